Source: an optimization exercise on an open RTL-to-GDS flow (aim: small area). Production flows keep margins and buffers that such runs may drop.
At most, simulation tests tie the RTL to the original design; equivalence was not proved.
The runs stand in the order in which they began. Some may have run side by side, so a run need not build on the results above it, and the first need not be the original design.
Some runs may be left out. An edit can pass the tests and still lose a function that they never use.
For runs 5 and 13 to 15, only the layout was checked, not whether the RTL still works.
No activity file was given, so power comes from the tool's default toggle rates.

$ cat flow/config.mk
export PLATFORM = sky130hd
export DESIGN_NAME = mini_audio
export DESIGN_NICKNAME = mini_audio
export VERILOG_FILES = /design/flow/design.v
export SDC_FILE = /design/flow/constraint.sdc
export NUM_CORES = 4
export LEC_CHECK = 0
export CAP_MARGIN = 20
export CORE_MARGIN = 2
export CORE_UTILIZATION = 40
export SLEW_MARGIN = 20
$ cat flow/constraint.sdc
create_clock -name core_clock -period 10.0 [get_ports {clk}]
set_input_delay 2.0000 -clock core_clock [delete_from_list [all_inputs] [get_ports {clk}]]
set_output_delay 2.0000 -clock core_clock [all_outputs]
set_load 0.01 [all_outputs]
$ cat flow/run.sh
#!/bin/bash
# synth_recipe.tcl (not shown) runs the flow's synth.tcl, then flattens the netlist and writes it again
# the make line also repeats each setting of config.mk as NAME=value (left out here)
make -C /OpenROAD-flow-scripts/flow DESIGN_CONFIG=/design/flow/config.mk WORK_HOME=/design/flow/orfs CLKGATE_MAP_FILE= SYNTH_SCRIPT=/design/flow/synth_recipe.tcl finish
$ cat flow/design.v
module fifo
  #(
    parameter WIDTH = 32,
    parameter DEPTH_IN_BITS = 3,
    parameter MAX_ITEMS = 5  
    )
  (
   input              clk,
   input              reset,
   input              req_r,
   input              we,
   input [WIDTH-1:0]  data_w,
   output [WIDTH-1:0] data_r,
   output             valid_r, 
   output             full,
   output             empty
   );
  localparam DEPTH = (1 << DEPTH_IN_BITS);
  localparam TRUE = 1'b1;
  localparam FALSE = 1'b0;
  localparam ONE = 1'd1;
  localparam ZERO = 1'd0;
  reg [WIDTH-1:0]     buffer [0:DEPTH-1];
  reg [DEPTH_IN_BITS-1:0] addr_r;
  reg [DEPTH_IN_BITS-1:0] addr_w;
  reg [DEPTH_IN_BITS-1:0] addr_r_next;
  reg [DEPTH_IN_BITS-1:0] addr_w_next;
  wire [DEPTH_IN_BITS-1:0] item_count;
  assign empty = (addr_r == addr_w) ? TRUE : FALSE;
  assign data_r = buffer[addr_r];
  assign item_count = addr_w - addr_r;
  assign full = (item_count > MAX_ITEMS) ? TRUE : FALSE;
  assign valid_r = ((req_r == TRUE) && (empty == FALSE)) ? TRUE : FALSE;
  always @(posedge clk)
    begin
      if (reset == TRUE)
        begin
          addr_r <= ZERO;
          addr_r_next <= ONE;
        end
      else
        begin
          if ((req_r == TRUE) && (empty == FALSE))
            begin
              addr_r <= addr_r_next;
              addr_r_next <= addr_r_next + ONE;
            end
        end
    end
  always @(posedge clk)
    begin
      if (reset == TRUE)
        begin
          addr_w <= ZERO;
          addr_w_next <= ONE;
        end
      else
        begin
          if (we)
            begin
              addr_w <= addr_w_next;
              addr_w_next <= addr_w_next + ONE;
              buffer[addr_w] <= data_w;
            end
        end
    end
endmodule
module frac_clk
  #(
    parameter COUNTER_BITS = 4
    )
  (
   input                           clk,
   input                           reset,
   input signed [COUNTER_BITS-1:0] factor_mul,
   input signed [COUNTER_BITS-1:0] factor_div,
   output reg                      en
   );
  localparam TRUE = 1'b1;
  localparam FALSE = 1'b0;
  localparam ONE = 1'd1;
  localparam ZERO = 1'd0;
  localparam SZERO = 1'sd0;
  reg signed [COUNTER_BITS-1:0] counter_mul;
  reg signed [COUNTER_BITS-1:0] counter_div;
  always @(posedge clk)
    begin
      if (reset == TRUE)
        begin
          counter_mul <= ZERO;
        end
      else
        begin
          counter_mul <= counter_mul + factor_mul;
        end
    end
  always @(posedge clk)
    begin
      if (reset == TRUE)
        begin
          counter_div <= ZERO;
          en <= FALSE;
        end
      else
        begin
          if (counter_mul - counter_div > SZERO)
            begin
              counter_div <= counter_div + factor_div;
              en <= TRUE;
            end
          else
            begin
              en <= FALSE;
            end
        end
    end
endmodule
module mini_audio
  #(
    parameter COUNTER_BITS = 32
    )
  (
   input                           clk,
   input                           reset,
   input [31:0]                    data,
   input                           valid_toggle,
   input signed [COUNTER_BITS-1:0] ext_factor_mul,
   input signed [COUNTER_BITS-1:0] ext_factor_div,
   output                          full,
   output                          ext_audio_r,
   output                          ext_audio_l
   );
  localparam TRUE = 1'b1;
  localparam FALSE = 1'b0;
  localparam ONE = 1'd1;
  localparam ZERO = 1'd0;
  localparam FIFO_DEPTH_IN_BITS = 4;
  wire          we;
  reg           toggle;
  reg           toggle_prev;
  reg [31:0]    data_in;
  assign we = ((toggle_prev != toggle) && (full == FALSE)) ? TRUE : FALSE;
  always @(posedge clk)
    begin
      if (reset == TRUE)
        begin
          toggle <= FALSE;
          data_in <= ZERO;
          toggle_prev <= FALSE;
        end
      else
        begin
          toggle <= valid_toggle;
          data_in <= data;
          toggle_prev <= toggle;
        end
    end
  wire          req;
  wire          empty;
  wire          valid;
  reg [15+1:0]  sample_sum_r;
  reg [15+1:0]  sample_sum_l;
  wire [31:0]   data_out;
  reg [31:0]    data_out_reg;
  assign ext_audio_r = sample_sum_r[15+1];
  assign ext_audio_l = sample_sum_l[15+1];
  always @(posedge clk)
    begin
      if (reset == TRUE)
        begin
          data_out_reg <=  ZERO;
        end
      else
        begin
          if (valid)
            begin
              data_out_reg <= data_out;
            end
        end
    end
  always @(posedge clk)
    begin
      if (reset == TRUE)
        begin
          sample_sum_r <= ZERO;
          sample_sum_l <= ZERO;
        end
      else
        begin
          sample_sum_r <= sample_sum_r[15:0] + data_out_reg[31:16];
          sample_sum_l <= sample_sum_l[15:0] + data_out_reg[15:0];
        end
    end
  frac_clk
    #(
      .COUNTER_BITS (COUNTER_BITS)
      )
  frac_clk_0
    (
     .clk (clk),
     .reset (reset),
     .factor_mul (ext_factor_mul),
     .factor_div (ext_factor_div),
     .en (req)
   );
  fifo
    #(
      .WIDTH (32),
      .DEPTH_IN_BITS (FIFO_DEPTH_IN_BITS),
      .MAX_ITEMS ((1 << FIFO_DEPTH_IN_BITS) - 3)
      )
  fifo_0
    (
     .clk (clk),
     .reset (reset),
     .req_r (req),
     .we (we),
     .data_w (data_in),
     .data_r (data_out),
     .valid_r (valid), 
     .full (full),
     .empty (empty)
     );
endmodule
==> qor.yml, run 1 <==
status: "timing/DRC/antenna clean"
vias_per_cell: 5.41
drcViolationCount: 0
route.antenna.remaining_nets: 0
fmax_mhz: 185
root_buffer: "clkbuf_16"
async_flop_share_pct: 0
reg2regPathDepth: 12
min-delay-start: "data_out_reg[15]"
grtUsageTotal_pct: 18.8
worst_pin_slew_ps: 977
portBuffers: 101
setup_viol: 0
cts_resized: 0
pwr_density_cell_nw_per_um2: 248
grt_max_degree: 115
clk_latency_ps: 630
relSlewSlack_pct: 34.8
cp-startpoint: "ext_factor_div[7]"
ys_warn_count: 3
synthTopCellsByArea: "edfxtp_1, dfxtp_1, mux4_2"
cp_max_fo: 5
boundaryPins: 102
vdd_ir_drop_max_uv: 163
maxCapViolCount: 0
rsz0062_at_grt: "no"
synth_flop_cell: "edfxtp_1"
worstHoldEndpoint: "data_out_reg[15]"
fin_setup_tns_ps: 0
largest_register_ffs: 512
p_leak_nw: 12.5
die_w_um: 281
syn_avg_cell_area_um2: 14.4
start_util_pct: 40.4
timing.final.hold_violations: 0
holdCritPathClass: "reg -> reg"
antenna_found_initial: 0
synth_seq_cells: 693
place_inst: 3226
clkTransAtPathRegs_ps: 60
postCtsSetupRepairBufs: 0
drive_above_1_share_pct: 15.2
top_register: "fifo_0.buffer"
cts_tree: "built"
r2r-end: "fifo_0.buffer[6][25]"
cts-buffers-inserted: 76
rrSetupSlack_ps: 5320
overflow: 0
crit_path_end_kind: "register"
drt_pass1_iterations: 5
slowest_delay_ps: 520
cts_htree_levels: 3
die_height_um: 281
worstSetupStartpointType: "primary input"
drt_iter0_markers: 1329
place_hpwl_um: 43300
area_delta_synth_final_pct: 16.4
fin_nets: 2509
syn_area_um2: 30800
cts.sinks: 693
crit_chain: "clkdlybuf4s50_1 -> ha_1 -> a21oi_1 -> nor2_1 -> a211oi_1 -> a21boi_0 -> a2111o_1 -> a311oi_1 -> o211ai_1 -> a21bo_2 -> o21ba_2 -> mux2i_1 -> o21ai_0 -> mux2_2"
skew_ps: 41.0
worstSetupPathType: "in -> reg"
yosysUniqueCellTypes: 77
crit_arrival_ps: 5910
clk_path_buf_depth: 3
grt_pass1_vias: 18500
hold_path_depth: 2
grt_pass1_wl_um: 111000
num_rows: 101
gp_congestion: 0.897
ys_seq_area_share_pct: 61.8
cp_data_required_time_ps: 10510
synthesis.instances: 2139
synth_edf_count: 512
synth_nets: 2374
cts_hold_buf: 0
vias: 18200
timing.rr.start: "fifo_0.addr_r[2]"
antenna_cells: 0
die_area_um2: 79100
post-synth-top-area-fraction_pct: 50.0
wire_per_inst_um: 22.0
min_period_over_period_pct: 53.9
finalNonFillerCells: 3368
totalWireLength_um: 74000
yosysTopAreaCell: "edfxtp_1"
nFillCells: 6658
post-route-min-period_ps: 5390
core-area_um2: 76100
cpMaxStageDelayCell: "a311oi_1"
drv_slew: 0
[layout by cell type (no fill, tap or decap), types with 10 or more instances in the layout]
cell and count:
a21boi_0 13, a21o_1 37, a21oi_1 125, buf_4 28, clkbuf_1 16, clkbuf_16 77
clkdlybuf4s50_1 100, clkinv_2 16, clkinvlp_4 10, dfxtp_1 178, edfxtp_1 512, ha_1 130
inv_1 86, mux2i_1 34, mux4_2 160, nand2_1 163, nand2b_1 20, nand3_1 22
nor2_1 141, nor2_4 13, nor2b_1 51, nor3_1 32, o211ai_1 11, o21a_1 16
o21ai_0 73, o21bai_1 12, xnor2_1 51, xor2_1 37
[cell usage after synthesis, drive strengths merged (10+ instances only)]
library cell	instances
edfxtp	512
dfxtp	181
nand2	163
mux4	160
nor2	154
ha	130
a21oi	125
inv	87
o21ai	75
nor2b	51
xnor2	51
clkbuf	46
a21o	37
xor2	37
nor3	36
mux2i	34
buf	27
nand3	22
nand2b	20
o21a	16
a21boi	13
o21bai	12
o211ai	11
a211oi	10
[metal layers]
layer | part of all wire, % | vias to the layer above | global-route usage [%] | wire [um]
li1 | - | 8430 | - | -
met1 | 42 | 9185 | 24.5 | 31400
met2 | 50 | 497 | 32.6 | 36700
met3 | 5.3 | 116 | 2.69 | 3900
met4 | 2.6 | 0 | 5.61 | 1950
met5 | 0 | - | 0 | 0
[cell families after synthesis]
| family | after synthesis | synth area share, % |
|---|---|---|
| flip-flops | 693 | 61.8 |
| AND/OR/NAND/NOR | 505 | 7.59 |
| AO/OA/AOI/OAI | 360 | 7.50 |
| multiplexers | 197 | 12.9 |
| buffers and inverters | 160 | 2.03 |
| adder cells (fa/ha/maj) | 136 | 5.68 |
| XOR/XNOR | 88 | 2.51 |
[worst max-delay path by stage]
stage               slack (ps)                    endpoint
finish                    4610  frac_clk_0.counter_div[31]
global route              4410  frac_clk_0.counter_div[31]
CTS                       4570                        full
detailed placement        4000  frac_clk_0.counter_div[31]
global placement          4110  frac_clk_0.counter_div[31]
floorplan                 4600         fifo_0.buffer[1][0]
[power by group]
group	total [W]	switching (W)	internal, W
Sequential	0.00339	0.000150	0.00324
Clock	0.00291	0.00119	0.00172
Combinational	0.00258	0.00143	0.00115
Total	0.00888	0.00277	0.00611
[area by class of cell]
type,count,area (um^2),share of cell area [%]
sequential,693,19000,53.1
multi-input combinational,1286,11300,31.4
clock buffer,98,2060,5.74
tap,1030,1290,3.60
timing repair buffer,130,1240,3.47
clock inverter,44,618,1.73
inverter,87,328,0.916
[critical path: cells and delay by family]
| kind | cells | cell delay, ps |
|---|---|---|
| fa+ha+maj | 1 | 360 |
| buf+inv | 1 | 420 |
| mux | 2 | 460 |
| simple gates | 1 | 60 |
| compound gates | 9 | 2600 |
[metrics by stage]
step / total power [W] / util (%) / instance area, um^2 / hold WS, ps / setup WS, ps
after floorplan: 0.00546 / - / 30800 / 440 / 4600
after global placement: 0.00597 / 43.5 / 33100 / 448 / 4110
after detailed placement: 0.00602 / 43.5 / 33100 / 453 / 4000
after CTS: 0.00896 / 47.1 / 35800 / 462 / 4570
after global routing: 0.00938 / 47.1 / 35800 / 476 / 4410
final: 0.00888 / 47.1 / 35800 / 460 / 4610
==> inputs of run 2 (changes only) <==
==> flow/design.v (replaced) <==
module fifo
  (
   input         clk,
   input         reset,
   input         req_r,
   input         toggle_diff,
   input [31:0]  data_w,
   output [31:0] data_held,
   output        full
   );
  reg [31:0] buffer [0:14];
  reg [3:0]  h;    
  reg [3:0]  w;    
  function [3:0] nxt;
    input [3:0] x;
    nxt = (x >= 4'd14) ? 4'd0 : x + 4'd1;
  endfunction
  wire [3:0] r = nxt(h);
  wire       empty = (w == r);
  assign full = (nxt(w) == r);
  wire       we = toggle_diff & ~full;
  wire       pop = req_r & ~empty;
  wire [3:0] w_next = we ? nxt(w) : w;
  wire [3:0] h_next = pop ? r : h;
  wire       wr_ok = (w_next != h_next);
  assign data_held = (h == 4'd15) ? 32'd0 : buffer[h];
  always @(posedge clk)
    begin
      if (reset)
        begin
          h <= 4'd15;
          w <= 4'd0;
        end
      else
        begin
          h <= h_next;
          w <= w_next;
        end
    end
  integer k;
  always @(posedge clk)
    for (k = 0; k < 15; k = k + 1)
      if (wr_ok && w_next == k)
        buffer[k] <= data_w;
endmodule
module frac_clk
  (
   input             clk,
   input             reset,
   input [29:0]      factor_mul,
   input [29:0]      factor_div,
   output reg        en
   );
  reg [30:0] e;
  wire       pos = ~e[30];
  always @(posedge clk)
    begin
      if (reset)
        begin
          e <= {31{1'b1}};
          en <= 1'b0;
        end
      else
        begin
          e <= e + {1'b0, factor_mul} - (pos ? {1'b0, factor_div} : 31'd0);
          en <= pos;
        end
    end
endmodule
module mini_audio
  (
   input         clk,
   input         reset,
   input [31:0]  data,
   input         valid_toggle,
   input [31:0]  ext_factor_mul,
   input [31:0]  ext_factor_div,
   output        full,
   output        ext_audio_r,
   output        ext_audio_l
   );
  reg toggle;
  reg toggle_prev;
  always @(posedge clk)
    begin
      if (reset)
        begin
          toggle <= 1'b0;
          toggle_prev <= 1'b0;
        end
      else
        begin
          toggle <= valid_toggle;
          toggle_prev <= toggle;
        end
    end
  wire        req;
  wire [31:0] sample;
  reg [16:0]  sample_sum_r;
  reg [16:0]  sample_sum_l;
  assign ext_audio_r = sample_sum_r[16];
  assign ext_audio_l = sample_sum_l[16];
  always @(posedge clk)
    begin
      if (reset)
        begin
          sample_sum_r <= 17'd0;
          sample_sum_l <= 17'd0;
        end
      else
        begin
          sample_sum_r <= sample_sum_r[15:0] + sample[31:16];
          sample_sum_l <= sample_sum_l[15:0] + sample[15:0];
        end
    end
  frac_clk frac_clk_0
    (
     .clk (clk),
     .reset (reset),
     .factor_mul (ext_factor_mul[29:0]),
     .factor_div (ext_factor_div[29:0]),
     .en (req)
     );
  fifo fifo_0
    (
     .clk (clk),
     .reset (reset),
     .req_r (req),
     .toggle_diff (toggle ^ toggle_prev),
     .data_w (data),
     .data_held (sample),
     .full (full)
     );
endmodule
==> run 2 against run 1 <==
Hold slack improved by 29 ps. Clock power fell by about 30%. Clock-buffer cell count fell by 25. Maximum frequency rose by 3.7%. Combinational power fell by 16%. Routed wire length fell by 17%. Clock skew fell by 20 ps. Critical path depth fell by 7. Flip-flop and latch count fell by 137. Sequential share of layout area rose by 4.5 points. Largest cell class unchanged. Highest routed layer is now met5.
==> qor.yml, run 2 <==
cp.depth: 7  # was 14
start_util_pct: 40.4  # about the same
power.switching_w: 0.00227  # was 0.00277 W
timing.final.hold_violations: 0  # unchanged
hold_path_depth: 1  # was 2
place_hpwl_um: 31900  # was 43,300 um
grt_max_degree: 51  # was 115
cp_top_family: "buffers and inverters"  # was compound AO/OA/AOI/OAI gates
pwr-share-seq_pct: 39.9  # was 38.1%
clk_path_buf_depth: 3  # unchanged
vias_per_cell: 5.62  # was 5.41
reg2regPathDepth: 12  # unchanged
cp_data_required_time_ps: 8000  # was 10,510 ps
boundaryPins: 102  # unchanged
final_cell_mix: "edfxtp_1, inv_1, nand2_1, clkdlybuf4s50_1, a221oi_1"  # was edfxtp_1, dfxtp_1, nand2_1, mux4_2, nor2_1
synth_flop_cell: "edfxtp_1"  # unchanged
die_height_um: 248  # was 281 um
syn_avg_cell_area_um2: 13.9  # was 14.4 um^2
top_register: "fifo_0.buffer"  # unchanged
num_rows: 89  # was 101
drcViolationCount: 0  # unchanged
clk_latency_ps: 630  # about the same
relSlewSlack_pct: 37.1  # was 34.8%
gp_congestion: 0.908  # was 0.897
crit_path_end_kind: "primary output"  # was register
post-route-util_pct: 46.9  # was 47.1%
worstSetupPathType: "reg -> out"  # was in -> reg
synthesis.instances: 1715  # was 2,139
worstSetupStartpointType: "register"  # was primary input
synth_edf_count: 480  # was 512
holdCritPathClass: "reg -> reg"  # unchanged
cts_hold_buf: 0  # unchanged
power_frac_comb_pct: 31.0  # was 29.1%
clkTransAtPathRegs_ps: 60  # about the same
pwr-share-clk_pct: 29.1  # was 32.8%
die_area_um2: 61600  # was 79,100 um^2
yosysUniqueCellTypes: 71  # was 77
cts_htree_levels: 2  # was 3
ys_warn_count: 4  # was 3
drt_pass1_iterations: 7  # was 5
vias: 14900  # was 18.2k
core-area_um2: 59000  # was 76,100 um^2
yosysTopAreaCell: "edfxtp_1"  # unchanged
wire_per_inst_um: 23.3  # was 22.0 um
cp_max_fo: 12  # was 5
syn_area_um2: 23900  # was 30,800 um^2
crit_buf_inv: 2  # was 1
drv_slew: 0  # unchanged
drive_above_1_share_pct: 8.44  # was 15.2%
synth_seq_cells: 556  # was 693
antenna_found_initial: 5  # was 0
totalWireLength_um: 61700  # was 74,000 um
cpMaxStageDelayCell: "dfxtp_1"  # was a311oi_1
p_sw_share_pct: 32.3  # was 31.2%
portBuffers: 97  # was 101
synth_nets: 1915  # was 2,374
root_buffer: "clkbuf_16"  # unchanged
worst_pin_slew_ps: 939  # was 977 ps
vdd_ir_drop_max_uv: 147  # was 163 uV
postCtsSetupRepairBufs: 0  # unchanged
crit_chain: "inv_1 -> ha_1 -> nor4b_1 -> a31oi_1 -> o32ai_2 -> and3_1 -> clkdlybuf4s50_1"  # was clkdlybuf4s50_1 -> ha_1 -> a21oi_1 -> nor2_1 -> a211oi_1 -> a21boi_0 -> a2111o_1 -> a311oi_1 -> o211ai_1 -> a21bo_2 -> o21ba_2 -> mux2i_1 -> o21ai_0 -> mux2_2
post-synth-top-area-fraction_pct: 60.4  # was 50.0%
cts_tree: "built"  # unchanged
intPower_w: 0.00476  # was 0.00611 W
post-route-min-period_ps: 5200  # was 5390 ps
route.antenna.remaining_nets: 0  # unchanged
status: "timing/DRC/antenna clean"  # unchanged
ys_seq_area_share_pct: 66.8  # was 61.8%
grt_pass1_wl_um: 91100  # was 111,000 um
rsz0062_at_grt: "no"  # unchanged
yosys-top-cells-count: "edfxtp_1, inv_1, nand2_1"  # was edfxtp_1, dfxtp_1, nand2_1
cts-buffers-inserted: 57  # was 76
die_w_um: 248  # was 281 um
area_delta_synth_final_pct: 15.9  # was 16.4%
fin_nets: 2027  # was 2,509
drt_iter0_markers: 1336  # was 1,329
min_period_over_period_pct: 52.0  # was 53.9%
async_flop_share_pct: 0  # unchanged
pwr_density_cell_nw_per_um2: 254  # was 248 nW/um^2
nFillCells: 5178  # was 6,658
cts_resized: 0  # unchanged
fmax_mhz: 192  # was 185 MHz
crit_arrival_ps: 3200  # was 5910 ps
slowest_delay_ps: 560  # was 520 ps
top_regs: "fifo_0.buffer (480), frac_clk_0.e (31)"
cts.sinks: 556  # was 693
largest_register_ffs: 480  # was 512
grtUsageTotal_pct: 20.0  # was 18.8%
maxCapViolCount: 0  # unchanged
skew_ps: 21.2  # was 41.0 ps
overflow: 0  # unchanged
grt_pass1_vias: 14600  # was 18.5k
fin_setup_tns_ps: 0  # unchanged
p_leak_nw: 9.94  # was 12.5 nW
setup_viol: 0  # unchanged
synthTopCellsByArea: "edfxtp_1, dfxtp_1, ha_1"  # was edfxtp_1, dfxtp_1, mux4_2
layout_commonest_cell: "edfxtp_1"  # unchanged
yosysMostFrequentCell: "edfxtp_1"  # unchanged
## run 2: stage by stage
step | cell area (um^2) | hold WS (ps) | power (W) | instances | setup slack, ps
2_1_floorplan | 23900 | 459 | 0.00444 | 1715 | 4580
3_3_place_gp | 25900 | 471 | 0.00496 | 2540 | 4270
3_5_place_dp | 25900 | 488 | 0.00501 | 2540 | 4260
4_1_cts | 27600 | 492 | 0.00705 | 2643 | 4800
5_1_grt | 27700 | 519 | 0.00742 | 2646 | 4520
6_report | 27700 | 489 | 0.00702 | 2647 | 4800
## run 2: final timing paths
check / start / end / slack (ps)
max reg2reg: fifo_0.w[0] / fifo_0.buffer[12][26] / 5010
min reg2reg: toggle / toggle_prev / 490
max: fifo_0.w[0] / full / 4800
min: toggle / toggle_prev / 490
## run 2: worst register-to-register path, delay by kind of cell (launching register included)
family	cells	cell delay [ps]
AOI/OAI and AO/OA	4	1070
xor gates and xnor gates	1	310
adders and majority gates	1	260
buffers and inverters	3	1000
DFF	1	560
muxes	1	530
and+or+nand+nor	2	880
## run 2: power by group through the flow
stage	Sequential, W	Clock [W]	Combinational (W)
after floorplan	0.00283	0	0.00162
after global placement	0.00284	0	0.00212
after detailed placement	0.00285	0	0.00216
after CTS	0.00280	0.00207	0.00217
after global routing	0.00282	0.00215	0.00245
final	0.00280	0.00204	0.00218
## run 2: kinds of logic (layout without fill, tap and decap cells)
group                    Yosys count  in the layout  share of synthesized area (%)
AO/OA/AOI/OAI                    423            423                           14.0
XOR/XNOR                          51             51                           1.87
adder cells (fa/ha/maj)          101            101                           6.30
buffers and inverters            235            391                           3.74
flip-flops                       556            556                           66.8
multiplexers                      10             10                          0.425
other                              0              3                              0
AND/OR/NAND/NOR                  339            339                           6.90
## run 2: routing by layer
layer | track usage, % | routed length, um | vias up
met5 | 0 | 43 | -
met4 | 5.78 | 1250 | 6
met3 | 3.10 | 4480 | 90
met2 | 34.1 | 30200 | 518
met1 | 26.3 | 25800 | 7492
li1 | - | - | 6757
## run 2: final cells by class
type | instances | area (um^2) | share of cell area, %
multi-input combinational | 924 | 7140 | 25.8
clock buffer | 73 | 1510 | 5.45
sequential | 556 | 15900 | 57.6
tap | 773 | 967 | 3.50
clock inverter | 30 | 278 | 1.00
inverter | 154 | 578 | 2.09
antenna | 3 | 7.51 | 0.0271
timing repair buffer | 134 | 1250 | 4.51
==> inputs of run 3 (changes only) <==
--- a/flow/config.mk
+++ b/flow/config.mk
@@ -6,6 +6,7 @@
 export NUM_CORES = 4
 export LEC_CHECK = 0
-export CAP_MARGIN = 20
+export CAP_MARGIN = 0
 export CORE_MARGIN = 2
 export CORE_UTILIZATION = 40
-export SLEW_MARGIN = 20
+export CTS_BUF_LIST = sky130_fd_sc_hd__clkbuf_4
+export SLEW_MARGIN = 0
==> run 3 against run 2 <==
Register-to-register slack improved by 20 ps. Synthesized cell count unchanged. First-iteration DRC count decreased by 16%. Maximum frequency decreased by 5.3%. Total power decreased by 1.1%. Combinational power about the same. Die area unchanged. Clock-buffer cell count increased by 143. Cell count increased by 5.7%. Global-route usage increased by 0.53 points. Largest cell class unchanged. Largest power group unchanged.
==> qor.yml, run 3 <==
yosysMostFrequentCell: "edfxtp_1"  # unchanged
final_cell_mix: "edfxtp_1, clkbuf_4, inv_1, nand2_1, clkdlybuf4s50_1"  # was edfxtp_1, inv_1, nand2_1, clkdlybuf4s50_1, a221oi_1
num_rows: 89  # unchanged
clkTransAtPathRegs_ps: 60  # about the same
drt_pass1_iterations: 8  # was 7
cts_hold_buf: 0  # unchanged
drv_slew: 0  # unchanged
place_inst: 2540  # unchanged
overflow: 0  # unchanged
cp_max_fo: 12  # unchanged
ys_warn_count: 4  # unchanged
post-synth-top-area-fraction_pct: 60.4  # unchanged
pwr_density_cell_nw_per_um2: 250  # was 254 nW/um^2
cpMaxStageDelayCell: "dfxtp_1"  # unchanged
maxCapViolCount: 0  # unchanged
die_w_um: 248  # unchanged
finalNonFillerCells: 2799  # was 2,647
cp_data_required_time_ps: 8000  # about the same
grt_max_degree: 51  # unchanged
skew_ps: 61.4  # was 21.2 ps
vias: 15400  # was 14.9k
crit_arrival_ps: 3490  # was 3200 ps
drive_above_1_share_pct: 15.3  # was 8.44%
rrSetupSlack_ps: 5030  # was 5010 ps
largest_register_ffs: 480  # unchanged
area_delta_synth_final_pct: 16.2  # was 15.9%
relSlewSlack_pct: 25.7  # was 37.1%
grtUsageTotal_pct: 20.5  # was 20.0%
vdd_ir_drop_max_uv: 122  # was 147 uV
totalWireLength_um: 62500  # was 61,700 um
synthesis.instances: 1715  # unchanged
layout_commonest_cell: "edfxtp_1"  # unchanged
yosysTopAreaCell: "edfxtp_1"  # unchanged
ys_seq_area_share_pct: 66.8  # unchanged
crit_path_end_kind: "primary output"  # unchanged
slowest_delay_ps: 560  # about the same
crit_chain: "inv_1 -> ha_1 -> nor4b_1 -> a31oi_1 -> o32ai_2 -> and3_1 -> clkdlybuf4s50_1"  # unchanged
holdCritPathClass: "reg -> reg"  # unchanged
grt_pass1_wl_um: 92500  # was 91,100 um
die_area_um2: 61600  # unchanged
yosysUniqueCellTypes: 71  # unchanged
grt_pass1_vias: 15400  # was 14.6k
root_buffer: "clkbuf_4"  # was clkbuf_16
post-route-min-period_ps: 5490  # was 5200 ps
p_leak_nw: 10.2  # was 9.94 nW
fmax_mhz: 182  # was 192 MHz
synth_edf_count: 480  # unchanged
postCtsSetupRepairBufs: 0  # unchanged
cts_tree: "built"  # unchanged
die_height_um: 248  # unchanged
place_hpwl_um: 31900  # unchanged
cts-buffers-inserted: 148  # was 57
drcViolationCount: 0  # unchanged
min_period_over_period_pct: 54.9  # was 52.0%
cts_htree_levels: 4  # was 2
cts.sinks: 556  # unchanged
clk_path_buf_depth: 3  # unchanged
fin_nets: 2117  # was 2,027
top_regs: "fifo_0.buffer (480), frac_clk_0.e (31)"  # unchanged
async_flop_share_pct: 0  # unchanged
core-area_um2: 59000  # unchanged
gp_congestion: 0.908  # unchanged
status: "timing/DRC/antenna clean"  # unchanged
worstSetupPathType: "reg -> out"  # unchanged
antenna_found_initial: 6  # was 5
route.antenna.remaining_nets: 0  # unchanged
rsz0062_at_grt: "no"  # unchanged
synth_nets: 1915  # unchanged
setup_viol: 0  # unchanged
timing.final.hold_violations: 0  # unchanged
fin_setup_tns_ps: 0  # unchanged
drt_iter0_markers: 1127  # was 1,336
boundaryPins: 102  # unchanged
top_register: "fifo_0.buffer"  # unchanged
start_util_pct: 40.4  # unchanged
worst_pin_slew_ps: 1110  # was 939 ps
syn_area_um2: 23900  # unchanged
syn_avg_cell_area_um2: 13.9  # unchanged
hold_slack_ps: 520  # was 489 ps
clk_latency_ps: 960  # was 630 ps
portBuffers: 97  # unchanged
yosys-top-cells-count: "edfxtp_1, inv_1, nand2_1"  # unchanged
nFillCells: 5266  # was 5,178
wire_per_inst_um: 22.3  # was 23.3 um
crit_buf_inv: 2  # unchanged
synthTopCellsByArea: "edfxtp_1, dfxtp_1, ha_1"  # unchanged
vias_per_cell: 5.50  # was 5.62
synth_flop_cell: "edfxtp_1"  # unchanged
cp_top_family: "buffers and inverters"  # unchanged
place_ws_ps: 4260  # unchanged
synth_seq_cells: 556  # unchanged
worstSetupStartpointType: "register"  # unchanged
timing.final.ws_setup_ps: 4510  # was 4800 ps
cts_resized: 0  # unchanged
[run 3: metrics by stage]
| step | power [W] | area [um^2] | utilization, % |
|---|---|---|---|
| global placement | 0.00496 | 25900 | 43.8 |
| floorplan | 0.00444 | 23900 | - |
| detailed placement | 0.00501 | 25900 | 43.8 |
| finish | 0.00695 | 27700 | 47.0 |
| global route | 0.00739 | 27700 | 47.0 |
| CTS | 0.00700 | 27700 | 47.0 |
[run 3: worst reg2reg max path, delay by kind of cell, from the launching register on]
family / cells / cell delay, ps
AO/OA/AOI/OAI: 4 / 1080
AND/OR/NAND/NOR: 2 / 1020
buffers and inverters: 2 / 840
flip-flops: 1 / 560
multiplexers: 1 / 530
XOR/XNOR: 1 / 310
adder cells (fa/ha/maj): 1 / 260
[run 3: routing by layer]
metal	part of all wire (%)	up-vias	wire length, um	track usage [%]
li1	-	7047	-	-
met5	0.064	-	40	0
met1	41	7653	25700	26.0
met4	2.0	6	1250	7.14
met3	7.8	95	4870	5.09
met2	49	592	30700	34.2
[run 3: logic make-up (layout without fill, tap and decap cells)]
family          Yosys count  count (layout)  synth area share (%)
xor+xnor                 51              51                  1.87
compound gates          423             423                  14.0
simple gates            339             339                  6.90
fa+ha+maj               101             101                  6.30
other cells               0               3                     0
flops                   556             556                  66.8
buf+inv                 235             543                  3.74
mux                      10              10                 0.425
[run 3: final timing paths]
kind	depth (start not counted)	from	end
setup reg to reg	11	fifo_0.w[0]	fifo_0.buffer[12][26]
hold / removal	1	toggle	toggle_prev
setup / recovery	7	fifo_0.w[0]	full
hold reg to reg	1	toggle	toggle_prev
[run 3: area by class of cell]
type                    count  area, um^2  area share (%)
inverters                 154         578            2.08
multi-input cells         924        7140            25.7
diodes                      3        7.51          0.0271
clock buffers             216        1620            5.85
flip-flops and latches    556       15900            57.5
clock inverters            40         254           0.916
well taps                 773         967            3.49
repair buffers            133        1240            4.46
[run 3: power breakdown]
group | leakage, nW | internal (W) | switching (W) | total, W
clock network | 1.11 | 0.00105 | 0.000927 | 0.00197
logic | 4.07 | 0.000879 | 0.00129 | 0.00217
registers | 4.99 | 0.00273 | 0.0000709 | 0.00280
total | 10.2 | 0.00466 | 0.00229 | 0.00695
==> inputs of run 4 (changes only) <==
==> flow/config.mk (replaced) <==
export PLATFORM = sky130hd
export DESIGN_NAME = mini_audio
export DESIGN_NICKNAME = mini_audio
export VERILOG_FILES = /design/flow/design.v
export SDC_FILE = /design/flow/constraint.sdc
export NUM_CORES = 4
export LEC_CHECK = 0
export CAP_MARGIN = 20
export CORE_MARGIN = 2
export CORE_UTILIZATION = 60
export CTS_BUF_LIST = sky130_fd_sc_hd__clkbuf_2 sky130_fd_sc_hd__clkbuf_4 sky130_fd_sc_hd__clkbuf_8
export CTS_CLUSTER_SIZE = 30
export SLEW_MARGIN = 20
==> run 4 against run 3 <==
Still clean. First-iteration DRC count grew 27%. Clock power is 6% lower. Routed wire length fell by 5.2%. Final area decreased by 1.8%. Combinational power hardly changed. Total power decreased by 2.1%. Cell count down 12%. Largest cell class unchanged.
==> qor.yml, run 4 <==
synthesis.instances: 1715  # unchanged
intPower_w: 0.00460  # was 0.00466 W
relSlewSlack_pct: 40.8  # was 25.7%
cts_htree_levels: 3  # was 4
synth_nets: 1915  # unchanged
fmax_mhz: 189  # was 182 MHz
setup_viol: 0  # unchanged
area_delta_synth_final_pct: 14.2  # was 16.2%
power.switching_w: 0.00221  # was 0.00229 W
rsz0062_at_grt: "no"  # unchanged
synthTopCellsByArea: "edfxtp_1, dfxtp_1, ha_1"  # unchanged
boundaryPins: 102  # unchanged
cp_data_required_time_ps: 10570  # was 8000 ps
cp_max_fo: 4  # was 12
final-seq-area_um2: 15900  # unchanged
yosysTopAreaCell: "edfxtp_1"  # unchanged
grt_max_degree: 51  # unchanged
async_flop_share_pct: 0  # unchanged
multiInputGateArea_um2: 7140  # unchanged
skew_ps: 27.0  # was 61.4 ps
totalWireLength_um: 59300  # was 62,500 um
crit_arrival_ps: 5860  # was 3490 ps
die_area_um2: 41400  # was 61,600 um^2
top_regs: "fifo_0.buffer (480), frac_clk_0.e (31)"  # unchanged
worst_pin_slew_ps: 877  # was 1110 ps
syn_avg_cell_area_um2: 13.9  # unchanged
holdCritPathClass: "reg -> reg"  # unchanged
wire_per_inst_um: 24.2  # was 22.3 um
top_register: "fifo_0.buffer"  # unchanged
num_rows: 73  # was 89
vias: 14900  # was 15.4k
drive_above_1_share_pct: 11.4  # was 15.3%
gp_congestion: 0.877  # was 0.908
start_util_pct: 60.5  # was 40.4%
grt_pass1_wl_um: 88800  # was 92,500 um
cts.sinks: 556  # unchanged
layout_commonest_cell: "edfxtp_1"  # unchanged
pwr-share-seq_pct: 41.1  # was 40.3%
post-synth-top-area-fraction_pct: 60.4  # unchanged
stdcell_area_um2: 27200  # was 27,700 um^2
cts-buffers-inserted: 88  # was 148
syn_area_um2: 23900  # unchanged
die_w_um: 203  # was 248 um
synth_edf_count: 480  # unchanged
p_leak_nw: 9.97  # was 10.2 nW
ys_warn_count: 4  # unchanged
clk_path_buf_depth: 3  # unchanged
fin_setup_tns_ps: 0  # unchanged
postCtsSetupRepairBufs: 0  # unchanged
yosys-top-cells-count: "edfxtp_1, inv_1, nand2_1"  # unchanged
maxCapViolCount: 0  # unchanged
pwr_density_cell_nw_per_um2: 250  # about the same
die_height_um: 203  # was 248 um
synth_seq_cells: 556  # unchanged
finalNonFillerCells: 2451  # was 2,799
drt_iter0_markers: 1428  # was 1,127
largest_register_ffs: 480  # unchanged
p_sw_share_pct: 32.4  # was 33.0%
root_buffer: "clkbuf_8"  # was clkbuf_4
yosysMostFrequentCell: "edfxtp_1"  # unchanged
cts_hold_buf: 0  # unchanged
antenna_found_initial: 0  # was 6
ys_seq_area_share_pct: 66.8  # unchanged
crit_path_end_kind: "register"  # was primary output
final_cell_mix: "edfxtp_1, inv_1, nand2_1, clkdlybuf4s50_1, a221oi_1"  # was edfxtp_1, clkbuf_4, inv_1, nand2_1, clkdlybuf4s50_1
power_frac_comb_pct: 31.8  # was 31.3%
status: "timing/DRC/antenna clean"  # unchanged
vdd_ir_drop_max_uv: 172  # was 122 uV
drcViolationCount: 0  # unchanged
fin_nets: 2060  # was 2,117
power_w: 0.00680  # was 0.00695 W
worstSetupStartpointType: "primary input"  # was register
worstSetupPathType: "in -> reg"  # was reg -> out
cts_resized: 0  # unchanged
cts_tree: "built"  # unchanged
place_hpwl_um: 31000  # was 31,900 um
yosysUniqueCellTypes: 71  # unchanged
grtUsageTotal_pct: 29.3  # was 20.5%
clkTransAtPathRegs_ps: 60  # about the same
nFillCells: 2832  # was 5,266
min_period_over_period_pct: 52.9  # was 54.9%
grt_pass1_vias: 15000  # was 15.4k
clk_latency_ps: 640  # was 960 ps
portBuffers: 97  # unchanged
dpl_cell_area_um2: 25600  # was 25,900 um^2
synth_flop_cell: "edfxtp_1"  # unchanged
post-route-min-period_ps: 5290  # was 5490 ps
place_inst: 2294  # was 2,540
overflow: 0  # unchanged
pwr-share-clk_pct: 27.1  # was 28.4%
drv_slew: 0  # unchanged
core-area_um2: 39500  # was 59,000 um^2
route.antenna.remaining_nets: 0  # unchanged
drt_pass1_iterations: 7  # was 8
timing.final.hold_violations: 0  # unchanged
vias_per_cell: 6.09  # was 5.50
==> run 4: cell counts after synthesis <==
No cell type changed its count.
==> run 4: cell families after synthesis <==
group / count (synthesis) / synth area share (%)
flip-flops: 556 / 66.8
adder cells (fa/ha/maj): 101 / 6.30
AND/OR/NAND/NOR: 339 / 6.90
multiplexers: 10 / 0.425
XOR/XNOR: 51 / 1.87
buffers and inverters: 235 / 3.74
AO/OA/AOI/OAI: 423 / 14.0
==> run 4: layout make-up <==
cell class,count,area share (%)
Tap cell,525,2.41
Sequential cell,556,58.5
Clock inverter,33,0.707
Clock buffer,122,5.45
Timing Repair Buffer,136,4.63
Inverter,154,2.12
Antenna cell,1,0.00918
Multi-Input combinational cell,924,26.2
==> run 4: power by group through the flow <==
stage,Sequential (W),Combinational [W],Clock (W)
after floorplan,0.00283,0.00162,0
after global placement,0.00284,0.00209,0
after detailed placement,0.00284,0.00213,0
after CTS,0.00280,0.00215,0.00188
after global routing,0.00281,0.00243,0.00198
final,0.00280,0.00216,0.00185
==> run 4: worst paths after layout <==
check | startpoint | to | slack, ps | cells after the start
worst max-delay path | ext_factor_mul[2] | frac_clk_0.e[25] | 4710 | 13
worst min-delay path | toggle | toggle_prev | 490 | 1
worst max register to register | fifo_0.h[2] | sample_sum_l[16] | 5010 | 15
worst min register to register | toggle | toggle_prev | 490 | 1
==> run 4: layer usage <==
layer  routed length (um)  track usage [%]  share of wire (%)  up-vias
li1                     -                -                  -     6827
met5                    0                0                  0        -
met1                23500             39.9                 40     7277
met2                28600             48.4                 48      710
met3                 5800             5.26                9.8      102
met4                 1340             9.31                2.3        0
==> run 4: metrics by stage <==
stage	util, %	setup slack, ps	hold slack, ps
floorplan	-	4580	459
global placement	64.8	4200	478
detailed placement	64.8	4130	471
CTS	69.0	4750	492
global route	69.1	4550	506
finish	69.1	4710	490
==> run 4: worst max-delay path, cell delays in order <==
cell and delay (ps):
clkdlybuf4s50_1 450, inv_1 60, fa_1 530, inv_1 40, ha_1 330, o21ai_0 160, o21ai_0 250, a31oi_1 220
o41ai_1 820, a21oi_1 250, o211a_1 310, or3_1 340, nand3_1 110
==> inputs of run 5 (changes only) <==
--- a/flow/design.v
+++ b/flow/design.v
@@ -54,4 +54,20 @@
   reg [30:0] e;
   wire       pos = ~e[30];
+  wire [30:0] a = e;
+  wire [30:0] b = {1'b0, factor_mul};
+  wire [30:0] c = {pos, ~factor_div & {30{pos}}};
+  wire [30:0] s = a ^ b ^ c;
+  wire [30:0] k = (a & b) | (a & c) | (b & c);
+  wire [30:0] y = {k[29:0], pos};
+  wire [31:0] cy;
+  assign cy[0] = 1'b0;
+  genvar i;
+  generate
+    for (i = 0; i < 31; i = i + 1)
+      begin : rc
+        assign cy[i+1] = (s[i] & y[i]) | (s[i] & cy[i]) | (y[i] & cy[i]);
+      end
+  endgenerate
+  wire [30:0] e_next = s ^ y ^ cy[30:0];
   always @(posedge clk)
     begin
@@ -63,5 +79,5 @@
       else
         begin
-          e <= e + {1'b0, factor_mul} - (pos ? {1'b0, factor_div} : 31'd0);
+          e <= e_next;
           en <= pos;
         end
@@ -101,4 +117,15 @@
   assign ext_audio_r = sample_sum_r[16];
   assign ext_audio_l = sample_sum_l[16];
+  wire [16:0] cr, cl;
+  assign cr[0] = 1'b0;
+  assign cl[0] = 1'b0;
+  genvar i;
+  generate
+    for (i = 0; i < 16; i = i + 1)
+      begin : rc
+        assign cr[i+1] = (sample_sum_r[i] & sample[16+i]) | (sample_sum_r[i] & cr[i]) | (sample[16+i] & cr[i]);
+        assign cl[i+1] = (sample_sum_l[i] & sample[i]) | (sample_sum_l[i] & cl[i]) | (sample[i] & cl[i]);
+      end
+  endgenerate
   always @(posedge clk)
     begin
@@ -110,6 +137,6 @@
       else
         begin
-          sample_sum_r <= sample_sum_r[15:0] + sample[31:16];
-          sample_sum_l <= sample_sum_l[15:0] + sample[15:0];
+          sample_sum_r <= {cr[16], sample_sum_r[15:0] ^ sample[31:16] ^ cr[15:0]};
+          sample_sum_l <= {cl[16], sample_sum_l[15:0] ^ sample[15:0] ^ cl[15:0]};
         end
     end
--- a/flow/config.mk
+++ b/flow/config.mk
@@ -8,6 +8,4 @@
 export CAP_MARGIN = 20
 export CORE_MARGIN = 2
-export CORE_UTILIZATION = 60
-export CTS_BUF_LIST = sky130_fd_sc_hd__clkbuf_2 sky130_fd_sc_hd__clkbuf_4 sky130_fd_sc_hd__clkbuf_8
-export CTS_CLUSTER_SIZE = 30
+export CORE_UTILIZATION = 40
 export SLEW_MARGIN = 20
==> run 5 against run 4 <==
The layout now fails its checks (negative setup slack). Maximum frequency shrank 58%. Flip-flop and latch count is the same. Critical path type unchanged. Critical endpoint is now frac_clk_0.e[29]. Final area shrank 5.0%. Highest routed layer is now met5. First-iteration DRC count shrank 21%. Cell count shrank 13%. Sequential share of layout area grew 3.1 points. Global-route usage shrank 9.0 points. Synthesized area shrank 7.9%.
==> qor.yml, run 5 <==
drt_iter0_markers: 1123  # was 1,428
vias: 12200  # was 14.9k
synthMuxAreaShare_pct: 0.256  # was 0.425%
grtUsageTotal_pct: 20.3  # was 29.3%
crit_arrival_ps: 13190  # was 5860 ps
syn_area_um2: 22000  # was 23,900 um^2
stdcell_area_um2: 25900  # was 27,200 um^2
cp-startpoint: "ext_factor_div[0]"  # was ext_factor_mul[2]
antenna_found_initial: 4  # was 0
rrSetupSlack_ps: -1670  # was 5010 ps
hold_path_depth: 1  # unchanged
post-route-util_pct: 47.9  # was 69.1%
power_frac_comb_pct: 19.8  # was 31.8%
grt_pass1_wl_um: 84000  # was 88,800 um
synth_simple_gate_area_share_pct: 5.44  # was 6.90%
slowest_delay_ps: 430  # was 820 ps
drt_pass1_iterations: 5  # was 7
dpl_cell_area_um2: 24000  # was 25,600 um^2
grt_pass1_vias: 12600  # was 15.0k
synthXorXnorAreaFrac_pct: 0.609  # was 1.87%
yosysUniqueCellTypes: 52  # was 71
async_flop_share_pct: 0  # unchanged
cts-buffers-inserted: 56  # was 88
synth_flop_cell: "edfxtp_1"  # unchanged
vdd_ir_drop_max_uv: 176  # was 172 uV
post-route-min-period_ps: 12700  # was 5290 ps
relSlewSlack_pct: 23.7  # was 40.8%
yosysTopAreaCell: "edfxtp_1"  # unchanged
die_w_um: 238  # was 203 um
die_area_um2: 56800  # was 41,400 um^2
vias_per_cell: 5.70  # was 6.09
totalWireLength_um: 56400  # was 59,300 um
power.switching_w: 0.00163  # was 0.00221 W
clk_latency_ps: 650  # was 640 ps
ys_seq_area_share_pct: 72.5  # was 66.8%
top_register: "fifo_0.buffer"  # unchanged
start_util_pct: 40.7  # was 60.5%
drv_slew: 0  # unchanged
syn_avg_cell_area_um2: 17.2  # was 13.9 um^2
worst_pin_slew_ps: 1140  # was 877 ps
synthTopCellsByArea: "edfxtp_1, fa_1, dfxtp_1"  # was edfxtp_1, dfxtp_1, ha_1
cts_hold_buf: 0  # unchanged
clkTransAtPathRegs_ps: 60  # about the same
synth_top_family_by_area: "compound AO/OA/AOI/OAI gates"  # unchanged
ys_warn_count: 4  # unchanged
min_period_over_period_pct: 127  # was 52.9%
crit_path_end_kind: "register"  # unchanged
grt_max_degree: 77  # was 51
status: "finished with violations"  # was timing/DRC/antenna clean
cpMaxStageDelayCell: "fa_1"  # was o41ai_1
cp_max_fo: 1  # was 4
rsz0062_at_grt: "yes"  # was no
cp_data_required_time_ps: 10490  # was 10,570 ps
fmax_mhz: 78.7  # was 189 MHz
worstSetupStartpointType: "primary input"  # unchanged
pwr-share-seq_pct: 46.1  # was 41.1%
timing.rr.start: "frac_clk_0.e[30]"  # was fifo_0.h[2]
yosysMostFrequentCell: "edfxtp_1"  # unchanged
largest_register_ffs: 480  # unchanged
fin_setup_tns_ps: -14790  # was 0 ps
layout_commonest_cell: "edfxtp_1"  # unchanged
overflow: 0  # unchanged
num_rows: 85  # was 73
wire_per_inst_um: 26.4  # was 24.2 um
r2r-end: "frac_clk_0.e[29]"  # was sample_sum_l[16]
synthAdderAreaFrac_pct: 8.62  # was 6.30%
core-area_um2: 54000  # was 39,500 um^2
timing.final.hold_violations: 0  # unchanged
worstSetupPathType: "in -> reg"  # unchanged
pwr-share-clk_pct: 34.1  # was 27.1%
clk_path_buf_depth: 3  # unchanged
p_sw_share_pct: 26.6  # was 32.4%
intPower_w: 0.00450  # was 0.00460 W
maxCapViolCount: 0  # unchanged
reg2regPathDepth: 33  # was 15
skew_ps: 52.6  # was 27.0 ps
place_ws_ps: -3790  # was 4130 ps
top_regs: "fifo_0.buffer (480), frac_clk_0.e (31)"  # unchanged
setup_viol: 9  # was 0
route.antenna.remaining_nets: 0  # unchanged
drive_above_1_share_pct: 16.9  # was 11.4%
boundaryPins: 102  # unchanged
area_delta_synth_final_pct: 17.8  # was 14.2%
violatedChecks: "negative setup slack"
fin_nets: 1596  # was 2,060
gp_congestion: 0.756  # was 0.877
cts_tree: "built"  # unchanged
synth_seq_cells: 556  # unchanged
synth_edf_count: 480  # unchanged
pwr_density_cell_nw_per_um2: 237  # was 250 nW/um^2
timing.final.ws_setup_ps: -2700  # was 4710 ps
cp_common_cell: "fa_2"
p_leak_nw: 8.70  # was 9.97 nW
hold_slack_ps: 485  # was 490 ps
portBuffers: 97  # unchanged
post-synth-top-area-fraction_pct: 65.6  # was 60.4%
root_buffer: "clkbuf_16"  # was clkbuf_8
cts.sinks: 556  # unchanged
cts_htree_levels: 2  # was 3
synth-compound-area-share_pct: 10.8  # was 14.0%
synthesis.instances: 1275  # was 1,715
drcViolationCount: 0  # unchanged
holdCritPathClass: "reg -> reg"  # unchanged
final_cell_mix: "edfxtp_1, a221oi_1, clkdlybuf4s50_1, dfxtp_1, nand2_1"  # was edfxtp_1, inv_1, nand2_1, clkdlybuf4s50_1, a221oi_1
place_hpwl_um: 30400  # was 31,000 um
die_height_um: 238  # was 203 um
endpoint: "frac_clk_0.e[29]"  # was frac_clk_0.e[25]
synth_nets: 1472  # was 1,915
yosys-top-cells-count: "edfxtp_1, a221oi_1, fa_1"  # was edfxtp_1, inv_1, nand2_1
nFillCells: 4575  # was 2,832
## run 5: timing repair
item	4_1_cts	5_1_grt
setup buffers	0	0
gates cloned	0	0
gates resized for setup	15	0
pin swaps	4	2
hold endpoints to repair	0	0
setup endpoints to repair	11	10
## run 5: cells by family (layout without fill, tap and decap cells)
logic type / after synthesis / in the layout
DFF: 556 / 556
AOI/OAI and AO/OA: 279 / 279
and+or+nand+nor: 231 / 231
adders and majority gates: 98 / 98
buffers and inverters: 96 / 262
xor gates and xnor gates: 11 / 11
muxes: 4 / 4
other: 0 / 1
## run 5: worst min-delay path by stage
stage	start	endpoint	slack (ps)
2_1_floorplan	frac_clk_0.e[30]	frac_clk_0.en	430
3_3_place_gp	toggle	toggle_prev	470
3_5_place_dp	toggle	toggle_prev	480
4_1_cts	toggle	toggle_prev	490
5_1_grt	toggle	toggle_prev	520
6_report	toggle	toggle_prev	480
## run 5: critical path, delay by kind of cell
kind                     cells  cell delay (ps)
adder cells (fa/ha/maj)     31            10790
buffers and inverters        1               90
AND/OR/NAND/NOR              2              290
## run 5: cell type report
cell class | count | area, um^2 | share of cell area, %
inverter | 17 | 63.8 | 0.246
multi-input combinational | 623 | 5850 | 22.6
antenna | 1 | 2.50 | 0.00967
timing repair buffer | 145 | 1320 | 5.11
sequential | 556 | 15900 | 61.6
clock inverter | 23 | 288 | 1.11
tap | 696 | 871 | 3.36
clock buffer | 77 | 1550 | 5.99
## run 5: per-layer routing
layer | track usage (%) | vias up | routed length (um)
li1 | - | 5257 | -
met5 | 0 | - | 23
met1 | 28.4 | 6334 | 24500
met2 | 32.8 | 519 | 26500
met4 | 5.55 | 4 | 1180
met3 | 3.52 | 83 | 4190
## run 5: power groups by stage
stage	Clock, W	Combinational (W)	Sequential (W)
after floorplan	0	0.000823	0.00285
after global placement	0	0.00119	0.00287
after detailed placement	0	0.00120	0.00287
after CTS	0.00212	0.00123	0.00282
after global routing	0.00221	0.00140	0.00284
final	0.00209	0.00121	0.00282
## run 5: through the flow
step / cells / power, W
3_3_place_gp: 2037 / 0.00406
4_1_cts: 2137 / 0.00618
5_1_grt: 2138 / 0.00646
3_5_place_dp: 2037 / 0.00407
6_report: 2138 / 0.00612
2_1_floorplan: 1275 / 0.00368
==> inputs of run 6 (changes only) <==
--- a/flow/design.v
+++ b/flow/design.v
@@ -52,7 +52,10 @@
    output reg        en
    );
-  reg [30:0] e;
-  wire       pos = ~e[30];
-  wire [30:0] a = e;
+  reg [14:0] eh;
+  reg [15:0] el;
+  reg        cp;
+  wire       neg = eh[14] ^ (cp & (&eh[13:0]));
+  wire       pos = ~neg;
+  wire [30:0] a = {eh, el};
   wire [30:0] b = {1'b0, factor_mul};
   wire [30:0] c = {pos, ~factor_div & {30{pos}}};
@@ -66,18 +69,24 @@
     for (i = 0; i < 31; i = i + 1)
       begin : rc
-        assign cy[i+1] = (s[i] & y[i]) | (s[i] & cy[i]) | (y[i] & cy[i]);
+        wire ci = (i == 16) ? cp : cy[i];
+        assign cy[i+1] = (s[i] & y[i]) | (s[i] & ci) | (y[i] & ci);
       end
   endgenerate
-  wire [30:0] e_next = s ^ y ^ cy[30:0];
+  wire [30:0] ci_all = {cy[30:17], cp, cy[15:0]};
+  wire [30:0] e_next = s ^ y ^ ci_all;
   always @(posedge clk)
     begin
       if (reset)
         begin
-          e <= {31{1'b1}};
+          eh <= {15{1'b1}};
+          el <= {16{1'b1}};
+          cp <= 1'b0;
           en <= 1'b0;
         end
       else
         begin
-          e <= e_next;
+          eh <= e_next[30:16];
+          el <= e_next[15:0];
+          cp <= cy[16];
           en <= pos;
         end
==> run 6 against run 5 <==
Now clean on timing, DRC and antenna. Die area grew 0.32%. Clock-buffer cell count grew 6. Cell count grew 2.5%. Flip-flop and latch count grew 1. Critical path depth shrank 14. Sequential power is essentially flat. Synthesized area grew 0.33%. Setup slack gained 3100 ps. Critical endpoint is now frac_clk_0.el[15].
==> qor.yml, run 6 <==
clk_latency_ps: 620  # was 650 ps
p_sw_share_pct: 27.2  # was 26.6%
timing.final.ws_setup_ps: 374  # was -2700 ps
fin_nets: 1636  # was 1,596
yosysUniqueCellTypes: 53  # was 52
worstSetupStartpointType: "primary input"  # unchanged
synth_nets: 1510  # was 1,472
pwr-share-clk_pct: 33.9  # was 34.1%
boundaryPins: 102  # unchanged
ys_warn_count: 4  # unchanged
worst_pin_slew_ps: 1090  # was 1140 ps
cts_htree_levels: 2  # unchanged
grt_pass1_vias: 12600  # about the same
finalNonFillerCells: 2191  # was 2,138
cp-startpoint: "ext_factor_div[0]"  # unchanged
min-delay-start: "toggle"  # unchanged
num_rows: 86  # was 85
clk_path_buf_depth: 3  # unchanged
skew_ps: 23.8  # was 52.6 ps
cts_tree: "built"  # unchanged
synth_flop_cell: "edfxtp_1"  # unchanged
place_hpwl_um: 32500  # was 30,400 um
worstSetupPathType: "in -> reg"  # unchanged
ys_seq_area_share_pct: 72.4  # was 72.5%
met3_usage_pct: 3.75  # was 3.52%
postCtsSetupRepairBufs: 0  # unchanged
cts-buffers-inserted: 56  # unchanged
drcViolationCount: 0  # unchanged
intPower_w: 0.00447  # was 0.00450 W
vias_per_cell: 5.65  # was 5.70
top_usage_layer: "met2"  # unchanged
wire_per_inst_um: 25.9  # was 26.4 um
post-route-min-period_ps: 9630  # was 12,700 ps
crit_chain: "clkdlybuf4s50_1 -> nor2_1 -> fa_1 -> ha_1 -> fa_1 -> fa_1 -> fa_2 -> fa_1 -> fa_1 -> fa_2 -> fa_2 -> fa_1 -> fa_2 -> fa_1 -> fa_1 -> fa_2 -> fa_1 -> fa_1 -> fa_1 -> or2_2"
slowest_delay_ps: 470  # was 430 ps
portBuffers: 97  # unchanged
timing.rr.start: "fifo_0.h[0]"  # was frac_clk_0.e[30]
grt_use_met2_pct: 33.2  # was 32.8%
vias: 12400  # was 12.2k
status: "timing/DRC/antenna clean"  # was finished with violations
crit_path_end_kind: "register"  # unchanged
cp_top_family: "adder cells"  # unchanged
die_area_um2: 57000  # was 56,800 um^2
place_ws_ps: -669  # was -3790 ps
die_w_um: 239  # was 238 um
fmax_mhz: 104  # was 78.7 MHz
min_period_over_period_pct: 96.3  # was 127%
drt_iter0_markers: 1110  # was 1,123
grt_pass1_wl_um: 83900  # was 84,000 um
synthesis.instances: 1313  # was 1,275
antenna_found_initial: 3  # was 4
drv_slew: 0  # unchanged
setup_viol: 0  # was 9
crit_buf_inv: 1  # unchanged
start_util_pct: 40.2  # was 40.7%
syn_avg_cell_area_um2: 16.8  # was 17.2 um^2
pwr-share-seq_pct: 46.4  # was 46.1%
fin_setup_tns_ps: 0  # was -14,790 ps
gp_congestion: 0.792  # was 0.756
grt.met1_usage_pct: 27.4  # was 28.4%
final_cell_mix: "edfxtp_1, a221oi_1, clkdlybuf4s50_1, nand2_1, fa_1"  # was edfxtp_1, a221oi_1, clkdlybuf4s50_1, dfxtp_1, nand2_1
cp_data_required_time_ps: 10500  # was 10,490 ps
relSlewSlack_pct: 27.3  # was 23.7%
totalWireLength_um: 56700  # was 56,400 um
yosys-top-cells-count: "edfxtp_1, a221oi_1, nand2_1"  # was edfxtp_1, a221oi_1, fa_1
layout_commonest_cell: "edfxtp_1"  # unchanged
yosysMostFrequentCell: "edfxtp_1"  # unchanged
post-route-util_pct: 47.4  # was 47.9%
syn_area_um2: 22000  # about the same
cp_common_cell: "fa_1"  # was fa_2
route.antenna.remaining_nets: 0  # unchanged
async_flop_share_pct: 0  # unchanged
place_inst: 2085  # was 2,037
cts.sinks: 557  # was 556
power_frac_comb_pct: 19.7  # was 19.8%
root_buffer: "clkbuf_16"  # unchanged
power.switching_w: 0.00167  # was 0.00163 W
synth_edf_count: 480  # unchanged
synthTopCellsByArea: "edfxtp_1, fa_1, dfxtp_1"  # unchanged
rsz0062_at_grt: "no"  # was yes
die_height_um: 239  # was 238 um
power_w: 0.00613  # was 0.00612 W
core-area_um2: 54800  # was 54,000 um^2
area_delta_synth_final_pct: 17.7  # was 17.8%
clkTransAtPathRegs_ps: 60  # about the same
grt_max_degree: 73  # was 77
overflow: 0  # unchanged
top_regs: "fifo_0.buffer (480), sample_sum_l (17), sample_sum_r (17)"  # was fifo_0.buffer (480), frac_clk_0.e (31)
yosysTopAreaCell: "edfxtp_1"  # unchanged
p_leak_nw: 8.74  # was 8.70 nW
pwr_density_cell_nw_per_um2: 236  # was 237 nW/um^2
drt_pass1_iterations: 5  # unchanged
timing.final.hold_violations: 0  # unchanged
grtUsageTotal_pct: 20.3  # about the same
holdCritPathClass: "reg -> reg"  # unchanged
cpMaxStageDelayCell: "fa_1"  # unchanged
largest_register_ffs: 480  # unchanged
synth_seq_cells: 557  # was 556
cp_max_fo: 1  # unchanged
top_register: "fifo_0.buffer"  # unchanged
maxCapViolCount: 0  # unchanged
post-synth-top-area-fraction_pct: 65.4  # was 65.6%
vdd_ir_drop_max_uv: 139  # was 176 uV
drive_above_1_share_pct: 13.7  # was 16.9%
crit_arrival_ps: 10130  # was 13,190 ps
==> run 6: cell types whose count changed after synthesis, sizes merged, moves of 4 or more <==
cell	before	now
buf	6	1
clkbuf	73	77
nand2	68	92
nor2	44	70
nor3	14	3
or2	34	29
==> run 6: logic make-up (layout without fill, tap and decap cells) <==
kind of cell             count (synthesis)  count (layout)  synth area share [%]
other                                    0               1                     0
AO/OA/AOI/OAI                          285             285                  10.9
flip-flops                             557             557                  72.4
buffers and inverters                   94             267                  1.62
AND/OR/NAND/NOR                        260             260                  5.74
XOR/XNOR                                15              15                 0.630
adder cells (fa/ha/maj)                 98              98                  8.59
multiplexers                             4               4                 0.182
==> run 6: through the flow <==
step           instance area, um^2  hold WS, ps
6_report                     26000          519
5_1_grt                      26000          561
4_1_cts                      25900          520
3_5_place_dp                 24100          501
3_3_place_gp                 24100          495
2_1_floorplan                22000          485
==> run 6: cell type report <==
type                       instances  area [um^2]
tap                              704          881
multi-input combinational        662         5900
fill                            4624        28800
sequential                       557        16000
inverter                          16         60.1
clock buffer                      83         1590
antenna                            1         2.50
clock inverter                    22          230
timing repair buffer             146         1330
==> run 6: what timing repair did <==
action | in CTS | in global routing
hold buffers | 0 | 0
resized for setup | 0 | 5
hold endpoints to repair | 0 | 0
endpoints found under the setup margin | 0 | 2
==> run 6: routing by layer <==
metal  vias to the layer above  routed length [um]
met5                         -                  26
met4                         4                1560
met3                        98                4250
met2                       508               27000
met1                      6382               23900
li1                       5395                   -
==> run 6: worst paths after layout <==
| kind | end | slack (ps) | cells past startpoint |
|---|---|---|---|
| hold / removal | toggle_prev | 520 | 1 |
| hold reg to reg | toggle_prev | 520 | 1 |
| setup / recovery | frac_clk_0.el[15] | 370 | 20 |
| setup reg to reg | sample_sum_l[15] | 600 | 26 |
==> run 6: power by group through the flow <==
| stage | registers, W | logic [W] | clock network [W] |
|---|---|---|---|
| finish | 0.00284 | 0.00121 | 0.00208 |
| detailed placement | 0.00289 | 0.00121 | 0 |
| global placement | 0.00289 | 0.00119 | 0 |
| CTS | 0.00285 | 0.00123 | 0.00211 |
| global route | 0.00287 | 0.00140 | 0.00220 |
| floorplan | 0.00287 | 0.000808 | 0 |
==> inputs of run 7 (changes only) <==
==> flow/flow/run.sh (new file) <==
#!/bin/bash
# Standard ORFS layout, with smaller port buffers and a clock tree without
# dummy loads. Each make step's output goes to flow.log here.
set -euo pipefail
export BUFFER_PORTS_ARGS="-buffer_cell sky130_fd_sc_hd__buf_1"
export CTS_ARGS="-sink_clustering_enable -repair_clock_nets -dont_use_dummy_load -buf_list sky130_fd_sc_hd__clkbuf_8 -sink_clustering_size 20 -sink_clustering_max_diameter 50"
bash standard.sh > flow.log 2>&1
==> flow/standard.sh (new file) <==
#!/bin/bash
# synth_recipe.tcl (not shown) runs the flow's synth.tcl, then flattens the netlist and writes it again
# the make line also repeats each setting of config.mk as NAME=value (left out here)
make -C /OpenROAD-flow-scripts/flow DESIGN_CONFIG=/design/flow/config.mk WORK_HOME=/design/flow/orfs CLKGATE_MAP_FILE= SYNTH_SCRIPT=/design/flow/synth_recipe.tcl "${@:-finish}"
removed: flow/run.sh
==> run 7 against run 6 <==
Sequential power hardly changed. Largest cell class unchanged. Still clean. Global-route usage is 0.39 points lower. Critical path type unchanged. Core utilization is 3.2 points lower.
==> qor.yml, run 7 <==
ys_warn_count: 4  # unchanged
fmax_mhz: 104  # about the same
syn_avg_cell_area_um2: 16.8  # unchanged
place_inst: 2085  # unchanged
portBuffers: 97  # unchanged
core-area_um2: 54800  # unchanged
syn_area_um2: 22000  # unchanged
setup_viol: 0  # unchanged
async_flop_share_pct: 0  # unchanged
num_rows: 86  # unchanged
finalNonFillerCells: 2134  # was 2,191
worstSetupStartpointType: "primary input"  # unchanged
dpl_cell_area_um2: 23500  # was 24,100 um^2
crit_path_end_kind: "register"  # unchanged
area_delta_synth_final_pct: 9.72  # was 17.7%
drive_above_1_share_pct: 11.9  # was 13.7%
synth_nets: 1510  # unchanged
cts_tree: "built"  # unchanged
largest_register_ffs: 480  # unchanged
drv_slew: 0  # unchanged
post-synth-top-area-fraction_pct: 65.4  # unchanged
top_register: "fifo_0.buffer"  # unchanged
timing.final.ws_setup_ps: 374  # about the same
yosysTopAreaCell: "edfxtp_1"  # unchanged
cp_max_fo: 1  # unchanged
worst_pin_slew_ps: 1090  # about the same
boundaryPins: 102  # unchanged
drt_iter0_markers: 1290  # was 1,110
yosysMostFrequentCell: "edfxtp_1"  # unchanged
holdCritPathClass: "reg -> reg"  # unchanged
synth_flop_cell: "edfxtp_1"  # unchanged
rsz0062_at_grt: "no"  # unchanged
route.antenna.remaining_nets: 0  # unchanged
cts_htree_levels: 2  # unchanged
start_util_pct: 40.2  # unchanged
gp_congestion: 0.746  # was 0.792
drcViolationCount: 0  # unchanged
grt_max_degree: 73  # unchanged
root_buffer: "clkbuf_8"  # was clkbuf_16
p_leak_nw: 7.96  # was 8.74 nW
top_regs: "fifo_0.buffer (480), sample_sum_l (17), sample_sum_r (17)"  # unchanged
place_hpwl_um: 30900  # was 32,500 um
layout_commonest_cell: "edfxtp_1"  # unchanged
pwr_density_cell_nw_per_um2: 213  # was 236 nW/um^2
overflow: 0  # unchanged
rrSetupSlack_ps: 610  # was 600 ps
die_area_um2: 57000  # unchanged
synth_seq_cells: 557  # unchanged
clk_latency_ps: 710  # was 620 ps
grt_pass1_vias: 12500  # was 12.6k
stdcell_area_um2: 24200  # was 26,000 um^2
cts-buffers-inserted: 49  # was 56
yosys-top-cells-count: "edfxtp_1, a221oi_1, nand2_1"  # unchanged
clkTransAtPathRegs_ps: 60  # about the same
maxCapViolCount: 0  # unchanged
worstSetupPathType: "in -> reg"  # unchanged
relSlewSlack_pct: 27.2  # was 27.3%
final_cell_mix: "edfxtp_1, a221oi_1, buf_1, nand2_1, fa_1"  # was edfxtp_1, a221oi_1, clkdlybuf4s50_1, nand2_1, fa_1
cts_hold_buf: 0  # unchanged
cp_data_required_time_ps: 10450  # was 10,500 ps
clk_path_buf_depth: 3  # unchanged
cts_resized: 0  # unchanged
die_w_um: 239  # unchanged
antenna_found_initial: 1  # was 3
synthesis.instances: 1313  # unchanged
post-route-min-period_ps: 9630  # about the same
status: "timing/DRC/antenna clean"  # unchanged
nFillCells: 4745  # was 4,624
cts.sinks: 557  # unchanged
vdd_ir_drop_max_uv: 130  # was 139 uV
vias_per_cell: 5.77  # was 5.65
skew_ps: 149  # was 23.8 ps
postCtsSetupRepairBufs: 0  # unchanged
ys_seq_area_share_pct: 72.4  # unchanged
place_ws_ps: -317  # was -669 ps
die_height_um: 239  # unchanged
yosysUniqueCellTypes: 53  # unchanged
timing.final.hold_violations: 0  # unchanged
grt_pass1_wl_um: 82500  # was 83,900 um
wire_per_inst_um: 26.2  # was 25.9 um
power_w: 0.00514  # was 0.00613 W
min_period_over_period_pct: 96.3  # about the same
final-seq-area_um2: 16000  # unchanged
synthTopCellsByArea: "edfxtp_1, fa_1, dfxtp_1"  # unchanged
drt_pass1_iterations: 5  # unchanged
crit_arrival_ps: 10080  # was 10,130 ps
grtUsageTotal_pct: 19.9  # was 20.3%
vias: 12300  # was 12.4k
multiInputGateArea_um2: 5880  # was 5900 um^2
synth_edf_count: 480  # unchanged
fin_nets: 1629  # was 1,636
antenna_cells: 0  # was 1
totalWireLength_um: 56000  # was 56,700 um
[run 7: changes by cell type in the layout (fill, tap and decap cells not counted), sizes merged, moves of 3 or more]
cell / before / now
buf: 50 / 145
bufinv: 3 / 0
clkbuf: 83 / 50
clkdlybuf4s50: 96 / 0
clkinv: 12 / 0
clkinvlp: 3 / 0
inv: 20 / 16
[run 7: path summary, 6_finish.rpt]
| check | start | cells after the start | endpoint |
|---|---|---|---|
| setup reg to reg | fifo_0.h[0] | 25 | sample_sum_l[15] |
| hold reg to reg | toggle | 1 | toggle_prev |
| hold / removal | toggle | 1 | toggle_prev |
| setup / recovery | ext_factor_div[0] | 20 | frac_clk_0.el[15] |
[run 7: report_power, final]
part / internal [W] / switching (W)
logic: 0.000502 / 0.000665
registers: 0.00274 / 0.0000985
clock network: 0.000436 / 0.000703
[run 7: final cells by class]
class	count	area share [%]
well taps	704	3.64
clock buffers	49	2.79
flip-flops and latches	557	66.0
multi-input cells	662	24.3
repair buffers	146	3.03
inverters	16	0.248
[run 7: logic make-up (layout without fill, tap and decap cells)]
family                     after synthesis  after routing  share of synthesized area (%)
adders and majority gates               98             98                           8.59
buffers and inverters                   94            211                           1.62
muxes                                    4              4                          0.182
xor gates and xnor gates                15             15                          0.630
AOI/OAI and AO/OA                      285            285                           10.9
and+or+nand+nor                        260            260                           5.74
DFF                                    557            557                           72.4
[run 7: metrics by stage]
step           hold WS [ps]  TNS, ps  util [%]
2_1_floorplan           485        0         -
3_3_place_gp            494     -240      42.9
3_5_place_dp            509     -465      42.9
4_1_cts                 516        0      44.2
5_1_grt                 531        0      44.2
6_report                513        0      44.2
[run 7: critical path: stages]
cell and delay, ps:
buf_1 70, nor2_1 120, fa_1 430, ha_1 240, fa_1 460, fa_1 460
fa_1 470, fa_1 480, fa_1 470, fa_1 460, fa_1 460, fa_1 460
fa_1 460, fa_1 460, fa_1 460, fa_1 460, fa_1 460, fa_1 460
fa_1 470, or2_2 280
[run 7: per-layer routing]
layer,wire length [um],global-route usage [%]
met1,24100,28.0
met5,13,0
met3,4360,3.38
met2,26500,32.3
met4,1000,4.87
==> inputs of run 8 (changes only) <==
==> flow/flow/run.sh (replaced) <==
#!/bin/bash
# Standard ORFS layout, with smaller port buffers and a clock tree without
# dummy loads. Each make step's output goes to flow.log here.
set -euo pipefail
export BUFFER_PORTS_ARGS="-buffer_cell sky130_fd_sc_hd__buf_1"
export CTS_ARGS="-sink_clustering_enable -repair_clock_nets -dont_use_dummy_load -buf_list sky130_fd_sc_hd__clkbuf_4 -sink_clustering_size 12 -sink_clustering_max_diameter 40"
bash standard.sh > flow.log 2>&1
--- a/flow/config.mk
+++ b/flow/config.mk
@@ -6,6 +6,6 @@
 export NUM_CORES = 4
 export LEC_CHECK = 0
-export CAP_MARGIN = 20
+export CAP_MARGIN = 0
 export CORE_MARGIN = 2
 export CORE_UTILIZATION = 40
-export SLEW_MARGIN = 20
+export SLEW_MARGIN = 0
==> run 8 against run 7 <==
Hold slack gained 0.53 ps. Critical path depth is the same. Routed wire length grew 0.24%. Largest cell class unchanged. Largest power group unchanged.
==> qor.yml, run 8 <==
cp_common_cell: "fa_1"  # unchanged
die_area_um2: 57000  # unchanged
post-synth-top-area-fraction_pct: 65.4  # unchanged
cp_max_fo: 1  # unchanged
grt_pass1_wl_um: 83400  # was 82,500 um
synth_seq_cells: 557  # unchanged
skew_ps: 148  # was 149 ps
gp_congestion: 0.746  # unchanged
post-route-min-period_ps: 9460  # was 9630 ps
postCtsSetupRepairBufs: 0  # unchanged
wire_per_inst_um: 25.9  # was 26.2 um
layout_commonest_cell: "edfxtp_1"  # unchanged
cts-buffers-inserted: 80  # was 49
maxCapViolCount: 0  # unchanged
area_delta_synth_final_pct: 9.40  # was 9.72%
totalWireLength_um: 56100  # was 56,000 um
grt_pass1_vias: 12700  # was 12.5k
core-area_um2: 54800  # unchanged
route.antenna.remaining_nets: 0  # unchanged
crit_path_end_kind: "register"  # unchanged
synth_nets: 1510  # unchanged
timing.final.hold_violations: 0  # unchanged
start_util_pct: 40.2  # unchanged
drt_iter0_markers: 1260  # was 1,290
p_leak_nw: 7.97  # was 7.96 nW
rsz0062_at_grt: "no"  # unchanged
cts_resized: 0  # unchanged
die_w_um: 239  # unchanged
stdcell_area_um2: 24100  # was 24,200 um^2
cts_hold_buf: 0  # unchanged
setup_viol: 0  # unchanged
die_height_um: 239  # unchanged
top_register: "fifo_0.buffer"  # unchanged
cp_data_required_time_ps: 10620  # was 10,450 ps
post-route-util_pct: 44.0  # was 44.2%
vdd_ir_drop_max_uv: 97.8  # was 130 uV
cts_tree: "built"  # unchanged
worstSetupStartpointType: "primary input"  # unchanged
clkTransAtPathRegs_ps: 70  # was 60 ps
drive_above_1_share_pct: 13.8  # was 11.9%
drt_pass1_iterations: 6  # was 5
ys_warn_count: 4  # unchanged
top_regs: "fifo_0.buffer (480), sample_sum_l (17), sample_sum_r (17)"  # unchanged
clk_path_buf_depth: 3  # unchanged
crit_arrival_ps: 10080  # about the same
slowest_delay_ps: 480  # about the same
syn_avg_cell_area_um2: 16.8  # unchanged
yosysTopAreaCell: "edfxtp_1"  # unchanged
min_period_over_period_pct: 94.6  # was 96.3%
yosys-top-cells-count: "edfxtp_1, a221oi_1, nand2_1"  # unchanged
ys_seq_area_share_pct: 72.4  # unchanged
clk_latency_ps: 850  # was 710 ps
synth_edf_count: 480  # unchanged
yosysMostFrequentCell: "edfxtp_1"  # unchanged
overflow: 0  # unchanged
fmax_mhz: 106  # was 104 MHz
yosysUniqueCellTypes: 53  # unchanged
synth_flop_cell: "edfxtp_1"  # unchanged
vias: 12500  # was 12.3k
grt_max_degree: 73  # unchanged
cp_top_family: "adder cells"  # unchanged
cpMaxStageDelayCell: "fa_1"  # unchanged
multiInputGateArea_um2: 5880  # unchanged
portBuffers: 97  # unchanged
dpl_cell_area_um2: 23500  # unchanged
syn_area_um2: 22000  # unchanged
boundaryPins: 102  # unchanged
cts_htree_levels: 3  # was 2
synthTopCellsByArea: "edfxtp_1, fa_1, dfxtp_1"  # unchanged
cts.sinks: 557  # unchanged
status: "timing/DRC/antenna clean"  # unchanged
largest_register_ffs: 480  # unchanged
synthesis.instances: 1313  # unchanged
async_flop_share_pct: 0  # unchanged
drv_slew: 0  # unchanged
antenna_found_initial: 2  # was 1
nFillCells: 4785  # was 4,745
root_buffer: "clkbuf_4"  # was clkbuf_8
drcViolationCount: 0  # unchanged
crit_buf_inv: 1  # unchanged
num_rows: 86  # unchanged
holdCritPathClass: "reg -> reg"  # unchanged
pwr_density_cell_nw_per_um2: 211  # was 213 nW/um^2
place_hpwl_um: 30900  # unchanged
grtUsageTotal_pct: 20.1  # was 19.9%
fin_nets: 1660  # was 1,629
worstSetupPathType: "in -> reg"  # unchanged
crit_chain: "buf_1 -> nor2_1 -> fa_1 -> ha_1 -> fa_1 -> fa_1 -> fa_1 -> fa_1 -> fa_1 -> fa_1 -> fa_1 -> fa_1 -> fa_1 -> fa_1 -> fa_1 -> fa_1 -> fa_1 -> fa_1 -> fa_1 -> or2_2"  # unchanged
final-seq-area_um2: 16000  # unchanged
vias_per_cell: 5.75  # was 5.77
worst_pin_slew_ps: 1090  # about the same
final_cell_mix: "edfxtp_1, a221oi_1, buf_1, nand2_1, fa_1"  # unchanged
relSlewSlack_pct: 27.0  # was 27.2%
## run 8: cell types whose count changed in the layout (fill, tap and decap cells not counted), sizes merged
cell	change
diode	+2
clkbuf	+31
## run 8: area by class of cell
| class | instances | share of cell area, % |
|---|---|---|
| sequential | 557 | 66.2 |
| multi-input combinational | 662 | 24.4 |
| tap | 704 | 3.65 |
| timing repair buffer | 146 | 3.04 |
| clock buffer | 80 | 2.49 |
| inverter | 16 | 0.249 |
| antenna | 2 | 0.0208 |
## run 8: worst register-to-register path: stages (launching register included)
cell,delay [ps]
dfxtp_1,510
inv_1,150
ha_1,360
and2_2,400
a22oi_1,250
nand2_1,80
a221oi_1,270
a41oi_1,180
ha_1,240
fa_1,440
fa_1,490
fa_1,440
fa_1,430
fa_1,430
fa_1,480
fa_1,470
fa_1,440
fa_1,490
fa_1,450
fa_1,440
fa_1,450
fa_1,430
fa_1,400
inv_1,90
fa_1,420
nor2_1,100
## run 8: kinds of logic after synthesis
family          count (synthesis)  share of synthesized area (%)
flops                         557                           72.4
xor+xnor                       15                          0.630
simple gates                  260                           5.74
fa+ha+maj                      98                           8.59
buf+inv                        94                           1.62
mux                             4                          0.182
compound gates                285                           10.9
## run 8: where the power goes
group	total, W	switching (W)	internal (W)
Combinational	0.00117	0.000666	0.000503
Sequential	0.00284	0.0000984	0.00274
Clock	0.00108	0.000712	0.000366
Total	0.00508	0.00148	0.00361
## run 8: metrics by stage
step | worst slack (ps) | TNS (ps) | std cells | power, W | hold slack, ps
3_3_place_gp | -201 | -240 | 2085 | 0.00404 | 494
3_5_place_dp | -317 | -465 | 2085 | 0.00407 | 509
6_report | 538 | 0 | 2167 | 0.00508 | 513
5_1_grt | 275 | 0 | 2167 | 0.00542 | 530
4_1_cts | 524 | 0 | 2165 | 0.00515 | 514
2_1_floorplan | 68.0 | 0 | 1313 | 0.00368 | 485
## run 8: worst paths after layout
path	from	to	slack, ps	depth (start not counted)
min	toggle	toggle_prev	510	1
max	ext_factor_div[0]	frac_clk_0.el[15]	540	20
min reg2reg	toggle	toggle_prev	510	1
max reg2reg	fifo_0.h[0]	sample_sum_l[15]	640	25
## run 8: layer usage
| metal | track usage, % | part of all wire, % | vias up |
|---|---|---|---|
| li1 | - | - | 5396 |
| met1 | 28.0 | 43 | 6386 |
| met2 | 32.3 | 47 | 571 |
| met3 | 4.18 | 8.4 | 96 |
| met4 | 5.30 | 2.1 | 2 |
| met5 | 0 | 0.023 | - |
==> inputs of run 9 (changes only) <==
==> flow/flow/run.sh (replaced) <==
#!/bin/bash
# Standard ORFS layout, with smaller port buffers and a clock tree without
# dummy loads. Each make step's output goes to flow.log here.
set -euo pipefail
export BUFFER_PORTS_ARGS="-buffer_cell sky130_fd_sc_hd__buf_1"
export CTS_ARGS="-sink_clustering_enable -repair_clock_nets -dont_use_dummy_load -buf_list sky130_fd_sc_hd__clkbuf_8 -sink_clustering_size 20 -sink_clustering_max_diameter 50"
bash standard.sh > flow.log 2>&1
--- a/flow/config.mk
+++ b/flow/config.mk
@@ -6,6 +6,6 @@
 export NUM_CORES = 4
 export LEC_CHECK = 0
-export CAP_MARGIN = 0
+export CAP_MARGIN = 20
 export CORE_MARGIN = 2
-export CORE_UTILIZATION = 40
-export SLEW_MARGIN = 0
+export CORE_UTILIZATION = 60
+export SLEW_MARGIN = 20
==> run 9 against run 8 <==
Via count fell by 1.7%. Final area fell by 0.88%. Sequential power barely moved. Clock power barely moved. Critical path type unchanged. Critical endpoint unchanged.
==> qor.yml, run 9 <==
status: "timing/DRC/antenna clean"  # unchanged
overflow: 0  # unchanged
largest_register_ffs: 480  # unchanged
clk_path_buf_depth: 3  # unchanged
finalNonFillerCells: 1903  # was 2,167
portBuffers: 97  # unchanged
fin_setup_tns_ps: 0  # unchanged
worstSetupStartpointType: "primary input"  # unchanged
nFillCells: 2566  # was 4,785
gp_congestion: 0.788  # was 0.746
async_flop_share_pct: 0  # unchanged
grt_pass1_vias: 12200  # was 12.7k
cts_hold_buf: 0  # unchanged
crit_path_end_kind: "register"  # unchanged
worstSetupPathType: "in -> reg"  # unchanged
drv_slew: 0  # unchanged
place_ws_ps: -281  # was -317 ps
post-route-min-period_ps: 9610  # was 9460 ps
syn_avg_cell_area_um2: 16.8  # unchanged
synth_edf_count: 480  # unchanged
yosysUniqueCellTypes: 53  # unchanged
totalWireLength_um: 53700  # was 56,100 um
pwr_density_cell_nw_per_um2: 213  # was 211 nW/um^2
cts.sinks: 557  # unchanged
relSlewSlack_pct: 24.6  # was 27.0%
timing.final.hold_violations: 0  # unchanged
start_util_pct: 60.5  # was 40.2%
syn_area_um2: 22000  # unchanged
top_regs: "fifo_0.buffer (480), sample_sum_l (17), sample_sum_r (17)"  # unchanged
grt_max_degree: 73  # unchanged
drcViolationCount: 0  # unchanged
timing.final.ws_setup_ps: 394  # was 538 ps
ys_seq_area_share_pct: 72.4  # unchanged
layout_commonest_cell: "edfxtp_1"  # unchanged
vdd_ir_drop_max_uv: 198  # was 97.8 uV
multiInputGateArea_um2: 5880  # unchanged
grtUsageTotal_pct: 29.0  # was 20.1%
yosysTopAreaCell: "edfxtp_1"  # unchanged
die_height_um: 196  # was 239 um
ys_warn_count: 4  # unchanged
vias: 12200  # was 12.5k
final-seq-area_um2: 16000  # unchanged
synth_flop_cell: "edfxtp_1"  # unchanged
cts_resized: 0  # unchanged
cp_max_fo: 1  # unchanged
wire_per_inst_um: 28.2  # was 25.9 um
drt_iter0_markers: 1312  # was 1,260
synthTopCellsByArea: "edfxtp_1, fa_1, dfxtp_1"  # unchanged
worst_pin_slew_ps: 1130  # was 1090 ps
num_rows: 70  # was 86
synthesis.instances: 1313  # unchanged
min_period_over_period_pct: 96.1  # was 94.6%
boundaryPins: 102  # unchanged
fmax_mhz: 104  # was 106 MHz
final_cell_mix: "edfxtp_1, a221oi_1, buf_1, nand2_1, fa_1"  # unchanged
cts_htree_levels: 2  # was 3
antenna_found_initial: 1  # was 2
skew_ps: 80.4  # was 148 ps
holdCritPathClass: "reg -> reg"  # unchanged
post-route-util_pct: 65.6  # was 44.0%
top_register: "fifo_0.buffer"  # unchanged
vias_per_cell: 6.43  # was 5.75
drive_above_1_share_pct: 12.1  # was 13.8%
die_area_um2: 38300  # was 57,000 um^2
cts_tree: "built"  # unchanged
maxCapViolCount: 0  # unchanged
yosys-top-cells-count: "edfxtp_1, a221oi_1, nand2_1"  # unchanged
place_inst: 1856  # was 2,085
area_delta_synth_final_pct: 8.44  # was 9.40%
setup_viol: 0  # unchanged
drt_pass1_iterations: 5  # was 6
core-area_um2: 36400  # was 54,800 um^2
synth_nets: 1510  # unchanged
crit_arrival_ps: 10090  # was 10,080 ps
clkTransAtPathRegs_ps: 50  # was 70 ps
place_hpwl_um: 29500  # was 30,900 um
grt_pass1_wl_um: 78900  # was 83,400 um
synth_seq_cells: 557  # unchanged
fin_nets: 1633  # was 1,660
route.antenna.remaining_nets: 0  # unchanged
root_buffer: "clkbuf_8"  # was clkbuf_4
rsz0062_at_grt: "no"  # unchanged
postCtsSetupRepairBufs: 0  # unchanged
p_leak_nw: 7.97  # about the same
yosysMostFrequentCell: "edfxtp_1"  # unchanged
cts-buffers-inserted: 46  # was 80
die_w_um: 196  # was 239 um
clk_latency_ps: 670  # was 850 ps
cp_data_required_time_ps: 10480  # was 10,620 ps
post-synth-top-area-fraction_pct: 65.4  # unchanged
## run 9: changes by cell type in the layout (fill, tap and decap cells not counted)
cell	change
clkbuf_4	-80
clkbuf_8	+46
buf_4	+7
buf_2	+1
clkbuf_2	-1
diode_2	-1
## run 9: per-stage QoR
stage	area (um^2)	hold WS (ps)	power, W
4_1_cts	23900	506	0.00515
2_1_floorplan	22000	485	0.00368
3_5_place_dp	23300	495	0.00406
3_3_place_gp	23300	496	0.00404
6_report	23900	501	0.00510
5_1_grt	23900	518	0.00539
## run 9: layout make-up
type                       count  share of cell area (%)
multi-input combinational    662                    24.6
tap                          468                    2.45
inverter                      16                   0.251
sequential                   557                    66.7
antenna                        1                  0.0105
clock buffer                  46                    2.65
timing repair buffer         153                    3.29
## run 9: final timing paths
path                     startpoint                 to  slack [ps]  cells past startpoint
setup / recovery  ext_factor_div[0]  frac_clk_0.el[15]         390                     20
hold / removal               toggle        toggle_prev         500                      1
hold reg to reg              toggle        toggle_prev         500                      1
setup reg to reg   frac_clk_0.eh[0]  frac_clk_0.el[15]         690                     24
## run 9: report_power, final
group	switching (W)	internal [W]	leakage [nW]	total (W)
logic	0.000662	0.000506	2.65	0.00117
registers	0.0000998	0.00274	5.00	0.00284
clock network	0.000678	0.000411	0.331	0.00109
## run 9: critical path: stages
cell	delay [ps]
buf_1	70
nor2_1	130
fa_1	440
ha_1	230
fa_1	450
fa_1	480
fa_1	470
fa_1	460
fa_1	460
fa_1	470
fa_1	460
fa_1	460
fa_1	460
fa_1	470
fa_1	460
fa_1	470
fa_1	460
fa_1	460
fa_1	460
or2_2	280
## run 9: layer usage
layer	vias to the layer above	track usage (%)	routed length, um
met5	-	0	11
met2	545	47.3	25900
met1	6298	41.1	22000
met3	86	4.44	4480
met4	2	9.12	1300
li1	5307	-	-
## run 9: kinds of logic after synthesis
kind of cell	Yosys count	share of synthesized area, %
buf+inv	94	1.62
xor+xnor	15	0.630
flops	557	72.4
compound gates	285	10.9
simple gates	260	5.74
mux	4	0.182
fa+ha+maj	98	8.59
==> inputs of run 10 (changes only) <==
==> flow/flow/run.sh (replaced) <==
#!/bin/bash
# Standard ORFS layout, with smaller port buffers and a clock tree without
# dummy loads. Each make step's output goes to flow.log here.
set -euo pipefail
export BUFFER_PORTS_ARGS="-buffer_cell sky130_fd_sc_hd__buf_1"
export CTS_ARGS="-sink_clustering_enable -repair_clock_nets -dont_use_dummy_load -buf_list sky130_fd_sc_hd__clkbuf_4 -sink_clustering_size 10 -sink_clustering_max_diameter 40"
bash standard.sh > flow.log 2>&1
--- a/flow/config.mk
+++ b/flow/config.mk
@@ -8,4 +8,5 @@
 export CAP_MARGIN = 20
 export CORE_MARGIN = 2
-export CORE_UTILIZATION = 60
+export CORE_UTILIZATION = 65
+export GPL_TIMING_DRIVEN = 0
 export SLEW_MARGIN = 20
==> run 10 against run 9 <==
Total power up 0.63%. Core utilization grew 7.3 points. Critical path type is now reg -> reg. Flip-flop and latch count stayed put. Highest routed layer is now met4. Setup slack got worse by 170 ps. Still clean.
==> qor.yml, run 10 <==
drv_slew: 0  # unchanged
syn_avg_cell_area_um2: 16.8  # unchanged
yosysMostFrequentCell: "edfxtp_1"  # unchanged
cts_htree_levels: 3  # was 2
synth_edf_count: 480  # unchanged
clk_latency_ps: 780  # was 670 ps
hold_slack_ps: 547  # was 501 ps
synthesis.instances: 1313  # unchanged
post-synth-top-area-fraction_pct: 65.4  # unchanged
layout_commonest_cell: "edfxtp_1"  # unchanged
grt_pass1_vias: 13300  # was 12.2k
start_util_pct: 65.9  # was 60.5%
cts_tree: "built"  # unchanged
yosys-top-cells-count: "edfxtp_1, a221oi_1, nand2_1"  # unchanged
drive_above_1_share_pct: 12.0  # was 12.1%
status: "timing/DRC/antenna clean"  # unchanged
totalWireLength_um: 60500  # was 53,700 um
p_leak_nw: 8.14  # was 7.97 nW
fmax_mhz: 102  # was 104 MHz
vias: 13200  # was 12.2k
drt_pass1_iterations: 5  # unchanged
num_rows: 67  # was 70
die_height_um: 188  # was 196 um
slowest_delay_ps: 530  # was 480 ps
cts-buffers-inserted: 74  # was 46
wire_per_inst_um: 30.8  # was 28.2 um
grt_max_degree: 20  # was 73
cp_data_required_time_ps: 10720  # was 10,480 ps
die_area_um2: 35400  # was 38,300 um^2
boundaryPins: 102  # unchanged
synth_seq_cells: 557  # unchanged
area_delta_synth_final_pct: 10.6  # was 8.44%
timing.final.ws_setup_ps: 225  # was 394 ps
final_cell_mix: "edfxtp_1, a221oi_1, buf_1, nand2_1, fa_1"  # unchanged
overflow: 0  # unchanged
yosysUniqueCellTypes: 53  # unchanged
synth_nets: 1510  # unchanged
crit_arrival_ps: 10490  # was 10,090 ps
syn_area_um2: 22000  # unchanged
relSlewSlack_pct: 15.3  # was 24.6%
min_period_over_period_pct: 97.7  # was 96.1%
fin_nets: 1712  # was 1,633
pwr_density_cell_nw_per_um2: 210  # was 213 nW/um^2
portBuffers: 96  # was 97
crit_path_end_kind: "register"  # unchanged
cp_common_cell: "fa_1"  # unchanged
holdCritPathClass: "reg -> reg"  # unchanged
grt_pass1_wl_um: 87600  # was 78,900 um
synthTopCellsByArea: "edfxtp_1, fa_1, dfxtp_1"  # unchanged
clkTransAtPathRegs_ps: 100  # was 50 ps
vdd_ir_drop_max_uv: 130  # was 198 uV
timing.final.hold_violations: 0  # unchanged
route.antenna.remaining_nets: 0  # unchanged
yosysTopAreaCell: "edfxtp_1"  # unchanged
cpMaxStageDelayCell: "fa_1"  # unchanged
fin_setup_tns_ps: 0  # unchanged
root_buffer: "clkbuf_4"  # was clkbuf_8
crit_buf_inv: 4  # was 1
ys_seq_area_share_pct: 72.4  # unchanged
worst_pin_slew_ps: 1270  # was 1130 ps
gp_congestion: 0.828  # was 0.788
skew_ps: 67.8  # was 80.4 ps
worstSetupPathType: "reg -> reg"  # was in -> reg
clk_path_buf_depth: 3  # unchanged
cp_max_fo: 10  # was 1
cts_hold_buf: 0  # unchanged
top_register: "fifo_0.buffer"  # unchanged
synth_flop_cell: "edfxtp_1"  # unchanged
die_w_um: 188  # was 196 um
maxCapViolCount: 0  # unchanged
place_ws_ps: -334  # was -281 ps
async_flop_share_pct: 0  # unchanged
place_hpwl_um: 38500  # was 29,500 um
antenna_found_initial: 1  # unchanged
setup_viol: 0  # unchanged
drt_iter0_markers: 1569  # was 1,312
largest_register_ffs: 480  # unchanged
cts.sinks: 557  # unchanged
post-route-util_pct: 72.9  # was 65.6%
vias_per_cell: 6.73  # was 6.43
rsz0062_at_grt: "yes"  # was no
post-route-min-period_ps: 9770  # was 9610 ps
grtUsageTotal_pct: 35.4  # was 29.0%
cp_top_family: "adder cells"  # unchanged
nFillCells: 2097  # was 2,566
core-area_um2: 33400  # was 36,400 um^2
top_regs: "fifo_0.buffer (480), sample_sum_l (17), sample_sum_r (17)"  # unchanged
worstSetupStartpointType: "register"  # was primary input
drcViolationCount: 0  # unchanged
ys_warn_count: 4  # unchanged
## run 10: area by class of cell
cell class	count	area, um^2	area share, %
diodes	1	2.50	0.0103
flip-flops and latches	557	16000	65.4
well taps	448	561	2.30
repair buffers	127	1080	4.43
multi-input cells	662	5850	24.0
clock buffers	74	556	2.28
plain buffers	77	314	1.29
inverters	16	60.1	0.246
## run 10: path summary, 6_finish.rpt
path,from,to,slack (ps),cells after the start
max,fifo_0.h[1],sample_sum_l[15],230,26
min,toggle,toggle_prev,550,1
max reg2reg,fifo_0.h[1],sample_sum_l[15],230,26
min reg2reg,toggle,toggle_prev,550,1
## run 10: kinds of logic (layout without fill, tap and decap cells)
group                    after synthesis  after routing  share of synthesized area (%)
AO/OA/AOI/OAI                        285            285                           10.9
XOR/XNOR                              15             15                          0.630
adder cells (fa/ha/maj)               98             98                           8.59
buffers and inverters                 94            294                           1.62
flip-flops                           557            557                           72.4
multiplexers                           4              4                          0.182
other                                  0              1                              0
AND/OR/NAND/NOR                      260            260                           5.74
## run 10: report_power, final
part           total [W]  leakage (nW)  switching [W]  internal [W]
Sequential       0.00284          5.00      0.0000985       0.00274
Combinational    0.00125          2.80       0.000718      0.000532
Clock            0.00104         0.340       0.000701      0.000341
## run 10: worst register-to-register path: cells and delay by family, from the launching register on
kind | cells | cell delay (ps)
fa+ha+maj | 17 | 7190
buf+inv | 4 | 950
compound gates | 3 | 830
flops | 1 | 490
simple gates | 2 | 300
## run 10: through the flow
step | cells | instance area (um^2) | total power [W]
global placement | 1857 | 23000 | 0.00405
CTS | 1961 | 24400 | 0.00515
detailed placement | 1886 | 23800 | 0.00413
global route | 1962 | 24400 | 0.00541
finish | 1962 | 24400 | 0.00513
floorplan | 1313 | 22000 | 0.00368
## run 10: layer usage
metal  routed length [um]  GRT usage (%)  part of all wire [%]
met5                    0              0                     0
met3                 7370           8.70                    12
met1                21900           48.4                    36
met2                28100           54.2                    46
met4                 3090           17.6                   5.1
## run 10: timing repair
action,in CTS,in global routing
gates cloned,0,0
pin swaps,1,0
gates resized for setup,7,17
setup buffers,2,0
endpoints found under the setup margin,6,6
==> inputs of run 11 (changes only) <==
==> flow/design.v (replaced) <==
module ao222n
  (
   input  a0, b0, a1, b1, a2, b2,
   output y
   );
  assign y = ~((a0 & b0) | (a1 & b1) | (a2 & b2));
endmodule
module mini_audio
  (
   input         clk,
   input         reset,
   input [31:0]  data,
   input         valid_toggle,
   input [31:0]  ext_factor_mul,
   input [31:0]  ext_factor_div,
   output        full,
   output        ext_audio_r,
   output        ext_audio_l
   );
  genvar i, j;
  reg toggle;
  reg toggle_prev;
  always @(posedge clk)
    begin
      if (reset)
        begin
          toggle <= 1'b0;
          toggle_prev <= 1'b0;
        end
      else
        begin
          toggle <= valid_toggle;
          toggle_prev <= toggle;
        end
    end
  reg [14:0] eh;
  reg [15:0] el;
  reg        cp;
  reg        en;
  wire       neg = eh[14] ^ (cp & (&eh[13:0]));
  wire       pos = ~neg;
  wire [30:0] fa = {eh, el};
  wire [30:0] fb = {1'b0, ext_factor_mul[29:0]};
  wire [30:0] fc = {pos, ~ext_factor_div[29:0] & {30{pos}}};
  wire [30:0] fs = fa ^ fb ^ fc;
  wire [30:0] fk = (fa & fb) | (fa & fc) | (fb & fc);
  wire [30:0] fy = {fk[29:0], pos};
  wire [31:0] fcy;
  assign fcy[0] = 1'b0;
  generate
    for (i = 0; i < 31; i = i + 1)
      begin : frc
        wire ci = (i == 16) ? cp : fcy[i];
        assign fcy[i+1] = (fs[i] & fy[i]) | (fs[i] & ci) | (fy[i] & ci);
      end
  endgenerate
  wire [30:0] fci = {fcy[30:17], cp, fcy[15:0]};
  wire [30:0] e_next = fs ^ fy ^ fci;
  always @(posedge clk)
    begin
      if (reset)
        begin
          eh <= {15{1'b1}};
          el <= {16{1'b1}};
          cp <= 1'b0;
          en <= 1'b0;
        end
      else
        begin
          eh <= e_next[30:16];
          el <= e_next[15:0];
          cp <= fcy[16];
          en <= pos;
        end
    end
  reg [31:0] buffer [0:14];
  reg [3:0]  h;    
  reg [3:0]  w;    
  function [3:0] nxt;
    input [3:0] x;
    nxt = (x >= 4'd14) ? 4'd0 : x + 4'd1;
  endfunction
  wire [3:0] r = nxt(h);
  wire       empty = (w == r);
  assign full = (nxt(w) == r);
  wire       we = (toggle ^ toggle_prev) & ~full;
  wire       pop = en & ~empty;
  wire [3:0] w_next = we ? nxt(w) : w;
  wire [3:0] h_next = pop ? r : h;
  wire       wr_ok = (w_next != h_next);
  always @(posedge clk)
    begin
      if (reset)
        begin
          h <= 4'd15;
          w <= 4'd0;
        end
      else
        begin
          h <= h_next;
          w <= w_next;
        end
    end
  integer k;
  always @(posedge clk)
    for (k = 0; k < 15; k = k + 1)
      if (wr_ok && w_next == k)
        buffer[k] <= data;
  wire [14:0] sel;
  wire [31:0] sample;
  generate
    for (j = 0; j < 15; j = j + 1)
      begin : dec
        assign sel[j] = (h == j);
      end
    for (i = 0; i < 32; i = i + 1)
      begin : rd
        wire [4:0] g;
        for (j = 0; j < 5; j = j + 1)
          begin : grp
            ao222n u (.a0(sel[3*j]), .b0(buffer[3*j][i]),
                      .a1(sel[3*j+1]), .b1(buffer[3*j+1][i]),
                      .a2(sel[3*j+2]), .b2(buffer[3*j+2][i]),
                      .y(g[j]));
          end
        assign sample[i] = ~&g;
      end
  endgenerate
  reg [16:0]  sample_sum_r;
  reg [16:0]  sample_sum_l;
  assign ext_audio_r = sample_sum_r[16];
  assign ext_audio_l = sample_sum_l[16];
  wire [16:0] cr, cl;
  assign cr[0] = 1'b0;
  assign cl[0] = 1'b0;
  generate
    for (i = 0; i < 16; i = i + 1)
      begin : dsc
        assign cr[i+1] = (sample_sum_r[i] & sample[16+i]) | (sample_sum_r[i] & cr[i]) | (sample[16+i] & cr[i]);
        assign cl[i+1] = (sample_sum_l[i] & sample[i]) | (sample_sum_l[i] & cl[i]) | (sample[i] & cl[i]);
      end
  endgenerate
  always @(posedge clk)
    begin
      if (reset)
        begin
          sample_sum_r <= 17'd0;
          sample_sum_l <= 17'd0;
        end
      else
        begin
          sample_sum_r <= {cr[16], sample_sum_r[15:0] ^ sample[31:16] ^ cr[15:0]};
          sample_sum_l <= {cl[16], sample_sum_l[15:0] ^ sample[15:0] ^ cl[15:0]};
        end
    end
endmodule
==> flow/flow/run.sh (replaced) <==
#!/bin/bash
# Standard ORFS layout, with smaller port buffers and a clock tree without
# dummy loads. Each make step's output goes to flow.log here.
set -euo pipefail
export BUFFER_PORTS_ARGS="-buffer_cell sky130_fd_sc_hd__buf_1"
export CTS_ARGS="-sink_clustering_enable -repair_clock_nets -dont_use_dummy_load -buf_list sky130_fd_sc_hd__clkbuf_4 -sink_clustering_size 10 -sink_clustering_max_diameter 35"
bash standard.sh > flow.log 2>&1
--- a/flow/config.mk
+++ b/flow/config.mk
@@ -8,5 +8,6 @@
 export CAP_MARGIN = 20
 export CORE_MARGIN = 2
-export CORE_UTILIZATION = 65
-export GPL_TIMING_DRIVEN = 0
+export CORE_UTILIZATION = 40
 export SLEW_MARGIN = 20
+export SYNTH_HIERARCHICAL = 1
+export SYNTH_MINIMUM_KEEP_SIZE = 0
==> run 11 against run 10 <==
Combinational power down 14%. Flip-flop and latch count unchanged. Critical path depth down 3. Hold slack worse by 60 ps. Total power down 1.4%. Core utilization down 28 points. Largest cell class unchanged. Largest power group unchanged.
==> qor.yml, run 11 <==
status: "timing/DRC/antenna clean"  # unchanged
grt_pass1_wl_um: 78500  # was 87,600 um
cp_common_cell: "fa_1"  # unchanged
timing.final.hold_violations: 0  # unchanged
grt.met1_usage_pct: 25.0  # was 48.4%
skew_ps: 111  # was 67.8 ps
holdCritPathClass: "reg -> reg"  # unchanged
fin_nets: 1600  # was 1,712
grt_use_met2_pct: 31.6  # was 54.2%
clkTransAtPathRegs_ps: 90  # was 100 ps
cp_data_required_time_ps: 10650  # was 10,720 ps
gp_congestion: 0.731  # was 0.828
met3_usage_pct: 4.58  # was 8.70%
post-route-min-period_ps: 8920  # was 9770 ps
worstSetupStartpointType: "register"  # unchanged
yosys-top-cells-count: "edfxtp_1, a222oi_1, nor2_1"  # was edfxtp_1, a221oi_1, nand2_1
vdd_ir_drop_max_uv: 116  # was 130 uV
intPower_w: 0.00364  # was 0.00361 W
ys_warn_count: 9  # was 4
grt_pass1_vias: 13000  # was 13.3k
maxCapViolCount: 0  # unchanged
power.switching_w: 0.00142  # was 0.00152 W
wire_per_inst_um: 25.1  # was 30.8 um
min-delay-start: "toggle"  # unchanged
synthTopCellsByArea: "edfxtp_1, fa_1, a222oi_1"  # was edfxtp_1, fa_1, dfxtp_1
cp_top_family: "adder cells"  # unchanged
worst_pin_slew_ps: 1110  # was 1270 ps
grt_max_degree: 78  # was 20
area_delta_synth_final_pct: 10.5  # was 10.6%
final_cell_mix: "edfxtp_1, a222oi_1, nor2_1, buf_1, clkbuf_4"  # was edfxtp_1, a221oi_1, buf_1, nand2_1, fa_1
die_height_um: 236  # was 188 um
num_rows: 84  # was 67
yosysMostFrequentCell: "edfxtp_1"  # unchanged
synth_seq_cells: 557  # unchanged
min_period_over_period_pct: 89.2  # was 97.7%
fin_setup_tns_ps: 0  # unchanged
pwr-share-clk_pct: 22.4  # was 20.3%
timing.rr.start: "eh[12]"  # was fifo_0.h[1]
stdcell_area_um2: 23700  # was 24,400 um^2
portBuffers: 97  # was 96
synth_edf_count: 480  # unchanged
fmax_mhz: 112  # was 102 MHz
boundaryPins: 102  # unchanged
cp_max_fo: 21  # was 10
syn_area_um2: 21400  # was 22,000 um^2
rsz0062_at_grt: "no"  # was yes
drive_above_1_share_pct: 14.8  # was 12.0%
reg2regPathDepth: 23  # was 26
p_sw_share_pct: 28.1  # was 29.6%
worstHoldEndpoint: "toggle_prev"  # unchanged
p_leak_nw: 7.74  # was 8.14 nW
root_buffer: "clkbuf_4"  # unchanged
cts_resized: 0  # was 7
cts-buffers-inserted: 91  # was 74
dpl_cell_area_um2: 23000  # was 23,800 um^2
crit_chain: "nand4_1 -> nor4_1 -> xor2_2 -> buf_4 -> nor2_1 -> fa_1 -> ha_1 -> fa_1 -> fa_1 -> fa_1 -> fa_1 -> fa_1 -> fa_1 -> fa_1 -> fa_1 -> fa_1 -> fa_1 -> fa_1 -> fa_1 -> fa_1 -> fa_1 -> fa_1 -> or2_2"
ys_seq_area_share_pct: 74.4  # was 72.4%
vias_per_cell: 5.76  # was 6.73
hold_slack_ps: 487  # was 547 ps
cts_tree: "built"  # unchanged
cpMaxStageDelayCell: "nor4_1"  # was fa_1
place_hpwl_um: 29300  # was 38,500 um
power_frac_comb_pct: 21.4  # was 24.4%
crit_buf_inv: 1  # was 4
antenna_found_initial: 3  # was 1
top_usage_layer: "met2"  # unchanged
pwr-share-seq_pct: 56.2  # was 55.3%
worstSetupPathType: "reg -> reg"  # unchanged
clk_path_buf_depth: 3  # unchanged
core-area_um2: 52800  # was 33,400 um^2
cts_htree_levels: 3  # unchanged
async_flop_share_pct: 0  # unchanged
yosysUniqueCellTypes: 48  # was 53
drcViolationCount: 0  # unchanged
largest_register_ffs: 480  # unchanged
synth_nets: 1388  # was 1,510
yosysTopAreaCell: "edfxtp_1"  # unchanged
cts_hold_buf: 0  # unchanged
synthesis.instances: 1191  # was 1,313
start_util_pct: 40.6  # was 65.9%
setup_viol: 0  # unchanged
relSlewSlack_pct: 25.5  # was 15.3%
rrSetupSlack_ps: 1080  # was 230 ps
overflow: 0  # unchanged
syn_avg_cell_area_um2: 18.0  # was 16.8 um^2
die_area_um2: 55500  # was 35,400 um^2
top_regs: "buffer (480), sample_sum_l (17), sample_sum_r (17)"  # was fifo_0.buffer (480), sample_sum_l (17), sample_sum_r (17)
postCtsSetupRepairBufs: 0  # was 2
top_register: "buffer"  # was fifo_0.buffer
pwr_density_cell_nw_per_um2: 213  # was 210 nW/um^2
r2r-end: "el[15]"  # was sample_sum_l[15]
totalWireLength_um: 52600  # was 60,500 um
slowest_delay_ps: 600  # was 530 ps
route.antenna.remaining_nets: 0  # unchanged
layout_commonest_cell: "edfxtp_1"  # unchanged
clk_latency_ps: 850  # was 780 ps
post-synth-top-area-fraction_pct: 67.2  # was 65.4%
drt_pass1_iterations: 8  # was 5
cts.sinks: 557  # unchanged
vias: 12100  # was 13.2k
drv_slew: 0  # unchanged
hold_path_depth: 1  # unchanged
crit_path_end_kind: "register"  # unchanged
crit_arrival_ps: 9560  # was 10,490 ps
nFillCells: 4619  # was 2,097
grtUsageTotal_pct: 19.1  # was 35.4%
synth_flop_cell: "edfxtp_1"  # unchanged
power_w: 0.00506  # was 0.00513 W
drt_iter0_markers: 1556  # was 1,569
die_w_um: 236  # was 188 um
## run 11: changes by cell type after synthesis, sizes merged, moves of 25 or more
| cell | before | now |
|---|---|---|
| a222oi | 0 | 160 |
| a221oi | 96 | 0 |
| clkbuf | 77 | 10 |
| a22oi | 64 | 1 |
| a22o | 64 | 2 |
| nand2 | 92 | 39 |
| nor2 | 70 | 105 |
| nand3 | 2 | 34 |
| a41oi | 30 | 0 |
| inv | 16 | 41 |
## run 11: metrics by stage
step                      std cells  setup slack [ps]  utilization [%]
after floorplan                1191               884                -
after global placement         1998               476             43.6
after detailed placement       1998               479             43.6
after CTS                      2089              1010             44.9
after global routing           2095               637             44.9
final                          2095              1080             44.9
## run 11: worst max path at each step
| stage | start | cells past startpoint | slack (ps) | endpoint |
|---|---|---|---|---|
| floorplan | ext_factor_div[16] | 21 | 880 | eh[14] |
| global placement | ext_factor_div[16] | 22 | 480 | eh[14] |
| detailed placement | ext_factor_div[16] | 22 | 480 | eh[14] |
| CTS | eh[12] | 24 | 1010 | eh[14] |
| global route | eh[11] | 23 | 640 | el[15] |
| finish | eh[12] | 23 | 1080 | el[15] |
## run 11: cells by family (layout without fill, tap and decap cells)
group | count (synthesis) | in the layout | synth area share, %
buffers and inverters | 59 | 269 | 1.16
other | 0 | 6 | 0
xor gates and xnor gates | 15 | 15 | 0.735
and+or+nand+nor | 276 | 276 | 6.26
AOI/OAI and AO/OA | 180 | 180 | 8.30
muxes | 6 | 6 | 0.309
adders and majority gates | 98 | 98 | 8.83
DFF | 557 | 557 | 74.4
## run 11: power by group through the flow
stage,sequential [W],clock (W),combinational (W)
6_report,0.00284,0.00113,0.00108
5_1_grt,0.00287,0.00126,0.00127
4_1_cts,0.00285,0.00117,0.00110
3_5_place_dp,0.00289,0,0.00110
3_3_place_gp,0.00289,0,0.00105
2_1_floorplan,0.00287,0,0.000782
## run 11: cell type report
cell class	instances	area [um^2]	share of cell area, %
repair buffers	137	666	2.81
diodes	6	15.0	0.0634
inverters	41	154	0.649
multi-input cells	575	5370	22.6
well taps	688	861	3.63
clock buffers	91	683	2.88
flip-flops and latches	557	16000	67.3
## run 11: modules after synthesis (local to each module, per instance)
module,cells,times used,area (um^2),flops+latches
mini_audio,1031,1,19800,557
ao222n,1,160,10.0,0
## run 11: layer usage
metal | up-vias | share of wire [%]
li1 | 5237 | -
met1 | 6105 | 40
met2 | 615 | 48
met3 | 110 | 9.4
met4 | 2 | 2.4
met5 | - | 0.027
==> inputs of run 12 (changes only) <==
==> flow/flow/run.sh (replaced) <==
#!/bin/bash
# Standard ORFS layout, with smaller port buffers and a clock tree without
# dummy loads. Each make step's output goes to flow.log here.
set -euo pipefail
export BUFFER_PORTS_ARGS="-buffer_cell sky130_fd_sc_hd__buf_1"
export CTS_ARGS="-sink_clustering_enable -repair_clock_nets -dont_use_dummy_load -buf_list sky130_fd_sc_hd__clkbuf_8 -sink_clustering_size 20 -sink_clustering_max_diameter 50"
bash standard.sh > flow.log 2>&1
==> run 12 against run 11 <==
Still clean. Routed wire length shrank 0.86%. Maximum frequency up 0.54%. Critical path depth is the same. Clock power about the same. Via count is 2.5% lower. Setup slack improved by 48 ps. Clock skew is 11 ps lower. Clock-buffer cell count shrank 45.
==> qor.yml, run 12 <==
root_buffer: "clkbuf_8"  # was clkbuf_4
clk_path_buf_depth: 3  # unchanged
nFillCells: 4616  # was 4,619
syn_avg_cell_area_um2: 18.0  # unchanged
ys_seq_area_share_pct: 74.4  # unchanged
min_period_over_period_pct: 88.7  # was 89.2%
antenna_found_initial: 1  # was 3
synth_flop_cell: "edfxtp_1"  # unchanged
drv_slew: 0  # unchanged
holdCritPathClass: "reg -> reg"  # unchanged
final-seq-area_um2: 16000  # unchanged
p_sw_share_pct: 27.7  # was 28.1%
portBuffers: 97  # unchanged
post-synth-top-area-fraction_pct: 67.2  # unchanged
stdcell_area_um2: 23600  # was 23,700 um^2
fin_nets: 1555  # was 1,600
synth_seq_cells: 557  # unchanged
fin_setup_tns_ps: 0  # unchanged
intPower_w: 0.00363  # was 0.00364 W
clk_latency_ps: 670  # was 850 ps
cp_max_fo: 21  # unchanged
start_util_pct: 40.6  # unchanged
synth_nets: 1388  # unchanged
wire_per_inst_um: 25.5  # was 25.1 um
grt_pass1_wl_um: 77700  # was 78,500 um
cts_htree_levels: 2  # was 3
cts-buffers-inserted: 46  # was 91
final_cell_mix: "edfxtp_1, a222oi_1, nor2_1, buf_1, fa_1"  # was edfxtp_1, a222oi_1, nor2_1, buf_1, clkbuf_4
boundaryPins: 102  # unchanged
maxCapViolCount: 0  # unchanged
worstSetupPathType: "reg -> reg"  # unchanged
worstSetupStartpointType: "register"  # unchanged
cp-startpoint: "eh[1]"  # was eh[12]
synth_edf_count: 480  # unchanged
postCtsSetupRepairBufs: 0  # unchanged
top_register: "buffer"  # unchanged
worst_pin_slew_ps: 1150  # was 1110 ps
hold_slack_ps: 486  # was 487 ps
pwr_density_cell_nw_per_um2: 212  # was 213 nW/um^2
crit_path_end_kind: "register"  # unchanged
synthesis.instances: 1191  # unchanged
totalWireLength_um: 52100  # was 52,600 um
yosys-top-cells-count: "edfxtp_1, a222oi_1, nor2_1"  # unchanged
core-area_um2: 52800  # unchanged
relSlewSlack_pct: 23.1  # was 25.5%
route.antenna.remaining_nets: 0  # unchanged
cts.sinks: 557  # unchanged
num_rows: 84  # unchanged
p_leak_nw: 7.66  # was 7.74 nW
rsz0062_at_grt: "no"  # unchanged
die_area_um2: 55500  # unchanged
pwr-share-clk_pct: 21.8  # was 22.4%
multiInputGateArea_um2: 5370  # unchanged
timing.rr.start: "eh[1]"  # was eh[12]
place_hpwl_um: 29300  # unchanged
vdd_ir_drop_max_uv: 109  # was 116 uV
die_height_um: 236  # unchanged
ys_warn_count: 9  # unchanged
drt_iter0_markers: 1544  # was 1,556
post-route-util_pct: 44.8  # was 44.9%
power_w: 0.00502  # was 0.00506 W
yosysUniqueCellTypes: 48  # unchanged
clkTransAtPathRegs_ps: 80  # was 90 ps
skew_ps: 100  # was 111 ps
drt_pass1_iterations: 5  # was 8
vias_per_cell: 5.76  # about the same
cts_tree: "built"  # unchanged
cts_resized: 0  # unchanged
drcViolationCount: 0  # unchanged
grt_pass1_vias: 12500  # was 13.0k
largest_register_ffs: 480  # unchanged
setup_viol: 0  # unchanged
dpl_cell_area_um2: 23000  # unchanged
cp_data_required_time_ps: 10540  # was 10,650 ps
top_regs: "buffer (480), sample_sum_l (17), sample_sum_r (17)"  # unchanged
power_frac_comb_pct: 21.6  # was 21.4%
grt_max_degree: 78  # unchanged
drive_above_1_share_pct: 12.0  # was 14.8%
vias: 11800  # was 12.1k
syn_area_um2: 21400  # unchanged
post-route-min-period_ps: 8870  # was 8920 ps
min-delay-start: "toggle"  # unchanged
grtUsageTotal_pct: 18.9  # was 19.1%
yosysMostFrequentCell: "edfxtp_1"  # unchanged
die_w_um: 236  # unchanged
layout_commonest_cell: "edfxtp_1"  # unchanged
rrSetupSlack_ps: 1130  # was 1080 ps
gp_congestion: 0.731  # unchanged
fmax_mhz: 113  # was 112 MHz
pwr-share-seq_pct: 56.6  # was 56.2%
cts_hold_buf: 0  # unchanged
status: "timing/DRC/antenna clean"  # unchanged
crit_arrival_ps: 9410  # was 9560 ps
yosysTopAreaCell: "edfxtp_1"  # unchanged
overflow: 0  # unchanged
synthTopCellsByArea: "edfxtp_1, fa_1, a222oi_1"  # unchanged
area_delta_synth_final_pct: 10.2  # was 10.5%
power.switching_w: 0.00139  # was 0.00142 W
timing.final.hold_violations: 0  # unchanged
async_flop_share_pct: 0  # unchanged
## run 12: modules after synthesis, one instance, submodules excluded
| module | cells | area [um^2] | copies in the design |
|---|---|---|---|
| mini_audio | 1031 | 19800 | 1 |
| ao222n | 1 | 10.0 | 160 |
## run 12: per-stage QoR
step / worst slack [ps] / instances
after floorplan: 884 / 1191
after detailed placement: 479 / 1998
after global routing: 682 / 2044
after CTS: 1050 / 2044
final: 1130 / 2045
after global placement: 476 / 1998
## run 12: final timing paths
path,endpoint,cells after the start
setup / recovery,el[15],23
hold / removal,toggle_prev,1
setup reg to reg,el[15],23
hold reg to reg,toggle_prev,1
## run 12: kinds of logic (layout without fill, tap and decap cells)
group | after synthesis | in the layout | synth area share [%]
flops | 557 | 557 | 74.4
simple gates | 276 | 276 | 6.26
compound gates | 180 | 180 | 8.30
fa+ha+maj | 98 | 98 | 8.83
buf+inv | 59 | 224 | 1.16
xor+xnor | 15 | 15 | 0.735
mux | 6 | 6 | 0.309
other cells | 0 | 1 | 0
## run 12: critical path: stages, from the launching register on
cell	delay, ps
dfxtp_1	380
nand4_1	120
nor4_1	590
xor2_2	370
buf_4	300
nor2_1	80
fa_1	440
ha_1	220
fa_1	390
fa_1	390
fa_1	390
fa_1	390
fa_1	390
fa_1	400
fa_1	410
fa_1	400
fa_1	400
fa_1	400
fa_1	400
fa_1	390
fa_1	390
fa_1	390
fa_1	430
or2_2	280
## run 12: cell type report
| type | count | share of cell area [%] |
|---|---|---|
| Clock buffer | 46 | 2.68 |
| Multi-Input combinational cell | 575 | 22.7 |
| Antenna cell | 1 | 0.0106 |
| Sequential cell | 557 | 67.5 |
| Tap cell | 688 | 3.64 |
| Timing Repair Buffer | 137 | 2.82 |
| Inverter | 41 | 0.651 |
## run 12: power groups by stage
stage | Combinational (W) | Sequential, W | Clock, W
2_1_floorplan | 0.000782 | 0.00287 | 0
3_3_place_gp | 0.00105 | 0.00289 | 0
3_5_place_dp | 0.00110 | 0.00289 | 0
4_1_cts | 0.00111 | 0.00284 | 0.00113
5_1_grt | 0.00127 | 0.00287 | 0.00120
6_report | 0.00108 | 0.00284 | 0.00110
## run 12: per-layer routing
layer / GRT usage [%] / vias up / part of all wire [%]
met2: 31.4 / 542 / 48
met4: 6.25 / 2 / 2.6
met5: 0 / - / 0.027
met1: 25.1 / 6018 / 41
li1: - / 5112 / -
met3: 3.66 / 98 / 8.8
==> inputs of run 13 (changes only) <==
--- a/flow/design.v
+++ b/flow/design.v
@@ -5,4 +5,12 @@
    );
   assign y = ~((a0 & b0) | (a1 & b1) | (a2 & b2));
+endmodule
+module fadd
+  (
+   input  a, b, c,
+   output s, co
+   );
+  assign s = a ^ b ^ c;
+  assign co = (a & b) | (a & c) | (b & c);
 endmodule
 module mini_audio
@@ -43,18 +51,30 @@
   wire [30:0] fb = {1'b0, ext_factor_mul[29:0]};
   wire [30:0] fc = {pos, ~ext_factor_div[29:0] & {30{pos}}};
-  wire [30:0] fs = fa ^ fb ^ fc;
-  wire [30:0] fk = (fa & fb) | (fa & fc) | (fb & fc);
+  wire [30:0] fs, fk;
+  wire [31:0] fcy;
+  wire [30:0] e_next;
+  assign fcy[0] = 1'b0;
+  generate
+    for (i = 0; i < 31; i = i + 1)
+      begin : fcsa
+        fadd u (.a(fa[i]), .b(fb[i]), .c(fc[i]), .s(fs[i]), .co(fk[i]));
+      end
+  endgenerate
   wire [30:0] fy = {fk[29:0], pos};
-  wire [31:0] fcy;
-  assign fcy[0] = 1'b0;
   generate
     for (i = 0; i < 31; i = i + 1)
       begin : frc
         wire ci = (i == 16) ? cp : fcy[i];
-        assign fcy[i+1] = (fs[i] & fy[i]) | (fs[i] & ci) | (fy[i] & ci);
+        if (i == 0)
+          begin : lsb
+            assign e_next[0] = fs[0] ^ fy[0];
+            assign fcy[1] = fs[0] & fy[0];
+          end
+        else
+          begin : fa
+            fadd u (.a(fs[i]), .b(fy[i]), .c(ci), .s(e_next[i]), .co(fcy[i+1]));
+          end
       end
   endgenerate
-  wire [30:0] fci = {fcy[30:17], cp, fcy[15:0]};
-  wire [30:0] e_next = fs ^ fy ^ fci;
   always @(posedge clk)
     begin
@@ -132,11 +152,16 @@
   assign ext_audio_l = sample_sum_l[16];
   wire [16:0] cr, cl;
+  wire [15:0] sr, sl;
   assign cr[0] = 1'b0;
   assign cl[0] = 1'b0;
+  assign sr[0] = sample_sum_r[0] ^ sample[16];
+  assign cr[1] = sample_sum_r[0] & sample[16];
+  assign sl[0] = sample_sum_l[0] ^ sample[0];
+  assign cl[1] = sample_sum_l[0] & sample[0];
   generate
-    for (i = 0; i < 16; i = i + 1)
+    for (i = 1; i < 16; i = i + 1)
       begin : dsc
-        assign cr[i+1] = (sample_sum_r[i] & sample[16+i]) | (sample_sum_r[i] & cr[i]) | (sample[16+i] & cr[i]);
-        assign cl[i+1] = (sample_sum_l[i] & sample[i]) | (sample_sum_l[i] & cl[i]) | (sample[i] & cl[i]);
+        fadd ur (.a(sample_sum_r[i]), .b(sample[16+i]), .c(cr[i]), .s(sr[i]), .co(cr[i+1]));
+        fadd ul (.a(sample_sum_l[i]), .b(sample[i]), .c(cl[i]), .s(sl[i]), .co(cl[i+1]));
       end
   endgenerate
@@ -150,6 +175,6 @@
       else
         begin
-          sample_sum_r <= {cr[16], sample_sum_r[15:0] ^ sample[31:16] ^ cr[15:0]};
-          sample_sum_l <= {cl[16], sample_sum_l[15:0] ^ sample[15:0] ^ cl[15:0]};
+          sample_sum_r <= {cr[16], sr};
+          sample_sum_l <= {cl[16], sl};
         end
     end
==> run 13 against run 12 <==
Core utilization hardly changed. Via count is 2.0% lower. Sequential power hardly changed. Global-route usage is 0.17 points lower. Total power is 0.99% lower. Still clean. Hold slack better by 59 ps. Synthesized cell count is 6.3% lower. Flip-flop and latch count stayed put. Non-clock buffer count is 5 lower. Sequential share of layout area is 0.16 points higher.
==> qor.yml, run 13 <==
status: "timing/DRC/antenna clean"  # unchanged
min-delay-start: "toggle"  # unchanged
nFillCells: 4513  # was 4,616
layout_commonest_cell: "edfxtp_1"  # unchanged
crit_arrival_ps: 9140  # was 9410 ps
largest_register_ffs: 480  # unchanged
async_flop_share_pct: 0  # unchanged
clk_latency_ps: 690  # was 670 ps
drive_above_1_share_pct: 12.8  # was 12.0%
post-synth-top-area-fraction_pct: 67.6  # was 67.2%
top_regs: "buffer (480), sample_sum_l (17), sample_sum_r (17)"  # unchanged
rrSetupSlack_ps: 1350  # was 1130 ps
hold_path_depth: 1  # unchanged
post-route-min-period_ps: 8650  # was 8870 ps
synth_seq_cells: 557  # unchanged
drv_slew: 0  # unchanged
synthesis.instances: 1116  # was 1,191
rsz0062_at_grt: "no"  # unchanged
cp_max_fo: 15  # was 21
timing.final.ws_setup_ps: 1350  # was 1130 ps
skew_ps: 89.3  # was 100 ps
synth_flop_cell: "edfxtp_1"  # unchanged
final_cell_mix: "edfxtp_1, a222oi_1, buf_1, fa_1, dfxtp_1"  # was edfxtp_1, a222oi_1, nor2_1, buf_1, fa_1
wire_per_inst_um: 26.1  # was 25.5 um
drt_iter0_markers: 1649  # was 1,544
portBuffers: 97  # unchanged
dpl_cell_area_um2: 22900  # was 23,000 um^2
cp_data_required_time_ps: 10490  # was 10,540 ps
hold_slack_ps: 545  # was 486 ps
root_buffer: "clkbuf_8"  # unchanged
ys_seq_area_share_pct: 74.8  # was 74.4%
relSlewSlack_pct: 37.6  # was 23.1%
clkTransAtPathRegs_ps: 100  # was 80 ps
cts_resized: 0  # unchanged
fin_setup_tns_ps: 0  # unchanged
holdCritPathClass: "reg -> reg"  # unchanged
cts_tree: "built"  # unchanged
gp_congestion: 0.758  # was 0.731
worstSetupStartpointType: "register"  # unchanged
drcViolationCount: 0  # unchanged
yosysTopAreaCell: "edfxtp_1"  # unchanged
route.antenna.remaining_nets: 0  # unchanged
clk_path_buf_depth: 3  # unchanged
stdcell_area_um2: 23600  # about the same
die_area_um2: 55200  # was 55,500 um^2
worstSetupPathType: "reg -> reg"  # unchanged
power_w: 0.00497  # was 0.00502 W
yosys-top-cells-count: "edfxtp_1, a222oi_1, fa_1"  # was edfxtp_1, a222oi_1, nor2_1
place_ws_ps: 750  # was 479 ps
pwr_density_cell_nw_per_um2: 211  # was 212 nW/um^2
antenna_cells: 0  # was 1
grt_pass1_vias: 11800  # was 12.5k
setup_viol: 0  # unchanged
cts-buffers-inserted: 52  # was 46
crit_path_end_kind: "register"  # unchanged
synthTopCellsByArea: "edfxtp_1, fa_1, a222oi_1"  # unchanged
final-seq-area_um2: 16000  # unchanged
fin_nets: 1486  # was 1,555
die_height_um: 235  # was 236 um
grt_pass1_wl_um: 77000  # was 77,700 um
timing.final.hold_violations: 0  # unchanged
maxCapViolCount: 0  # unchanged
vdd_ir_drop_max_uv: 137  # was 109 uV
top_register: "buffer"  # unchanged
worst_pin_slew_ps: 910  # was 1150 ps
die_w_um: 235  # was 236 um
ys_warn_count: 9  # unchanged
cts_hold_buf: 0  # unchanged
p_leak_nw: 7.63  # was 7.66 nW
core-area_um2: 52700  # was 52,800 um^2
worstHoldEndpoint: "toggle_prev"  # unchanged
totalWireLength_um: 51600  # was 52,100 um
yosysUniqueCellTypes: 49  # was 48
boundaryPins: 102  # unchanged
synth_nets: 1315  # was 1,388
r2r-end: "el[15]"  # unchanged
vias_per_cell: 5.85  # was 5.76
syn_avg_cell_area_um2: 19.1  # was 18.0 um^2
area_delta_synth_final_pct: 10.6  # was 10.2%
cts.sinks: 557  # unchanged
reg2regPathDepth: 22  # was 23
timing.rr.start: "eh[5]"  # was eh[1]
multiInputGateArea_um2: 5400  # was 5370 um^2
overflow: 0  # unchanged
syn_area_um2: 21300  # was 21,400 um^2
fmax_mhz: 116  # was 113 MHz
grtUsageTotal_pct: 18.7  # was 18.9%
grt_max_degree: 78  # unchanged
antenna_found_initial: 0  # was 1
synth_edf_count: 480  # unchanged
num_rows: 84  # unchanged
min_period_over_period_pct: 86.5  # was 88.7%
vias: 11500  # was 11.8k
place_hpwl_um: 27700  # was 29,300 um
cts_htree_levels: 2  # unchanged
postCtsSetupRepairBufs: 0  # unchanged
yosysMostFrequentCell: "edfxtp_1"  # unchanged
drt_pass1_iterations: 7  # was 5
start_util_pct: 40.5  # was 40.6%
[run 13: cell count changes after synthesis, moves of 3 or more]
cell / delta
nand3_1: +3
xnor2_1: -5
inv_1: -36
nor2_1: -59
nor2b_1: +28
nor3_1: -4
and3_1: +25
xor2_1: +3
nand2_1: -32
[run 13: worst max-delay path by stage]
stage / from / endpoint / slack [ps] / depth (start not counted)
after floorplan: ext_factor_div[0] / el[15] / 1170 / 19
after global placement: ext_factor_div[0] / el[15] / 810 / 20
after detailed placement: ext_factor_div[0] / el[15] / 750 / 20
after CTS: eh[5] / el[15] / 1260 / 22
after global routing: eh[5] / el[15] / 900 / 22
final: eh[5] / el[15] / 1350 / 22
[run 13: cells by family after synthesis]
kind of cell / synth area share (%)
AOI/OAI and AO/OA: 8.29
xor gates and xnor gates: 0.657
adders and majority gates: 9.07
buffers and inverters: 0.393
DFF: 74.8
muxes: 0.405
other: 0.0176
and+or+nand+nor: 6.36
[run 13: layout make-up]
class | instances | share of cell area (%)
well taps | 688 | 3.65
multi-input cells | 539 | 22.9
flip-flops and latches | 557 | 67.7
clock buffers | 52 | 3.03
repair buffers | 132 | 2.66
inverters | 5 | 0.0796
[run 13: worst max-delay path: stages (launching register included)]
cell,delay (ps)
dfxtp_1,370
nand4_1,120
nor4_1,460
xor2_2,570
nor2_1,130
fa_1,450
ha_1,200
fa_1,380
fa_1,410
fa_1,410
fa_1,400
fa_1,400
fa_1,400
fa_1,390
fa_1,380
fa_1,390
fa_1,390
fa_1,390
fa_1,400
fa_1,390
fa_1,390
fa_1,420
or2_2,270
[run 13: through the flow]
step / util, % / std cells
global placement: 43.4 / 1921
finish: 44.8 / 1973
global route: 44.8 / 1973
CTS: 44.8 / 1973
floorplan: - / 1116
detailed placement: 43.4 / 1921
[run 13: report_power, final]
group          switching (W)  internal [W]  total, W
registers           0.000100       0.00273   0.00283
clock network       0.000697      0.000461   0.00116
logic               0.000533      0.000447  0.000980
total                0.00133       0.00364   0.00497
[run 13: layer usage]
metal | global-route usage [%] | part of all wire [%]
met2 | 31.2 | 49
met5 | 0 | 0
met3 | 3.45 | 9.1
met1 | 25.6 | 40
met4 | 4.49 | 1.7
[run 13: per-module statistics from Yosys (local to each module, per instance)]
module,flip-flops and latches,copies in the design,cells
mini_audio,557,1,865
fadd,0,91,1
ao222n,0,160,1
==> inputs of run 14 (changes only) <==
==> flow/flow/run.sh (replaced) <==
#!/bin/bash
# Standard ORFS layout, with smaller port buffers and a clock tree without
# dummy loads. Each make step's output goes to flow.log here.
set -euo pipefail
export BUFFER_PORTS_ARGS="-buffer_cell sky130_fd_sc_hd__buf_1"
export CTS_ARGS="-sink_clustering_enable -repair_clock_nets -dont_use_dummy_load -buf_list sky130_fd_sc_hd__clkbuf_8 -sink_clustering_size 24 -sink_clustering_max_diameter 40"
bash standard.sh > flow.log 2>&1
==> run 14 against run 13 <==
Cell count is 1.5% higher. Largest power group unchanged. Total power grew 6.1%. Register-to-register slack about the same. Largest cell class unchanged. Non-clock buffer count unchanged. Core utilization grew 0.74 points. Via count up 0.76%. Still clean on timing, DRC and antenna. Hold slack got worse by 65 ps.
==> qor.yml, run 14 <==
status: "timing/DRC/antenna clean"  # unchanged
totalWireLength_um: 51800  # was 51,600 um
cts_hold_buf: 0  # unchanged
grt_pass1_vias: 12000  # was 11.8k
stdcell_area_um2: 24000  # was 23,600 um^2
top_regs: "buffer (480), sample_sum_l (17), sample_sum_r (17)"  # unchanged
dpl_cell_area_um2: 22900  # unchanged
yosysMostFrequentCell: "edfxtp_1"  # unchanged
route.antenna.remaining_nets: 0  # unchanged
start_util_pct: 40.5  # unchanged
vdd_ir_drop_max_uv: 135  # was 137 uV
post-synth-top-area-fraction_pct: 67.6  # unchanged
clkTransAtPathRegs_ps: 60  # was 100 ps
post-route-util_pct: 45.5  # was 44.8%
async_flop_share_pct: 0  # unchanged
fin_nets: 1514  # was 1,486
core-area_um2: 52700  # unchanged
cp_data_required_time_ps: 10510  # was 10,490 ps
power_w: 0.00527  # was 0.00497 W
vias_per_cell: 5.81  # was 5.85
yosys-top-cells-count: "edfxtp_1, a222oi_1, fa_1"  # unchanged
cts.sinks: 557  # unchanged
post-route-min-period_ps: 8650  # about the same
clk_path_buf_depth: 3  # unchanged
rsz0062_at_grt: "no"  # unchanged
gp_congestion: 0.758  # unchanged
yosysUniqueCellTypes: 49  # unchanged
min_period_over_period_pct: 86.5  # about the same
drt_iter0_markers: 1668  # was 1,649
holdCritPathClass: "reg -> reg"  # unchanged
cts_htree_levels: 3  # was 2
area_delta_synth_final_pct: 12.4  # was 10.6%
portBuffers: 97  # unchanged
dr_wl_met3_um: 4730  # was 4670 um
cts-buffers-inserted: 80  # was 52
grt_max_degree: 78  # unchanged
wire_per_inst_um: 25.9  # was 26.1 um
met2_wirelength_um: 25300  # was 25,400 um
wl_met1_um: 20600  # was 20,700 um
die_height_um: 235  # unchanged
nFillCells: 4493  # was 4,513
overflow: 0  # unchanged
die_w_um: 235  # unchanged
boundaryPins: 102  # unchanged
die_area_um2: 55200  # unchanged
top_register: "buffer"  # unchanged
postCtsSetupRepairBufs: 0  # unchanged
synthesis.instances: 1116  # unchanged
synth_edf_count: 480  # unchanged
place_hpwl_um: 27700  # unchanged
relSlewSlack_pct: 37.5  # was 37.6%
drv_slew: 0  # unchanged
fin_setup_tns_ps: 0  # unchanged
synth_flop_cell: "edfxtp_1"  # unchanged
cts_tree: "built"  # unchanged
dr.max_layer_used: "met4"  # unchanged
drive_above_1_share_pct: 14.6  # was 12.8%
synthTopCellsByArea: "edfxtp_1, fa_1, a222oi_1"  # unchanged
fmax_mhz: 116  # about the same
pwr_density_cell_nw_per_um2: 220  # was 211 nW/um^2
layout_commonest_cell: "edfxtp_1"  # unchanged
num_rows: 84  # unchanged
synth_nets: 1315  # unchanged
grtUsageTotal_pct: 18.9  # was 18.7%
drt_pass1_iterations: 7  # unchanged
final_cell_mix: "edfxtp_1, a222oi_1, buf_1, fa_1, clkbuf_8"  # was edfxtp_1, a222oi_1, buf_1, fa_1, dfxtp_1
root_buffer: "clkbuf_8"  # unchanged
clk_latency_ps: 660  # was 690 ps
syn_avg_cell_area_um2: 19.1  # unchanged
drcViolationCount: 0  # unchanged
worst_pin_slew_ps: 911  # was 910 ps
multiInputGateArea_um2: 5400  # unchanged
ys_seq_area_share_pct: 74.8  # unchanged
vias: 11600  # was 11.5k
antenna_found_initial: 1  # was 0
synth_seq_cells: 557  # unchanged
crit_path_end_kind: "register"  # unchanged
grt_pass1_wl_um: 77500  # was 77,000 um
cp_max_fo: 15  # unchanged
crit_arrival_ps: 9160  # was 9140 ps
worstSetupStartpointType: "register"  # unchanged
largest_register_ffs: 480  # unchanged
syn_area_um2: 21300  # unchanged
ys_warn_count: 9  # unchanged
yosysTopAreaCell: "edfxtp_1"  # unchanged
maxCapViolCount: 0  # unchanged
final-seq-area_um2: 16000  # unchanged
p_leak_nw: 7.83  # was 7.63 nW
timing.final.hold_violations: 0  # unchanged
cts_resized: 0  # unchanged
worstSetupPathType: "reg -> reg"  # unchanged
skew_ps: 70.7  # was 89.3 ps
setup_viol: 0  # unchanged
-- run 14: cell types whose count changed in the layout (fill, tap and decap cells not counted), sizes merged --
cell	before	now
clkbuf	52	80
diode	0	1
-- run 14: logic make-up after synthesis --
logic type                 count (synthesis)  synth area share, %
xor gates and xnor gates                  13                0.657
DFF                                      557                 74.8
adders and majority gates                100                 9.07
AOI/OAI and AO/OA                        179                 8.29
and+or+nand+nor                          239                 6.36
other                                      1               0.0176
muxes                                      7                0.405
buffers and inverters                     20                0.393
-- run 14: final cells by class --
type                            count  area share, %
Antenna cell                        1         0.0104
Clock buffer                       80           4.59
Inverter                            5         0.0783
Multi-Input combinational cell    539           22.5
Sequential cell                   557           66.6
Tap cell                          688           3.59
Timing Repair Buffer              132           2.62
-- run 14: worst paths after layout --
kind	from	end	slack (ps)	cells past startpoint
max	eh[5]	el[15]	1350	22
min	toggle	toggle_prev	480	1
min reg2reg	toggle	toggle_prev	480	1
max reg2reg	eh[5]	el[15]	1350	22
-- run 14: critical path, stage by stage, from the launching register on --
cell and delay (ps):
dfxtp_1 380, nand4_1 120, nor4_1 460, xor2_2 570, nor2_1 130, fa_1 450, ha_1 200, fa_1 380
fa_1 410, fa_1 420, fa_1 400, fa_1 400, fa_1 400, fa_1 390, fa_1 380, fa_1 380
fa_1 390, fa_1 390, fa_1 400, fa_1 390, fa_1 390, fa_1 420, or2_2 270
-- run 14: per-module statistics from Yosys, one instance, submodules excluded --
module / area (um^2) / flip-flops and latches / cells inside / times used
ao222n: 10.0 / 0 / 1 / 160
fadd: 20.0 / 0 / 1 / 91
mini_audio: 17900 / 557 / 865 / 1
-- run 14: metrics by stage --
| step | worst slack, ps | hold WS (ps) | cells |
|---|---|---|---|
| 2_1_floorplan | 1170 | 458 | 1116 |
| 3_3_place_gp | 813 | 479 | 1921 |
| 3_5_place_dp | 750 | 484 | 1921 |
| 4_1_cts | 1270 | 486 | 2001 |
| 5_1_grt | 918 | 493 | 2002 |
| 6_report | 1350 | 480 | 2002 |
-- run 14: power breakdown --
group	switching, W	leakage [nW]	internal [W]
clock network	0.000751	0.575	0.000704
logic	0.000534	2.26	0.000447
registers	0.000101	5.00	0.00274
-- run 14: layer usage --
layer	vias to the layer above	track usage [%]
met1	5965	25.7
met4	0	4.81
met5	-	0
met2	567	31.4
met3	95	3.67
li1	5001	-
==> inputs of run 15 (changes only) <==
==> flow/flow/run.sh (replaced) <==
#!/bin/bash
# Standard ORFS layout, with smaller port buffers and a clock tree without
# dummy loads. Each make step's output goes to flow.log here.
set -euo pipefail
export BUFFER_PORTS_ARGS="-buffer_cell sky130_fd_sc_hd__buf_1"
export CTS_ARGS="-sink_clustering_enable -repair_clock_nets -dont_use_dummy_load -buf_list sky130_fd_sc_hd__clkbuf_8 -sink_clustering_size 22 -sink_clustering_max_diameter 45"
bash standard.sh > flow.log 2>&1
--- a/flow/config.mk
+++ b/flow/config.mk
@@ -8,5 +8,5 @@
 export CAP_MARGIN = 20
 export CORE_MARGIN = 2
-export CORE_UTILIZATION = 40
+export CORE_UTILIZATION = 55
 export SLEW_MARGIN = 20
 export SYNTH_HIERARCHICAL = 1
==> run 15 against run 14 <==
Still clean. Core utilization up 15 points. Synthesized cell count unchanged. Maximum frequency shrank 2.0%. Clock power is 19% lower. Largest power group unchanged.
==> qor.yml, run 15 <==
post-synth-top-area-fraction_pct: 67.6  # unchanged
cts_hold_buf: 0  # unchanged
relSlewSlack_pct: 36.8  # was 37.5%
vias: 11500  # was 11.6k
top_regs: "buffer (480), sample_sum_l (17), sample_sum_r (17)"  # unchanged
ys_warn_count: 9  # unchanged
largest_register_ffs: 480  # unchanged
worstSetupPathType: "reg -> reg"  # unchanged
antenna_found_initial: 0  # was 1
synth_seq_cells: 557  # unchanged
portBuffers: 97  # unchanged
power_w: 0.00499  # was 0.00527 W
timing.final.hold_violations: 0  # unchanged
syn_area_um2: 21300  # unchanged
core-area_um2: 38500  # was 52,700 um^2
cts-buffers-inserted: 54  # was 80
rsz0062_at_grt: "no"  # unchanged
status: "timing/DRC/antenna clean"  # unchanged
holdCritPathClass: "reg -> reg"  # unchanged
drv_slew: 0  # unchanged
synthTopCellsByArea: "edfxtp_1, fa_1, a222oi_1"  # unchanged
num_rows: 72  # was 84
worst_pin_slew_ps: 948  # was 911 ps
grt_pass1_vias: 11600  # was 12.0k
start_util_pct: 55.4  # was 40.5%
grtUsageTotal_pct: 24.9  # was 18.9%
multiInputGateArea_um2: 5400  # unchanged
totalWireLength_um: 49200  # was 51,800 um
root_buffer: "clkbuf_8"  # unchanged
dr_wl_met3_um: 4330  # was 4730 um
cts_resized: 0  # unchanged
nFillCells: 2908  # was 4,493
postCtsSetupRepairBufs: 0  # unchanged
maxCapViolCount: 0  # unchanged
synth_flop_cell: "edfxtp_1"  # unchanged
antenna_cells: 0  # was 1
crit_arrival_ps: 9330  # was 9160 ps
stdcell_area_um2: 23400  # was 24,000 um^2
overflow: 0  # unchanged
route.antenna.remaining_nets: 0  # unchanged
grt_max_degree: 78  # unchanged
post-route-util_pct: 60.9  # was 45.5%
cts_tree: "built"  # unchanged
top_register: "buffer"  # unchanged
async_flop_share_pct: 0  # unchanged
yosysMostFrequentCell: "edfxtp_1"  # unchanged
die_height_um: 201  # was 235 um
cts_htree_levels: 2  # was 3
fin_setup_tns_ps: 0  # unchanged
met2_wirelength_um: 23600  # was 25,300 um
synth_nets: 1315  # unchanged
area_delta_synth_final_pct: 9.76  # was 12.4%
grt_pass1_wl_um: 73500  # was 77,500 um
dpl_cell_area_um2: 22700  # was 22,900 um^2
vdd_ir_drop_max_uv: 126  # was 135 uV
syn_avg_cell_area_um2: 19.1  # unchanged
wire_per_inst_um: 27.2  # was 25.9 um
drt_pass1_iterations: 6  # was 7
hold_slack_ps: 481  # was 480 ps
place_hpwl_um: 26600  # was 27,700 um
die_w_um: 201  # was 235 um
yosysTopAreaCell: "edfxtp_1"  # unchanged
dr.max_layer_used: "met4"  # unchanged
clk_path_buf_depth: 3  # unchanged
wl_met1_um: 20300  # was 20,600 um
clkTransAtPathRegs_ps: 80  # was 60 ps
drive_above_1_share_pct: 13.0  # was 14.6%
clk_latency_ps: 670  # was 660 ps
synthesis.instances: 1116  # unchanged
drcViolationCount: 0  # unchanged
cts.sinks: 557  # unchanged
die_area_um2: 40400  # was 55,200 um^2
synth_edf_count: 480  # unchanged
setup_viol: 0  # unchanged
crit_path_end_kind: "register"  # unchanged
drt_iter0_markers: 1536  # was 1,668
min_period_over_period_pct: 88.2  # was 86.5%
ys_seq_area_share_pct: 74.8  # unchanged
layout_commonest_cell: "edfxtp_1"  # unchanged
final_cell_mix: "edfxtp_1, a222oi_1, buf_1, fa_1, dfxtp_1"  # was edfxtp_1, a222oi_1, buf_1, fa_1, clkbuf_8
yosys-top-cells-count: "edfxtp_1, a222oi_1, fa_1"  # unchanged
pwr_density_cell_nw_per_um2: 213  # was 220 nW/um^2
gp_congestion: 0.754  # was 0.758
hold_path_depth: 1  # unchanged
p_leak_nw: 7.66  # was 7.83 nW
skew_ps: 67.4  # was 70.7 ps
yosysUniqueCellTypes: 49  # unchanged
post-route-min-period_ps: 8820  # was 8650 ps
fmax_mhz: 113  # was 116 MHz
boundaryPins: 102  # unchanged
final-seq-area_um2: 16000  # unchanged
worstSetupStartpointType: "register"  # unchanged
cp_data_required_time_ps: 10500  # was 10,510 ps
vias_per_cell: 6.39  # was 5.81
cp_max_fo: 22  # was 15
reg2regPathDepth: 22  # unchanged
fin_nets: 1490  # was 1,514
-- run 15: final timing paths --
check / from / to / slack [ps]
setup reg to reg: h[0] / sample_sum_l[15] / 1180
setup / recovery: h[0] / sample_sum_l[15] / 1180
hold / removal: toggle / toggle_prev / 480
hold reg to reg: toggle / toggle_prev / 480
-- run 15: Yosys stat by module, one instance, submodules excluded --
module,area [um^2],cells inside,flip-flops and latches,copies in the design
mini_audio,17900,865,557,1
ao222n,10.0,1,0,160
fadd,20.0,1,0,91
-- run 15: layout make-up --
| type | instances | area share, % |
|---|---|---|
| multi-input combinational | 539 | 23.1 |
| inverter | 5 | 0.0802 |
| clock buffer | 54 | 3.17 |
| timing repair buffer | 134 | 2.75 |
| sequential | 557 | 68.2 |
| tap | 518 | 2.77 |
-- run 15: report_power, final --
part / leakage (nW) / switching [W] / total [W] / internal [W]
Sequential: 5.00 / 0.000101 / 0.00283 / 0.00273
Clock: 0.388 / 0.000700 / 0.00118 / 0.000478
Combinational: 2.27 / 0.000528 / 0.000975 / 0.000447
Total: 7.66 / 0.00133 / 0.00499 / 0.00366
-- run 15: cell families after synthesis --
logic type                 count (synthesis)  synth area share (%)
AOI/OAI and AO/OA                        179                  8.29
buffers and inverters                     20                 0.393
other                                      1                0.0176
xor gates and xnor gates                  13                 0.657
and+or+nand+nor                          239                  6.36
adders and majority gates                100                  9.07
DFF                                      557                  74.8
muxes                                      7                 0.405
-- run 15: per-stage QoR --
stage,worst slack [ps],cells
2_1_floorplan,1170,1116
3_3_place_gp,854,1753
3_5_place_dp,808,1753
4_1_cts,1180,1807
5_1_grt,928,1807
6_report,1180,1807
-- run 15: routing by layer --
layer / global-route usage (%) / vias up
met5: 0 / -
li1: - / 4947
met3: 4.11 / 71
met4: 6.72 / 0
met2: 40.1 / 524
met1: 35.8 / 6003
-- run 15: worst max-delay path, stage by stage, from the launching register on --
cell,delay [ps]
dfxtp_1,430
inv_1,140
ha_1,320
and3_2,520
a222oi_1,490
nand3_1,130
ha_1,240
fa_1,430
fa_1,420
fa_1,410
fa_1,390
fa_1,430
fa_1,400
fa_1,390
fa_1,410
fa_1,410
fa_1,430
fa_1,420
fa_1,430
fa_1,450
fa_1,430
fa_1,440
nor2b_1,140
==> inputs of run 16 (changes only) <==
--- a/flow/design.v
+++ b/flow/design.v
@@ -55,6 +55,8 @@
   wire [30:0] e_next;
   assign fcy[0] = 1'b0;
+  assign fs[30] = fa[30] ^ fc[30];
+  assign fk[30] = 1'b0;
   generate
-    for (i = 0; i < 31; i = i + 1)
+    for (i = 0; i < 30; i = i + 1)
       begin : fcsa
         fadd u (.a(fa[i]), .b(fb[i]), .c(fc[i]), .s(fs[i]), .co(fk[i]));
@@ -94,10 +96,10 @@
         end
     end
-  reg [31:0] buffer [0:14];
+  reg [31:0] buffer [1:15];
   reg [3:0]  h;    
   reg [3:0]  w;    
   function [3:0] nxt;
     input [3:0] x;
-    nxt = (x >= 4'd14) ? 4'd0 : x + 4'd1;
+    nxt = {x[2:0], (x[3] ^ x[2]) | (x == 4'd0)};
   endfunction
   wire [3:0] r = nxt(h);
@@ -113,6 +115,6 @@
       if (reset)
         begin
-          h <= 4'd15;
-          w <= 4'd0;
+          h <= 4'd0;
+          w <= 4'd1;
         end
       else
@@ -124,5 +126,5 @@
   integer k;
   always @(posedge clk)
-    for (k = 0; k < 15; k = k + 1)
+    for (k = 1; k < 16; k = k + 1)
       if (wr_ok && w_next == k)
         buffer[k] <= data;
@@ -132,5 +134,5 @@
     for (j = 0; j < 15; j = j + 1)
       begin : dec
-        assign sel[j] = (h == j);
+        assign sel[j] = (h == j + 1);
       end
     for (i = 0; i < 32; i = i + 1)
@@ -139,7 +141,7 @@
         for (j = 0; j < 5; j = j + 1)
           begin : grp
-            ao222n u (.a0(sel[3*j]), .b0(buffer[3*j][i]),
-                      .a1(sel[3*j+1]), .b1(buffer[3*j+1][i]),
-                      .a2(sel[3*j+2]), .b2(buffer[3*j+2][i]),
+            ao222n u (.a0(sel[3*j]), .b0(buffer[3*j+1][i]),
+                      .a1(sel[3*j+1]), .b1(buffer[3*j+2][i]),
+                      .a2(sel[3*j+2]), .b2(buffer[3*j+3][i]),
                       .y(g[j]));
           end
==> flow/flow/run.sh (replaced) <==
#!/bin/bash
# Standard ORFS layout, with smaller port buffers and a clock tree without
# dummy loads. Each make step's output goes to flow.log here.
set -euo pipefail
export BUFFER_PORTS_ARGS="-buffer_cell sky130_fd_sc_hd__buf_1"
export CTS_ARGS="-sink_clustering_enable -repair_clock_nets -dont_use_dummy_load -buf_list sky130_fd_sc_hd__clkbuf_8 -sink_clustering_size 20 -sink_clustering_max_diameter 50"
bash standard.sh > flow.log 2>&1
--- a/flow/config.mk
+++ b/flow/config.mk
@@ -6,8 +6,9 @@
 export NUM_CORES = 4
 export LEC_CHECK = 0
-export CAP_MARGIN = 20
+export CAP_MARGIN = 0
 export CORE_MARGIN = 2
-export CORE_UTILIZATION = 55
-export SLEW_MARGIN = 20
+export CORE_UTILIZATION = 40
+export GPL_TIMING_DRIVEN = 0
+export SLEW_MARGIN = 0
 export SYNTH_HIERARCHICAL = 1
 export SYNTH_MINIMUM_KEEP_SIZE = 0
==> run 16 against run 15 <==
Core utilization decreased by 15 points. Synthesized area shrank 0.63%. Largest power group unchanged. Die area rose by 36%. Routed wire length grew 1.2%. Via count increased by 0.42%. Final area grew 3.4%. First-iteration DRC count is 0.39% higher. Cell count grew 12%. Clock-buffer cell count decreased by 7. Flip-flop and latch count did not move. Combinational power is 18% lower. Global-route usage decreased by 6.3 points.
==> qor.yml, run 16 <==
antenna_cells: 0  # unchanged
synth_edf_count: 480  # unchanged
holdCritPathClass: "reg -> reg"  # unchanged
antenna_found_initial: 3  # was 0
p_leak_nw: 7.91  # was 7.66 nW
skew_ps: 121  # was 67.4 ps
stdcell_area_um2: 24200  # was 23,400 um^2
yosysMostFrequentCell: "edfxtp_1"  # unchanged
rsz0062_at_grt: "no"  # unchanged
multiInputGateArea_um2: 5210  # was 5400 um^2
yosysUniqueCellTypes: 39  # was 49
start_util_pct: 40.4  # was 55.4%
crit_chain: "nand4_1 -> nor4_1 -> xor2_1 -> clkbuf_1 -> nor2_1 -> fa_1 -> ha_1 -> fa_1 -> fa_1 -> fa_1 -> fa_1 -> fa_1 -> fa_1 -> fa_1 -> fa_1 -> fa_1 -> fa_1 -> fa_1 -> fa_1 -> fa_1 -> fa_1 -> fa_1 -> or2_2"  # was inv_1 -> ha_1 -> and3_2 -> a222oi_1 -> nand3_1 -> ha_1 -> fa_1 -> fa_1 -> fa_1 -> fa_1 -> fa_1 -> fa_1 -> fa_1 -> fa_1 -> fa_1 -> fa_1 -> fa_1 -> fa_1 -> fa_1 -> fa_1 -> fa_1 -> nor2b_1
portBuffers: 96  # was 97
synth_seq_cells: 557  # unchanged
overflow: 0  # unchanged
worstSetupStartpointType: "register"  # unchanged
cp_max_fo: 10  # was 22
synth_nets: 1308  # was 1,315
maxCapViolCount: 0  # unchanged
clk_path_buf_depth: 3  # unchanged
postCtsSetupRepairBufs: 0  # unchanged
fin_nets: 1529  # was 1,490
crit_arrival_ps: 9460  # was 9330 ps
totalWireLength_um: 49800  # was 49,200 um
place_inst: 1971  # was 1,753
top_register: "buffer"  # unchanged
synthesis.instances: 1111  # was 1,116
async_flop_share_pct: 0  # unchanged
place_hpwl_um: 34300  # was 26,600 um
cts_tree: "built"  # unchanged
synth_flop_cell: "edfxtp_1"  # unchanged
clkTransAtPathRegs_ps: 100  # was 80 ps
syn_avg_cell_area_um2: 19.1  # about the same
wire_per_inst_um: 24.7  # was 27.2 um
nFillCells: 4459  # was 2,908
die_w_um: 234  # was 201 um
ys_warn_count: 9  # unchanged
root_buffer: "clkbuf_8"  # unchanged
yosys-top-cells-count: "edfxtp_1, a222oi_1, fa_1"  # unchanged
cts_hold_buf: 0  # unchanged
boundaryPins: 102  # unchanged
status: "timing/DRC/antenna clean"  # unchanged
slowest_delay_ps: 470  # was 520 ps
drive_above_1_share_pct: 14.7  # was 13.0%
cts_htree_levels: 2  # unchanged
num_rows: 84  # was 72
cp_common_cell: "fa_1"  # unchanged
grt_max_degree: 29  # was 78
ys_seq_area_share_pct: 75.3  # was 74.8%
crit_path_end_kind: "register"  # unchanged
yosysTopAreaCell: "edfxtp_1"  # unchanged
cts-buffers-inserted: 47  # was 54
post-route-util_pct: 46.2  # was 60.9%
drcViolationCount: 0  # unchanged
synthTopCellsByArea: "edfxtp_1, fa_1, a222oi_1"  # unchanged
cpMaxStageDelayCell: "xor2_1"  # was and3_2
timing.final.hold_violations: 0  # unchanged
vias_per_cell: 5.74  # was 6.39
core-area_um2: 52400  # was 38,500 um^2
die_area_um2: 54800  # was 40,400 um^2
cts_resized: 0  # unchanged
setup_viol: 0  # unchanged
final-seq-area_um2: 16000  # unchanged
layout_commonest_cell: "edfxtp_1"  # unchanged
grt_pass1_vias: 11700  # was 11.6k
area_delta_synth_final_pct: 14.3  # was 9.76%
fmax_mhz: 112  # was 113 MHz
pwr_density_cell_nw_per_um2: 193  # was 213 nW/um^2
cts.sinks: 557  # unchanged
dpl_cell_area_um2: 23600  # was 22,700 um^2
drt_iter0_markers: 1542  # was 1,536
worst_pin_slew_ps: 1110  # was 948 ps
drt_pass1_iterations: 8  # was 6
post-synth-top-area-fraction_pct: 68.0  # was 67.6%
gp_congestion: 0.740  # was 0.754
vdd_ir_drop_max_uv: 117  # was 126 uV
vias: 11600  # was 11.5k
largest_register_ffs: 480  # unchanged
grtUsageTotal_pct: 18.6  # was 24.9%
final_cell_mix: "edfxtp_1, a222oi_1, buf_1, fa_1, dfxtp_1"  # unchanged
drv_slew: 0  # unchanged
cp_data_required_time_ps: 10500  # about the same
syn_area_um2: 21200  # was 21,300 um^2
grt_pass1_wl_um: 74500  # was 73,500 um
min_period_over_period_pct: 89.6  # was 88.2%
relSlewSlack_pct: 25.8  # was 36.8%
route.antenna.remaining_nets: 0  # unchanged
die_height_um: 234  # was 201 um
clk_latency_ps: 680  # was 670 ps
top_regs: "buffer (480), sample_sum_l (17), sample_sum_r (17)"  # unchanged
worstSetupPathType: "reg -> reg"  # unchanged
post-route-min-period_ps: 8960  # was 8820 ps
finalNonFillerCells: 2018  # was 1,807
## run 16: cell count changes after synthesis, moves of 4 or more
cell and change:
xnor2_1 +4, o21ai_0 -4, nor3_1 +7, inv_1 +4, and2_1 -6, and3_1 +5
nor2_1 -4
## run 16: cell type report
class,count,area share [%]
buffer,20,0.424
clock buffer,47,2.67
inverter,9,0.139
multi-input combinational,525,21.5
sequential,557,65.9
tap,688,3.55
timing repair buffer,172,5.82
## run 16: power breakdown
part	switching, W	internal, W	leakage [nW]	total, W
combinational	0.000435	0.000366	2.60	0.000801
clock	0.000679	0.000419	0.338	0.00110
sequential	0.0000659	0.00270	4.97	0.00277
## run 16: routing by layer
metal	wire length [um]	share of wire (%)	vias up	track usage (%)
met2	22900	46	537	29.1
met1	20900	42	5944	26.5
met4	1210	2.4	6	5.12
li1	-	-	5017	-
met5	34	0.068	-	0
met3	4760	9.5	89	3.77
## run 16: path summary, 6_finish.rpt
| kind | startpoint | end | slack [ps] | cells past startpoint |
|---|---|---|---|---|
| setup / recovery | eh[3] | el[15] | 1040 | 23 |
| hold / removal | toggle | toggle_prev | 540 | 1 |
| setup reg to reg | eh[3] | el[15] | 1040 | 23 |
| hold reg to reg | toggle | toggle_prev | 540 | 1 |
## run 16: kinds of logic after synthesis
group,Yosys count,share of synthesized area [%]
flip-flops,557,75.3
AND/OR/NAND/NOR,235,6.12
AO/OA/AOI/OAI,172,8.02
adder cells (fa/ha/maj),98,8.97
buffers and inverters,29,0.643
XOR/XNOR,12,0.496
multiplexers,8,0.472
## run 16: Yosys stat by module (local to each module, per instance)
module      times used  flops+latches
fadd                90              0
mini_audio           1            557
ao222n             160              0
## run 16: critical path, delay by kind of cell, from the launching register on
family	cells	cell delay [ps]
xor+xnor	1	470
flops	1	380
simple gates	4	940
buf+inv	1	450
fa+ha+maj	17	6610
## run 16: stage by stage
step | worst slack [ps] | TNS, ps | total power, W | hold WS [ps]
3_3_place_gp | -193 | -233 | 0.00357 | 473
6_report | 1040 | 0 | 0.00467 | 536
3_5_place_dp | 784 | 0 | 0.00363 | 473
5_1_grt | 600 | 0 | 0.00493 | 573
2_1_floorplan | 1170 | 0 | 0.00335 | 458
4_1_cts | 887 | 0 | 0.00472 | 535
==> inputs of run 17 (changes only) <==
--- a/flow/config.mk
+++ b/flow/config.mk
@@ -6,9 +6,8 @@
 export NUM_CORES = 4
 export LEC_CHECK = 0
-export CAP_MARGIN = 0
+export CAP_MARGIN = 20
 export CORE_MARGIN = 2
 export CORE_UTILIZATION = 40
-export GPL_TIMING_DRIVEN = 0
-export SLEW_MARGIN = 0
+export SLEW_MARGIN = 20
 export SYNTH_HIERARCHICAL = 1
 export SYNTH_MINIMUM_KEEP_SIZE = 0
==> run 17 against run 16 <==
Routed wire length is 1.3% lower. Clock-buffer cell count is 3 higher. Largest cell class unchanged. Hold slack worse by 26 ps. Critical endpoint is now sample_sum_r[15]. Synthesized cell count stayed put. Largest power group unchanged.
==> qor.yml, run 17 <==
die_w_um: 234  # unchanged
setup_viol: 0  # unchanged
synthesis.instances: 1111  # unchanged
synthMuxAreaShare_pct: 0.472  # unchanged
largest_register_ffs: 480  # unchanged
fmax_mhz: 113  # was 112 MHz
crit_arrival_ps: 9380  # was 9460 ps
grtUsageTotal_pct: 18.2  # was 18.6%
async_flop_share_pct: 0  # unchanged
syn_avg_cell_area_um2: 19.1  # unchanged
ys_warn_count: 9  # unchanged
cp_max_fo: 18  # was 10
crit_chain: "nor2b_1 -> and2_1 -> a222oi_1 -> and3_1 -> nand3_1 -> ha_1 -> fa_1 -> fa_1 -> fa_1 -> fa_1 -> fa_1 -> fa_1 -> fa_1 -> fa_1 -> fa_1 -> fa_1 -> fa_1 -> fa_1 -> fa_1 -> fa_1 -> fa_1 -> nor2b_1"  # was nand4_1 -> nor4_1 -> xor2_1 -> clkbuf_1 -> nor2_1 -> fa_1 -> ha_1 -> fa_1 -> fa_1 -> fa_1 -> fa_1 -> fa_1 -> fa_1 -> fa_1 -> fa_1 -> fa_1 -> fa_1 -> fa_1 -> fa_1 -> fa_1 -> fa_1 -> fa_1 -> or2_2
synth_seq_cells: 557  # unchanged
clkTransAtPathRegs_ps: 80  # was 100 ps
worst_pin_slew_ps: 928  # was 1110 ps
timing.final.hold_violations: 0  # unchanged
vdd_ir_drop_max_uv: 125  # was 117 uV
drcViolationCount: 0  # unchanged
antenna_found_initial: 3  # unchanged
fin_nets: 1472  # was 1,529
totalWireLength_um: 49200  # was 49,800 um
final_cell_mix: "edfxtp_1, a222oi_1, buf_1, fa_1, dfxtp_1"  # unchanged
yosys-top-cells-count: "edfxtp_1, a222oi_1, fa_1"  # unchanged
syn_area_um2: 21200  # unchanged
fin_setup_tns_ps: 0  # unchanged
cts_resized: 0  # unchanged
synth_nets: 1308  # unchanged
synthTopCellsByArea: "edfxtp_1, fa_1, a222oi_1"  # unchanged
top_regs: "buffer (480), sample_sum_l (17), sample_sum_r (17)"  # unchanged
vias_per_cell: 5.81  # was 5.74
cp_top_family: "adder cells"  # unchanged
root_buffer: "clkbuf_8"  # unchanged
synth_top_family_by_area: "adder cells"  # unchanged
p_leak_nw: 7.55  # was 7.91 nW
clk_latency_ps: 690  # was 680 ps
grt_max_degree: 78  # was 29
place_inst: 1911  # was 1,971
min_period_over_period_pct: 88.7  # was 89.6%
cts_tree: "built"  # unchanged
cts-buffers-inserted: 50  # was 47
worstSetupStartpointType: "register"  # unchanged
grt_pass1_vias: 11400  # was 11.7k
post-route-util_pct: 44.6  # was 46.2%
yosysMostFrequentCell: "edfxtp_1"  # unchanged
maxCapViolCount: 0  # unchanged
drv_slew: 0  # unchanged
cts_hold_buf: 0  # unchanged
core-area_um2: 52400  # unchanged
holdCritPathClass: "reg -> reg"  # unchanged
start_util_pct: 40.4  # unchanged
drt_iter0_markers: 1583  # was 1,542
pwr_density_cell_nw_per_um2: 199  # was 193 nW/um^2
num_rows: 84  # unchanged
synth_edf_count: 480  # unchanged
boundaryPins: 102  # unchanged
synth_simple_gate_area_share_pct: 6.12  # unchanged
worstSetupPathType: "reg -> reg"  # unchanged
clk_path_buf_depth: 3  # unchanged
cp_data_required_time_ps: 10510  # was 10,500 ps
post-synth-top-area-fraction_pct: 68.0  # unchanged
skew_ps: 115  # was 121 ps
route.antenna.remaining_nets: 0  # unchanged
cts_htree_levels: 2  # unchanged
rsz0062_at_grt: "no"  # unchanged
synth_flop_cell: "edfxtp_1"  # unchanged
synth-compound-area-share_pct: 8.02  # unchanged
gp_congestion: 0.727  # was 0.740
synthAdderAreaFrac_pct: 8.97  # unchanged
finalNonFillerCells: 1962  # was 2,018
postCtsSetupRepairBufs: 0  # unchanged
cp_common_cell: "fa_1"  # unchanged
top_register: "buffer"  # unchanged
drive_above_1_share_pct: 11.9  # was 14.7%
area_delta_synth_final_pct: 10.3  # was 14.3%
wire_per_inst_um: 25.1  # was 24.7 um
cpMaxStageDelayCell: "dfxtp_1"  # was xor2_1
hold_slack_ps: 510  # was 536 ps
vias: 11400  # was 11.6k
relSlewSlack_pct: 38.2  # was 25.8%
synthXorXnorAreaFrac_pct: 0.496  # unchanged
grt_pass1_wl_um: 72900  # was 74,500 um
ys_seq_area_share_pct: 75.3  # unchanged
crit_path_end_kind: "register"  # unchanged
yosysTopAreaCell: "edfxtp_1"  # unchanged
overflow: 0  # unchanged
cts.sinks: 557  # unchanged
yosysUniqueCellTypes: 39  # unchanged
die_area_um2: 54800  # unchanged
die_height_um: 234  # unchanged
status: "timing/DRC/antenna clean"  # unchanged
crit_buf_inv: 0  # was 1
portBuffers: 97  # was 96
layout_commonest_cell: "edfxtp_1"  # unchanged
drt_pass1_iterations: 6  # was 8
slowest_delay_ps: 780  # was 470 ps
post-route-min-period_ps: 8870  # was 8960 ps
place_hpwl_um: 26400  # was 34,300 um
==> run 17: cell types whose count changed in the layout (fill, tap and decap cells not counted), moves of 2 or more <==
cell	change
buf_16	-9
and2_2	-2
clkbuf_1	-15
buf_6	-46
and2_1	+2
buf_12	-5
buf_4	+25
clkbuf_8	+3
buf_8	-10
==> run 17: cell families after synthesis <==
family / after synthesis
xor gates and xnor gates: 12
and+or+nand+nor: 235
muxes: 8
adders and majority gates: 98
AOI/OAI and AO/OA: 172
DFF: 557
buffers and inverters: 29
==> run 17: where the power goes <==
part           total, W  leakage [nW]  switching, W  internal [W]
Sequential      0.00278          4.97     0.0000710       0.00270
Combinational  0.000745          2.22      0.000413      0.000332
Clock           0.00114         0.360      0.000698      0.000444
Total           0.00466          7.55       0.00118       0.00348
==> run 17: final timing paths <==
kind	from	end	slack [ps]	cells after the start
max	h[0]	sample_sum_r[15]	1130	22
min	toggle	toggle_prev	510	1
max reg2reg	h[0]	sample_sum_r[15]	1130	22
min reg2reg	toggle	toggle_prev	510	1
==> run 17: metrics by stage <==
step / cell area, um^2 / worst slack (ps) / total power [W]
finish: 23400 / 1130 / 0.00466
floorplan: 21200 / 1170 / 0.00335
detailed placement: 22700 / 800 / 0.00358
global placement: 22700 / 883 / 0.00356
CTS: 23400 / 1140 / 0.00472
global route: 23400 / 802 / 0.00494
==> run 17: cell type report <==
cell class              instances  area [um^2]
flip-flops and latches        557        16000
inverters                       9         33.8
repair buffers                132          628
clock buffers                  50          688
fillers                      4470        29100
well taps                     688          861
multi-input cells             525         5210
diodes                          1         2.50
==> run 17: layer usage <==
| metal | vias up | track usage (%) | routed length (um) |
|---|---|---|---|
| met5 | - | 0 | 21 |
| li1 | 4894 | - | - |
| met2 | 525 | 29.2 | 23200 |
| met4 | 4 | 5.68 | 1150 |
| met1 | 5887 | 25.6 | 20500 |
| met3 | 88 | 2.93 | 4340 |
==> run 17: Yosys stat by module (local to each module, per instance) <==
module	flip-flops and latches	cells	times used
fadd	0	1	90
ao222n	0	1	160
mini_audio	557	861	1
==> inputs of run 18 (changes only) <==
==> flow/flow/run.sh (replaced) <==
#!/bin/bash
# Standard ORFS layout, with smaller port buffers and a clock tree without
# dummy loads. Each make step's output goes to flow.log here.
set -euo pipefail
export BUFFER_PORTS_ARGS="-buffer_cell sky130_fd_sc_hd__buf_1"
export CTS_ARGS='-sink_clustering_enable -repair_clock_nets -dont_use_dummy_load -buf_list {sky130_fd_sc_hd__clkbuf_4 sky130_fd_sc_hd__clkbuf_8} -sink_clustering_size 20 -sink_clustering_max_diameter 50'
bash standard.sh > flow.log 2>&1
==> run 18 against run 17 <==
Still clean. Critical path depth stayed put. Sequential share of layout area stayed put. Setup slack did not move.
==> qor.yml, run 18 <==
yosysMostFrequentCell: "edfxtp_1"  # unchanged
clk_latency_ps: 690  # about the same
rsz0062_at_grt: "no"  # unchanged
power_frac_comb_pct: 16.0  # about the same
cts_htree_levels: 2  # unchanged
synth_edf_count: 480  # unchanged
ys_warn_count: 9  # unchanged
async_flop_share_pct: 0  # unchanged
cts-buffers-inserted: 50  # unchanged
grt_pass1_wl_um: 72900  # unchanged
drcViolationCount: 0  # unchanged
ys_seq_area_share_pct: 75.3  # unchanged
r2r-end: "sample_sum_r[15]"  # unchanged
postCtsSetupRepairBufs: 0  # unchanged
area_delta_synth_final_pct: 10.3  # unchanged
gp_congestion: 0.727  # unchanged
min-delay-start: "toggle"  # unchanged
synth_flop_cell: "edfxtp_1"  # unchanged
place_inst: 1911  # unchanged
fin_setup_tns_ps: 0  # unchanged
core-area_um2: 52400  # unchanged
overflow: 0  # unchanged
cts_tree: "built"  # unchanged
min_period_over_period_pct: 88.7  # unchanged
cp_max_fo: 18  # unchanged
p_leak_nw: 7.55  # unchanged
finalNonFillerCells: 1962  # unchanged
start_util_pct: 40.4  # unchanged
rrSetupSlack_ps: 1130  # about the same
drv_slew: 0  # unchanged
boundaryPins: 102  # unchanged
p_sw_share_pct: 25.3  # unchanged
yosysTopAreaCell: "edfxtp_1"  # unchanged
top_register: "buffer"  # unchanged
cts_resized: 0  # unchanged
route.antenna.remaining_nets: 0  # unchanged
die_area_um2: 54800  # unchanged
timing.final.hold_violations: 0  # unchanged
vias: 11400  # unchanged
cts.sinks: 557  # unchanged
synth_seq_cells: 557  # unchanged
hold_slack_ps: 510  # unchanged
worstSetupStartpointType: "register"  # unchanged
maxCapViolCount: 0  # unchanged
clk_path_buf_depth: 3  # unchanged
pwr-share-clk_pct: 24.5  # about the same
yosys-top-cells-count: "edfxtp_1, a222oi_1, fa_1"  # unchanged
drt_pass1_iterations: 6  # unchanged
pwr_density_cell_nw_per_um2: 199  # unchanged
worstSetupPathType: "reg -> reg"  # unchanged
wire_per_inst_um: 25.1  # unchanged
die_w_um: 234  # unchanged
worstHoldEndpoint: "toggle_prev"  # unchanged
relSlewSlack_pct: 38.2  # unchanged
layout_commonest_cell: "edfxtp_1"  # unchanged
crit_path_end_kind: "register"  # unchanged
timing.rr.start: "h[0]"  # unchanged
skew_ps: 115  # unchanged
fmax_mhz: 113  # unchanged
grtUsageTotal_pct: 18.2  # unchanged
totalWireLength_um: 49200  # unchanged
grt_pass1_vias: 11400  # unchanged
place_hpwl_um: 26400  # unchanged
antenna_found_initial: 3  # unchanged
status: "timing/DRC/antenna clean"  # unchanged
portBuffers: 97  # unchanged
syn_area_um2: 21200  # unchanged
vias_per_cell: 5.81  # unchanged
post-route-min-period_ps: 8870  # unchanged
holdCritPathClass: "reg -> reg"  # unchanged
die_height_um: 234  # unchanged
power_w: 0.00466  # unchanged
cp_data_required_time_ps: 10510  # about the same
synthTopCellsByArea: "edfxtp_1, fa_1, a222oi_1"  # unchanged
vdd_ir_drop_max_uv: 125  # unchanged
final_cell_mix: "edfxtp_1, a222oi_1, buf_1, fa_1, dfxtp_1"  # unchanged
setup_viol: 0  # unchanged
synthesis.instances: 1111  # unchanged
drive_above_1_share_pct: 11.9  # unchanged
pwr-share-seq_pct: 59.5  # about the same
drt_iter0_markers: 1583  # unchanged
power.switching_w: 0.00118  # unchanged
fin_nets: 1472  # unchanged
syn_avg_cell_area_um2: 19.1  # unchanged
reg2regPathDepth: 22  # unchanged
synth_nets: 1308  # unchanged
crit_arrival_ps: 9380  # about the same
largest_register_ffs: 480  # unchanged
top_regs: "buffer (480), sample_sum_l (17), sample_sum_r (17)"  # unchanged
hold_path_depth: 1  # unchanged
intPower_w: 0.00348  # unchanged
num_rows: 84  # unchanged
grt_max_degree: 78  # unchanged
worst_pin_slew_ps: 928  # unchanged
root_buffer: "clkbuf_8"  # unchanged
yosysUniqueCellTypes: 39  # unchanged
post-synth-top-area-fraction_pct: 68.0  # unchanged
clkTransAtPathRegs_ps: 80  # about the same
cts_hold_buf: 0  # unchanged
-- run 18: cell counts after synthesis --
Identical to the previous run, type by type.
-- run 18: cell type report --
| class | instances | area [um^2] |
|---|---|---|
| well taps | 688 | 861 |
| fillers | 4470 | 29100 |
| diodes | 1 | 2.50 |
| repair buffers | 132 | 628 |
| clock buffers | 50 | 688 |
| flip-flops and latches | 557 | 16000 |
| multi-input cells | 525 | 5210 |
| inverters | 9 | 33.8 |
-- run 18: power by group through the flow --
| stage | clock (W) | combinational [W] | sequential (W) |
|---|---|---|---|
| floorplan | 0 | 0.000530 | 0.00282 |
| global placement | 0 | 0.000737 | 0.00282 |
| detailed placement | 0 | 0.000749 | 0.00283 |
| CTS | 0.00118 | 0.000766 | 0.00278 |
| global route | 0.00126 | 0.000886 | 0.00279 |
| finish | 0.00114 | 0.000745 | 0.00278 |
-- run 18: worst max-delay path by stage --
stage / from / endpoint / slack [ps] / cells past startpoint
floorplan: ext_factor_div[0] / el[15] / 1170 / 19
global placement: ext_factor_div[0] / el[15] / 880 / 20
detailed placement: ext_factor_div[0] / el[15] / 800 / 20
CTS: h[0] / sample_sum_r[15] / 1140 / 22
global route: eh[1] / eh[14] / 800 / 22
finish: h[0] / sample_sum_r[15] / 1130 / 22
-- run 18: worst max-delay path, cell delays in order (launching register included) --
cell,delay [ps]
dfxtp_1,780
nor2b_1,150
and2_1,470
a222oi_1,460
and3_1,230
nand3_1,90
ha_1,220
fa_1,380
fa_1,410
fa_1,390
fa_1,390
fa_1,390
fa_1,420
fa_1,440
fa_1,470
fa_1,460
fa_1,410
fa_1,410
fa_1,400
fa_1,420
fa_1,420
fa_1,430
nor2b_1,140
-- run 18: cell families (layout without fill, tap and decap cells) --
logic type | Yosys count | after routing | synth area share (%)
flops | 557 | 557 | 75.3
simple gates | 235 | 235 | 6.12
compound gates | 172 | 172 | 8.02
fa+ha+maj | 98 | 98 | 8.97
buf+inv | 29 | 191 | 0.643
xor+xnor | 12 | 12 | 0.496
mux | 8 | 8 | 0.472
other cells | 0 | 1 | 0
-- run 18: per-module statistics from Yosys, one instance, submodules excluded --
| module | flops+latches | cells |
|---|---|---|
| ao222n | 0 | 1 |
| fadd | 0 | 1 |
| mini_audio | 557 | 861 |
-- run 18: stage by stage --
step / worst slack (ps) / utilization, % / cell area, um^2
after floorplan: 1170 / - / 21200
after global placement: 883 / 43.3 / 22700
after detailed placement: 800 / 43.3 / 22700
after CTS: 1140 / 44.6 / 23400
after global routing: 802 / 44.6 / 23400
final: 1130 / 44.6 / 23400
-- run 18: layer usage --
layer / global-route usage, % / wire [um]
met5: 0 / 21
met4: 5.68 / 1150
met3: 2.93 / 4340
met2: 29.2 / 23200
met1: 25.6 / 20500
==> inputs of run 19 (changes only) <==
==> flow/flow/run.sh (replaced) <==
#!/bin/bash
# Standard ORFS layout, with smaller port buffers and a clock tree without
# dummy loads. Each make step's output goes to flow.log here.
set -euo pipefail
export BUFFER_PORTS_ARGS="-buffer_cell sky130_fd_sc_hd__buf_1"
export CTS_ARGS="-sink_clustering_enable -repair_clock_nets -dont_use_dummy_load -buf_list sky130_fd_sc_hd__clkbuf_8 -sink_clustering_size 20 -sink_clustering_max_diameter 70"
bash standard.sh > flow.log 2>&1
==> run 19 against run 18 <==
Sequential share of layout area increased by 0.53 points. Flip-flop and latch count stayed put. Clock power shrank 11%. Register-to-register slack gained 20 ps. First-iteration DRC count grew 2.5%. Core utilization is 0.35 points lower. Maximum frequency rose by 0.25%. Via count is 0.49% lower. Critical path depth is the same. Cell count decreased by 0.71%. Critical endpoint unchanged. Largest power group unchanged. Highest routed layer unchanged.
==> qor.yml, run 19 <==
relSlewSlack_pct: 37.6  # was 38.2%
synth_nets: 1308  # unchanged
die_area_um2: 54800  # unchanged
antenna_cells: 0  # was 1
root_buffer: "clkbuf_8"  # unchanged
top_register: "buffer"  # unchanged
largest_register_ffs: 480  # unchanged
skew_ps: 108  # was 115 ps
die_w_um: 234  # unchanged
portBuffers: 97  # unchanged
postCtsSetupRepairBufs: 0  # unchanged
hold_path_depth: 1  # unchanged
worstSetupPathType: "reg -> reg"  # unchanged
yosysTopAreaCell: "edfxtp_1"  # unchanged
drt_iter0_markers: 1622  # was 1,583
boundaryPins: 102  # unchanged
ys_seq_area_share_pct: 75.3  # unchanged
cp_common_cell: "fa_1"  # unchanged
power_frac_comb_pct: 16.5  # was 16.0%
crit_path_end_kind: "register"  # unchanged
crit_chain: "nor2b_1 -> and2_1 -> a222oi_1 -> and3_1 -> nand3_1 -> ha_1 -> fa_1 -> fa_1 -> fa_1 -> fa_1 -> fa_1 -> fa_1 -> fa_1 -> fa_1 -> fa_1 -> fa_1 -> fa_1 -> fa_1 -> fa_1 -> fa_1 -> fa_1 -> nor2b_1"  # unchanged
p_sw_share_pct: 25.5  # was 25.3%
gp_congestion: 0.727  # unchanged
cts_htree_levels: 2  # unchanged
place_ws_ps: 800  # unchanged
route.antenna.remaining_nets: 0  # unchanged
maxCapViolCount: 0  # unchanged
yosysMostFrequentCell: "edfxtp_1"  # unchanged
clkTransAtPathRegs_ps: 110  # was 80 ps
cp_max_fo: 18  # unchanged
pwr_density_cell_nw_per_um2: 195  # was 199 nW/um^2
area_delta_synth_final_pct: 9.45  # was 10.3%
yosys-top-cells-count: "edfxtp_1, a222oi_1, fa_1"  # unchanged
antenna_found_initial: 4  # was 3
post-synth-top-area-fraction_pct: 68.0  # unchanged
crit_arrival_ps: 9350  # was 9380 ps
power.switching_w: 0.00116  # was 0.00118 W
reg2regPathDepth: 22  # unchanged
wire_per_inst_um: 25.1  # about the same
pwr-share-seq_pct: 61.3  # was 59.5%
syn_area_um2: 21200  # unchanged
start_util_pct: 40.4  # unchanged
synthTopCellsByArea: "edfxtp_1, fa_1, a222oi_1"  # unchanged
drv_slew: 0  # unchanged
syn_avg_cell_area_um2: 19.1  # unchanged
drt_pass1_iterations: 7  # was 6
cp-startpoint: "h[0]"  # unchanged
totalWireLength_um: 48900  # was 49,200 um
yosysUniqueCellTypes: 39  # unchanged
fin_setup_tns_ps: 0  # unchanged
clk_path_buf_depth: 3  # unchanged
post-route-min-period_ps: 8840  # was 8870 ps
grt_pass1_wl_um: 72500  # was 72,900 um
timing.rr.start: "h[0]"  # unchanged
timing.final.ws_setup_ps: 1160  # was 1130 ps
synth_edf_count: 480  # unchanged
rrSetupSlack_ps: 1160  # was 1130 ps
cts_resized: 0  # unchanged
clk_latency_ps: 650  # was 690 ps
cpMaxStageDelayCell: "dfxtp_1"  # unchanged
fin_nets: 1459  # was 1,472
setup_viol: 0  # unchanged
core-area_um2: 52400  # unchanged
pwr-share-clk_pct: 22.2  # was 24.5%
holdCritPathClass: "reg -> reg"  # unchanged
place_hpwl_um: 26400  # unchanged
intPower_w: 0.00337  # was 0.00348 W
async_flop_share_pct: 0  # unchanged
rsz0062_at_grt: "no"  # unchanged
grtUsageTotal_pct: 18.1  # was 18.2%
vdd_ir_drop_max_uv: 106  # was 125 uV
overflow: 0  # unchanged
synthesis.instances: 1111  # unchanged
final_cell_mix: "edfxtp_1, a222oi_1, buf_1, fa_1, dfxtp_1"  # unchanged
worst_pin_slew_ps: 936  # was 928 ps
min_period_over_period_pct: 88.4  # was 88.7%
vias_per_cell: 5.82  # was 5.81
die_height_um: 234  # unchanged
cts-buffers-inserted: 37  # was 50
p_leak_nw: 7.46  # was 7.55 nW
grt_max_degree: 78  # unchanged
cts.sinks: 557  # unchanged
cts_tree: "built"  # unchanged
layout_commonest_cell: "edfxtp_1"  # unchanged
worstSetupStartpointType: "register"  # unchanged
num_rows: 84  # unchanged
cp_data_required_time_ps: 10510  # about the same
top_regs: "buffer (480), sample_sum_l (17), sample_sum_r (17)"  # unchanged
status: "timing/DRC/antenna clean"  # unchanged
synth_seq_cells: 557  # unchanged
grt_pass1_vias: 11400  # about the same
synth_flop_cell: "edfxtp_1"  # unchanged
slowest_delay_ps: 790  # was 780 ps
fmax_mhz: 113  # about the same
drive_above_1_share_pct: 11.0  # was 11.9%
vias: 11300  # was 11.4k
drcViolationCount: 0  # unchanged
ys_warn_count: 9  # unchanged
timing.final.hold_violations: 0  # unchanged
cts_hold_buf: 0  # unchanged
min-delay-start: "toggle"  # unchanged
run 19: cells by family (layout without fill, tap and decap cells):
logic type	Yosys count	in the layout	share of synthesized area, %
AOI/OAI and AO/OA	172	172	8.02
xor gates and xnor gates	12	12	0.496
adders and majority gates	98	98	8.97
buffers and inverters	29	178	0.643
DFF	557	557	75.3
muxes	8	8	0.472
and+or+nand+nor	235	235	6.12
run 19: Yosys stat by module, one instance, submodules excluded:
module / area (um^2) / cells
ao222n: 10.0 / 1
mini_audio: 17800 / 861
fadd: 20.0 / 1
run 19: worst paths after layout:
check / endpoint
hold reg to reg: toggle_prev
hold / removal: toggle_prev
setup / recovery: sample_sum_r[15]
setup reg to reg: sample_sum_r[15]
run 19: per-stage QoR:
step | std cells | power (W) | hold WS [ps] | area [um^2] | utilization (%)
2_1_floorplan | 1111 | 0.00335 | 458 | 21200 | -
3_3_place_gp | 1911 | 0.00356 | 514 | 22700 | 43.3
3_5_place_dp | 1911 | 0.00358 | 512 | 22700 | 43.3
4_1_cts | 1948 | 0.00458 | 530 | 23200 | 44.2
5_1_grt | 1948 | 0.00479 | 543 | 23200 | 44.2
6_report | 1948 | 0.00453 | 509 | 23200 | 44.2
run 19: final cells by class:
cell class,count,area (um^2)
multi-input cells,525,5210
flip-flops and latches,557,16000
inverters,9,33.8
fillers,4471,29200
repair buffers,132,628
clock buffers,37,509
well taps,688,861
run 19: power by group through the flow:
stage	clock network (W)	registers, W	logic (W)
floorplan	0	0.00282	0.000530
global placement	0	0.00282	0.000737
detailed placement	0	0.00283	0.000749
CTS	0.00104	0.00278	0.000766
global route	0.00111	0.00279	0.000886
finish	0.00101	0.00277	0.000746
run 19: worst max-delay path: cells and delay by family, from the launching register on:
family	cells	cell delay, ps
simple gates	5	1080
fa+ha+maj	16	6480
compound gates	1	460
flops	1	790
run 19: metal layers:
metal	vias to the layer above	share of wire, %	global-route usage [%]
li1	4868	-	-
met2	538	47	29.1
met4	8	2.1	4.33
met3	76	9.4	3.20
met1	5852	41	25.7
met5	-	0.10	0
==> inputs of run 20 (changes only) <==
==> flow/flow/run.sh (replaced) <==
#!/bin/bash
# Standard ORFS layout, with smaller port buffers and a clock tree without
# dummy loads. Each make step's output goes to flow.log here.
set -euo pipefail
export BUFFER_PORTS_ARGS="-buffer_cell sky130_fd_sc_hd__buf_1"
export CTS_ARGS="-sink_clustering_enable -repair_clock_nets -dont_use_dummy_load -buf_list sky130_fd_sc_hd__clkbuf_8 -sink_clustering_size 20 -sink_clustering_max_diameter 60"
bash standard.sh > flow.log 2>&1
==> run 20 against run 19 <==
Clock skew is 20 ps higher. Global-route usage increased by 0.053 points. Synthesized area unchanged. Clock power rose by 4%. Cell count increased by 0.26%. Flip-flop and latch count unchanged. Non-clock buffer count is the same. Register-to-register slack hardly changed. Total power rose by 0.86%. Routed wire length increased by 0.20%. Die area is the same. Synthesized cell count stayed put.
==> qor.yml, run 20 <==
status: "timing/DRC/antenna clean"  # unchanged
layout_commonest_cell: "edfxtp_1"  # unchanged
num_rows: 84  # unchanged
vias_per_cell: 5.83  # was 5.82
vias: 11400  # was 11.3k
drt_iter0_markers: 1669  # was 1,622
route.antenna.remaining_nets: 0  # unchanged
ys_warn_count: 9  # unchanged
place_ws_ps: 800  # unchanged
synth_nets: 1308  # unchanged
totalWireLength_um: 49000  # was 48,900 um
clk_path_buf_depth: 3  # unchanged
cp_data_required_time_ps: 10530  # was 10,510 ps
top_regs: "buffer (480), sample_sum_l (17), sample_sum_r (17)"  # unchanged
crit_path_end_kind: "register"  # unchanged
synth_top_family_by_area: "adder cells"  # unchanged
final_cell_mix: "edfxtp_1, a222oi_1, buf_1, fa_1, dfxtp_1"  # unchanged
grt_max_degree: 78  # unchanged
hold_slack_ps: 503  # was 509 ps
largest_register_ffs: 480  # unchanged
clk_latency_ps: 670  # was 650 ps
portBuffers: 97  # unchanged
async_flop_share_pct: 0  # unchanged
place_hpwl_um: 26400  # unchanged
timing.final.hold_violations: 0  # unchanged
synth_edf_count: 480  # unchanged
crit_arrival_ps: 9360  # was 9350 ps
fmax_mhz: 113  # about the same
setup_viol: 0  # unchanged
clkTransAtPathRegs_ps: 110  # about the same
boundaryPins: 102  # unchanged
ys_seq_area_share_pct: 75.3  # unchanged
power_w: 0.00457  # was 0.00453 W
drcViolationCount: 0  # unchanged
yosysMostFrequentCell: "edfxtp_1"  # unchanged
synthAdderAreaFrac_pct: 8.97  # unchanged
nFillCells: 4489  # was 4,471
synthXorXnorAreaFrac_pct: 0.496  # unchanged
die_area_um2: 54800  # unchanged
pwr_density_cell_nw_per_um2: 196  # was 195 nW/um^2
postCtsSetupRepairBufs: 0  # unchanged
synthTopCellsByArea: "edfxtp_1, fa_1, a222oi_1"  # unchanged
fin_setup_tns_ps: 0  # unchanged
area_delta_synth_final_pct: 9.72  # was 9.45%
relSlewSlack_pct: 38.8  # was 37.6%
worstSetupPathType: "reg -> reg"  # unchanged
root_buffer: "clkbuf_8"  # unchanged
die_w_um: 234  # unchanged
p_leak_nw: 7.49  # was 7.46 nW
start_util_pct: 40.4  # unchanged
yosys-top-cells-count: "edfxtp_1, a222oi_1, fa_1"  # unchanged
timing.final.ws_setup_ps: 1160  # about the same
maxCapViolCount: 0  # unchanged
post-route-min-period_ps: 8840  # about the same
rsz0062_at_grt: "no"  # unchanged
top_register: "buffer"  # unchanged
core-area_um2: 52400  # unchanged
post-synth-top-area-fraction_pct: 68.0  # unchanged
grt_pass1_wl_um: 72600  # was 72,500 um
yosysTopAreaCell: "edfxtp_1"  # unchanged
skew_ps: 129  # was 108 ps
wire_per_inst_um: 25.1  # about the same
syn_area_um2: 21200  # unchanged
cp_max_fo: 18  # unchanged
gp_congestion: 0.727  # unchanged
yosysUniqueCellTypes: 39  # unchanged
synth_flop_cell: "edfxtp_1"  # unchanged
drv_slew: 0  # unchanged
synth_seq_cells: 557  # unchanged
synth_simple_gate_area_share_pct: 6.12  # unchanged
cts_hold_buf: 0  # unchanged
worst_pin_slew_ps: 919  # was 936 ps
vdd_ir_drop_max_uv: 135  # was 106 uV
die_height_um: 234  # unchanged
cts.sinks: 557  # unchanged
fin_nets: 1463  # was 1,459
worstSetupStartpointType: "register"  # unchanged
antenna_found_initial: 4  # unchanged
grtUsageTotal_pct: 18.1  # about the same
cts_tree: "built"  # unchanged
holdCritPathClass: "reg -> reg"  # unchanged
synthesis.instances: 1111  # unchanged
grt_pass1_vias: 11400  # about the same
cts_resized: 0  # unchanged
min_period_over_period_pct: 88.4  # about the same
cts-buffers-inserted: 41  # was 37
synth-compound-area-share_pct: 8.02  # unchanged
synthMuxAreaShare_pct: 0.472  # unchanged
drt_pass1_iterations: 6  # was 7
overflow: 0  # unchanged
drive_above_1_share_pct: 11.3  # was 11.0%
syn_avg_cell_area_um2: 19.1  # unchanged
cts_htree_levels: 2  # unchanged
run 20: kinds of logic (layout without fill, tap and decap cells):
kind of cell,count (synthesis),count (layout)
compound gates,172,172
flops,557,557
xor+xnor,12,12
mux,8,8
other cells,0,1
simple gates,235,235
buf+inv,29,182
fa+ha+maj,98,98
run 20: metal layers:
layer	global-route usage (%)	up-vias	share of wire [%]
met2	29.1	514	47
met3	2.69	81	8.9
met5	0	-	0.090
met1	25.7	5905	41
li1	-	4882	-
met4	5.40	8	2.4
run 20: worst max-delay path, stage by stage, from the launching register on:
cell and delay, ps:
dfxtp_1 780, nor2b_1 150, and2_1 470, a222oi_1 470, and3_1 230, nand3_1 90
ha_1 220, fa_1 380, fa_1 410, fa_1 390, fa_1 390, fa_1 390
fa_1 430, fa_1 430, fa_1 470, fa_1 470, fa_1 420, fa_1 410
fa_1 400, fa_1 410, fa_1 420, fa_1 430, nor2b_1 140
run 20: layout make-up:
class / count / area (um^2) / share of cell area (%)
Inverter: 9 / 33.8 / 0.145
Clock buffer: 41 / 564 / 2.43
Antenna cell: 1 / 2.50 / 0.0108
Sequential cell: 557 / 16000 / 68.6
Tap cell: 688 / 861 / 3.70
Multi-Input combinational cell: 525 / 5210 / 22.4
Timing Repair Buffer: 132 / 628 / 2.70
run 20: path summary, 6_finish.rpt:
| path | slack, ps | from | to | cells past startpoint |
|---|---|---|---|---|
| max | 1160 | h[0] | sample_sum_r[15] | 22 |
| min | 500 | toggle | toggle_prev | 1 |
| max reg2reg | 1160 | h[0] | sample_sum_r[15] | 22 |
| min reg2reg | 500 | toggle | toggle_prev | 1 |
run 20: where the power goes:
group          leakage [nW]  internal [W]  switching, W
clock network         0.295      0.000368      0.000681
logic                  2.22      0.000332      0.000412
registers              4.97       0.00270     0.0000708
run 20: per-stage QoR:
step	cell area, um^2	cells	util, %
final	23300	1953	44.3
after global routing	23300	1952	44.3
after CTS	23300	1952	44.3
after detailed placement	22700	1911	43.3
after global placement	22700	1911	43.3
after floorplan	21200	1111	-
run 20: modules after synthesis (local to each module, per instance):
module / cells inside / copies in the design / flip-flops and latches
ao222n: 1 / 160 / 0
fadd: 1 / 90 / 0
mini_audio: 861 / 1 / 557
==> inputs of run 21 (changes only) <==
==> flow/flow/run.sh (replaced) <==
#!/bin/bash
# Standard ORFS layout, with smaller port buffers and a clock tree without
# dummy loads. Each make step's output goes to flow.log here.
set -euo pipefail
export BUFFER_PORTS_ARGS="-buffer_cell sky130_fd_sc_hd__buf_1"
export CTS_ARGS="-sink_clustering_enable -repair_clock_nets -dont_use_dummy_load -buf_list sky130_fd_sc_hd__clkbuf_8 -sink_clustering_size 18 -sink_clustering_max_diameter 70"
bash standard.sh > flow.log 2>&1
==> run 21 against run 20 <==
Still clean on timing, DRC and antenna. Combinational power barely moved. Synthesized cell count did not move. Largest power group unchanged. Global-route usage barely moved. Highest routed layer unchanged. Critical path type unchanged. Non-clock buffer count did not move. Flip-flop and latch count did not move. Clock power barely moved. Largest cell class unchanged.
==> qor.yml, run 21 <==
grt_max_degree: 78  # unchanged
nFillCells: 4483  # was 4,489
synth_edf_count: 480  # unchanged
cts-buffers-inserted: 40  # was 41
async_flop_share_pct: 0  # unchanged
setup_viol: 0  # unchanged
largest_register_ffs: 480  # unchanged
syn_avg_cell_area_um2: 19.1  # unchanged
totalWireLength_um: 48900  # was 49,000 um
start_util_pct: 40.4  # unchanged
crit_buf_inv: 0  # unchanged
fin_nets: 1462  # was 1,463
vdd_ir_drop_max_uv: 144  # was 135 uV
yosysTopAreaCell: "edfxtp_1"  # unchanged
cp_data_required_time_ps: 10490  # was 10,530 ps
grtUsageTotal_pct: 18.1  # about the same
worst_pin_slew_ps: 925  # was 919 ps
holdCritPathClass: "reg -> reg"  # unchanged
crit_chain: "nor2b_1 -> and2_1 -> a222oi_1 -> and3_1 -> nand3_1 -> ha_1 -> fa_1 -> fa_1 -> fa_1 -> fa_1 -> fa_1 -> fa_1 -> fa_1 -> fa_1 -> fa_1 -> fa_1 -> fa_1 -> fa_1 -> fa_1 -> fa_1 -> fa_1 -> nor2b_1"  # unchanged
yosysUniqueCellTypes: 39  # unchanged
timing.rr.start: "h[0]"  # unchanged
num_rows: 84  # unchanged
boundaryPins: 102  # unchanged
die_area_um2: 54800  # unchanged
post-synth-top-area-fraction_pct: 68.0  # unchanged
cts_tree: "built"  # unchanged
crit_arrival_ps: 9340  # was 9360 ps
route.antenna.remaining_nets: 0  # unchanged
rsz0062_at_grt: "no"  # unchanged
die_w_um: 234  # unchanged
synthesis.instances: 1111  # unchanged
maxCapViolCount: 0  # unchanged
synth_nets: 1308  # unchanged
pwr_density_cell_nw_per_um2: 196  # about the same
fin_setup_tns_ps: 0  # unchanged
r2r-end: "sample_sum_r[15]"  # unchanged
cts_htree_levels: 2  # unchanged
status: "timing/DRC/antenna clean"  # unchanged
timing.final.ws_setup_ps: 1150  # was 1160 ps
die_height_um: 234  # unchanged
antenna_cells: 0  # was 1
synthTopCellsByArea: "edfxtp_1, fa_1, a222oi_1"  # unchanged
grt_pass1_vias: 11400  # about the same
wire_per_inst_um: 25.0  # was 25.1 um
worstSetupPathType: "reg -> reg"  # unchanged
crit_path_end_kind: "register"  # unchanged
rrSetupSlack_ps: 1150  # was 1160 ps
ys_seq_area_share_pct: 75.3  # unchanged
postCtsSetupRepairBufs: 0  # unchanged
antenna_found_initial: 3  # was 4
place_inst: 1911  # unchanged
place_ws_ps: 800  # unchanged
synth_flop_cell: "edfxtp_1"  # unchanged
vias: 11300  # was 11.4k
min_period_over_period_pct: 88.5  # was 88.4%
cp_common_cell: "fa_1"  # unchanged
syn_area_um2: 21200  # unchanged
drive_above_1_share_pct: 11.2  # was 11.3%
clk_path_buf_depth: 3  # unchanged
relSlewSlack_pct: 38.3  # was 38.8%
timing.final.hold_violations: 0  # unchanged
cts_resized: 0  # unchanged
yosysMostFrequentCell: "edfxtp_1"  # unchanged
ys_warn_count: 9  # unchanged
place_hpwl_um: 26400  # unchanged
final_cell_mix: "edfxtp_1, a222oi_1, buf_1, fa_1, dfxtp_1"  # unchanged
skew_ps: 105  # was 129 ps
post-route-min-period_ps: 8850  # was 8840 ps
core-area_um2: 52400  # unchanged
top_register: "buffer"  # unchanged
cp_top_family: "adder cells"  # unchanged
drt_iter0_markers: 1605  # was 1,669
fmax_mhz: 113  # about the same
yosys-top-cells-count: "edfxtp_1, a222oi_1, fa_1"  # unchanged
cpMaxStageDelayCell: "dfxtp_1"  # unchanged
synth_seq_cells: 557  # unchanged
reg2regPathDepth: 22  # unchanged
clk_latency_ps: 650  # was 670 ps
cts.sinks: 557  # unchanged
drt_pass1_iterations: 6  # unchanged
cp.depth: 22  # unchanged
min-delay-start: "toggle"  # unchanged
drcViolationCount: 0  # unchanged
area_delta_synth_final_pct: 9.65  # was 9.72%
drv_slew: 0  # unchanged
endpoint: "sample_sum_r[15]"  # unchanged
layout_commonest_cell: "edfxtp_1"  # unchanged
cp-startpoint: "h[0]"  # unchanged
grt_pass1_wl_um: 72600  # about the same
vias_per_cell: 5.80  # was 5.83
slowest_delay_ps: 780  # about the same
top_regs: "buffer (480), sample_sum_l (17), sample_sum_r (17)"  # unchanged
overflow: 0  # unchanged
cts_hold_buf: 0  # unchanged
portBuffers: 97  # unchanged
root_buffer: "clkbuf_8"  # unchanged
p_leak_nw: 7.48  # was 7.49 nW
clkTransAtPathRegs_ps: 90  # was 110 ps
finalNonFillerCells: 1951  # was 1,953
cp_max_fo: 18  # unchanged
gp_congestion: 0.727  # unchanged
worstSetupStartpointType: "register"  # unchanged
-- run 21: cell counts after synthesis --
No cell type changed its count.
-- run 21: worst min path at each step --
stage | to | slack [ps] | cells after the start
final | toggle_prev | 510 | 1
after global routing | toggle_prev | 540 | 1
after CTS | toggle_prev | 530 | 1
after detailed placement | toggle_prev | 510 | 1
after global placement | toggle_prev | 510 | 1
after floorplan | toggle_prev | 460 | 1
-- run 21: report_power, final --
group          internal, W  switching [W]
logic             0.000332       0.000414
registers          0.00270      0.0000709
clock network     0.000361       0.000673
total              0.00340        0.00116
-- run 21: stage by stage --
step	cell area [um^2]	util (%)	power [W]	hold slack [ps]
floorplan	21200	-	0.00335	458
global placement	22700	43.3	0.00356	514
detailed placement	22700	43.3	0.00358	512
CTS	23200	44.3	0.00461	530
global route	23200	44.3	0.00483	543
finish	23200	44.3	0.00456	511
-- run 21: cells by family (layout without fill, tap and decap cells) --
family                   after synthesis  after routing  share of synthesized area (%)
flip-flops                           557            557                           75.3
AO/OA/AOI/OAI                        172            172                           8.02
adder cells (fa/ha/maj)               98             98                           8.97
AND/OR/NAND/NOR                      235            235                           6.12
multiplexers                           8              8                          0.472
XOR/XNOR                              12             12                          0.496
buffers and inverters                 29            181                          0.643
-- run 21: worst reg2reg max path, stage by stage, from the launching register on --
cell      delay (ps)
dfxtp_1          780
nor2b_1          160
and2_1           470
a222oi_1         470
and3_1           230
nand3_1           90
ha_1             220
fa_1             380
fa_1             400
fa_1             390
fa_1             390
fa_1             390
fa_1             430
fa_1             430
fa_1             470
fa_1             470
fa_1             410
fa_1             410
fa_1             400
fa_1             420
fa_1             420
fa_1             430
nor2b_1          130
-- run 21: final cells by class --
| type | instances | area, um^2 | area share, % |
|---|---|---|---|
| multi-input cells | 525 | 5210 | 22.4 |
| repair buffers | 132 | 628 | 2.70 |
| clock buffers | 40 | 551 | 2.37 |
| well taps | 688 | 861 | 3.70 |
| flip-flops and latches | 557 | 16000 | 68.7 |
| inverters | 9 | 33.8 | 0.145 |
-- run 21: layer usage --
metal	wire length, um	track usage [%]	up-vias
met4	967	5.08	6
met1	20300	25.8	5849
met5	40	0	-
li1	-	-	4878
met2	23300	29.0	514
met3	4320	2.74	72
-- run 21: Yosys stat by module (local to each module, per instance) --
module,flops+latches,area (um^2)
mini_audio,557,17800
ao222n,0,10.0
fadd,0,20.0
==> inputs of run 22 (changes only) <==
==> flow/flow/run.sh (replaced) <==
#!/bin/bash
# Standard ORFS layout, with smaller port buffers and a clock tree without
# dummy loads. Each make step's output goes to flow.log here.
set -euo pipefail
export BUFFER_PORTS_ARGS="-buffer_cell sky130_fd_sc_hd__buf_1"
export CTS_ARGS="-sink_clustering_enable -repair_clock_nets -dont_use_dummy_load -buf_list sky130_fd_sc_hd__clkbuf_8 -sink_clustering_size 18 -sink_clustering_max_diameter 90"
bash standard.sh > flow.log 2>&1
==> run 22 against run 21 <==
Combinational power about the same. Final area decreased by 0.18%. Die area is the same. Setup slack worse by 67 ps. Clock skew shrank 26 ps. Hold slack worse by 9.0 ps. Critical endpoint unchanged. Highest routed layer unchanged.
==> qor.yml, run 22 <==
top_register: "buffer"  # unchanged
worstSetupStartpointType: "register"  # unchanged
cts-buffers-inserted: 37  # was 40
worstHoldEndpoint: "toggle_prev"  # unchanged
cts_tree: "built"  # unchanged
vias: 11300  # about the same
syn_avg_cell_area_um2: 19.1  # unchanged
crit_buf_inv: 0  # unchanged
portBuffers: 97  # unchanged
timing.rr.start: "h[0]"  # unchanged
holdCritPathClass: "reg -> reg"  # unchanged
synth_flop_cell: "edfxtp_1"  # unchanged
synthTopCellsByArea: "edfxtp_1, fa_1, a222oi_1"  # unchanged
wire_per_inst_um: 25.1  # was 25.0 um
min_period_over_period_pct: 89.2  # was 88.5%
die_area_um2: 54800  # unchanged
die_w_um: 234  # unchanged
p_leak_nw: 7.46  # was 7.48 nW
drt_pass1_iterations: 7  # was 6
largest_register_ffs: 480  # unchanged
skew_ps: 78.5  # was 105 ps
rrSetupSlack_ps: 1080  # was 1150 ps
timing.final.hold_violations: 0  # unchanged
async_flop_share_pct: 0  # unchanged
crit_arrival_ps: 9430  # was 9340 ps
postCtsSetupRepairBufs: 0  # unchanged
cts.sinks: 557  # unchanged
place_hpwl_um: 26400  # unchanged
slowest_delay_ps: 790  # was 780 ps
worst_pin_slew_ps: 915  # was 925 ps
fmax_mhz: 112  # was 113 MHz
synthesis.instances: 1111  # unchanged
drv_slew: 0  # unchanged
die_height_um: 234  # unchanged
finalNonFillerCells: 1948  # was 1,951
clkTransAtPathRegs_ps: 110  # was 90 ps
yosys-top-cells-count: "edfxtp_1, a222oi_1, fa_1"  # unchanged
grt_max_degree: 78  # unchanged
rsz0062_at_grt: "no"  # unchanged
start_util_pct: 40.4  # unchanged
fin_nets: 1459  # was 1,462
cp_top_family: "adder cells"  # unchanged
syn_area_um2: 21200  # unchanged
yosysUniqueCellTypes: 39  # unchanged
pwr_density_cell_nw_per_um2: 195  # was 196 nW/um^2
fin_setup_tns_ps: 0  # unchanged
cts_resized: 0  # unchanged
antenna_found_initial: 3  # unchanged
vias_per_cell: 5.78  # was 5.80
post-route-min-period_ps: 8920  # was 8850 ps
cp_common_cell: "fa_1"  # unchanged
num_rows: 84  # unchanged
route.antenna.remaining_nets: 0  # unchanged
ys_seq_area_share_pct: 75.3  # unchanged
synth_seq_cells: 557  # unchanged
overflow: 0  # unchanged
drt_iter0_markers: 1542  # was 1,605
clk_path_buf_depth: 3  # unchanged
cts_hold_buf: 0  # unchanged
core-area_um2: 52400  # unchanged
worstSetupPathType: "reg -> reg"  # unchanged
place_inst: 1911  # unchanged
antenna_cells: 0  # unchanged
layout_commonest_cell: "edfxtp_1"  # unchanged
hold_path_depth: 1  # unchanged
gp_congestion: 0.727  # unchanged
top_regs: "buffer (480), sample_sum_l (17), sample_sum_r (17)"  # unchanged
synth_nets: 1308  # unchanged
min-delay-start: "toggle"  # unchanged
r2r-end: "sample_sum_r[15]"  # unchanged
ys_warn_count: 9  # unchanged
crit_path_end_kind: "register"  # unchanged
setup_viol: 0  # unchanged
crit_chain: "nor2b_1 -> and2_1 -> a222oi_1 -> and3_1 -> nand3_1 -> ha_1 -> fa_1 -> fa_1 -> fa_1 -> fa_1 -> fa_1 -> fa_1 -> fa_1 -> fa_1 -> fa_1 -> fa_1 -> fa_1 -> fa_1 -> fa_1 -> fa_1 -> fa_1 -> nor2b_1"  # unchanged
vdd_ir_drop_max_uv: 118  # was 144 uV
grtUsageTotal_pct: 18.1  # about the same
grt_pass1_wl_um: 72500  # was 72,600 um
root_buffer: "clkbuf_8"  # unchanged
clk_latency_ps: 650  # about the same
cts_htree_levels: 2  # unchanged
nFillCells: 4480  # was 4,483
cp_max_fo: 18  # unchanged
area_delta_synth_final_pct: 9.45  # was 9.65%
yosysMostFrequentCell: "edfxtp_1"  # unchanged
boundaryPins: 102  # unchanged
drcViolationCount: 0  # unchanged
place_ws_ps: 800  # unchanged
reg2regPathDepth: 22  # unchanged
maxCapViolCount: 0  # unchanged
yosysTopAreaCell: "edfxtp_1"  # unchanged
cp_data_required_time_ps: 10510  # was 10,490 ps
timing.final.ws_setup_ps: 1080  # was 1150 ps
post-synth-top-area-fraction_pct: 68.0  # unchanged
final_cell_mix: "edfxtp_1, a222oi_1, buf_1, fa_1, dfxtp_1"  # unchanged
totalWireLength_um: 48800  # was 48,900 um
hold_slack_ps: 502  # was 511 ps
relSlewSlack_pct: 39.0  # was 38.3%
synth_edf_count: 480  # unchanged
grt_pass1_vias: 11400  # about the same
drive_above_1_share_pct: 11.0  # was 11.2%
cpMaxStageDelayCell: "dfxtp_1"  # unchanged
status: "timing/DRC/antenna clean"  # unchanged
## run 22: cell count changes in the layout (fill, tap and decap cells not counted), sizes merged
cell    before  now
clkbuf      40   37
## run 22: layout make-up
type                       count  area, um^2  area share (%)
tap                          688         861            3.71
timing repair buffer         132         628            2.71
inverter                       9        33.8           0.146
multi-input combinational    525        5210            22.5
sequential                   557       16000            68.8
clock buffer                  37         509            2.20
## run 22: how the worst max path moves through the flow
stage,slack [ps],endpoint,startpoint,depth (start not counted)
after global placement,880,el[15],ext_factor_div[0],20
final,1080,sample_sum_r[15],h[0],22
after floorplan,1170,el[15],ext_factor_div[0],19
after global routing,810,eh[14],eh[1],22
after detailed placement,800,el[15],ext_factor_div[0],20
after CTS,1110,sample_sum_l[15],h[0],23
## run 22: layer usage
metal,GRT usage [%],part of all wire [%]
met1,25.7,42
met2,29.3,48
met3,2.44,8.6
met4,5.00,2.2
met5,0,0.076
## run 22: cells by family after synthesis
family / Yosys count / share of synthesized area [%]
flip-flops: 557 / 75.3
AND/OR/NAND/NOR: 235 / 6.12
AO/OA/AOI/OAI: 172 / 8.02
adder cells (fa/ha/maj): 98 / 8.97
buffers and inverters: 29 / 0.643
XOR/XNOR: 12 / 0.496
multiplexers: 8 / 0.472
## run 22: per-module statistics from Yosys (local to each module, per instance)
module      times used  cells  flip-flops and latches
mini_audio           1    861                     557
fadd                90      1                       0
ao222n             160      1                       0
## run 22: power breakdown
| group | leakage [nW] | total, W | switching (W) | internal (W) |
|---|---|---|---|---|
| clock network | 0.266 | 0.00100 | 0.000668 | 0.000335 |
| registers | 4.97 | 0.00277 | 0.0000713 | 0.00270 |
| logic | 2.22 | 0.000743 | 0.000412 | 0.000331 |
| total | 7.46 | 0.00452 | 0.00115 | 0.00337 |
## run 22: per-stage QoR
stage          area [um^2]  util (%)  total power [W]
3_3_place_gp         22700      43.3          0.00356
5_1_grt              23200      44.2          0.00479
4_1_cts              23200      44.2          0.00458
6_report             23200      44.2          0.00452
2_1_floorplan        21200         -          0.00335
3_5_place_dp         22700      43.3          0.00358
==> inputs of run 23 (changes only) <==
==> flow/flow/run.sh (replaced) <==
#!/bin/bash
# Standard ORFS layout, with smaller port buffers and a clock tree without
# dummy loads. Each make step's output goes to flow.log here.
set -euo pipefail
export BUFFER_PORTS_ARGS="-buffer_cell sky130_fd_sc_hd__buf_1"
export CTS_ARGS="-sink_clustering_enable -repair_clock_nets -dont_use_dummy_load -buf_list sky130_fd_sc_hd__clkbuf_8 -sink_clustering_size 18 -sink_clustering_max_diameter 120"
bash standard.sh > flow.log 2>&1
==> run 23 against run 22 <==
Still clean. Clock-buffer cell count is 1 lower. Setup slack better by 1.2 ps. Final area barely moved. Cell count about the same. Flip-flop and latch count did not move. Clock power barely moved. Largest power group unchanged. Highest routed layer unchanged.
==> qor.yml, run 23 <==
status: "timing/DRC/antenna clean"  # unchanged
fin_nets: 1458  # was 1,459
yosysUniqueCellTypes: 39  # unchanged
cp_data_required_time_ps: 10490  # was 10,510 ps
worstSetupStartpointType: "register"  # unchanged
top_register: "buffer"  # unchanged
final-seq-area_um2: 16000  # unchanged
cts_tree: "built"  # unchanged
p_sw_share_pct: 25.5  # about the same
post-synth-top-area-fraction_pct: 68.0  # unchanged
antenna_cells: 0  # unchanged
syn_area_um2: 21200  # unchanged
cp_max_fo: 18  # unchanged
p_leak_nw: 7.45  # was 7.46 nW
fin_setup_tns_ps: 0  # unchanged
drv_slew: 0  # unchanged
cts-buffers-inserted: 36  # was 37
worstSetupPathType: "reg -> reg"  # unchanged
crit_path_end_kind: "register"  # unchanged
nFillCells: 4478  # was 4,480
timing.final.hold_violations: 0  # unchanged
postCtsSetupRepairBufs: 0  # unchanged
synth_flop_cell: "edfxtp_1"  # unchanged
timing.final.ws_setup_ps: 1080  # about the same
yosysTopAreaCell: "edfxtp_1"  # unchanged
wire_per_inst_um: 25.1  # about the same
holdCritPathClass: "reg -> reg"  # unchanged
drt_iter0_markers: 1553  # was 1,542
area_delta_synth_final_pct: 9.39  # was 9.45%
min_period_over_period_pct: 89.2  # about the same
synthTopCellsByArea: "edfxtp_1, fa_1, a222oi_1"  # unchanged
grt_max_degree: 78  # unchanged
hold_path_depth: 1  # unchanged
skew_ps: 65.1  # was 78.5 ps
worst_pin_slew_ps: 925  # was 915 ps
boundaryPins: 102  # unchanged
yosysMostFrequentCell: "edfxtp_1"  # unchanged
async_flop_share_pct: 0  # unchanged
clkTransAtPathRegs_ps: 120  # was 110 ps
grt_pass1_vias: 11400  # unchanged
grtUsageTotal_pct: 18.0  # was 18.1%
vdd_ir_drop_max_uv: 117  # was 118 uV
die_w_um: 234  # unchanged
clk_path_buf_depth: 3  # unchanged
top_regs: "buffer (480), sample_sum_l (17), sample_sum_r (17)"  # unchanged
synthesis.instances: 1111  # unchanged
intPower_w: 0.00336  # was 0.00337 W
multiInputGateArea_um2: 5210  # unchanged
place_hpwl_um: 26400  # unchanged
antenna_found_initial: 3  # unchanged
pwr-share-clk_pct: 22.0  # was 22.2%
fmax_mhz: 112  # about the same
root_buffer: "clkbuf_8"  # unchanged
ys_warn_count: 9  # unchanged
ys_seq_area_share_pct: 75.3  # unchanged
finalNonFillerCells: 1947  # was 1,948
core-area_um2: 52400  # unchanged
totalWireLength_um: 48900  # was 48,800 um
grt_pass1_wl_um: 72300  # was 72,500 um
route.antenna.remaining_nets: 0  # unchanged
synth_edf_count: 480  # unchanged
num_rows: 84  # unchanged
place_inst: 1911  # unchanged
reg2regPathDepth: 22  # unchanged
pwr_density_cell_nw_per_um2: 195  # about the same
relSlewSlack_pct: 38.3  # was 39.0%
cts_hold_buf: 0  # unchanged
yosys-top-cells-count: "edfxtp_1, a222oi_1, fa_1"  # unchanged
synth_nets: 1308  # unchanged
drcViolationCount: 0  # unchanged
start_util_pct: 40.4  # unchanged
gp_congestion: 0.727  # unchanged
largest_register_ffs: 480  # unchanged
overflow: 0  # unchanged
synth_seq_cells: 557  # unchanged
power.switching_w: 0.00115  # about the same
die_height_um: 234  # unchanged
power_frac_comb_pct: 16.5  # was 16.4%
cts_resized: 0  # unchanged
layout_commonest_cell: "edfxtp_1"  # unchanged
cts.sinks: 557  # unchanged
clk_latency_ps: 640  # was 650 ps
crit_arrival_ps: 9410  # was 9430 ps
vias_per_cell: 5.82  # was 5.78
die_area_um2: 54800  # unchanged
drive_above_1_share_pct: 11.0  # about the same
cts_htree_levels: 2  # unchanged
post-route-min-period_ps: 8920  # about the same
portBuffers: 97  # unchanged
setup_viol: 0  # unchanged
syn_avg_cell_area_um2: 19.1  # unchanged
power_w: 0.00451  # was 0.00452 W
place_ws_ps: 800  # unchanged
pwr-share-seq_pct: 61.5  # was 61.4%
final_cell_mix: "edfxtp_1, a222oi_1, buf_1, fa_1, dfxtp_1"  # unchanged
rsz0062_at_grt: "no"  # unchanged
maxCapViolCount: 0  # unchanged
drt_pass1_iterations: 6  # was 7
vias: 11300  # about the same
[run 23: cell families (layout without fill, tap and decap cells)]
family	Yosys count	after routing	share of synthesized area [%]
AO/OA/AOI/OAI	172	172	8.02
XOR/XNOR	12	12	0.496
adder cells (fa/ha/maj)	98	98	8.97
buffers and inverters	29	177	0.643
flip-flops	557	557	75.3
multiplexers	8	8	0.472
AND/OR/NAND/NOR	235	235	6.12
[run 23: through the flow]
step	hold slack, ps	cell area, um^2	util, %
detailed placement	512	22700	43.3
CTS	553	23200	44.2
finish	517	23200	44.2
global route	558	23200	44.2
global placement	514	22700	43.3
floorplan	458	21200	-
[run 23: path summary, 6_finish.rpt]
check,from,slack [ps],to
worst max register to register,h[0],1080,sample_sum_r[15]
worst min register to register,toggle,520,toggle_prev
worst min-delay path,toggle,520,toggle_prev
worst max-delay path,h[0],1080,sample_sum_r[15]
[run 23: power by group through the flow]
stage | sequential (W) | clock, W | combinational, W
after global routing | 0.00279 | 0.00110 | 0.000886
after floorplan | 0.00282 | 0 | 0.000530
after detailed placement | 0.00283 | 0 | 0.000749
after global placement | 0.00282 | 0 | 0.000737
after CTS | 0.00278 | 0.00102 | 0.000766
final | 0.00277 | 0.000990 | 0.000745
[run 23: area by class of cell]
| class | instances | share of cell area, % |
|---|---|---|
| clock buffers | 36 | 2.14 |
| inverters | 9 | 0.146 |
| well taps | 688 | 3.71 |
| repair buffers | 132 | 2.71 |
| multi-input cells | 525 | 22.5 |
| flip-flops and latches | 557 | 68.8 |
[run 23: critical path: stages (launching register included)]
cell and delay (ps):
dfxtp_1 810, nor2b_1 150, and2_1 470, a222oi_1 460, and3_1 230, nand3_1 90, ha_1 220, fa_1 380
fa_1 410, fa_1 390, fa_1 390, fa_1 390, fa_1 430, fa_1 440, fa_1 470, fa_1 470
fa_1 420, fa_1 410, fa_1 400, fa_1 410, fa_1 420, fa_1 430, nor2b_1 130
[run 23: routing by layer]
metal | up-vias | routed length [um] | global-route usage (%)
met3 | 74 | 4300 | 2.48
met2 | 540 | 23300 | 29.2
met5 | - | 37 | 0
met4 | 6 | 1050 | 4.75
met1 | 5849 | 20200 | 25.7
li1 | 4870 | - | -
[run 23: modules after synthesis (local to each module, per instance)]
module / cells / flip-flops and latches / cell area [um^2] / times used
fadd: 1 / 0 / 20.0 / 90
ao222n: 1 / 0 / 10.0 / 160
mini_audio: 861 / 557 / 17800 / 1
==> inputs of run 24 (changes only) <==
==> flow/flow/run.sh (replaced) <==
#!/bin/bash
# Standard ORFS layout, with smaller port buffers and a clock tree without
# dummy loads. Each make step's output goes to flow.log here.
set -euo pipefail
export BUFFER_PORTS_ARGS="-buffer_cell sky130_fd_sc_hd__buf_1"
export CTS_ARGS="-sink_clustering_enable -repair_clock_nets -dont_use_dummy_load -buf_list sky130_fd_sc_hd__clkbuf_8 -sink_clustering_size 18 -sink_clustering_max_diameter 90"
bash standard.sh > flow.log 2>&1
--- a/flow/config.mk
+++ b/flow/config.mk
@@ -8,5 +8,5 @@
 export CAP_MARGIN = 20
 export CORE_MARGIN = 2
-export CORE_UTILIZATION = 40
+export CORE_UTILIZATION = 50
 export SLEW_MARGIN = 20
 export SYNTH_HIERARCHICAL = 1
==> run 24 against run 23 <==
Critical path type unchanged. Setup slack improved by 110 ps. Routed wire length up 0.87%. Flip-flop and latch count stayed put. Sequential share of layout area grew 0.49 points. Die area is 20% lower. Via count increased by 0.71%.
==> qor.yml, run 24 <==
status: "timing/DRC/antenna clean"  # unchanged
hold_slack_ps: 492  # was 517 ps
worst_pin_slew_ps: 941  # was 925 ps
multiInputGateArea_um2: 5220  # was 5210 um^2
num_rows: 75  # was 84
top_regs: "buffer (480), sample_sum_l (17), sample_sum_r (17)"  # unchanged
grt_pass1_wl_um: 73300  # was 72,300 um
layout_commonest_cell: "edfxtp_1"  # unchanged
crit_path_end_kind: "register"  # unchanged
root_buffer: "clkbuf_8"  # unchanged
clk_latency_ps: 640  # about the same
ys_warn_count: 9  # unchanged
clk_path_buf_depth: 3  # unchanged
yosysTopAreaCell: "edfxtp_1"  # unchanged
fin_setup_tns_ps: 0  # unchanged
synth_seq_cells: 557  # unchanged
grtUsageTotal_pct: 22.8  # was 18.0%
vias_per_cell: 6.34  # was 5.82
totalWireLength_um: 49300  # was 48,900 um
intPower_w: 0.00337  # was 0.00336 W
grt_max_degree: 78  # unchanged
cts_resized: 0  # unchanged
rsz0062_at_grt: "no"  # unchanged
syn_area_um2: 21200  # unchanged
timing.final.hold_violations: 0  # unchanged
synthTopCellsByArea: "edfxtp_1, fa_1, a222oi_1"  # unchanged
pwr-share-seq_pct: 61.4  # was 61.5%
slowest_delay_ps: 520  # was 810 ps
pwr-share-clk_pct: 21.8  # was 22.0%
cp_top_family: "adder cells"  # unchanged
cts_tree: "built"  # unchanged
worstSetupPathType: "reg -> reg"  # unchanged
hold_path_depth: 1  # unchanged
die_height_um: 210  # was 234 um
synth_nets: 1308  # unchanged
portBuffers: 97  # unchanged
p_leak_nw: 7.46  # was 7.45 nW
drv_slew: 0  # unchanged
largest_register_ffs: 480  # unchanged
top_register: "buffer"  # unchanged
ys_seq_area_share_pct: 75.3  # unchanged
place_hpwl_um: 26600  # was 26,400 um
grt_pass1_vias: 11400  # about the same
boundaryPins: 102  # unchanged
synth_flop_cell: "edfxtp_1"  # unchanged
core-area_um2: 41900  # was 52,400 um^2
cts_htree_levels: 2  # unchanged
drive_above_1_share_pct: 11.3  # was 11.0%
dpl_cell_area_um2: 22500  # was 22,700 um^2
clkTransAtPathRegs_ps: 120  # about the same
syn_avg_cell_area_um2: 19.1  # unchanged
overflow: 0  # unchanged
setup_viol: 0  # unchanged
drt_pass1_iterations: 6  # unchanged
stdcell_area_um2: 23000  # was 23,200 um^2
rrSetupSlack_ps: 1190  # was 1080 ps
worstSetupStartpointType: "register"  # unchanged
timing.rr.start: "h[2]"  # was h[0]
final_cell_mix: "edfxtp_1, a222oi_1, buf_1, fa_1, dfxtp_1"  # unchanged
power.switching_w: 0.00115  # about the same
crit_chain: "inv_1 -> ha_1 -> and3_2 -> a222oi_1 -> and3_1 -> nand3_1 -> ha_1 -> fa_1 -> fa_1 -> fa_1 -> fa_1 -> fa_1 -> fa_1 -> fa_1 -> fa_1 -> fa_1 -> fa_1 -> fa_1 -> fa_1 -> fa_1 -> fa_1 -> fa_1 -> nor2b_1"  # was nor2b_1 -> and2_1 -> a222oi_1 -> and3_1 -> nand3_1 -> ha_1 -> fa_1 -> fa_1 -> fa_1 -> fa_1 -> fa_1 -> fa_1 -> fa_1 -> fa_1 -> fa_1 -> fa_1 -> fa_1 -> fa_1 -> fa_1 -> fa_1 -> fa_1 -> nor2b_1
fmax_mhz: 114  # was 112 MHz
gp_congestion: 0.727  # about the same
vdd_ir_drop_max_uv: 115  # was 117 uV
relSlewSlack_pct: 37.3  # was 38.3%
cp_common_cell: "fa_1"  # unchanged
synthesis.instances: 1111  # unchanged
skew_ps: 57.7  # was 65.1 ps
post-route-min-period_ps: 8810  # was 8920 ps
r2r-end: "sample_sum_l[15]"  # was sample_sum_r[15]
wire_per_inst_um: 27.4  # was 25.1 um
die_w_um: 210  # was 234 um
holdCritPathClass: "reg -> reg"  # unchanged
post-synth-top-area-fraction_pct: 68.0  # unchanged
area_delta_synth_final_pct: 8.61  # was 9.39%
cpMaxStageDelayCell: "dfxtp_1"  # unchanged
route.antenna.remaining_nets: 0  # unchanged
yosysMostFrequentCell: "edfxtp_1"  # unchanged
crit_arrival_ps: 9260  # was 9410 ps
postCtsSetupRepairBufs: 0  # unchanged
worstHoldEndpoint: "toggle_prev"  # unchanged
cp_max_fo: 11  # was 18
drt_iter0_markers: 1640  # was 1,553
maxCapViolCount: 0  # unchanged
cp-startpoint: "h[2]"  # was h[0]
cts_hold_buf: 0  # unchanged
cts.sinks: 557  # unchanged
die_area_um2: 44100  # was 54,800 um^2
min-delay-start: "toggle"  # unchanged
crit_buf_inv: 1  # was 0
drcViolationCount: 0  # unchanged
cts-buffers-inserted: 36  # unchanged
power_frac_comb_pct: 16.8  # was 16.5%
pwr_density_cell_nw_per_um2: 196  # was 195 nW/um^2
synth_edf_count: 480  # unchanged
yosysUniqueCellTypes: 39  # unchanged
power_w: 0.00452  # was 0.00451 W
final-seq-area_um2: 16000  # unchanged
min_period_over_period_pct: 88.1  # was 89.2%
antenna_found_initial: 2  # was 3
fin_nets: 1460  # was 1,458
nFillCells: 3344  # was 4,478
p_sw_share_pct: 25.5  # about the same
yosys-top-cells-count: "edfxtp_1, a222oi_1, fa_1"  # unchanged
async_flop_share_pct: 0  # unchanged
vias: 11400  # was 11.3k
cp_data_required_time_ps: 10460  # was 10,490 ps
reg2regPathDepth: 23  # was 22
start_util_pct: 50.6  # was 40.4%
-- run 24: cell types whose count changed in the layout (fill, tap and decap cells not counted), sizes merged --
cell / before / now
diode: 0 / 1
buf: 132 / 134
-- run 24: worst max-delay path by stage --
stage / end / slack (ps) / cells after the start
detailed placement: el[15] / 710 / 20
global route: sample_sum_l[15] / 850 / 23
floorplan: el[15] / 1170 / 19
global placement: el[15] / 850 / 20
finish: sample_sum_l[15] / 1190 / 23
CTS: sample_sum_r[15] / 1130 / 22
-- run 24: kinds of logic (layout without fill, tap and decap cells) --
family / count (synthesis) / count (layout) / synth area share, %
simple gates: 235 / 235 / 6.12
compound gates: 172 / 172 / 8.02
xor+xnor: 12 / 12 / 0.496
mux: 8 / 8 / 0.472
flops: 557 / 557 / 75.3
buf+inv: 29 / 179 / 0.643
other cells: 0 / 1 / 0
fa+ha+maj: 98 / 98 / 8.97
-- run 24: final cells by class --
type / instances / share of cell area [%]
inverters: 9 / 0.147
flip-flops and latches: 557 / 69.3
diodes: 1 / 0.0109
repair buffers: 134 / 2.79
clock buffers: 36 / 2.15
well taps: 539 / 2.93
multi-input cells: 525 / 22.7
-- run 24: stage by stage --
step / instances / worst slack (ps) / utilization, %
detailed placement: 1764 / 710 / 53.8
global route: 1800 / 853 / 55.0
global placement: 1764 / 845 / 53.8
CTS: 1800 / 1130 / 55.0
finish: 1801 / 1190 / 55.0
floorplan: 1111 / 1170 / -
-- run 24: metal layers --
layer,share of wire [%],global-route usage (%),up-vias
met2,46,35.0,521
met1,42,34.0,5963
li1,-,-,4873
met4,1.5,4.74,2
met3,10,5.25,61
met5,0.026,0,-
-- run 24: per-module statistics from Yosys, one instance, submodules excluded --
module | flip-flops and latches | cells inside | area, um^2
fadd | 0 | 1 | 20.0
mini_audio | 557 | 861 | 17800
ao222n | 0 | 1 | 10.0
-- run 24: power groups by stage --
stage	Combinational, W	Clock, W	Sequential (W)
after global placement	0.000742	0	0.00282
after floorplan	0.000530	0	0.00282
after global routing	0.000884	0.00108	0.00279
final	0.000760	0.000986	0.00277
after detailed placement	0.000766	0	0.00283
after CTS	0.000779	0.00101	0.00278
==> inputs of run 25 (changes only) <==
--- a/flow/config.mk
+++ b/flow/config.mk
@@ -8,5 +8,6 @@
 export CAP_MARGIN = 20
 export CORE_MARGIN = 2
-export CORE_UTILIZATION = 50
+export CORE_UTILIZATION = 40
+export PLACE_DENSITY = 0.75
 export SLEW_MARGIN = 20
 export SYNTH_HIERARCHICAL = 1
==> run 25 against run 24 <==
Critical path depth is 1 lower. Global-route usage shrank 5.0 points. Routed wire length decreased by 1.5%. Final area increased by 1.2%. Register-to-register slack lost 250 ps. Still clean on timing, DRC and antenna.
==> qor.yml, run 25 <==
ys_seq_area_share_pct: 75.3  # unchanged
drt_pass1_iterations: 8  # was 6
skew_ps: 110  # was 57.7 ps
clk_path_buf_depth: 3  # unchanged
die_area_um2: 54800  # was 44,100 um^2
multiInputGateArea_um2: 5200  # was 5220 um^2
crit_arrival_ps: 9510  # was 9260 ps
cp_top_family: "adder cells"  # unchanged
status: "timing/DRC/antenna clean"  # unchanged
place_hpwl_um: 28100  # was 26,600 um
power.switching_w: 0.00115  # about the same
totalWireLength_um: 48500  # was 49,300 um
worstSetupPathType: "reg -> reg"  # unchanged
syn_area_um2: 21200  # unchanged
yosysTopAreaCell: "edfxtp_1"  # unchanged
root_buffer: "clkbuf_8"  # unchanged
top_regs: "buffer (480), sample_sum_l (17), sample_sum_r (17)"  # unchanged
core-area_um2: 52400  # was 41,900 um^2
timing.final.hold_violations: 0  # unchanged
final_cell_mix: "edfxtp_1, a222oi_1, buf_1, fa_1, dfxtp_1"  # unchanged
start_util_pct: 40.4  # was 50.6%
cts.sinks: 557  # unchanged
grt_max_degree: 78  # unchanged
p_leak_nw: 7.53  # was 7.46 nW
vias_per_cell: 5.91  # was 6.34
dpl_cell_area_um2: 22800  # was 22,500 um^2
cts_htree_levels: 2  # unchanged
layout_commonest_cell: "edfxtp_1"  # unchanged
route.antenna.remaining_nets: 0  # unchanged
intPower_w: 0.00338  # was 0.00337 W
rrSetupSlack_ps: 950  # was 1190 ps
antenna_found_initial: 3  # was 2
top_register: "buffer"  # unchanged
vdd_ir_drop_max_uv: 128  # was 115 uV
clkTransAtPathRegs_ps: 110  # was 120 ps
timing.final.ws_setup_ps: 945  # was 1190 ps
synth_seq_cells: 557  # unchanged
pwr-share-seq_pct: 61.3  # was 61.4%
post-synth-top-area-fraction_pct: 68.0  # unchanged
die_height_um: 234  # was 210 um
drcViolationCount: 0  # unchanged
wire_per_inst_um: 24.7  # was 27.4 um
post-route-min-period_ps: 9050  # was 8810 ps
min-delay-start: "toggle"  # unchanged
gp_congestion: 0.761  # was 0.727
clk_latency_ps: 650  # was 640 ps
fmax_mhz: 110  # was 114 MHz
cp_max_fo: 17  # was 11
fin_setup_tns_ps: 0  # unchanged
portBuffers: 97  # unchanged
slowest_delay_ps: 740  # was 520 ps
worstHoldEndpoint: "toggle_prev"  # unchanged
synthesis.instances: 1111  # unchanged
post-route-util_pct: 44.4  # was 55.0%
vias: 11600  # was 11.4k
cts_resized: 0  # unchanged
synth_edf_count: 480  # unchanged
stdcell_area_um2: 23300  # was 23,000 um^2
area_delta_synth_final_pct: 9.86  # was 8.61%
cts_tree: "built"  # unchanged
place_ws_ps: 738  # was 710 ps
power_frac_comb_pct: 16.8  # about the same
overflow: 0  # unchanged
fin_nets: 1472  # was 1,460
num_rows: 84  # was 75
cp_common_cell: "fa_1"  # unchanged
setup_viol: 0  # unchanged
yosys-top-cells-count: "edfxtp_1, a222oi_1, fa_1"  # unchanged
p_sw_share_pct: 25.3  # was 25.5%
async_flop_share_pct: 0  # unchanged
rsz0062_at_grt: "no"  # unchanged
min_period_over_period_pct: 90.5  # was 88.1%
grt_pass1_wl_um: 72000  # was 73,300 um
cp_data_required_time_ps: 10460  # about the same
nFillCells: 4414  # was 3,344
synthTopCellsByArea: "edfxtp_1, fa_1, a222oi_1"  # unchanged
grt_pass1_vias: 11700  # was 11.4k
cts-buffers-inserted: 37  # was 36
worstSetupStartpointType: "register"  # unchanged
relSlewSlack_pct: 38.3  # was 37.3%
drv_slew: 0  # unchanged
postCtsSetupRepairBufs: 0  # unchanged
yosysMostFrequentCell: "edfxtp_1"  # unchanged
pwr-share-clk_pct: 21.8  # about the same
reg2regPathDepth: 22  # was 23
timing.rr.start: "h[1]"  # was h[2]
boundaryPins: 102  # unchanged
final-seq-area_um2: 16000  # unchanged
drt_iter0_markers: 1884  # was 1,640
grtUsageTotal_pct: 17.8  # was 22.8%
maxCapViolCount: 0  # unchanged
hold_path_depth: 1  # unchanged
holdCritPathClass: "reg -> reg"  # unchanged
worst_pin_slew_ps: 923  # was 941 ps
cts_hold_buf: 0  # unchanged
synth_nets: 1308  # unchanged
largest_register_ffs: 480  # unchanged
syn_avg_cell_area_um2: 19.1  # unchanged
crit_path_end_kind: "register"  # unchanged
die_w_um: 234  # was 210 um
r2r-end: "sample_sum_r[15]"  # was sample_sum_l[15]
yosysUniqueCellTypes: 39  # unchanged
drive_above_1_share_pct: 11.2  # was 11.3%
crit_buf_inv: 1  # unchanged
cpMaxStageDelayCell: "dfxtp_1"  # unchanged
ys_warn_count: 9  # unchanged
crit_chain: "nor2b_1 -> and2_1 -> buf_4 -> a222oi_1 -> and3_1 -> nand3_1 -> fa_1 -> fa_1 -> fa_1 -> fa_1 -> fa_1 -> fa_1 -> fa_1 -> fa_1 -> fa_1 -> fa_1 -> fa_1 -> fa_1 -> fa_1 -> fa_1 -> fa_1 -> nor2b_1"  # was inv_1 -> ha_1 -> and3_2 -> a222oi_1 -> and3_1 -> nand3_1 -> ha_1 -> fa_1 -> fa_1 -> fa_1 -> fa_1 -> fa_1 -> fa_1 -> fa_1 -> fa_1 -> fa_1 -> fa_1 -> fa_1 -> fa_1 -> fa_1 -> fa_1 -> fa_1 -> nor2b_1
synth_flop_cell: "edfxtp_1"  # unchanged
pwr_density_cell_nw_per_um2: 194  # was 196 nW/um^2
[run 25: cell counts after synthesis]
No cell type changed its count.
[run 25: how the worst max path moves through the flow]
stage                      startpoint          endpoint  slack [ps]  cells after the start
finish                           h[1]  sample_sum_r[15]         950                     22
global route                     h[1]  sample_sum_r[15]         650                     22
CTS                              h[0]  sample_sum_r[15]         940                     22
detailed placement  ext_factor_div[0]            el[15]         740                     20
global placement    ext_factor_div[0]            el[15]         820                     20
floorplan           ext_factor_div[0]            el[15]        1170                     19
[run 25: power by group through the flow]
stage	sequential (W)	combinational, W	clock (W)
floorplan	0.00282	0.000530	0
global placement	0.00282	0.000717	0
CTS	0.00278	0.000775	0.00101
global route	0.00279	0.000877	0.00109
finish	0.00277	0.000760	0.000988
detailed placement	0.00283	0.000760	0
[run 25: worst register-to-register path: stages (launching register included)]
cell      delay [ps]
dfxtp_1          740
nor2b_1          140
and2_1           480
buf_4            330
a222oi_1         260
and3_1           230
nand3_1          120
fa_1             440
fa_1             440
fa_1             410
fa_1             390
fa_1             420
fa_1             430
fa_1             440
fa_1             510
fa_1             480
fa_1             440
fa_1             430
fa_1             390
fa_1             390
fa_1             410
fa_1             440
nor2b_1          140
[run 25: layout make-up]
class	count	area share, %
Inverter	9	0.145
Tap cell	688	3.70
Timing Repair Buffer	145	3.12
Clock buffer	37	2.19
Sequential cell	557	68.5
Antenna cell	1	0.0107
Multi-Input combinational cell	525	22.3
[run 25: stage by stage]
stage	total power [W]	hold WS, ps	cells
floorplan	0.00335	458	1111
global placement	0.00354	472	1924
detailed placement	0.00359	469	1924
CTS	0.00456	498	1961
global route	0.00476	514	1962
finish	0.00452	494	1962
[run 25: Yosys stat by module (local to each module, per instance)]
module / flops+latches / cells / times used
fadd: 0 / 1 / 90
mini_audio: 557 / 861 / 1
ao222n: 0 / 1 / 160
[run 25: cells by family (layout without fill, tap and decap cells)]
logic type	after synthesis	count (layout)	share of synthesized area, %
XOR/XNOR	12	12	0.496
buffers and inverters	29	191	0.643
adder cells (fa/ha/maj)	98	98	8.97
AO/OA/AOI/OAI	172	172	8.02
other	0	1	0
AND/OR/NAND/NOR	235	235	6.12
flip-flops	557	557	75.3
multiplexers	8	8	0.472
[run 25: per-layer routing]
layer / wire length (um) / track usage (%) / vias up
met2: 23200 / 29.0 / 714
met5: 27 / 0 / -
met4: 1760 / 7.20 / 4
met1: 18300 / 23.7 / 5876
li1: - / - / 4901
met3: 5300 / 3.25 / 107
==> inputs of run 26 (changes only) <==
--- a/flow/config.mk
+++ b/flow/config.mk
@@ -9,5 +9,5 @@
 export CORE_MARGIN = 2
 export CORE_UTILIZATION = 40
-export PLACE_DENSITY = 0.75
+export PLACE_DENSITY = 0.9
 export SLEW_MARGIN = 20
 export SYNTH_HIERARCHICAL = 1
==> run 26 against run 25 <==
Still clean on timing, DRC and antenna. Sequential power barely moved. Core utilization barely moved. Total power rose by 0.51%. Flip-flop and latch count did not move. Synthesized area did not move. Via count rose by 2.1%. Combinational power rose by 1%. Setup slack improved by 120 ps. Cell count did not move. Synthesized cell count did not move. Largest cell class unchanged. Largest power group unchanged. Highest routed layer unchanged.
==> qor.yml, run 26 <==
syn_avg_cell_area_um2: 19.1  # unchanged
status: "timing/DRC/antenna clean"  # unchanged
wire_per_inst_um: 25.2  # was 24.7 um
cts_hold_buf: 0  # unchanged
drive_above_1_share_pct: 11.2  # unchanged
grt_pass1_vias: 12100  # was 11.7k
holdCritPathClass: "reg -> reg"  # unchanged
cp_max_fo: 18  # was 17
pwr_density_cell_nw_per_um2: 195  # was 194 nW/um^2
top_register: "buffer"  # unchanged
relSlewSlack_pct: 39.0  # was 38.3%
fin_setup_tns_ps: 0  # unchanged
gp_congestion: 0.775  # was 0.761
drt_iter0_markers: 2158  # was 1,884
min-delay-start: "toggle"  # unchanged
antenna_found_initial: 2  # was 3
clkTransAtPathRegs_ps: 110  # about the same
post-route-min-period_ps: 8930  # was 9050 ps
cp_data_required_time_ps: 10500  # was 10,460 ps
die_area_um2: 54800  # unchanged
worstSetupPathType: "reg -> reg"  # unchanged
stdcell_area_um2: 23300  # about the same
timing.rr.start: "h[0]"  # was h[1]
fmax_mhz: 112  # was 110 MHz
ys_seq_area_share_pct: 75.3  # unchanged
overflow: 0  # unchanged
num_rows: 84  # unchanged
setup_viol: 0  # unchanged
start_util_pct: 40.4  # unchanged
rsz0062_at_grt: "no"  # unchanged
cp-startpoint: "h[0]"  # was h[1]
timing.final.ws_setup_ps: 1070  # was 945 ps
grt_pass1_wl_um: 72600  # was 72,000 um
crit_path_end_kind: "register"  # unchanged
timing.final.hold_violations: 0  # unchanged
nFillCells: 4258  # was 4,414
final_cell_mix: "edfxtp_1, a222oi_1, buf_1, fa_1, dfxtp_1"  # unchanged
drcViolationCount: 0  # unchanged
synthTopCellsByArea: "edfxtp_1, fa_1, a222oi_1"  # unchanged
min_period_over_period_pct: 89.3  # was 90.5%
cts.sinks: 557  # unchanged
core-area_um2: 52400  # unchanged
grt_max_degree: 78  # unchanged
p_leak_nw: 7.53  # about the same
place_ws_ps: 755  # was 738 ps
synth_nets: 1308  # unchanged
yosysMostFrequentCell: "edfxtp_1"  # unchanged
vdd_ir_drop_max_uv: 89.0  # was 128 uV
post-synth-top-area-fraction_pct: 68.0  # unchanged
synth_flop_cell: "edfxtp_1"  # unchanged
yosys-top-cells-count: "edfxtp_1, a222oi_1, fa_1"  # unchanged
largest_register_ffs: 480  # unchanged
die_height_um: 234  # unchanged
worstSetupStartpointType: "register"  # unchanged
yosysTopAreaCell: "edfxtp_1"  # unchanged
top_regs: "buffer (480), sample_sum_l (17), sample_sum_r (17)"  # unchanged
syn_area_um2: 21200  # unchanged
cts_tree: "built"  # unchanged
cts_resized: 0  # unchanged
clk_latency_ps: 650  # about the same
drt_pass1_iterations: 7  # was 8
totalWireLength_um: 49300  # was 48,500 um
cts_htree_levels: 2  # unchanged
cts-buffers-inserted: 38  # was 37
place_hpwl_um: 28600  # was 28,100 um
synthesis.instances: 1111  # unchanged
yosysUniqueCellTypes: 39  # unchanged
crit_arrival_ps: 9430  # was 9510 ps
boundaryPins: 102  # unchanged
clk_path_buf_depth: 3  # unchanged
postCtsSetupRepairBufs: 0  # unchanged
area_delta_synth_final_pct: 9.87  # was 9.86%
skew_ps: 104  # was 110 ps
vias: 11900  # was 11.6k
async_flop_share_pct: 0  # unchanged
drv_slew: 0  # unchanged
synth_seq_cells: 557  # unchanged
die_w_um: 234  # unchanged
maxCapViolCount: 0  # unchanged
hold_slack_ps: 420  # was 494 ps
dpl_cell_area_um2: 22800  # about the same
fin_nets: 1472  # unchanged
root_buffer: "clkbuf_8"  # unchanged
route.antenna.remaining_nets: 0  # unchanged
synth_edf_count: 480  # unchanged
ys_warn_count: 9  # unchanged
grtUsageTotal_pct: 17.8  # about the same
power_w: 0.00454  # was 0.00452 W
layout_commonest_cell: "edfxtp_1"  # unchanged
portBuffers: 97  # unchanged
vias_per_cell: 6.04  # was 5.91
worst_pin_slew_ps: 915  # was 923 ps
run 26: cell counts after synthesis:
Identical to the previous run, type by type.
run 26: per-stage QoR:
step	std cells	utilization [%]
finish	1962	44.4
global route	1961	44.4
floorplan	1111	-
detailed placement	1923	43.4
global placement	1923	43.4
CTS	1961	44.4
run 26: worst paths after layout:
check                                        end  slack, ps  cells past startpoint
worst max-delay path            sample_sum_l[15]       1070                     23
worst min-delay path                 toggle_prev        420                      1
worst max register to register  sample_sum_l[15]       1070                     23
worst min register to register       toggle_prev        420                      1
run 26: logic make-up (layout without fill, tap and decap cells):
family	count (synthesis)	count (layout)	synth area share (%)
adder cells (fa/ha/maj)	98	98	8.97
AO/OA/AOI/OAI	172	172	8.02
buffers and inverters	29	191	0.643
other	0	1	0
multiplexers	8	8	0.472
AND/OR/NAND/NOR	235	235	6.12
flip-flops	557	557	75.3
XOR/XNOR	12	12	0.496
run 26: worst max-delay path: stages (launching register included):
cell,delay (ps)
dfxtp_1,810
nor2b_1,170
and2_1,260
buf_4,240
a222oi_1,420
and3_1,260
nand3_1,100
ha_1,230
fa_1,400
fa_1,420
fa_1,440
fa_1,400
fa_1,430
fa_1,460
fa_1,420
fa_1,390
fa_1,380
fa_1,400
fa_1,400
fa_1,410
fa_1,390
fa_1,420
fa_1,430
nor2b_1,150
run 26: per-layer routing:
metal / GRT usage [%] / up-vias / routed length, um
met3: 4.47 / 144 / 6340
li1: - / 4899 / -
met4: 6.84 / 4 / 1890
met5: 0 / - / 35
met1: 21.3 / 5889 / 16700
met2: 30.9 / 914 / 24400
run 26: final cells by class:
cell class	count	area [um^2]	share of cell area [%]
Tap cell	688	861	3.70
Timing Repair Buffer	144	718	3.08
Sequential cell	557	16000	68.5
Multi-Input combinational cell	525	5190	22.3
Antenna cell	1	2.50	0.0107
Inverter	9	33.8	0.145
Clock buffer	38	523	2.25
run 26: power by group:
| group | leakage, nW | internal, W | switching, W |
|---|---|---|---|
| Combinational | 2.28 | 0.000340 | 0.000428 |
| Sequential | 4.97 | 0.00270 | 0.0000765 |
| Clock | 0.273 | 0.000343 | 0.000652 |
| Total | 7.53 | 0.00339 | 0.00116 |
run 26: per-module statistics from Yosys (local to each module, per instance):
module | times used | area [um^2] | flops+latches
mini_audio | 1 | 17800 | 557
ao222n | 160 | 10.0 | 0
fadd | 90 | 20.0 | 0

==> afterwards: timing with drivers on the ports <==
Ports are ideal in the flow. The routed layouts listed here were re-timed in OpenROAD. Step 1 sets driving cells, clkbuf_16 on the clock port and buf_2 on the other inputs (assumed; they add their load-dependent delay and slew). Step 2 adds t to the input delays and takes it off the output delays; t is the mean of the earliest and latest rising clock arrival at the registers after step 1. Input paths then give back, and output paths get back, about the clock's delay inside the block. Slacks: ideal / step 1 / step 2; pairs: ideal / step 1.
run	t (ns)	setup slack, ns	worst setup path after step 2	slew at the worst register clock pin (ns)	worst slew at a driven data input, ns
run 1	0.676	4.607 / 4.613 / 3.967	input to register	0.06 / 0.06	0.08
run 2	0.677	4.800 / 4.737 / 4.229	input to register	0.06 / 0.06	0.09
run 3	0.990	4.511 / 4.449 / 4.252	input to register	0.07 / 0.07	0.09
run 4	0.678	4.709 / 4.734 / 4.055	input to register	0.06 / 0.06	0.07
run 5	0.678	-2.699 / -2.677 / -3.355	input to register	0.07 / 0.07	0.11
run 6	0.669	0.374 / 0.404 / -0.265	input to register	0.07 / 0.07	0.09
run 7	0.689	0.374 / 0.401 / -0.287	input to register	0.11 / 0.11	0.10
run 8	0.829	0.538 / 0.566 / -0.262	input to register	0.12 / 0.12	0.10
run 9	0.676	0.394 / 0.419 / -0.257	input to register	0.12 / 0.12	0.08
run 10	0.801	0.225 / 0.225 / -0.232	input to register	0.11 / 0.11	0.08
run 11	0.849	1.084 / 1.084 / 0.520	input to register	0.11 / 0.11	0.10
run 12	0.669	1.132 / 1.132 / 0.592	input to register	0.12 / 0.12	0.10
run 13	0.697	1.351 / 1.351 / 0.742	input to register	0.11 / 0.11	0.12
run 14	0.676	1.352 / 1.352 / 0.778	input to register	0.09 / 0.09	0.11
run 15	0.689	1.175 / 1.175 / 0.817	input to register	0.12 / 0.12	0.07
run 16	0.678	1.042 / 1.042 / 0.809	input to register	0.11 / 0.11	0.13
run 17	0.682	1.135 / 1.135 / 0.829	input to register	0.12 / 0.12	0.08
run 18	0.682	1.135 / 1.135 / 0.829	input to register	0.12 / 0.12	0.08
run 19	0.641	1.157 / 1.157 / 0.845	input to register	0.12 / 0.12	0.09
run 20	0.654	1.164 / 1.164 / 0.856	input to register	0.12 / 0.12	0.09
run 21	0.647	1.149 / 1.149 / 0.834	input to register	0.11 / 0.11	0.08
run 22	0.660	1.082 / 1.082 / 0.847	input to register	0.11 / 0.11	0.09
run 23	0.651	1.083 / 1.083 / 0.855	input to register	0.12 / 0.12	0.09
run 24	0.660	1.194 / 1.194 / 0.709	input to register	0.12 / 0.12	0.10
run 25	0.650	0.945 / 0.945 / 0.764	input to register	0.12 / 0.12	0.10
run 26	0.635	1.068 / 1.068 / 0.727	input to register	0.12 / 0.12	0.08
With both steps, setup timing fails in 5 of these runs, where it was met with ideal ports. For run 8, which loses most, drivers alone change the setup slack by +0.028 ns; drivers and shift together by -0.800 ns.
